This is an optimization exercise on Yosys and OpenROAD, whose aim is small area, a short achievable clock period and few clock cycles per item, not a production implementation. RTL that was checked went through simulation tests only; none was proved equivalent to the original. Order is by start time. A run may have started before the one above it ended, and the first run may already hold edits. The series may have gaps, and a smaller design here may also do less where the tests do not look. Function not checked in runs 5 to 7, 15 to 17 and 19: the RTL went through the layout flow alone.

==> flow/design.v <==
module minha_fpu
(
    input logic clock_100KHz,
    input logic reset,
    input logic start,
    input logic [31:0] op_A_in,
    input logic [31:0] op_B_in,
    output logic [3:0] status_out,
    output logic [31:0] data_out,
    output logic done
);
    logic        sA, sB;
    logic [9:0]  eA, eB;
    logic [20:0] fA, fB;
    assign sA = op_A_in[31];
    assign sB = op_B_in[31];
    assign eA = op_A_in[30:21];
    assign eB = op_B_in[30:21];
    assign fA = op_A_in[20:0];
    assign fB = op_B_in[20:0];
    logic zA, zB, mA, mB, nan_res;
    assign zA = (op_A_in == 32'h0);
    assign zB = (op_B_in == 32'h0);
    assign mA = &eA;
    assign mB = &eB;
    assign nan_res = (mA && fA != 21'h0) || (mB && fB != 21'h0) || (mA && mB && (sA != sB));
    logic        swap;
    logic        sX;
    logic [9:0]  eX, eY, d;
    logic [20:0] fX, fY;
    assign swap = (op_A_in[30:0] < op_B_in[30:0]);
    assign sX = swap ? sB : sA;
    assign eX = swap ? eB : eA;
    assign eY = swap ? eA : eB;
    assign fX = swap ? fB : fA;
    assign fY = swap ? fA : fB;
    assign d  = eX - eY;
    logic        big;
    logic [21:0] mY;
    logic [22:0] m;
    assign big = (d > 10'd22);
    assign mY  = {1'b1, fY} >> d[4:0];
    assign m   = (sA != sB) ? ({2'b01, fX} - {1'b0, mY}) : ({2'b01, fX} + {1'b0, mY});
    logic [4:0]  lz;
    logic [21:0] mL;
    logic [19:0] mn;      
    logic [9:0]  en;
    always_comb begin
        lz = 5'd0;
        for (int i = 0; i <= 21; i++)
            if (m[i]) lz = 5'(21 - i);
    end
    assign mL = m[21:0] << lz;
    assign mn = m[22] ? m[21:2] : mL[20:1];
    assign en = m[22] ? (eX + 10'd1) : (eX - {5'd0, lz});
    logic [31:0] res;
    logic [1:0]  st;      
    always_comb begin
        if (zA) begin
            res = op_B_in; st = 2'd0;
        end else if (zB) begin
            res = op_A_in; st = 2'd0;
        end else if (mA || mB) begin
            if (nan_res) begin
                res = {1'b0, 10'h3FF, 21'h1}; st = 2'd3;
            end else begin
                res = {(mA ? sA : sB), 10'h3FF, 21'h0}; st = 2'd1;
            end
        end else if (big) begin
            res = {sX, eX, fX}; st = 2'd2;
        end else if (m == 23'h0 || en == 10'h0) begin
            res = 32'h0; st = 2'd2;
        end else begin
            res = {sX, en, 2'b01, mn[19:1]}; st = mn[0] ? 2'd3 : 2'd0;
        end
    end
    logic [1:0] st_q;
    always_ff @(posedge clock_100KHz) begin
        if (start) begin
            data_out <= res;
            st_q     <= st;
        end
    end
    always_ff @(posedge clock_100KHz or negedge reset) begin
        if (!reset) done <= 1'b0;
        else if (start) done <= 1'b1;
    end
    assign status_out = {st_q == 2'd3, st_q == 2'd2, st_q == 2'd1, st_q == 2'd0};
endmodule
==> flow/run.sh <==
#!/bin/bash
# synth_recipe.tcl (not shown) runs the flow's synth.tcl, then flattens the netlist and writes it again
# the make line also repeats each setting of config.mk as NAME=value (left out here)
make -C /OpenROAD-flow-scripts/flow DESIGN_CONFIG=/design/flow/config.mk WORK_HOME=/design/flow/orfs CLKGATE_MAP_FILE= SYNTH_SCRIPT=/design/flow/synth_recipe.tcl finish
==> flow/config.mk <==
export PLATFORM = sky130hd
export DESIGN_NAME = minha_fpu
export DESIGN_NICKNAME = minha_fpu
export VERILOG_FILES = /design/flow/design.v
export SDC_FILE = /design/flow/constraint.sdc
export NUM_CORES = 4
export LEC_CHECK = 0
export CAP_MARGIN = 20
export CORE_MARGIN = 2
export CORE_UTILIZATION = 40
export SLEW_MARGIN = 20
==> flow/constraint.sdc <==
create_clock -name core_clock -period 11.0 [get_ports {clock_100KHz}]
set_input_delay 2.2000 -clock core_clock [delete_from_list [all_inputs] [get_ports {clock_100KHz}]]
set_output_delay 2.2000 -clock core_clock [all_outputs]
set_load 0.01 [all_outputs]
==> qor.txt, run 1 <==
Synth Flop Type: edfxtp_1
Area Overhead vs Synth: 71.7%
Design area: 0.0160 mm²
Ys async rst share: 2.86%
Setup tns final: -42060 ps
Largest net degree at the start of global routing: 40
Vias in the first global route: 12900
Tcrit/Tclk final: 114%
DRT antenna net count: 0
DR vias/cell: 6.23
Die width: 157 µm
Die Area: 0.0245 mm²
Final HPWL DP: 40000 µm
Utilization after layout: 70.2%
Status: complete, but fails checks
Post-Syn Area: 0.00931 mm²
Post-CTS Hold Buffers: 0
Drt drc: 0
Violated checks: setup timing
Final Hold Fails: 0
H-tree levels: 2
Startpoint Class: input pin
Endpoints failing setup: 32
Seq/Total Area, Yosys: 11.2%
TritonCTS clock tree: done
Initial DRC Count: 1712
Core area: 0.0228 mm²
Worst-path clk slew: 60 ps
Worst-Margin Slew: 1280 ps
Hold Crit Class: flip-flop to flip-flop
Routed wire per std cell: 23.1 µm
Global Route Usage Sum: 39.9%
Cells after Synth: 1287
Synthesis Warnings: 1
GR Overflow Total: 0
Die H: 157 µm
Row count: 55
Slew Limit Fails: 0
Critical Path RT: 11030 ps
Effective utilization at floorplan: 40.9%
Worst Clk Skew: 0 ps
Post-Place Cell Area: 0.0143 mm²
Max Freq: 79.4 MHz
Root buf cell: clkbuf_16
Critical path type: input pin to flip-flop
Synthesis-stage register bit count: 35
EDFF count, synth: 34
Global-route wire length before repair: 74700 µm
Router iterations before antenna repair: 6
Max FO, Critical Path: 5
Crit path arrival time: 12620 ps
Clk sinks: 35
RSZ-0062 raised after global routing: true
Crit-path max cell delay: 510 ps
Antenna diode instance count: 0
Final WS setup: -1590 ps
Cell mode on critical path: ha_4
Buffers from clock root to sink, at most: 2
Relative slew margins: 13.8%
Syn avg cell area: 7.24 µm²
Worst setup EP type: flip-flop
WL final: 50700 µm
Placer Congestion: 1.05
Initial antenna violation count: 0
Fraction of layout cells with a size suffix above 1: 45.7%
Worst path slowest cell: or4_4
Port buffer count: 103
Netlist cell types: 98
Min Tclk post-route: 12590 ps
Via count: 13700
# IOs: 104
Mapped Nets: 1421
Inserted Clock Buffers: 5
Clock Latency Late Sink: 290 ps
NumNets Final: 2012
Max Cap Viol: 0
Setup WS pre-CTS: -2480 ps
## logic make-up after synthesis
kind of cell               after synthesis  share of synthesized area, %
buffers and inverters                  136                          6.10
AOI/OAI and AO/OA                      492                          36.0
DFF                                     35                          11.2
and+or+nand+nor                        451                          23.7
muxes                                   58                          9.34
adders and majority gates               67                          9.16
xor gates and xnor gates                48                          4.51
## cells in the final DEF, fill, tap and decap left out, drive strengths merged, types with 12 or more instances in the layout
cell,n
inv,67
mux4,23
or2,13
o22ai,19
nand4,23
mux2i,34
ha,65
nand3,41
a21o,15
o221ai,13
buf,582
xnor2,31
nand2,119
nor2,124
a22oi,22
dlygate4sd2,18
o21a,18
edfxtp,34
xor2,17
nor4,19
and3,12
and2,16
o31ai,15
a21oi,106
o211ai,24
clkdlybuf4s50,42
nor3,45
a211oi,13
o21ai,114
a31oi,16
## registers in the layout, indices dropped and copies added (netlist names)
name      count
data_out     32
st_q          2
done          1
## timing repair
item                       CTS  global route
buffers inserted            48            32
pin swaps                  116            98
gates resized for setup    352            94
setup endpoints to repair   33            33
cloned                       1             0
## path summary, 6_finish.rpt
kind	from	endpoint	slack [ps]	cells after the start
max	op_B_in[16]	data_out[31]$_DFFE_PP_	-1590	55
min	done$_DFFE_PN0P_	done$_DFFE_PN0P_	470	1
max reg2reg	done$_DFFE_PN0P_	done$_DFFE_PN0P_	10230	1
min reg2reg	done$_DFFE_PN0P_	done$_DFFE_PN0P_	470	1
max in group asynchronous	reset	done$_DFFE_PN0P_	8850	1
min in group asynchronous	reset	done$_DFFE_PN0P_	2050	1
## layer usage
metal	GRT usage, %	wire (µm)	part of all wire (%)	up-vias
li1	-	-	-	6173
met1	53.5	20500	40	6426
met2	63.6	22300	44	881
met3	6.62	5150	10	186
met4	16.2	2700	5.3	0
met5	0	0	0	-
## synthesized netlist by cell type, types with 5 or more instances
master / count / area [µm²]
xor2_1: 17 / 149
a2bb2oi_1: 6 / 52.6
a221oi_1: 9 / 78.8
edfxtp_1: 34 / 1020
o21ai_1: 7 / 35.0
a221o_1: 6 / 60.1
and2_1: 16 / 100
nor4_1: 16 / 100
mux2i_1: 34 / 340
nand3_1: 39 / 195
o221ai_1: 12 / 105
a21o_1: 15 / 113
a22oi_1: 22 / 165
o21bai_1: 10 / 75.1
or2_2: 10 / 62.6
nor3_1: 43 / 215
inv_1: 66 / 248
buf_4: 5 / 37.5
clkbuf_1: 44 / 165
o22ai_1: 19 / 119
nand4_1: 22 / 138
a211oi_1: 13 / 97.6
nor2b_1: 10 / 62.6
o21ai_0: 107 / 536
or4_1: 5 / 37.5
or3_1: 10 / 62.6
buf_2: 13 / 65.1
a31oi_1: 16 / 100
ha_1: 65 / 813
nand2_1: 118 / 443
a21boi_0: 5 / 37.5
a21oi_1: 105 / 526
o211ai_1: 23 / 173
nor2_1: 122 / 458
o31ai_1: 12 / 90.1
o21a_1: 18 / 135
mux4_2: 23 / 518
and3_1: 12 / 75.1
xnor2_1: 31 / 272
a211o_1: 8 / 70.1
o32ai_1: 9 / 78.8
## through the flow
step | cells | hold WS [ps]
after floorplan | 1287 | 512
after global placement | 2109 | 451
after detailed placement | 2109 | 464
after CTS | 2163 | 475
after global routing | 2192 | 501
final | 2192 | 473
## layout make-up
type	count	area, µm²
multi-input cells	1116	8920
clock inverters	2	12.5
repair buffers	652	5220
inverters	68	275
clock buffers	6	129
flip-flops and latches	35	1050
well taps	313	392
fillers	1855	6790
## critical path: cells and delay by family
family          cells  cell delay, ps
compound gates     24            5110
simple gates       10            2090
buf+inv            12            1410
fa+ha+maj           6            1310
xor+xnor            3             470
Testbench counts, summed over its fixed seeds: cycles 24,000, items 24,000.
Power of run 1 is not shown: the default activity estimate is doubtful for this run.
==> run 2: changes to the inputs <==
==> flow/design.v (replaced) <==
module minha_fpu
(
    input logic clock_100KHz,
    input logic reset,
    input logic start,
    input logic [31:0] op_A_in,
    input logic [31:0] op_B_in,
    output logic [3:0] status_out,
    output logic [31:0] data_out,
    output logic done
);
    logic        sA, sB;
    logic [9:0]  eA, eB;
    logic [20:0] fA, fB;
    assign sA = op_A_in[31];
    assign sB = op_B_in[31];
    assign eA = op_A_in[30:21];
    assign eB = op_B_in[30:21];
    assign fA = op_A_in[20:0];
    assign fB = op_B_in[20:0];
    logic zA, zB, mA, mB, nan_res;
    assign zA = (op_A_in == 32'h0);
    assign zB = (op_B_in == 32'h0);
    assign mA = &eA;
    assign mB = &eB;
    assign nan_res = (mA && fA != 21'h0) || (mB && fB != 21'h0) || (mA && mB && (sA != sB));
    logic        swap;
    logic        sX;
    logic [9:0]  eX, eY, d;
    logic [20:0] fX, fY;
    assign swap = (op_A_in[30:0] < op_B_in[30:0]);
    assign sX = swap ? sB : sA;
    assign eX = swap ? eB : eA;
    assign eY = swap ? eA : eB;
    assign fX = swap ? fB : fA;
    assign fY = swap ? fA : fB;
    assign d  = eX - eY;
    logic        big;
    logic [21:0] mY;
    logic [22:0] m;
    assign big = (d > 10'd22);
    assign mY  = {1'b1, fY} >> d[4:0];
    assign m   = (sA != sB) ? ({2'b01, fX} - {1'b0, mY}) : ({2'b01, fX} + {1'b0, mY});
    logic        s_d, pass_d;
    logic [9:0]  e_d;
    logic [22:0] m_d;
    logic [1:0]  ps_d;
    always_comb begin
        pass_d = 1'b1;
        s_d = sX; e_d = eX; m_d = {2'b00, fX}; ps_d = 2'd2;
        if (zA) begin
            s_d = sB; e_d = eB; m_d = {2'b00, fB}; ps_d = 2'd0;
        end else if (zB) begin
            s_d = sA; e_d = eA; m_d = {2'b00, fA}; ps_d = 2'd0;
        end else if (mA || mB) begin
            e_d = 10'h3FF;
            if (nan_res) begin
                s_d = 1'b0; m_d = 23'h1; ps_d = 2'd3;
            end else begin
                s_d = mA ? sA : sB; m_d = 23'h0; ps_d = 2'd1;
            end
        end else if (!big) begin
            pass_d = 1'b0; m_d = m;
        end
    end
    logic        s_q, pass_q;
    logic [9:0]  e_q;
    logic [22:0] m_q;
    logic [1:0]  ps_q;
    always_ff @(posedge clock_100KHz) begin
        if (start) begin
            s_q    <= s_d;
            pass_q <= pass_d;
            e_q    <= e_d;
            m_q    <= m_d;
            ps_q   <= ps_d;
        end
    end
    always_ff @(posedge clock_100KHz or negedge reset) begin
        if (!reset) done <= 1'b0;
        else if (start) done <= 1'b1;
    end
    logic [4:0]  lz;
    logic [21:0] mL;
    logic [19:0] mn;      
    logic [9:0]  en;
    always_comb begin
        lz = 5'd0;
        for (int i = 0; i <= 21; i++)
            if (m_q[i]) lz = 5'(21 - i);
    end
    assign mL = m_q[21:0] << lz;
    assign mn = m_q[22] ? m_q[21:2] : mL[20:1];
    assign en = m_q[22] ? (e_q + 10'd1) : (e_q - {5'd0, lz});
    logic [1:0] st;
    always_comb begin
        if (pass_q) begin
            data_out = {s_q, e_q, m_q[20:0]}; st = ps_q;
        end else if (m_q == 23'h0 || en == 10'h0) begin
            data_out = 32'h0; st = 2'd2;
        end else begin
            data_out = {s_q, en, 2'b01, mn[19:1]}; st = mn[0] ? 2'd3 : 2'd0;
        end
    end
    assign status_out = {st == 2'd3, st == 2'd2, st == 2'd1, st == 2'd0};
endmodule
==> run 2 against run 1 <==
Against the previous run: the run now finishes clean; worst setup slack better by 2300 ps; critical path depth is 20 lower; via count is 26% lower; critical path type unchanged.
==> qor.txt, run 2 <==
Worst-path clk slew: 50 ps (about the same)
Die H: 155 µm (-0.74%)
Routed wire per std cell: 21.4 µm (-7.5%)
Fraction of layout cells with a size suffix above 1: 10.6% (-35 points)
Commonest non-fill, non-tap cells in the layout: 152 x nand2_1, 102 x clkdlybuf4s50_1, 99 x a21oi_1, 93 x nor2_1, 77 x o21ai_0
Final Hold Fails: 0 (unchanged)
Synth top cells by count: 152 x nand2_1, 101 x a21oi_1, 94 x nor2_1, 77 x o21ai_0, 68 x inv_1
Largest registers: m_q (23), e_q (10), ps_q (2)
Drt drc: 0 (unchanged)
Clk sinks: 38 (+8.6%)
Global-route wire length before repair: 53200 µm (-29%)
Initial DRC Count: 820 (-52%)
Netlist cell types: 91 (-7.1%)
Row count: 55 (unchanged)
Endpoints failing setup: 0 (-100%)
Die width: 155 µm (-0.74%)
Largest Register: m_q
Max reg flops: 23 (-28%)
Syn avg cell area: 7.37 µm² (+1.8%)
R2R setup slack: 10230 ps (about the same)
Max Cap Viol: 0 (unchanged)
Vias in the first global route: 9383 (-27%)
Initial antenna violation count: 2 (+2)
Synthesis Warnings: 1 (unchanged)
RSZ-0062 raised after global routing: false
Status: complete, no violations
Filler cell count: 2282 (+23%)
Relative slew margins: 27.5% (+14 points)
Post-Syn Area: 0.00917 mm² (-1.5%)
Critical path type: input pin to flip-flop
Synth top area share: 12.1% (+1.1 points)
Worst setup EP type: flip-flop
Max FO, Critical Path: 16 (+11)
Worst path slowest cell: clkdlybuf4s50_1
GR Overflow Total: 0 (unchanged)
DR vias/cell: 6.29 (+0.90%)
Worst Clk Skew: 0 ps (unchanged)
Die Area: 0.0242 mm² (-1.5%)
EDFF count, synth: 37 (+8.8%)
Critical Path RT: 11020 ps (about the same)
TritonCTS clock tree: done
Hold Crit Class: flip-flop to flip-flop
Area Overhead vs Synth: 18.5%
Multi-input logic area: 0.00749 mm² (-16%)
Router iterations before antenna repair: 6 (unchanged)
Placer Congestion: 1.02 (-3.1%)
NumNets Final: 1463 (-27%)
Root buf cell: clkbuf_16
Worst-Margin Slew: 1080 ps (-195 ps)
H-tree levels: 2 (unchanged)
Tcrit/Tclk final: 93.2% (-21 points)
Startpoint Class: input pin
Cells after Synth: 1245 (-3.3%)
Register area: 0.00114 mm² (+8.6%)
Inserted Clock Buffers: 5 (unchanged)
Buffers from clock root to sink, at most: 2 (unchanged)
Largest net degree at the start of global routing: 64 (+60%)
Crit path arrival time: 10270 ps (-2350 ps)
Via count: 10200 (-26%)
Global Route Usage Sum: 28.0% (-12 points)
Commonest non-fill, non-tap cell in the layout: nand2_1
Top-count cell post-synth: nand2_1
Mapped Nets: 1378 (-3.0%)
Final HPWL DP: 27900 µm (-30%)
Synthesis-stage register bit count: 38 (+8.6%)
Crit-path max cell delay: 580 ps (+70 ps)
Clock Latency Late Sink: 280 ps (about the same)
Port buffer count: 103 (unchanged)
Synth Flop Type: edfxtp_1
Seq/Total Area, Yosys: 12.4% (+1.2 points)
DRT antenna net count: 0 (unchanged)
Slew Limit Fails: 0 (unchanged)
Min Tclk post-route: 10250 ps (-2340 ps)
Core area: 0.0226 mm² (-0.91%)
Synth area leader: edfxtp_1
Effective utilization at floorplan: 40.6% (-0.25 points)
Synth area leaders: edfxtp_1 12%, ha_1 8.7%, nand2_1 6.2%
Setup tns final: 0 ps (+42060 ps)
WL final: 34500 µm (-32%)
Max Freq: 97.6 MHz (+23%)
Ys async rst share: 2.63% (-0.23 points)
# IOs: 104 (unchanged)
## run 2: changes by cell type in the layout (fill, tap and decap cells not counted), sizes merged, moves of 14 or more
cell           change
nand2             +34
o21ai             -24
mux2i             +14
nor2              -28
o21a              -14
buf              -530
mux2              +22
nand3             -20
clkdlybuf4s50     +60
dlygate4sd2       -18
## run 2: layout make-up
type	instances	share of cell area [%]
clock inverter	3	0.633
sequential	38	10.5
multi-input combinational	1060	68.9
inverter	71	2.49
clock buffer	5	1.15
antenna	1	0.0230
timing repair buffer	154	13.1
tap	285	3.28
## run 2: per-stage QoR
| stage | worst slack (ps) | util, % | cell area [µm²] | hold WS [ps] | cells |
|---|---|---|---|---|---|
| floorplan | 1780 | - | 9170 | 512 | 1245 |
| finish | 750 | 48.1 | 10900 | 474 | 1617 |
| CTS | 719 | 47.9 | 10800 | 480 | 1611 |
| global placement | 475 | 47.0 | 10600 | 455 | 1603 |
| global route | 28.0 | 48.1 | 10900 | 497 | 1617 |
| detailed placement | 474 | 47.0 | 10600 | 468 | 1603 |
## run 2: repair_timing
action                     CTS  global route
setup buffers                0             5
hold endpoints to repair     0             0
setup endpoints to repair    0             2
resized for setup            0             3
hold buffers                 0             0
## run 2: worst paths after layout
path,from,to,depth (start not counted)
hold / removal,done$_DFFE_PN0P_,done$_DFFE_PN0P_,1
setup reg to reg,done$_DFFE_PN0P_,done$_DFFE_PN0P_,1
min in group asynchronous,reset,done$_DFFE_PN0P_,1
hold reg to reg,done$_DFFE_PN0P_,done$_DFFE_PN0P_,1
max in group asynchronous,reset,done$_DFFE_PN0P_,1
setup / recovery,op_B_in[23],m_q[22]$_SDFFCE_PP0P_,35
## run 2: cell families after synthesis
logic type,synth area share [%]
simple gates,22.7
mux,12.3
buf+inv,6.48
fa+ha+maj,9.17
xor+xnor,4.49
compound gates,32.5
flops,12.4
## run 2: critical path: cells and delay by family
family	cells	cell delay (ps)
compound gates	12	2870
simple gates	14	2430
fa+ha+maj	3	1010
buf+inv	4	1130
xor+xnor	2	630
## run 2: metal layers
metal  up-vias  part of all wire (%)  global-route usage (%)
met3        87                   6.0                    2.03
met5         -                 0.032                       0
met4         2                   5.3                    14.0
li1       4904                     -                       -
met1      4733                    42                    35.9
met2       446                    47                    47.3
Testbench counts for the RTL of run 2, summed over its fixed seeds: cycles 24,000, items 24,000.
Power of run 2 is not shown: the default activity estimate is doubtful for this run.
==> run 3: changes to the inputs <==
--- a/flow/config.mk
+++ b/flow/config.mk
@@ -10,2 +10,3 @@
 export CORE_UTILIZATION = 40
+export SETUP_SLACK_MARGIN = 2
 export SLEW_MARGIN = 20
==> run 3 against run 2 <==
Against the previous run: count of clock-buffer cells in the layout stayed put; sequential share of layout area is 0.83 points lower; area after synthesis unchanged; highest routed layer unchanged.
==> qor.txt, run 3 <==
Status: complete, no violations
Root buf cell: clkbuf_16
GR Overflow Total: 0 (unchanged)
Routed wire per std cell: 22.1 µm (+3.7%)
Largest Register: m_q
Fraction of layout cells with a size suffix above 1: 26.5% (+16 points)
Seq/Total Area, Yosys: 12.4% (unchanged)
NumNets Final: 1511 (+3.3%)
Tcrit/Tclk final: 80.0% (-13 points)
Slew Limit Fails: 0 (unchanged)
Effective utilization at floorplan: 40.6% (unchanged)
Crit path arrival time: 8820 ps (-1450 ps)
Final Instance Count excl. Fillers: 1665 (+3.0%)
Worst-Margin Slew: 1090 ps (+10.1 ps)
Global Route Usage Sum: 29.3% (+1.3 points)
Max Freq: 114 MHz (+16%)
RSZ-0062 raised after global routing: true
Router iterations before antenna repair: 7 (+1)
Synth top area share: 12.1% (unchanged)
Ys async rst share: 2.63% (unchanged)
Worst R2R Path Depth: 1 (unchanged)
# IOs: 104 (unchanged)
Min Tclk post-route: 8800 ps (-1450 ps)
Hold path startpoint: done$_DFFE_PN0P_
Post-CTS Hold Buffers: 0 (unchanged)
Worst hold endpoint: done$_DFFE_PN0P_
Critical Path RT: 11020 ps (about the same)
Synth area leader: edfxtp_1
Synthesis-stage register bit count: 38 (unchanged)
Initial DRC Count: 865 (+5.5%)
Commonest non-fill, non-tap cell in the layout: nand2_1
Worst setup EP type: flip-flop
Cells after DPL: 1593 (-0.62%)
Drt drc: 0 (unchanged)
Global-route wire length before repair: 55400 µm (+4.1%)
Max reg flops: 23 (unchanged)
Buffers from clock root to sink, at most: 2 (unchanged)
Via count: 10500 (+2.8%)
Worst path slowest cell: or4_4
Placer Congestion: 0.972 (-4.3%)
Cells after Synth: 1245 (unchanged)
Max Cap Viol: 0 (unchanged)
DR vias/cell: 6.28 (-0.13%)
H-tree levels: 2 (unchanged)
R2R setup slack: 10220 ps (about the same)
Row count: 55 (unchanged)
Synth Flop Type: edfxtp_1
WL final: 36900 µm (+6.7%)
Worst Clk Skew: 0 ps (unchanged)
Die Area: 0.0242 mm² (unchanged)
Endpoints failing setup: 0 (unchanged)
Worst-path clk slew: 50 ps (about the same)
Startpoint Class: input pin
Core area: 0.0226 mm² (unchanged)
Capturing point of the worst reg2reg path: done$_DFFE_PN0P_
Commonest non-fill, non-tap cells in the layout: 144 x nand2_1, 96 x buf_4, 88 x nor2_1, 81 x a21oi_1, 66 x o21ai_0
Top-count cell post-synth: nand2_1
DRT antenna net count: 0 (unchanged)
Die H: 155 µm (unchanged)
Clock Latency Late Sink: 280 ps (about the same)
EDFF count, synth: 37 (unchanged)
Min-Delay Path Depth: 1 (unchanged)
Worst reg2reg startpoint: done$_DFFE_PN0P_
Clk sinks: 38 (unchanged)
Cell mode on critical path: buf_4
Relative slew margins: 27.0% (-0.49 points)
Area Overhead vs Synth: 28.7%
Inserted Clock Buffers: 5 (unchanged)
Synth top cells by count: 152 x nand2_1, 101 x a21oi_1, 94 x nor2_1, 77 x o21ai_0, 68 x inv_1
Max FO, Critical Path: 6 (-10)
Syn avg cell area: 7.37 µm² (unchanged)
Initial antenna violation count: 2 (unchanged)
Synth area leaders: edfxtp_1 12%, ha_1 8.7%, nand2_1 6.2%
Final HPWL DP: 28400 µm (+1.9%)
Largest net degree at the start of global routing: 64 (unchanged)
Netlist cell types: 91 (unchanged)
Post-Syn Area: 0.00917 mm² (unchanged)
Crit-path max cell delay: 610 ps (+30 ps)
Mapped Nets: 1378 (unchanged)
Port buffer count: 103 (unchanged)
Final Hold Fails: 0 (unchanged)
Final WS setup: 2200 ps (+1450 ps)
TritonCTS clock tree: done
Setup WS pre-CTS: 374 ps (-100 ps)
Hold Crit Class: flip-flop to flip-flop
Vias in the first global route: 9763 (+4.0%)
Synthesis Warnings: 1 (unchanged)
Die width: 155 µm (unchanged)
Largest registers: m_q (23), e_q (10), ps_q (2)
Setup tns final: 0 ps (unchanged)
Critical path type: input pin to flip-flop
[run 3: per-layer routing]
metal | wire length, µm | vias to the layer above | global-route usage (%)
met3 | 2560 | 116 | 3.12
met1 | 14500 | 4852 | 35.9
met4 | 2180 | 2 | 16.5
met2 | 17700 | 486 | 50.0
met5 | 13 | - | 0
li1 | - | 5004 | -
[run 3: cell type report]
type / instances / area, µm²
Sequential cell: 38 / 1140
Clock buffer: 5 / 125
Multi-Input combinational cell: 1062 / 8300
Clock inverter: 3 / 68.8
Inverter: 71 / 284
Fill cell: 2204 / 10800
Timing Repair Buffer: 200 / 1530
Antenna cell: 1 / 2.50
Tap cell: 285 / 357
[run 3: cells by family after synthesis]
family,synth area share [%]
flops,12.4
simple gates,22.7
buf+inv,6.48
fa+ha+maj,9.17
mux,12.3
compound gates,32.5
xor+xnor,4.49
[run 3: what timing repair did]
action                     CTS  global route
setup buffers               36            25
cloned                       2             0
setup endpoints to repair   22            46
pin swaps                   37            63
resized for setup          174           228
[run 3: metrics by stage]
stage	utilization, %	hold slack (ps)	cell area [µm²]
after floorplan	-	512	9180
after global placement	46.7	460	10500
after detailed placement	46.7	470	10500
after CTS	50.2	482	11300
after global routing	52.3	503	11800
final	52.3	481	11800
[run 3: worst max-delay path by stage]
stage / cells after the start / startpoint / slack [ps] / to
final: 36 / op_B_in[29] / 2200 / m_q[19]$_DFFE_PP_
after detailed placement: 35 / op_B_in[29] / 370 / m_q[22]$_SDFFCE_PP0P_
after global routing: 37 / op_B_in[24] / 1900 / m_q[19]$_DFFE_PP_
after floorplan: 38 / op_B_in[29] / 1990 / m_q[19]$_DFFE_PP_
after global placement: 35 / op_B_in[27] / 600 / m_q[22]$_SDFFCE_PP0P_
after CTS: 33 / op_A_in[20] / 2000 / m_q[19]$_DFFE_PP_
[run 3: worst max-delay path: cells and delay by family]
family	cells	cell delay, ps
AOI/OAI and AO/OA	14	2130
and+or+nand+nor	8	1750
muxes	3	960
buffers and inverters	7	880
adders and majority gates	3	790
xor gates and xnor gates	1	130
Power of run 3 is not shown: the default activity estimate is doubtful for this run.
==> run 4: changes to the inputs <==
--- a/flow/config.mk
+++ b/flow/config.mk
@@ -10,3 +10,3 @@
 export CORE_UTILIZATION = 40
-export SETUP_SLACK_MARGIN = 2
+export SETUP_SLACK_MARGIN = 4
 export SLEW_MARGIN = 20
==> run 4 against run 3 <==
Against the previous run: still clean; worst setup slack worse by 16 ps; global-route usage is 2.4 points higher; sequential share of layout area shrank 1.4 points; clock skew unchanged; synthesized cell count unchanged.
==> qor.txt, run 4 <==
Effective utilization at floorplan: 40.6% (unchanged)
Startpoint Class: input pin
Worst-Margin Slew: 879 ps (-215 ps)
Endpoints failing setup: 0 (unchanged)
Clk sinks: 38 (unchanged)
Root buf cell: clkbuf_16
Post-synthesis mux area share: 12.3% (unchanged)
Synth area leader: edfxtp_1
# IOs: 104 (unchanged)
Post-Synth Adder-Cell Area: 9.17% (unchanged)
Synthesis Warnings: 1 (unchanged)
Clock Latency Late Sink: 280 ps (about the same)
Ys async rst share: 2.63% (unchanged)
Max FO, Critical Path: 5 (-1)
Final Hold Fails: 0 (unchanged)
Synth area leaders: edfxtp_1 12%, ha_1 8.7%, nand2_1 6.2%
Commonest non-fill, non-tap cells in the layout: 172 x buf_4, 142 x nand2_1, 87 x nor2_1, 66 x buf_6, 65 x a21oi_1
Max Freq: 113 MHz (-0.19%)
Largest registers: m_q (23), e_q (10), ps_q (2)
Inserted Clock Buffers: 5 (unchanged)
Synth Flop Type: edfxtp_1
Netlist cell types: 91 (unchanged)
TritonCTS clock tree: done
Area Overhead vs Synth: 50.8%
Syn avg cell area: 7.37 µm² (unchanged)
H-tree levels: 2 (unchanged)
Largest Register: m_q
Slew Limit Fails: 0 (unchanged)
Largest family of logic cells by synthesized area: compound AO/OA/AOI/OAI gates
Synth top area share: 12.1% (unchanged)
GR Overflow Total: 0 (unchanged)
Compound-Gate Fraction of Synth Area: 32.5% (unchanged)
Initial DRC Count: 1340 (+55%)
Worst Clk Skew: 0 ps (unchanged)
Core area: 0.0226 mm² (unchanged)
Largest net degree at the start of global routing: 64 (unchanged)
Buffers from clock root to sink, at most: 2 (unchanged)
Simple-Gate Fraction of Synth Area: 22.7% (unchanged)
Tcrit/Tclk final: 80.1% (+0.15 points)
Router iterations before antenna repair: 6 (-1)
Synth top cells by count: 152 x nand2_1, 101 x a21oi_1, 94 x nor2_1, 77 x o21ai_0, 68 x inv_1
Filler cell count: 1912 (-13%)
Mapped Nets: 1378 (unchanged)
Row count: 55 (unchanged)
Global Route Usage Sum: 31.7% (+2.4 points)
EDFF count, synth: 37 (unchanged)
Status: complete, no violations
Initial antenna violation count: 0 (-2)
Commonest non-fill, non-tap cell in the layout: buf_4
Relative slew margins: 40.8% (+14 points)
Hold Crit Class: flip-flop to flip-flop
Max reg flops: 23 (unchanged)
Die H: 155 µm (unchanged)
Worst path slowest cell: or4_4
Synthesis-stage register bit count: 38 (unchanged)
NumNets Final: 1636 (+8.3%)
Cells after Synth: 1245 (unchanged)
Fraction of layout cells with a size suffix above 1: 42.1% (+16 points)
Die Area: 0.0242 mm² (unchanged)
RSZ-0062 raised after global routing: true
DR vias/cell: 6.55 (+4.3%)
Min Tclk post-route: 8820 ps (+16.5 ps)
Critical Path RT: 11030 ps (about the same)
Global-route wire length before repair: 61000 µm (+10%)
Worst setup EP type: flip-flop
Worst-path clk slew: 60 ps (about the same)
Seq/Total Area, Yosys: 12.4% (unchanged)
Via count: 11700 (+12%)
Max Cap Viol: 0 (unchanged)
Drt drc: 0 (unchanged)
Critical path type: input pin to flip-flop
Crit-path max cell delay: 600 ps (about the same)
Top-count cell post-synth: nand2_1
Die width: 155 µm (unchanged)
Post-Syn Area: 0.00917 mm² (unchanged)
R2R setup slack: 10220 ps (about the same)
Post-Synth XOR/XNOR Area: 4.49% (unchanged)
Placer Congestion: 0.974 (+0.24%)
Setup tns final: 0 ps (unchanged)
Final HPWL DP: 27800 µm (-2.2%)
Crit path arrival time: 8840 ps (+20 ps)
Port buffer count: 103 (unchanged)
WL final: 41000 µm (+11%)
Vias in the first global route: 10800 (+11%)
Antenna diode instance count: 0 (-1)
DRT antenna net count: 0 (unchanged)
Routed wire per std cell: 22.9 µm (+3.5%)
-- run 4: cell counts after synthesis --
No cell type changed its count.
-- run 4: metal layers --
layer | global-route usage (%) | part of all wire, %
met5 | 0 | 0
met4 | 10.4 | 3.4
met3 | 2.92 | 8.2
met2 | 52.9 | 48
met1 | 43.1 | 41
-- run 4: logic make-up after synthesis --
group                      after synthesis
AOI/OAI and AO/OA                      435
and+or+nand+nor                        424
buffers and inverters                  147
muxes                                   88
adders and majority gates               66
xor gates and xnor gates                47
DFF                                     38
-- run 4: path summary, 6_finish.rpt --
kind / start / endpoint / cells after the start
worst max-delay path: op_A_in[0] / m_q[22]$_SDFFCE_PP0P_ / 35
worst min-delay path: done$_DFFE_PN0P_ / done$_DFFE_PN0P_ / 1
worst max register to register: done$_DFFE_PN0P_ / done$_DFFE_PN0P_ / 1
worst min register to register: done$_DFFE_PN0P_ / done$_DFFE_PN0P_ / 1
max in group asynchronous: reset / done$_DFFE_PN0P_ / 1
min in group asynchronous: reset / done$_DFFE_PN0P_ / 1
-- run 4: metrics by stage --
stage	worst slack, ps	std cells	hold WS (ps)	util (%)	cell area, µm²
6_report	2180	1789	482	61.3	13800
5_1_grt	2020	1789	498	61.3	13800
4_1_cts	2280	1742	479	56.4	12700
3_5_place_dp	616	1582	466	47.6	10700
3_3_place_gp	585	1582	454	47.6	10700
2_1_floorplan	2450	1245	512	-	9510
-- run 4: repair_timing --
action                                  4_1_cts  5_1_grt
endpoints found under the setup margin       58       57
hold buffers                                  0        0
gates resized for setup                     667      176
buffers inserted                            147       47
gates cloned                                  5        0
pin swaps                                   134      112
-- run 4: critical path: cells and delay by family --
family | cells | cell delay, ps
AOI/OAI and AO/OA | 17 | 2340
and+or+nand+nor | 7 | 1680
buffers and inverters | 7 | 1280
muxes | 2 | 750
adders and majority gates | 2 | 580
-- run 4: area by class of cell --
type	count	area, µm²	area share [%]
multi-input combinational	1063	9060	65.5
timing repair buffer	324	2800	20.2
sequential	38	1140	8.21
tap	285	357	2.58
inverter	71	337	2.43
clock buffer	5	125	0.904
clock inverter	3	21.3	0.154
Power of run 4 is not shown: the default activity estimate is doubtful for this run.
==> run 5: changes to the inputs <==
==> flow/design.v (replaced) <==
module minha_fpu_add #(parameter int W = 8)
(
    input  logic [W-1:0] a,
    input  logic [W-1:0] b,
    input  logic         cin,
    output logic [W-1:0] s,
    output logic         cout
);
    logic [W-1:0] p, g, gg, pp;
    always_comb begin
        p  = a ^ b;
        g  = a & b;
        gg = g;
        pp = p;
        gg[0] = g[0] | (p[0] & cin);
        for (int d = 1; d < W; d = d * 2)
            for (int i = 2 * d - 1; i < W; i += 2 * d) begin
                gg[i] = gg[i] | (pp[i] & gg[i-d]);
                pp[i] = pp[i] & pp[i-d];
            end
        for (int d = (1 << ($clog2(W) - 1)); d >= 1; d = d / 2)
            for (int i = 3 * d - 1; i < W; i += 2 * d) begin
                gg[i] = gg[i] | (pp[i] & gg[i-d]);
                pp[i] = pp[i] & pp[i-d];
            end
        s    = p ^ {gg[W-2:0], cin};
        cout = gg[W-1];
    end
endmodule
module minha_fpu
(
    input logic clock_100KHz,
    input logic reset,
    input logic start,
    input logic [31:0] op_A_in,
    input logic [31:0] op_B_in,
    output logic [3:0] status_out,
    output logic [31:0] data_out,
    output logic done
);
    logic        sA, sB;
    logic [9:0]  eA, eB;
    logic [20:0] fA, fB;
    assign sA = op_A_in[31];
    assign sB = op_B_in[31];
    assign eA = op_A_in[30:21];
    assign eB = op_B_in[30:21];
    assign fA = op_A_in[20:0];
    assign fB = op_B_in[20:0];
    logic zA, zB, mA, mB, nan_res;
    assign zA = (op_A_in == 32'h0);
    assign zB = (op_B_in == 32'h0);
    assign mA = &eA;
    assign mB = &eB;
    assign nan_res = (mA && fA != 21'h0) || (mB && fB != 21'h0) || (mA && mB && (sA != sB));
    logic [9:0] dAB, dBA, d;
    logic       geE, leE, geM, unused0;
    minha_fpu_add #(10) u_dab (.a(eA), .b(~eB), .cin(1'b1), .s(dAB), .cout(geE));
    minha_fpu_add #(10) u_dba (.a(eB), .b(~eA), .cin(1'b1), .s(dBA), .cout(leE));
    logic [30:0] cmp_s;
    minha_fpu_add #(31) u_cmp (.a(op_A_in[30:0]), .b(~op_B_in[30:0]), .cin(1'b1), .s(cmp_s), .cout(geM));
    logic        swap, sX;
    logic [9:0]  eX;
    logic [20:0] fX, fY;
    assign swap = !geM;
    assign sX = swap ? sB : sA;
    assign fX = swap ? fB : fA;
    assign fY = swap ? fA : fB;
    assign eX = geE ? eA : eB;
    assign d  = geE ? dAB : dBA;
    logic        big, sub;
    logic [21:0] mY;
    logic [22:0] m;
    logic [9:0]  eX1;
    assign big = (d[9:5] != 5'd0) || (d[4:0] > 5'd22);
    assign mY  = {1'b1, fY} >> d[4:0];
    assign sub = sA ^ sB;
    minha_fpu_add #(23) u_add (.a({2'b01, fX}), .b({1'b0, mY} ^ {23{sub}}), .cin(sub), .s(m), .cout(unused0));
    assign eX1 = eX + 10'd1;
    logic        s_d, pass_d;
    logic [9:0]  e_d;
    logic [20:0] f_d;
    logic [1:0]  ps_d;
    always_comb begin
        pass_d = 1'b1;
        s_d = sX; e_d = eX; f_d = fX; ps_d = 2'd2;
        if (zA) begin
            s_d = sB; e_d = eB; f_d = fB; ps_d = 2'd0;
        end else if (zB) begin
            s_d = sA; e_d = eA; f_d = fA; ps_d = 2'd0;
        end else if (mA || mB) begin
            e_d = 10'h3FF;
            if (nan_res) begin
                s_d = 1'b0; f_d = 21'h1; ps_d = 2'd3;
            end else begin
                s_d = mA ? sA : sB; f_d = 21'h0; ps_d = 2'd1;
            end
        end else if (!big) begin
            pass_d = 1'b0; e_d = eX1;
        end
    end
    logic        s_q, pass_q;
    logic [9:0]  e_q;
    logic [22:0] m_q;
    logic [1:0]  ps_q;
    always_ff @(posedge clock_100KHz) begin
        if (start) begin
            s_q    <= s_d;
            pass_q <= pass_d;
            e_q    <= e_d;
            m_q    <= pass_d ? {1'b0, f_d[18:0], 1'b0, f_d[20:19]} : m;
            ps_q   <= ps_d;
        end
    end
    always_ff @(posedge clock_100KHz or negedge reset) begin
        if (!reset) done <= 1'b0;
        else if (start) done <= 1'b1;
    end
    logic [22:0] n0, n1, n2, n3, n4, n5;
    logic [4:0]  z;
    always_comb begin
        n0   = m_q;
        z[4] = !pass_q && (n0[22:7] == 16'h0);
        n1   = z[4] ? {n0[6:0], 16'h0} : n0;
        z[3] = !pass_q && (n1[22:15] == 8'h0);
        n2   = z[3] ? {n1[14:0], 8'h0} : n1;
        z[2] = !pass_q && (n2[22:19] == 4'h0);
        n3   = z[2] ? {n2[18:0], 4'h0} : n2;
        z[1] = !pass_q && (n3[22:21] == 2'h0);
        n4   = z[1] ? {n3[20:0], 2'h0} : n3;
        z[0] = !pass_q && !n4[22];
        n5   = z[0] ? {n4[21:0], 1'b0} : n4;
    end
    logic [9:0] en;
    logic       uf, unused1;
    minha_fpu_add #(10) u_en (.a(e_q), .b(~{5'd0, z}), .cin(1'b1), .s(en), .cout(unused1));
    assign uf = !pass_q && (m_q == 23'h0 || (e_q[9:5] == 5'd0 && e_q[4:0] == z));
    assign data_out = uf ? 32'h0 : {s_q, en, (pass_q ? m_q[1:0] : 2'b01), n5[21:3]};
    always_comb begin
        if (pass_q)  status_out = 4'b0001 << ps_q;
        else if (uf) status_out = 4'b0100;
        else         status_out = n5[2] ? 4'b1000 : 4'b0001;
    end
endmodule
--- a/flow/config.mk
+++ b/flow/config.mk
@@ -10,3 +10,3 @@
 export CORE_UTILIZATION = 40
-export SETUP_SLACK_MARGIN = 4
+export SETUP_SLACK_MARGIN = 2
 export SLEW_MARGIN = 20
==> run 5 against run 4 <==
Against the previous run: die area fell by 9.0%; register-to-register slack barely moved; clock skew did not move; utilization fell by 12 points; area after synthesis fell by 9.2%; via count fell by 28%; maximum frequency rose by 1.3%; global-route usage fell by 6.4 points; highest routed layer unchanged.
==> qor.txt, run 5 <==
Row count: 52 (-5.5%)
Crit path arrival time: 8710 ps (-130 ps)
Initial DRC Count: 806 (-40%)
Cells after Synth: 1030 (-17%)
Post-Syn Area: 0.00832 mm² (-9.2%)
Area Overhead vs Synth: 20.5%
Synth Flop Type: edfxtp_1
GR Overflow Total: 0 (unchanged)
Synth area leaders: edfxtp_1 13%, ha_1 10%, mux2i_1 6.4%
Worst setup EP type: flip-flop
DRT antenna net count: 0 (unchanged)
Max Cap Viol: 0 (unchanged)
Synthesis-stage register bit count: 38 (unchanged)
Endpoints failing setup: 0 (unchanged)
DR vias/cell: 6.12 (-6.6%)
Setup tns final: 0 ps (unchanged)
RSZ-0062 raised after global routing: true
WL final: 28200 µm (-31%)
Placer Congestion: 0.986 (+1.2%)
Critical Path RT: 11010 ps (-20 ps)
Syn avg cell area: 8.08 µm² (+9.7%)
NumNets Final: 1265 (-23%)
Routed wire per std cell: 20.5 µm (-11%)
Critical path type: input pin to flip-flop
Synth top area share: 13.3% (+1.2 points)
Max FO, Critical Path: 21 (+16)
Root buf cell: clkbuf_16
Fraction of layout cells with a size suffix above 1: 11.8% (-30 points)
Largest registers: m_q (23), e_q (10), ps_q (2)
TritonCTS clock tree: done
Router iterations before antenna repair: 6 (unchanged)
Top-count cell post-synth: nand2_1
Status: complete, no violations
Synthesis Warnings: 4 (+3)
Startpoint Class: input pin
Commonest non-fill, non-tap cell in the layout: nand2_1
Worst Clk Skew: 0 ps (unchanged)
Ys async rst share: 2.63% (unchanged)
Inserted Clock Buffers: 5 (unchanged)
Max reg flops: 23 (unchanged)
Utilization after layout: 49.4% (-12 points)
Worst-Margin Slew: 939 ps (+59.7 ps)
# IOs: 104 (unchanged)
Via count: 8429 (-28%)
Worst-path clk slew: 50 ps (about the same)
Clock Latency Late Sink: 280 ps (about the same)
Buffers from clock root to sink, at most: 2 (unchanged)
Largest Register: m_q
Final HPWL DP: 22500 µm (-19%)
Clk sinks: 38 (unchanged)
Netlist cell types: 85 (-6.6%)
Synth area leader: edfxtp_1
Core area: 0.0203 mm² (-10%)
Drt drc: 0 (unchanged)
Effective utilization at floorplan: 41.0% (+0.37 points)
Hold Crit Class: flip-flop to flip-flop
Global-route wire length before repair: 44200 µm (-27%)
Fin Hold WS: 470 ps (-11.7 ps)
Largest net degree at the start of global routing: 44 (-31%)
Seq/Total Area, Yosys: 13.6% (+1.3 points)
Port buffer count: 103 (unchanged)
Max Freq: 115 MHz (+1.3%)
Post-CTS Hold Buffers: 0 (unchanged)
Vias in the first global route: 7982 (-26%)
Mapped Nets: 1188 (-14%)
EDFF count, synth: 37 (unchanged)
H-tree levels: 2 (unchanged)
Tcrit/Tclk final: 79.1% (-1.0 points)
Antenna diode instance count: 0 (unchanged)
Initial antenna violation count: 0 (unchanged)
Final Hold Fails: 0 (unchanged)
Relative slew margins: 37.4% (-3.4 points)
Die Area: 0.0220 mm² (-9.0%)
Commonest non-fill, non-tap cells in the layout: 101 x nand2_1, 89 x nor2_1, 88 x clkdlybuf4s50_1, 77 x a21oi_1, 66 x ha_1
Global Route Usage Sum: 25.3% (-6.4 points)
Die width: 148 µm (-4.6%)
Slew Limit Fails: 0 (unchanged)
Min Tclk post-route: 8710 ps (-110 ps)
Synth top cells by count: 101 x nand2_1, 91 x nor2_1, 81 x a21oi_1, 67 x ha_1, 65 x inv_1
Die H: 148 µm (-4.6%)
==> run 5: through the flow <==
step | worst slack, ps | std cells | area [µm²]
2_1_floorplan | 2830 | 1030 | 8320
3_3_place_gp | 1090 | 1361 | 9570
3_5_place_dp | 1030 | 1361 | 9570
4_1_cts | 2050 | 1377 | 9900
5_1_grt | 1990 | 1378 | 10000
6_report | 2290 | 1378 | 10000
==> run 5: path summary, 6_finish.rpt <==
kind,start,end,slack [ps],cells past startpoint
worst max-delay path,op_A_in[28],m_q[21]$_DFFE_PP_,2290,27
worst min-delay path,done$_DFFE_PN0P_,done$_DFFE_PN0P_,470,1
worst max register to register,done$_DFFE_PN0P_,done$_DFFE_PN0P_,10230,1
worst min register to register,done$_DFFE_PN0P_,done$_DFFE_PN0P_,470,1
max in group asynchronous,reset,done$_DFFE_PN0P_,8840,1
min in group asynchronous,reset,done$_DFFE_PN0P_,2060,1
==> run 5: cell type report <==
class,instances,area [µm²]
inverters,70,272
well taps,270,338
flip-flops and latches,38,1140
clock inverters,3,68.8
fillers,2030,10300
multi-input cells,864,6830
clock buffers,5,125
repair buffers,128,1260
==> run 5: metal layers <==
metal	routed length (µm)	GRT usage (%)	up-vias
met5	0	0	-
li1	-	-	4014
met1	12700	35.9	3988
met4	937	8.86	0
met2	12600	40.0	369
met3	1890	2.82	58
==> run 5: worst max-delay path, cell delays in order <==
cell,delay [ps]
clkdlybuf4s50_1,670
inv_1,110
ha_1,400
o21a_1,250
o21a_1,200
o32ai_4,150
buf_12,160
mux2_4,420
mux2i_1,150
mux4_2,510
a21oi_2,220
o221ai_1,220
mux2i_1,180
fa_1,410
a21o_1,190
nand4_1,110
a21oi_1,110
a211oi_2,190
o31ai_1,150
nor4_2,300
o41ai_2,160
a21o_1,210
a21o_1,190
fa_1,430
xnor2_1,190
xnor2_1,140
a21oi_1,90
==> run 5: kinds of logic (layout without fill, tap and decap cells) <==
kind of cell | Yosys count | after routing | synth area share [%]
compound gates | 282 | 282 | 23.8
simple gates | 336 | 337 | 18.9
buf+inv | 129 | 206 | 6.72
mux | 101 | 101 | 15.5
fa+ha+maj | 91 | 91 | 15.8
xor+xnor | 53 | 53 | 5.58
flops | 38 | 38 | 13.6
==> run 5: what timing repair did <==
action                                  CTS  global route
endpoints found under the setup margin    6             5
cloned                                    1             0
setup buffers                             7             1
pin swaps                                 3             2
resized for setup                        17            30
Power of run 5 is not shown: the default activity estimate is doubtful for this run.
==> run 6: changes to the inputs <==
--- a/flow/config.mk
+++ b/flow/config.mk
@@ -10,3 +10,3 @@
 export CORE_UTILIZATION = 40
-export SETUP_SLACK_MARGIN = 2
+export SETUP_SLACK_MARGIN = 1
 export SLEW_MARGIN = 20
==> run 6 against run 5 <==
Against the previous run: register-to-register slack barely moved; via count fell by 0.25%; clock skew did not move; routed wire length fell by 0.56%; worst setup slack got worse by 760 ps; hold slack barely moved; first-iteration DRC count rose by 7.7%; largest cell class unchanged; critical path type unchanged; maximum frequency fell by 8.0%; area after synthesis did not move; sequential share of layout area rose by 0.23 points; die area did not move.
==> qor.txt, run 6 <==
Status: complete, no violations
Post-Place Cell Area: 0.00957 mm² (unchanged)
Synth Flop Type: edfxtp_1
Routed wire per std cell: 20.4 µm (-0.42%)
Fin Hold WS: 470 ps (+0.0850 ps)
Cell mode on critical path: a21oi_1
Buffers from clock root to sink, at most: 2 (unchanged)
Drt drc: 0 (unchanged)
Cells after Synth: 1030 (unchanged)
Commonest non-fill, non-tap cells in the layout: 102 x clkdlybuf4s50_1, 101 x nand2_1, 91 x nor2_1, 80 x a21oi_1, 67 x ha_1
Hold path startpoint: done$_DFFE_PN0P_
TritonCTS clock tree: done
Largest Register: m_q
Synth top area share: 13.3% (unchanged)
Top-count cell post-synth: nand2_1
Largest net degree at the start of global routing: 44 (unchanged)
Effective utilization at floorplan: 41.0% (unchanged)
Die Area: 0.0220 mm² (unchanged)
Worst path slowest cell: clkdlybuf4s50_1
Min Tclk post-route: 9460 ps (+756 ps)
Final Instance Count excl. Fillers: 1376 (-0.15%)
Worst-Margin Slew: 936 ps (-3.34 ps)
Syn avg cell area: 8.08 µm² (unchanged)
DRT antenna net count: 0 (unchanged)
Tcrit/Tclk final: 86.0% (+6.9 points)
Core area: 0.0203 mm² (unchanged)
Vias in the first global route: 7927 (-0.69%)
Placer Congestion: 0.986 (unchanged)
Port buffer count: 103 (unchanged)
Row count: 52 (unchanged)
Seq/Total Area, Yosys: 13.6% (unchanged)
Crit path arrival time: 9470 ps (+760 ps)
Critical path type: input pin to flip-flop
Relative slew margins: 37.6% (+0.22 points)
Critical Path RT: 11010 ps (about the same)
Ys async rst share: 2.63% (unchanged)
Startpoint Class: input pin
EDFF count, synth: 37 (unchanged)
Synth top cells by count: 101 x nand2_1, 91 x nor2_1, 81 x a21oi_1, 67 x ha_1, 65 x inv_1
Netlist cell types: 85 (unchanged)
Crit-path max cell delay: 690 ps (+20 ps)
Setup crit start: op_A_in[27]
Max Freq: 106 MHz (-8.0%)
Worst-path clk slew: 50 ps (about the same)
Worst Clk Skew: 0 ps (unchanged)
Router iterations before antenna repair: 5 (-1)
Hold Crit Class: flip-flop to flip-flop
Synth area leader: edfxtp_1
GR Overflow Total: 0 (unchanged)
Synth area leaders: edfxtp_1 13%, ha_1 10%, mux2i_1 6.4%
Die H: 148 µm (unchanged)
Clk sinks: 38 (unchanged)
Final Hold Fails: 0 (unchanged)
Fraction of layout cells with a size suffix above 1: 10.2% (-1.6 points)
Inserted Clock Buffers: 5 (unchanged)
Area Overhead vs Synth: 18.2%
Worst reg2reg startpoint: done$_DFFE_PN0P_
WL final: 28000 µm (-0.56%)
Clock Latency Late Sink: 280 ps (about the same)
NumNets Final: 1263 (-0.16%)
Via count: 8408 (-0.25%)
Worst setup EP type: flip-flop
Post-Syn Area: 0.00832 mm² (unchanged)
Initial DRC Count: 868 (+7.7%)
Cells after DPL: 1361 (unchanged)
Largest registers: m_q (23), e_q (10), ps_q (2)
Global Route Usage Sum: 25.2% (-0.13 points)
Initial antenna violation count: 0 (unchanged)
Endpoints failing setup: 0 (unchanged)
Antenna diode instance count: 0 (unchanged)
Synthesis-stage register bit count: 38 (unchanged)
H-tree levels: 2 (unchanged)
Setup tns final: 0 ps (unchanged)
Design area: 0.00984 mm² (-2.0%)
Synthesis Warnings: 4 (unchanged)
DR vias/cell: 6.11 (-0.10%)
Mapped Nets: 1188 (unchanged)
RSZ-0062 raised after global routing: false
Root buf cell: clkbuf_16
Max Cap Viol: 0 (unchanged)
Die width: 148 µm (unchanged)
Slew Limit Fails: 0 (unchanged)
Max FO, Critical Path: 21 (unchanged)
Final HPWL DP: 22500 µm (unchanged)
Max reg flops: 23 (unchanged)
Commonest non-fill, non-tap cell in the layout: clkdlybuf4s50_1
# IOs: 104 (unchanged)
Global-route wire length before repair: 44000 µm (-0.66%)
-- run 6: cell families after synthesis --
logic type / share of synthesized area (%)
fa+ha+maj: 15.8
flops: 13.6
buf+inv: 6.72
compound gates: 23.8
mux: 15.5
simple gates: 18.9
xor+xnor: 5.58
-- run 6: final timing paths --
kind	slack, ps	endpoint	depth (start not counted)
setup / recovery	1540	m_q[21]$_DFFE_PP_	25
hold / removal	470	done$_DFFE_PN0P_	1
setup reg to reg	10230	done$_DFFE_PN0P_	1
hold reg to reg	470	done$_DFFE_PN0P_	1
max in group asynchronous	8840	done$_DFFE_PN0P_	1
min in group asynchronous	2060	done$_DFFE_PN0P_	1
-- run 6: critical path, delay by kind of cell --
kind / cells / cell delay, ps
compound gates: 10 / 2640
buf+inv: 2 / 890
simple gates: 4 / 930
xor+xnor: 3 / 470
mux: 3 / 1290
fa+ha+maj: 3 / 1020
-- run 6: cell type report --
class | count | area [µm²]
clock buffers | 5 | 125
clock inverters | 3 | 68.8
fillers | 2043 | 10500
inverters | 70 | 270
multi-input cells | 864 | 6690
flip-flops and latches | 38 | 1140
well taps | 270 | 338
repair buffers | 126 | 1210
-- run 6: repair_timing --
| item | 4_1_cts | 5_1_grt |
|---|---|---|
| resized for setup | 0 | 2 |
| buffers inserted | 0 | 6 |
| endpoints found under the setup margin | 0 | 4 |
| hold buffers | 0 | 0 |
-- run 6: metal layers --
layer	wire [µm]	global-route usage (%)
met1	12600	35.9
met3	1990	2.79
met4	910	8.90
met2	12500	39.6
met5	0	0
-- run 6: stage by stage --
stage	setup WS (ps)	utilization [%]
detailed placement	1030	47.1
CTS	1300	48.1
floorplan	2830	-
global placement	1090	47.1
global route	1030	48.5
finish	1540	48.5
Power of run 6 is not shown: the default activity estimate is doubtful for this run.
==> run 7: changes to the inputs <==
--- a/flow/config.mk
+++ b/flow/config.mk
@@ -10,3 +10,3 @@
 export CORE_UTILIZATION = 40
-export SETUP_SLACK_MARGIN = 1
+export SETUP_SLACK_MARGIN = 3
 export SLEW_MARGIN = 20
==> run 7 against run 6 <==
Against the previous run: count of clock-buffer cells in the layout unchanged; maximum frequency is 20% higher; cell count increased by 2.5%; global-route usage is 1.1 points higher; die area stayed put; routed wire length is 5.2% higher; non-clock buffer count is 33 higher; worst setup slack improved by 1500 ps; final area grew 7.5%; synthesized cell count did not move; utilization rose by 3.6 points; first-iteration DRC count shrank 15%; critical path type unchanged.
==> qor.txt, run 7 <==
Status: complete, no violations
Netlist cell types: 85 (unchanged)
Largest Register: m_q
Crit path arrival time: 7930 ps (-1540 ps)
Final Hold Fails: 0 (unchanged)
Max reg flops: 23 (unchanged)
Synthesis-stage register bit count: 38 (unchanged)
Commonest non-fill, non-tap cell in the layout: nand2_1
Buffers from clock root to sink, at most: 2 (unchanged)
Final WS setup: 3090 ps (+1550 ps)
Largest net degree at the start of global routing: 44 (unchanged)
Worst R2R Path Depth: 1 (unchanged)
Antenna diode instance count: 0 (unchanged)
Core area: 0.0203 mm² (unchanged)
CP endpoint: m_q[21]$_DFFE_PP_
Fraction of layout cells with a size suffix above 1: 25.0% (+15 points)
Seq/Total Area, Yosys: 13.6% (unchanged)
DRT antenna net count: 0 (unchanged)
Tcrit/Tclk final: 71.9% (-14 points)
Mapped Nets: 1188 (unchanged)
Die Area: 0.0220 mm² (unchanged)
Synth top area share: 13.3% (unchanged)
Capturing point of the worst reg2reg path: done$_DFFE_PN0P_
Synth Flop Type: edfxtp_1
Commonest non-fill, non-tap cells in the layout: 97 x nand2_1, 87 x nor2_1, 66 x a21oi_1, 54 x inv_1, 50 x buf_4
Router iterations before antenna repair: 5 (unchanged)
Critical Path RT: 11010 ps (about the same)
Global Route Usage Sum: 26.3% (+1.1 points)
GR Overflow Total: 0 (unchanged)
Root buf cell: clkbuf_16
Cell mode on critical path: a21o_1
Buf+Inv Stages, Crit Path: 3 (+1)
H-tree levels: 2 (unchanged)
Worst-Margin Slew: 963 ps (+27.5 ps)
Initial antenna violation count: 0 (unchanged)
Port buffer count: 103 (unchanged)
Worst reg2reg startpoint: done$_DFFE_PN0P_
Slew Limit Fails: 0 (unchanged)
Relative slew margins: 35.8% (-1.8 points)
R2R setup slack: 10220 ps (about the same)
Vias in the first global route: 8216 (+3.6%)
Worst Clk Skew: 0 ps (unchanged)
Routed wire per std cell: 20.9 µm (+2.6%)
WL final: 29500 µm (+5.2%)
Largest registers: m_q (23), e_q (10), ps_q (2)
Initial DRC Count: 738 (-15%)
Global-route wire length before repair: 46100 µm (+4.9%)
Max Cap Viol: 0 (unchanged)
Setup crit start: op_B_in[21]
Crit-path max cell delay: 500 ps (-190 ps)
Clock Latency Late Sink: 280 ps (about the same)
CP delay by family, top: compound AO/OA/AOI/OAI gates
Synthesis Warnings: 4 (unchanged)
Min Tclk post-route: 7910 ps (-1550 ps)
Synth area leader: edfxtp_1
Top-count cell post-synth: nand2_1
# IOs: 104 (unchanged)
Max Freq: 126 MHz (+20%)
Die width: 148 µm (unchanged)
Synth area leaders: edfxtp_1 13%, ha_1 10%, mux2i_1 6.4%
Drt drc: 0 (unchanged)
Worst-path clk slew: 60 ps (about the same)
TritonCTS clock tree: done
NumNets Final: 1298 (+2.8%)
Synth top cells by count: 101 x nand2_1, 91 x nor2_1, 81 x a21oi_1, 67 x ha_1, 65 x inv_1
EDFF count, synth: 37 (unchanged)
Final Instance Count excl. Fillers: 1411 (+2.5%)
Critical path type: input pin to flip-flop
Setup WS pre-CTS: 1240 ps (+214 ps)
Area Overhead vs Synth: 27.1%
Final HPWL DP: 22600 µm (+0.32%)
Utilization after layout: 52.1% (+3.6 points)
Post-CTS Hold Buffers: 0 (unchanged)
Crit. path cell count: 29 (+16%)
Worst setup EP type: flip-flop
Worst path slowest cell: mux4_2
Post-Syn Area: 0.00832 mm² (unchanged)
Row count: 52 (unchanged)
RSZ-0062 raised after global routing: true
Via count: 8603 (+2.3%)
Cells after DPL: 1362 (+0.073%)
Hold Crit Class: flip-flop to flip-flop
Syn avg cell area: 8.08 µm² (unchanged)
DR vias/cell: 6.10 (-0.22%)
Effective utilization at floorplan: 41.0% (unchanged)
Endpoints failing setup: 0 (unchanged)
Die H: 148 µm (unchanged)
Max FO, Critical Path: 6 (-71%)
Startpoint Class: input pin
Ys async rst share: 2.63% (unchanged)
Setup tns final: 0 ps (unchanged)
Clk sinks: 38 (unchanged)
Inserted Clock Buffers: 5 (unchanged)
Placer Congestion: 1.01 (+2.1%)
Cells after Synth: 1030 (unchanged)
run 7: cell types whose count changed in the layout (fill, tap and decap cells not counted), sizes merged:
cell | before | now
dlygate4sd2 | 0 | 7
buf | 24 | 74
nor2 | 93 | 92
clkdlybuf4s18 | 0 | 2
clkdlybuf4s50 | 102 | 40
clkbuf | 5 | 26
inv | 70 | 69
clkdlybuf4s15 | 0 | 15
mux2 | 27 | 30
clkinvlp | 0 | 1
run 7: layer usage:
layer  part of all wire, %  vias to the layer above  GRT usage (%)
met1                    44                     4062           36.0
met4                   3.3                        0           8.43
li1                      -                     4093              -
met2                    46                      368           43.1
met3                   6.6                       80           3.53
met5                     0                        -              0
run 7: worst min-delay path by stage:
stage	slack, ps	cells after the start	end	from
4_1_cts	480	1	done$_DFFE_PN0P_	done$_DFFE_PN0P_
2_1_floorplan	510	1	done$_DFFE_PN0P_	done$_DFFE_PN0P_
3_5_place_dp	460	1	done$_DFFE_PN0P_	done$_DFFE_PN0P_
3_3_place_gp	470	1	done$_DFFE_PN0P_	done$_DFFE_PN0P_
5_1_grt	500	1	done$_DFFE_PN0P_	done$_DFFE_PN0P_
6_report	480	1	done$_DFFE_PN0P_	done$_DFFE_PN0P_
run 7: cell families (layout without fill, tap and decap cells):
logic type	after synthesis	count (layout)	share of synthesized area (%)
adder cells (fa/ha/maj)	91	91	15.8
flip-flops	38	38	13.6
XOR/XNOR	53	53	5.58
AO/OA/AOI/OAI	282	282	23.8
buffers and inverters	129	237	6.72
multiplexers	101	104	15.5
AND/OR/NAND/NOR	336	336	18.9
run 7: layout make-up:
type,count,area (µm²)
multi-input combinational,866,7280
clock inverter,3,68.8
inverter,70,282
sequential,38,1140
timing repair buffer,159,1350
tap,270,338
fill,1942,9720
clock buffer,5,125
run 7: timing repair:
item                       CTS  global route
resized for setup          209           125
pin swaps                   15            36
setup endpoints to repair   42            30
cloned                       3             0
buffers inserted            20            18
run 7: through the flow:
stage / cell area (µm²) / hold slack, ps
floorplan: 8360 / 512
global placement: 9600 / 472
detailed placement: 9600 / 463
CTS: 10300 / 476
global route: 10600 / 496
finish: 10600 / 477
Power of run 7 is not shown: the default activity estimate is doubtful for this run.
==> run 8: changes to the inputs <==
--- a/flow/design.v
+++ b/flow/design.v
@@ -8,2 +8,3 @@
 );
+    localparam int TOP = (W > 16) ? 16 : (W > 8) ? 8 : (W > 4) ? 4 : (W > 2) ? 2 : 1;
     logic [W-1:0] p, g, gg, pp;
@@ -20,3 +21,3 @@
             end
-        for (int d = (1 << ($clog2(W) - 1)); d >= 1; d = d / 2)
+        for (int d = TOP; d >= 1; d = d / 2)
             for (int i = 3 * d - 1; i < W; i += 2 * d) begin
--- a/flow/config.mk
+++ b/flow/config.mk
@@ -10,3 +10,3 @@
 export CORE_UTILIZATION = 40
-export SETUP_SLACK_MARGIN = 3
+export SETUP_SLACK_MARGIN = 2
 export SLEW_MARGIN = 20
==> run 8 against run 7 <==
Against the previous run: clock skew did not move; maximum frequency shrank 9.1%; synthesized cell count did not move; register-to-register slack about the same; critical path depth down 2; non-clock buffer count is 31 lower; utilization down 2.7 points; hold slack worse by 7.3 ps; sequential cell count is the same; final area shrank 5.1%; via count decreased by 2.0%; global-route usage down 0.98 points; critical path type unchanged; largest cell class unchanged; highest routed layer unchanged.
==> qor.txt, run 8 <==
Ys async rst share: 2.63% (unchanged)
Worst-Margin Slew: 939 ps (-24.2 ps)
Die H: 148 µm (unchanged)
Worst-path clk slew: 50 ps (about the same)
Global-route wire length before repair: 44200 µm (-4.1%)
Met3 usage in global routing: 2.82% (-0.71 points)
NumNets Final: 1265 (-2.5%)
Top-count cell post-synth: nand2_1
Core area: 0.0203 mm² (unchanged)
Clock Latency Late Sink: 280 ps (about the same)
Relative slew margins: 37.4% (+1.6 points)
CP delay by family, top: compound AO/OA/AOI/OAI gates
Worst reg2reg startpoint: done$_DFFE_PN0P_
Synth area leader: edfxtp_1
RSZ-0062 raised after global routing: true
EDFF count, synth: 37 (unchanged)
TritonCTS clock tree: done
Setup crit start: op_A_in[28]
Hold Crit Class: flip-flop to flip-flop
Min Tclk post-route: 8710 ps (+793 ps)
Met2 Use GR: 40.0% (-3.1 points)
Buf+Inv Stages, Crit Path: 3 (unchanged)
Design area: 0.0100 mm² (-5.1%)
Antenna diode instance count: 0 (unchanged)
Initial DRC Count: 806 (+9.2%)
Synthesis Warnings: 4 (unchanged)
Grt met1 use: 35.9% (-0.077 points)
Root buf cell: clkbuf_16
Tcrit/Tclk final: 79.1% (+7.2 points)
Effective utilization at floorplan: 41.0% (unchanged)
Synth top cells by count: 101 x nand2_1, 91 x nor2_1, 81 x a21oi_1, 67 x ha_1, 65 x inv_1
Syn avg cell area: 8.08 µm² (unchanged)
Placer Congestion: 0.986 (-2.0%)
Max FO, Critical Path: 21 (+15)
Router iterations before antenna repair: 6 (+1)
Register area: 0.00114 mm² (unchanged)
Status: complete, no violations
Largest registers: m_q (23), e_q (10), ps_q (2)
DR vias/cell: 6.12 (+0.32%)
Worst setup EP type: flip-flop
Via count: 8429 (-2.0%)
Inserted Clock Buffers: 5 (unchanged)
Mapped Nets: 1188 (unchanged)
Vias in the first global route: 7982 (-2.8%)
Slew Limit Fails: 0 (unchanged)
Initial antenna violation count: 0 (unchanged)
Crit path arrival time: 8710 ps (+780 ps)
Fin Hold WS: 470 ps (-7.31 ps)
Seq/Total Area, Yosys: 13.6% (unchanged)
Synth area leaders: edfxtp_1 13%, ha_1 10%, mux2i_1 6.4%
Endpoints failing setup: 0 (unchanged)
Setup WS pre-CTS: 1030 ps (-214 ps)
Multi-input logic area: 0.00683 mm² (-6.2%)
Largest Register: m_q
Critical path type: input pin to flip-flop
Setup tns final: 0 ps (unchanged)
Worst Clk Skew: 0 ps (unchanged)
Commonest non-fill, non-tap cells in the layout: 101 x nand2_1, 89 x nor2_1, 88 x clkdlybuf4s50_1, 77 x a21oi_1, 66 x ha_1
Crit-path max cell delay: 670 ps (+170 ps)
Clk sinks: 38 (unchanged)
Drt drc: 0 (unchanged)
Fraction of layout cells with a size suffix above 1: 11.8% (-13 points)
Final WS setup: 2290 ps (-793 ps)
Critical Path RT: 11010 ps (about the same)
WL final: 28200 µm (-4.4%)
Die Area: 0.0220 mm² (unchanged)
Die width: 148 µm (unchanged)
Max reg flops: 23 (unchanged)
Synth top area share: 13.3% (unchanged)
Worst path slowest cell: clkdlybuf4s50_1
Most Used Layer, Global Route: met2
Worst R2R Path Depth: 1 (unchanged)
R2R setup slack: 10230 ps (about the same)
CP endpoint: m_q[21]$_DFFE_PP_
Max Freq: 115 MHz (-9.1%)
GR Overflow Total: 0 (unchanged)
Post-Place Cell Area: 0.00957 mm² (-0.36%)
Buffers from clock root to sink, at most: 2 (unchanged)
Crit. path cell count: 27 (-6.9%)
Commonest non-fill, non-tap cell in the layout: nand2_1
Largest net degree at the start of global routing: 44 (unchanged)
Netlist cell types: 85 (unchanged)
Capturing point of the worst reg2reg path: done$_DFFE_PN0P_
Synth Flop Type: edfxtp_1
Filler cell count: 2030 (+4.5%)
Startpoint Class: input pin
Synthesis-stage register bit count: 38 (unchanged)
Post-Syn Area: 0.00832 mm² (unchanged)
Cells after Synth: 1030 (unchanged)
Area Overhead vs Synth: 20.5%
Global Route Usage Sum: 25.3% (-0.98 points)
DRT antenna net count: 0 (unchanged)
Post-CTS Hold Buffers: 0 (unchanged)
Port buffer count: 103 (unchanged)
Cell mode on critical path: a21o_1
Routed wire per std cell: 20.5 µm (-2.1%)
# IOs: 104 (unchanged)
Row count: 52 (unchanged)
Final HPWL DP: 22500 µm (-0.32%)
H-tree levels: 2 (unchanged)
Final Hold Fails: 0 (unchanged)
Max Cap Viol: 0 (unchanged)
[run 8: changes by cell type in the layout (fill, tap and decap cells not counted), moves of 14 or more]
| cell | delta |
|---|---|
| buf_2 | -14 |
| ha_1 | +18 |
| buf_4 | -28 |
| clkdlybuf4s50_1 | +48 |
| ha_4 | -16 |
| clkbuf_2 | -17 |
[run 8: layout make-up]
| class | instances | area share [%] |
|---|---|---|
| Clock inverter | 3 | 0.686 |
| Tap cell | 270 | 3.37 |
| Timing Repair Buffer | 128 | 12.6 |
| Clock buffer | 5 | 1.25 |
| Inverter | 70 | 2.71 |
| Multi-Input combinational cell | 864 | 68.1 |
| Sequential cell | 38 | 11.3 |
[run 8: per-stage QoR]
step,std cells,utilization [%]
floorplan,1030,-
global placement,1361,47.1
detailed placement,1361,47.1
CTS,1377,48.8
global route,1378,49.4
finish,1378,49.4
[run 8: worst min-delay path by stage]
stage                     startpoint               end  slack (ps)  cells after the start
floorplan           done$_DFFE_PN0P_  done$_DFFE_PN0P_         510                      1
global placement    done$_DFFE_PN0P_  done$_DFFE_PN0P_         450                      1
detailed placement  done$_DFFE_PN0P_  done$_DFFE_PN0P_         460                      1
CTS                 done$_DFFE_PN0P_  done$_DFFE_PN0P_         470                      1
global route        done$_DFFE_PN0P_  done$_DFFE_PN0P_         490                      1
finish              done$_DFFE_PN0P_  done$_DFFE_PN0P_         470                      1
[run 8: metal layers]
layer  wire length (µm)  share of wire, %
met1              12700                45
met2              12600                45
met3               1890               6.7
met4                937               3.3
met5                  0                 0
[run 8: kinds of logic after synthesis]
group | share of synthesized area, %
and+or+nand+nor | 18.9
AOI/OAI and AO/OA | 23.8
buffers and inverters | 6.72
xor gates and xnor gates | 5.58
muxes | 15.5
DFF | 13.6
adders and majority gates | 15.8
[run 8: repair_timing]
action,in CTS,in global routing
resized for setup,17,30
endpoints found under the setup margin,6,5
hold endpoints to repair,0,0
buffers inserted,7,1
gates cloned,1,0
pin swaps,3,2
Testbench counts for the RTL of run 8, summed over its fixed seeds: cycles 24,000, items 24,000.
Power of run 8 is not shown: the default activity estimate is doubtful for this run.
==> run 9: changes to the inputs <==
==> flow/flow/run.sh (new file) <==
#!/bin/bash
# Standard ORFS layout (standard.sh), except that the port buffers use
# sky130_fd_sc_hd__buf_1 instead of the cell buffer_ports picks by default.
set -euo pipefail
export BUFFER_PORTS_ARGS="-buffer_cell sky130_fd_sc_hd__buf_1"
bash standard.sh > standard.log 2>&1
==> flow/standard.sh (new file) <==
#!/bin/bash
# synth_recipe.tcl (not shown) runs the flow's synth.tcl, then flattens the netlist and writes it again
# the make line also repeats each setting of config.mk as NAME=value (left out here)
make -C /OpenROAD-flow-scripts/flow DESIGN_CONFIG=/design/flow/config.mk WORK_HOME=/design/flow/orfs CLKGATE_MAP_FILE= SYNTH_SCRIPT=/design/flow/synth_recipe.tcl "${@:-finish}"
removed: flow/run.sh
==> run 9 against run 8 <==
Against the previous run: still clean; via count up 0.82%; routed wire length up 0.18%; sequential cell count stayed put; cell count is 0.15% lower; first-iteration DRC count grew 3.2%; die area unchanged.
==> qor.txt, run 9 <==
Post-Syn Area: 0.00832 mm² (unchanged)
Final Hold Fails: 0 (unchanged)
Max FO, Critical Path: 18 (-14%)
Die Area: 0.0220 mm² (unchanged)
Fraction of layout cells with a size suffix above 1: 11.8% (-0.069 points)
Port buffer count: 103 (unchanged)
Min Tclk post-route: 8690 ps (-16.1 ps)
DRT antenna net count: 0 (unchanged)
NumNets Final: 1263 (-0.16%)
Max Cap Viol: 0 (unchanged)
Tcrit/Tclk final: 79.0% (-0.15 points)
Setup tns final: 0 ps (unchanged)
Slew Limit Fails: 0 (unchanged)
RSZ-0062 raised after global routing: false
Cells after Synth: 1030 (unchanged)
Met3 usage in global routing: 2.61% (-0.21 points)
H-tree levels: 2 (unchanged)
Most Used Layer, Global Route: met2
Commonest non-fill, non-tap cells in the layout: 101 x nand2_1, 97 x buf_1, 90 x nor2_1, 79 x a21oi_1, 66 x ha_1
Synth top cells by count: 101 x nand2_1, 91 x nor2_1, 81 x a21oi_1, 67 x ha_1, 65 x inv_1
Die H: 148 µm (unchanged)
Synthesis Warnings: 4 (unchanged)
Antenna diode instance count: 0 (unchanged)
Synth area leader: edfxtp_1
Worst-Margin Slew: 967 ps (+28.3 ps)
Inserted Clock Buffers: 5 (unchanged)
TritonCTS clock tree: done
Root buf cell: clkbuf_16
Syn avg cell area: 8.08 µm² (unchanged)
Worst Clk Skew: 0 ps (unchanged)
Commonest non-fill, non-tap cell in the layout: nand2_1
Clock Latency Late Sink: 280 ps (about the same)
Seq/Total Area, Yosys: 13.6% (unchanged)
Critical Path RT: 10990 ps (-20 ps)
Core area: 0.0203 mm² (unchanged)
Clk sinks: 38 (unchanged)
Synthesis-stage register bit count: 38 (unchanged)
Synth top area share: 13.3% (unchanged)
Post-CTS Hold Buffers: 0 (unchanged)
Via count: 8498 (+0.82%)
Buffers from clock root to sink, at most: 2 (unchanged)
Status: complete, no violations
Router iterations before antenna repair: 7 (+1)
Filler cell count: 2109 (+3.9%)
Global Route Usage Sum: 25.3% (-0.039 points)
Synth Flop Type: edfxtp_1
Mapped Nets: 1188 (unchanged)
Endpoints failing setup: 0 (unchanged)
Synth area leaders: edfxtp_1 13%, ha_1 10%, mux2i_1 6.4%
Drt drc: 0 (unchanged)
Effective utilization at floorplan: 41.0% (unchanged)
Global-route wire length before repair: 44700 µm (+1.1%)
Max reg flops: 23 (unchanged)
Largest net degree at the start of global routing: 44 (unchanged)
Initial antenna violation count: 0 (unchanged)
Worst setup EP type: flip-flop
Grt met1 use: 36.5% (+0.65 points)
EDFF count, synth: 37 (unchanged)
Top-count cell post-synth: nand2_1
Max Freq: 115 MHz (+0.19%)
GR Overflow Total: 0 (unchanged)
Initial DRC Count: 832 (+3.2%)
DR vias/cell: 6.18 (+0.97%)
Die width: 148 µm (unchanged)
Vias in the first global route: 8003 (+0.26%)
Hold Crit Class: flip-flop to flip-flop
Row count: 52 (unchanged)
Worst-path clk slew: 50 ps (about the same)
Largest registers: m_q (23), e_q (10), ps_q (2)
Netlist cell types: 85 (unchanged)
Final HPWL DP: 22300 µm (-0.92%)
Ys async rst share: 2.63% (unchanged)
# IOs: 104 (unchanged)
WL final: 28200 µm (+0.18%)
Met2 Use GR: 39.8% (-0.25 points)
Placer Congestion: 1.00 (+1.4%)
Largest Register: m_q
Routed wire per std cell: 20.5 µm (+0.33%)
Startpoint Class: input pin
Relative slew margins: 35.5% (-1.9 points)
Critical path type: input pin to flip-flop
Crit path arrival time: 8680 ps (-30 ps)
Area Overhead vs Synth: 12.1%
## run 9: cell counts after synthesis
No cell type changed its count.
## run 9: kinds of logic (layout without fill, tap and decap cells)
family          Yosys count  after routing  synth area share, %
flops                    38             38                 13.6
simple gates            336            337                 18.9
buf+inv                 129            204                 6.72
mux                     101            101                 15.5
compound gates          282            282                 23.8
fa+ha+maj                91             91                 15.8
xor+xnor                 53             53                 5.58
## run 9: final cells by class
cell class,count,area [µm²],share of cell area (%)
multi-input cells,864,6790,72.8
flip-flops and latches,38,1140,12.2
repair buffers,126,604,6.48
well taps,270,338,3.62
inverters,70,270,2.90
clock buffers,5,125,1.34
clock inverters,3,68.8,0.738
## run 9: worst max-delay path, cell delays in order
cell and delay, ps:
buf_1 320, inv_1 120, ha_1 450, a21oi_1 260
a21oi_2 140, o32ai_4 250, buf_12 170, mux2i_2 190
buf_4 280, mux2i_1 100, mux4_2 510, a21oi_1 340
nand2_1 120, a21oi_1 350, xnor2_1 120, ha_1 200
or3_1 370, a211oi_1 300, o31ai_1 170, nor4_2 250
o41ai_2 160, a21o_1 210, a21o_1 190, fa_1 430
xnor2_1 200, xnor2_1 130, a21oi_1 110
## run 9: layer usage
metal	share of wire, %	vias up	wire [µm]
met5	0	-	0
met4	2.6	0	722
met3	6.8	54	1920
met2	45	409	12800
met1	45	4029	12800
li1	-	4006	-
## run 9: metrics by stage
step	util (%)	cells	hold WS [ps]	instance area, µm²	setup slack [ps]
final	46.0	1376	467	9330	2310
after floorplan	-	1030	512	8320	2830
after global placement	43.9	1358	452	8910	1540
after global routing	46.0	1376	504	9330	1940
after CTS	45.5	1374	478	9230	2060
after detailed placement	43.9	1358	464	8910	1350
## run 9: worst paths after layout
kind | slack, ps | from | to | depth (start not counted)
worst max-delay path | 2310 | op_A_in[24] | m_q[21]$_DFFE_PP_ | 27
worst min-delay path | 470 | done$_DFFE_PN0P_ | done$_DFFE_PN0P_ | 1
worst max register to register | 10230 | done$_DFFE_PN0P_ | done$_DFFE_PN0P_ | 1
worst min register to register | 470 | done$_DFFE_PN0P_ | done$_DFFE_PN0P_ | 1
max in group asynchronous | 9230 | reset | done$_DFFE_PN0P_ | 1
min in group asynchronous | 1670 | reset | done$_DFFE_PN0P_ | 1
## run 9: repair_timing
action,4_1_cts,5_1_grt
pin swaps,2,1
resized for setup,4,23
cloned,1,0
setup endpoints to repair,2,4
setup buffers,7,2
Power of run 9 is not shown: the default activity estimate is doubtful for this run.
==> run 10: changes to the inputs <==
==> flow/run.sh (new file) <==
#!/bin/bash
# synth_recipe.tcl (not shown) runs the flow's synth.tcl, then flattens the netlist and writes it again
# the make line also repeats each setting of config.mk as NAME=value (left out here)
make -C /OpenROAD-flow-scripts/flow DESIGN_CONFIG=/design/flow/config.mk WORK_HOME=/design/flow/orfs CLKGATE_MAP_FILE= SYNTH_SCRIPT=/design/flow/synth_recipe.tcl finish
--- a/flow/config.mk
+++ b/flow/config.mk
@@ -7,2 +7,3 @@
 export LEC_CHECK = 0
+export ABC_AREA = 1
 export CAP_MARGIN = 20
@@ -10,3 +11,3 @@
 export CORE_UTILIZATION = 40
-export SETUP_SLACK_MARGIN = 2
+export SETUP_SLACK_MARGIN = 3
 export SLEW_MARGIN = 20
removed: flow/flow/run.sh
removed: flow/standard.sh
==> run 10 against run 9 <==
Against the previous run: hold slack better by 7.1 ps; routed wire length up 5.6%; still clean; die area up 1.2%.
==> qor.txt, run 10 <==
Drt drc: 0 (unchanged)
Fin Hold WS: 474 ps (+7.09 ps)
Synth top area share: 20.5% (+7.1 points)
Max reg flops: 23 (unchanged)
Inserted Clock Buffers: 5 (unchanged)
Die H: 149 µm (+0.59%)
Seq/Total Area, Yosys: 13.5% (-0.16 points)
RSZ-0062 raised after global routing: true
Die Area: 0.0222 mm² (+1.2%)
Top-count cell post-synth: nand2_1
Root buf cell: clkbuf_16
Slew Limit Fails: 0 (unchanged)
Final HPWL DP: 23300 µm (+4.6%)
Endpoints failing setup: 0 (unchanged)
Worst path slowest cell: clkdlybuf4s50_1
TritonCTS clock tree: done
Vias in the first global route: 8843 (+10%)
Ys async rst share: 2.63% (unchanged)
Post-CTS Hold Buffers: 0 (unchanged)
Antenna diode instance count: 0 (unchanged)
Commonest non-fill, non-tap cell in the layout: nand2_1
Worst-Margin Slew: 863 ps (-104 ps)
Routed wire per std cell: 16.8 µm (-18%)
Port buffer count: 103 (unchanged)
Worst Clk Skew: 0 ps (unchanged)
Final Hold Fails: 0 (unchanged)
Min Tclk post-route: 7780 ps (-912 ps)
Router iterations before antenna repair: 5 (-2)
Hold Crit Class: flip-flop to flip-flop
# IOs: 104 (unchanged)
Final Instance Count excl. Fillers: 1772 (+29%)
Cells after DPL: 1728 (+27%)
Die width: 149 µm (+0.59%)
Clk sinks: 38 (unchanged)
Max FO, Critical Path: 13 (-5)
Crit path arrival time: 7780 ps (-900 ps)
Setup tns final: 0 ps (unchanged)
Synthesis Warnings: 4 (unchanged)
Area Overhead vs Synth: 24.8%
Cells after Synth: 1403 (+36%)
Buffers from clock root to sink, at most: 2 (unchanged)
GR Overflow Total: 0 (unchanged)
Critical path type: input pin to flip-flop
Via count: 9659 (+14%)
H-tree levels: 2 (unchanged)
Filler cell count: 2239 (+6.2%)
Max Freq: 129 MHz (+12%)
WL final: 29800 µm (+5.6%)
Synth Flop Type: edfxtp_1
Netlist cell types: 52 (-39%)
Synth area leader: nand2_1
Fraction of layout cells with a size suffix above 1: 10.9% (-0.87 points)
Critical Path RT: 11000 ps (about the same)
Effective utilization at floorplan: 40.5% (-0.54 points)
Global Route Usage Sum: 26.2% (+0.90 points)
Cell mode on critical path: nand3_1
Worst setup EP type: flip-flop
EDFF count, synth: 37 (unchanged)
Status: complete, no violations
Row count: 53 (+1.9%)
Largest net degree at the start of global routing: 59 (+34%)
Worst-path clk slew: 60 ps (about the same)
Initial DRC Count: 812 (-2.4%)
Largest Register: m_q
Startpoint Class: input pin
DR vias/cell: 5.45 (-12%)
DRT antenna net count: 0 (unchanged)
Placer Congestion: 0.958 (-4.2%)
Initial antenna violation count: 0 (unchanged)
Synth area leaders: nand2_1 20%, edfxtp_1 13%, ha_1 9.9%
Max Cap Viol: 0 (unchanged)
Largest registers: m_q (23), e_q (10), ps_q (2)
Synth top cells by count: 460 x nand2_1, 159 x nand3_1, 143 x inv_1, 102 x nor2_1, 89 x o21ai_0
Syn avg cell area: 6.01 µm² (-26%)
Mapped Nets: 1561 (+31%)
Commonest non-fill, non-tap cells in the layout: 447 x nand2_1, 151 x nand3_1, 125 x inv_1, 98 x nor2_1, 79 x o21ai_0
Relative slew margins: 42.3% (+6.8 points)
Synthesis-stage register bit count: 38 (unchanged)
Clock Latency Late Sink: 280 ps (about the same)
Core area: 0.0208 mm² (+2.6%)
Global-route wire length before repair: 46300 µm (+3.5%)
Post-Syn Area: 0.00843 mm² (+1.2%)
Crit-path max cell delay: 670 ps (+160 ps)
Tcrit/Tclk final: 70.7% (-8.3 points)
NumNets Final: 1654 (+31%)
[run 10: changes by cell type in the layout (fill, tap and decap cells not counted), moves of 34 or more]
cell / previous run / this run
a21oi_1: 79 / 26
buf_1: 97 / 0
clkdlybuf4s50_1: 0 / 60
dlymetal6s2s_1: 0 / 34
inv_1: 65 / 125
mux2i_1: 51 / 0
nand2_1: 101 / 447
nand3_1: 35 / 151
o21ai_0: 43 / 79
[run 10: routing by layer]
| layer | share of wire, % | global-route usage (%) | vias to the layer above |
|---|---|---|---|
| li1 | - | - | 4840 |
| met1 | 46 | 37.2 | 4465 |
| met4 | 2.5 | 7.29 | 0 |
| met2 | 46 | 42.9 | 314 |
| met3 | 6.0 | 1.68 | 40 |
| met5 | 0 | 0 | - |
[run 10: layout make-up]
type / count / area, µm² / share of cell area [%]
Multi-Input combinational cell: 1147 / 6760 / 64.2
Timing Repair Buffer: 142 / 1450 / 13.8
Sequential cell: 38 / 1140 / 10.8
Inverter: 158 / 611 / 5.80
Tap cell: 275 / 344 / 3.27
Clock buffer: 5 / 125 / 1.19
Clock inverter: 3 / 68.8 / 0.654
Timing Repair inverter: 4 / 27.5 / 0.262
[run 10: cell families (layout without fill, tap and decap cells)]
family / count (synthesis) / in the layout / synth area share [%]
xor+xnor: 37 / 37 / 3.94
fa+ha+maj: 91 / 91 / 15.7
flops: 38 / 38 / 13.5
simple gates: 805 / 808 / 41.0
buf+inv: 221 / 312 / 11.1
compound gates: 211 / 211 / 14.8
[run 10: path summary, 6_finish.rpt]
path,from,endpoint,slack (ps),cells past startpoint
min in group asynchronous,reset,done$_DFFE_PN0P_,2060,1
setup reg to reg,done$_DFFE_PN0P_,done$_DFFE_PN0P_,10220,1
max in group asynchronous,reset,done$_DFFE_PN0P_,8840,1
hold / removal,done$_DFFE_PN0P_,done$_DFFE_PN0P_,470,1
setup / recovery,op_B_in[29],m_q[21]$_DFFE_PP_,3220,31
hold reg to reg,done$_DFFE_PN0P_,done$_DFFE_PN0P_,470,1
[run 10: worst max-delay path: cells and delay by family]
family	cells	cell delay (ps)
and+or+nand+nor	14	1360
xor gates and xnor gates	2	340
buffers and inverters	6	1580
AOI/OAI and AO/OA	6	1240
adders and majority gates	3	1000
[run 10: what timing repair did]
| action | CTS | global route |
|---|---|---|
| buffers inserted | 13 | 13 |
| cloned | 6 | 4 |
| pin swaps | 7 | 26 |
| hold endpoints to repair | 0 | 0 |
| setup endpoints to repair | 45 | 39 |
| resized for setup | 44 | 123 |
[run 10: stage by stage]
step                util, %  setup WS (ps)  area, µm²
global placement       45.8           1610       9540
global route           50.5           2910      10500
CTS                    48.0           2960       9980
floorplan                 -           3510       8430
detailed placement     45.8           1470       9540
finish                 50.5           3220      10500
Power of run 10 is not shown: the default activity estimate is doubtful for this run.
==> run 11: changes to the inputs <==
==> flow/flow/run.sh (new file) <==
#!/bin/bash
# Standard ORFS layout (standard.sh), except that the port buffers use
# sky130_fd_sc_hd__buf_1 instead of the cell buffer_ports picks by default.
set -euo pipefail
export BUFFER_PORTS_ARGS="-buffer_cell sky130_fd_sc_hd__buf_1"
bash standard.sh > standard.log 2>&1
==> flow/standard.sh (new file) <==
#!/bin/bash
# synth_recipe.tcl (not shown) runs the flow's synth.tcl, then flattens the netlist and writes it again
# the make line also repeats each setting of config.mk as NAME=value (left out here)
make -C /OpenROAD-flow-scripts/flow DESIGN_CONFIG=/design/flow/config.mk WORK_HOME=/design/flow/orfs CLKGATE_MAP_FILE= SYNTH_SCRIPT=/design/flow/synth_recipe.tcl "${@:-finish}"
--- a/flow/config.mk
+++ b/flow/config.mk
@@ -7,3 +7,2 @@
 export LEC_CHECK = 0
-export ABC_AREA = 1
 export CAP_MARGIN = 20
removed: flow/run.sh
==> run 11 against run 10 <==
Against the previous run: critical path depth up 9; still clean on timing, DRC and antenna; global-route usage about the same; hold slack better by 13 ps; maximum frequency down 1.8%; via count down 7.8%; first-iteration DRC count up 31%; sequential share of layout area up 0.22 points; cell count down 19%.
==> qor.txt, run 11 <==
Status: complete, no violations
Multi-input logic area: 0.00726 mm² (+7.4%)
Die Area: 0.0220 mm² (-1.2%)
Fraction of layout cells with a size suffix above 1: 23.7% (+13 points)
Initial DRC Count: 1067 (+31%)
Worst reg2reg startpoint: done$_DFFE_PN0P_
Worst-Margin Slew: 1010 ps (+144 ps)
Max FO, Critical Path: 6 (-7)
Worst path slowest cell: mux4_2
Worst-path clk slew: 60 ps (about the same)
Final WS setup: 3080 ps (-143 ps)
Synth top cells by count: 101 x nand2_1, 91 x nor2_1, 81 x a21oi_1, 67 x ha_1, 65 x inv_1
Via count: 8904 (-7.8%)
Die H: 148 µm (-0.59%)
Global Route Usage Sum: 26.2% (about the same)
Synth top area share: 13.3% (-7.1 points)
Largest net degree at the start of global routing: 44 (-25%)
Worst setup EP type: flip-flop
Antenna diode instance count: 0 (unchanged)
Global-route wire length before repair: 46000 µm (-0.61%)
Clock Latency Late Sink: 280 ps (about the same)
Commonest non-fill, non-tap cell in the layout: nand2_1
Router iterations before antenna repair: 6 (+1)
H-tree levels: 2 (unchanged)
Netlist cell types: 85 (+63%)
EDFF count, synth: 37 (unchanged)
Setup crit start: op_A_in[21]
Setup WS pre-CTS: 1340 ps (-122 ps)
Utilization after layout: 50.8% (+0.25 points)
Synth Flop Type: edfxtp_1
Max Freq: 126 MHz (-1.8%)
Ys async rst share: 2.63% (unchanged)
Vias in the first global route: 8214 (-7.1%)
Area Overhead vs Synth: 23.8%
Filler cell count: 1987 (-11%)
Slew Limit Fails: 0 (unchanged)
Clk sinks: 38 (unchanged)
Final Hold Fails: 0 (unchanged)
Seq/Total Area, Yosys: 13.6% (+0.16 points)
Buf+Inv Stages, Crit Path: 23 (+17)
Row count: 52 (-1.9%)
Synth area leader: edfxtp_1
Hold Crit Class: flip-flop to flip-flop
Initial antenna violation count: 0 (unchanged)
Synthesis-stage register bit count: 38 (unchanged)
CP delay by family, top: buffers and inverters
DR vias/cell: 6.23 (+14%)
Startpoint Class: input pin
Synthesis Warnings: 4 (unchanged)
Min Tclk post-route: 7920 ps (+143 ps)
Register area: 0.00114 mm² (unchanged)
NumNets Final: 1316 (-20%)
Final Instance Count excl. Fillers: 1429 (-19%)
Root buf cell: clkbuf_16
Drt drc: 0 (unchanged)
Post-Syn Area: 0.00832 mm² (-1.2%)
Cells after Synth: 1030 (-27%)
Effective utilization at floorplan: 41.0% (+0.54 points)
Port buffer count: 103 (unchanged)
# IOs: 104 (unchanged)
WL final: 29900 µm (+0.21%)
Max reg flops: 23 (unchanged)
RSZ-0062 raised after global routing: true
Placer Congestion: 0.999 (+4.3%)
Relative slew margins: 32.2% (-10 points)
Synth area leaders: edfxtp_1 13%, ha_1 10%, mux2i_1 6.4%
Max Cap Viol: 0 (unchanged)
Crit-path max cell delay: 540 ps (-130 ps)
Cells after DPL: 1360 (-21%)
Mapped Nets: 1188 (-24%)
Core area: 0.0203 mm² (-2.5%)
Final HPWL DP: 22200 µm (-5.1%)
Buffers from clock root to sink, at most: 2 (unchanged)
TritonCTS clock tree: done
Inserted Clock Buffers: 5 (unchanged)
Tcrit/Tclk final: 72.0% (+1.3 points)
Die width: 148 µm (-0.59%)
Routed wire per std cell: 20.9 µm (+24%)
Top-count cell post-synth: nand2_1
Critical path type: input pin to flip-flop
Critical Path RT: 11020 ps (+20 ps)
Cell mode on critical path: buf_4
Endpoints failing setup: 0 (unchanged)
DRT antenna net count: 0 (unchanged)
Hold path startpoint: done$_DFFE_PN0P_
Crit path arrival time: 7940 ps (+160 ps)
Commonest non-fill, non-tap cells in the layout: 95 x nand2_1, 87 x nor2_1, 70 x a21oi_1, 69 x buf_1, 65 x buf_4
GR Overflow Total: 0 (unchanged)
Setup tns final: 0 ps (unchanged)
Largest Register: m_q
Largest registers: m_q (23), e_q (10), ps_q (2)
Syn avg cell area: 8.08 µm² (+35%)
Post-CTS Hold Buffers: 0 (unchanged)
Worst Clk Skew: 0 ps (unchanged)
[run 11: path summary, 6_finish.rpt]
| check | endpoint | slack, ps | cells past startpoint |
|---|---|---|---|
| worst max register to register | done$_DFFE_PN0P_ | 10210 | 1 |
| max in group asynchronous | done$_DFFE_PN0P_ | 9230 | 1 |
| worst min register to register | done$_DFFE_PN0P_ | 490 | 1 |
| worst max-delay path | m_q[3]$_DFFE_PP_ | 3080 | 40 |
| min in group asynchronous | done$_DFFE_PN0P_ | 1670 | 1 |
| worst min-delay path | done$_DFFE_PN0P_ | 490 | 1 |
[run 11: layer usage]
metal | part of all wire (%) | track usage (%) | routed length (µm) | vias to the layer above
met5 | 0 | 0 | 0 | -
met1 | 42 | 36.6 | 12500 | 4188
met2 | 45 | 40.7 | 13400 | 502
li1 | - | - | - | 4124
met4 | 4.0 | 10.1 | 1190 | 0
met3 | 9.4 | 3.96 | 2820 | 90
[run 11: per-stage QoR]
stage | hold WS (ps) | instance area [µm²]
after floorplan | 512 | 8360
after global placement | 486 | 8940
after detailed placement | 481 | 8950
after CTS | 494 | 9730
after global routing | 508 | 10300
final | 488 | 10300
[run 11: area by class of cell]
type,count,area share (%)
clock buffers,5,1.21
clock inverters,3,0.668
inverters,70,2.72
multi-input cells,867,70.4
flip-flops and latches,38,11.0
well taps,270,3.28
repair buffers,176,10.7
[run 11: what timing repair did]
action                                  CTS  global route
buffers inserted                         35            21
endpoints found under the setup margin   21            11
gates cloned                              4             1
pin swaps                                14            30
endpoints found under the hold margin     0             0
gates resized for setup                  78            97
[run 11: kinds of logic (layout without fill, tap and decap cells)]
group / count (synthesis) / after routing / synth area share (%)
AOI/OAI and AO/OA: 282 / 282 / 23.8
xor gates and xnor gates: 53 / 53 / 5.58
adders and majority gates: 91 / 91 / 15.8
buffers and inverters: 129 / 254 / 6.72
DFF: 38 / 38 / 13.6
muxes: 101 / 104 / 15.5
and+or+nand+nor: 336 / 337 / 18.9
Power of run 11 is not shown: the default activity estimate is doubtful for this run.
==> run 12: changes to the inputs <==
--- a/flow/design.v
+++ b/flow/design.v
@@ -119,16 +119,23 @@
     end
-    logic [22:0] n0, n1, n2, n3, n4, n5;
     logic [4:0]  z;
+    logic [22:0] n5;
     always_comb begin
-        n0   = m_q;
-        z[4] = !pass_q && (n0[22:7] == 16'h0);
-        n1   = z[4] ? {n0[6:0], 16'h0} : n0;
-        z[3] = !pass_q && (n1[22:15] == 8'h0);
-        n2   = z[3] ? {n1[14:0], 8'h0} : n1;
-        z[2] = !pass_q && (n2[22:19] == 4'h0);
-        n3   = z[2] ? {n2[18:0], 4'h0} : n2;
-        z[1] = !pass_q && (n3[22:21] == 2'h0);
-        n4   = z[1] ? {n3[20:0], 2'h0} : n3;
-        z[0] = !pass_q && !n4[22];
-        n5   = z[0] ? {n4[21:0], 1'b0} : n4;
+        logic [31:0] v;
+        logic [4:0]  zz [32];
+        logic [31:0] nv;
+        logic [4:0]  nz [32];
+        v = {m_q, 9'h1FF};
+        for (int i = 0; i < 32; i++) zz[i] = 5'd0;
+        for (int w = 1; w < 32; w = w * 2) begin
+            nv = '0;
+            for (int i = 0; i < 32; i++) nz[i] = 5'd0;
+            for (int j = 0; j < 32 / (2 * w); j++) begin
+                nv[j] = v[2*j+1] | v[2*j];
+                nz[j] = v[2*j+1] ? zz[2*j+1] : (zz[2*j] | 5'(w));
+            end
+            v = nv;
+            for (int i = 0; i < 32; i++) zz[i] = nz[i];
+        end
+        z = pass_q ? 5'd0 : zz[0];
+        n5 = m_q << z;
     end
==> flow/flow/run.sh (replaced) <==
#!/bin/bash
# Standard ORFS layout (standard.sh) with two changes:
# - the port buffers use sky130_fd_sc_hd__buf_1 instead of the cell buffer_ports
#   picks by default;
# - synthesis does not extract full/half adder cells (ADDER_MAP_FILE empty), so
#   ABC maps the prefix adders of the RTL itself.
set -euo pipefail
export BUFFER_PORTS_ARGS="-buffer_cell sky130_fd_sc_hd__buf_1"
export ADDER_MAP_FILE=
bash standard.sh > standard.log 2>&1
--- a/flow/config.mk
+++ b/flow/config.mk
@@ -7,2 +7,3 @@
 export LEC_CHECK = 0
+export ABC_AREA = 1
 export CAP_MARGIN = 20
==> run 12 against run 11 <==
Against the previous run: non-clock buffer count fell by 66; register-to-register slack gained 20 ps; synthesized cell count grew 44%; first-iteration DRC count down 37%; die area is 3.8% lower.
==> qor.txt, run 12 <==
Critical Path RT: 8800 ps (-2220 ps)
Hold Crit Class: flip-flop to flip-flop
Global-route wire length before repair: 43000 µm (-6.6%)
Commonest non-fill, non-tap cell in the layout: nand2_1
Vias in the first global route: 8494 (+3.4%)
Post-CTS Hold Buffers: 0 (unchanged)
Clk sinks: 38 (unchanged)
Cells after DPL: 1799 (+32%)
Slew Limit Fails: 0 (unchanged)
Max FO, Critical Path: 26 (+20)
Compound-Gate Fraction of Synth Area: 20.6% (-3.2 points)
Top-count cell post-synth: nand2_1
Antenna diode instance count: 0 (unchanged)
RSZ-0062 raised after global routing: false
DR vias/cell: 5.35 (-14%)
Final Instance Count excl. Fillers: 1807 (+26%)
WL final: 26600 µm (-11%)
Largest net degree at the start of global routing: 67 (+52%)
Core area: 0.0195 mm² (-3.8%)
Largest Register: m_q
Relative slew margins: 39.8% (+7.6 points)
Post-Synth Adder-Cell Area: 0% (-16 points)
Syn avg cell area: 5.40 µm² (-33%)
Utilization after layout: 44.2% (-6.5 points)
Synthesis-stage register bit count: 38 (unchanged)
Row count: 51 (-1.9%)
Die Area: 0.0211 mm² (-3.8%)
Crit path arrival time: 4760 ps (-3180 ps)
Endpoints failing setup: 0 (unchanged)
Worst-path clk slew: 50 ps (about the same)
TritonCTS clock tree: done
Multi-input logic area: 0.00587 mm² (-19%)
Worst-Margin Slew: 903 ps (-105 ps)
Worst path slowest cell: a31oi_2
Max reg flops: 23 (unchanged)
Post-Synth XOR/XNOR Area: 2.74% (-2.8 points)
Netlist cell types: 54 (-36%)
Tcrit/Tclk final: 63.3% (-8.7 points)
Synth Flop Type: edfxtp_1
CP delay by family, top: simple AND/OR/NAND/NOR gates
Post-CTS setup buffers: 0 (-100%)
Max Freq: 144 MHz (+14%)
R2R setup slack: 10230 ps (+20 ps)
Buffers from clock root to sink, at most: 2 (unchanged)
Die width: 145 µm (-1.9%)
Worst setup EP type: output pin
EDFF count, synth: 37 (unchanged)
Final Hold Fails: 0 (unchanged)
Worst R2R Path Depth: 1 (unchanged)
Root buf cell: clkbuf_16
Largest family of logic cells by synthesized area: simple AND/OR/NAND/NOR gates
Buf+Inv Stages, Crit Path: 6 (-74%)
Worst Clk Skew: 0 ps (unchanged)
Setup tns final: 0 ps (unchanged)
Initial antenna violation count: 0 (unchanged)
Setup WS pre-CTS: 3770 ps (+2430 ps)
Seq/Total Area, Yosys: 14.2% (+0.56 points)
Critical path type: flip-flop to output pin
Die H: 145 µm (-1.9%)
Synth area leader: nand2_1
Synth top cells by count: 474 x nand2_1, 173 x nand3_1, 168 x inv_1, 132 x o21ai_0, 115 x nor2_1
Crit. path cell count: 25 (-38%)
Register area: 0.00114 mm² (unchanged)
Synth top area share: 22.2% (+8.9 points)
Worst reg2reg startpoint: done$_DFFE_PN0P_
Global Route Usage Sum: 24.3% (-1.8 points)
Cells after Synth: 1482 (+44%)
CP endpoint: data_out[30]
Min Tclk post-route: 6960 ps (-957 ps)
DRT antenna net count: 0 (unchanged)
Commonest non-fill, non-tap cells in the layout: 474 x nand2_1, 173 x nand3_1, 168 x inv_1, 132 x o21ai_0, 115 x nor2_1
Routed wire per std cell: 14.7 µm (-30%)
Effective utilization at floorplan: 41.0% (-0.049 points)
Area Overhead vs Synth: 7.98%
Final WS setup: 4040 ps (+957 ps)
Inserted Clock Buffers: 5 (unchanged)
Synth area leaders: nand2_1 22%, edfxtp_1 14%, nand3_1 11%
Final HPWL DP: 22000 µm (-0.70%)
Clock Latency Late Sink: 280 ps (about the same)
# IOs: 104 (unchanged)
H-tree levels: 2 (unchanged)
GR Overflow Total: 0 (unchanged)
Drt drc: 0 (unchanged)
Synthesis Warnings: 6 (+2)
Fraction of layout cells with a size suffix above 1: 6.61% (-17 points)
Status: complete, no violations
Port buffer count: 103 (unchanged)
Simple-Gate Fraction of Synth Area: 49.3% (+30 points)
Router iterations before antenna repair: 5 (-1)
Post-synthesis mux area share: 0.501% (-15 points)
Placer Congestion: 0.983 (-1.6%)
Filler cell count: 2228 (+12%)
Mapped Nets: 1549 (+30%)
Setup crit start: m_q[21]$_DFFE_PP_
Ys async rst share: 2.63% (unchanged)
Largest registers: m_q (23), e_q (10), ps_q (2)
Via count: 9668 (+8.6%)
Initial DRC Count: 673 (-37%)
NumNets Final: 1608 (+22%)
Post-Syn Area: 0.00800 mm² (-3.9%)
Crit-path max cell delay: 660 ps (+120 ps)
Capturing point of the worst reg2reg path: done$_DFFE_PN0P_
Startpoint Class: flip-flop
Post-CTS Resized: 0 (-100%)
Max Cap Viol: 0 (unchanged)
-- run 12: worst min path at each step --
stage,startpoint,end,cells past startpoint
after global placement,done$_DFFE_PN0P_,done$_DFFE_PN0P_,1
after floorplan,done$_DFFE_PN0P_,done$_DFFE_PN0P_,1
after global routing,done$_DFFE_PN0P_,done$_DFFE_PN0P_,1
final,done$_DFFE_PN0P_,done$_DFFE_PN0P_,1
after CTS,done$_DFFE_PN0P_,done$_DFFE_PN0P_,1
after detailed placement,done$_DFFE_PN0P_,done$_DFFE_PN0P_,1
-- run 12: layout make-up --
| class | count | area share (%) |
|---|---|---|
| clock buffer | 7 | 1.54 |
| timing repair buffer | 110 | 5.10 |
| sequential | 38 | 13.2 |
| multi-input combinational | 1200 | 67.9 |
| inverter | 186 | 8.10 |
| tap | 265 | 3.84 |
| clock inverter | 1 | 0.348 |
-- run 12: logic make-up after synthesis --
kind of cell           after synthesis
AND/OR/NAND/NOR                    887
flip-flops                          38
multiplexers                         4
XOR/XNOR                            25
AO/OA/AOI/OAI                      284
buffers and inverters              244
-- run 12: metal layers --
metal,GRT usage [%],wire [µm],vias up
met4,6.32,552,0
met5,0,0,-
met1,35.7,13000,4304
met3,1.50,1400,33
li1,-,-,5029
met2,38.8,11700,302
-- run 12: metrics by stage --
step / hold slack [ps] / instance area [µm²]
after detailed placement: 461 / 8470
final: 466 / 8640
after global routing: 504 / 8640
after CTS: 473 / 8630
after global placement: 454 / 8470
after floorplan: 512 / 8000
Testbench counts for the RTL of run 12, summed over its fixed seeds: cycles 24,000, items 24,000.
Power of run 12 is not shown: the default activity estimate is doubtful for this run.
==> run 13: changes to the inputs <==
--- a/flow/config.mk
+++ b/flow/config.mk
@@ -11,3 +11,3 @@
 export CORE_UTILIZATION = 40
-export SETUP_SLACK_MARGIN = 3
+export SETUP_SLACK_MARGIN = 2
 export SLEW_MARGIN = 20
==> run 13 against run 12 <==
Against the previous run: cell count unchanged; utilization is the same; synthesized cell count unchanged; global-route usage did not move.
==> qor.txt, run 13 <==
Largest Register: m_q
Most Used Layer, Global Route: met2
Die Area: 0.0211 mm² (unchanged)
Synthesis Warnings: 6 (unchanged)
Crit-path max cell delay: 660 ps (about the same)
Placer Congestion: 0.983 (unchanged)
Crit path arrival time: 4760 ps (about the same)
Row count: 51 (unchanged)
Grt met1 use: 35.7% (unchanged)
Filler cell count: 2228 (unchanged)
Synth Flop Type: edfxtp_1
Worst-Margin Slew: 903 ps (unchanged)
Endpoints failing setup: 0 (unchanged)
Die width: 145 µm (unchanged)
Via count: 9668 (unchanged)
Synth area leaders: nand2_1 22%, edfxtp_1 14%, nand3_1 11%
H-tree levels: 2 (unchanged)
Met3 usage in global routing: 1.50% (unchanged)
Post-CTS Hold Buffers: 0 (unchanged)
Effective utilization at floorplan: 41.0% (unchanged)
Netlist cell types: 54 (unchanged)
Max Cap Viol: 0 (unchanged)
WL final: 26600 µm (unchanged)
DRT antenna net count: 0 (unchanged)
Max FO, Critical Path: 26 (unchanged)
Core area: 0.0195 mm² (unchanged)
Fraction of layout cells with a size suffix above 1: 6.61% (unchanged)
Critical path type: flip-flop to output pin
Commonest non-fill, non-tap cell in the layout: nand2_1
Cells after Synth: 1482 (unchanged)
GR Overflow Total: 0 (unchanged)
TritonCTS clock tree: done
NumNets Final: 1608 (unchanged)
# IOs: 104 (unchanged)
Met2 Use GR: 38.8% (unchanged)
Synth top area share: 22.2% (unchanged)
Commonest non-fill, non-tap cells in the layout: 474 x nand2_1, 173 x nand3_1, 168 x inv_1, 132 x o21ai_0, 115 x nor2_1
Ys async rst share: 2.63% (unchanged)
Clock Latency Late Sink: 280 ps (about the same)
Hold Crit Class: flip-flop to flip-flop
Mapped Nets: 1549 (unchanged)
Initial DRC Count: 673 (unchanged)
Worst path slowest cell: a31oi_2
Buffers from clock root to sink, at most: 2 (unchanged)
Relative slew margins: 39.8% (unchanged)
RSZ-0062 raised after global routing: false
Initial antenna violation count: 0 (unchanged)
Min Tclk post-route: 6960 ps (unchanged)
Seq/Total Area, Yosys: 14.2% (unchanged)
Syn avg cell area: 5.40 µm² (unchanged)
EDFF count, synth: 37 (unchanged)
Synthesis-stage register bit count: 38 (unchanged)
Max reg flops: 23 (unchanged)
Inserted Clock Buffers: 5 (unchanged)
Global-route wire length before repair: 43000 µm (unchanged)
Worst setup EP type: output pin
Antenna diode instance count: 0 (unchanged)
Largest net degree at the start of global routing: 67 (unchanged)
Fin Hold WS: 466 ps (unchanged)
Global Route Usage Sum: 24.3% (unchanged)
Worst-path clk slew: 50 ps (about the same)
Vias in the first global route: 8494 (unchanged)
Post-CTS Resized: 0 (unchanged)
Status: complete, no violations
Port buffer count: 103 (unchanged)
Tcrit/Tclk final: 63.3% (unchanged)
Synth top cells by count: 474 x nand2_1, 173 x nand3_1, 168 x inv_1, 132 x o21ai_0, 115 x nor2_1
Max Freq: 144 MHz (unchanged)
DR vias/cell: 5.35 (unchanged)
Router iterations before antenna repair: 5 (unchanged)
Startpoint Class: flip-flop
Post-CTS setup buffers: 0 (unchanged)
Setup WS pre-CTS: 3770 ps (unchanged)
Final Hold Fails: 0 (unchanged)
Die H: 145 µm (unchanged)
Routed wire per std cell: 14.7 µm (unchanged)
Worst Clk Skew: 0 ps (unchanged)
Synth area leader: nand2_1
Slew Limit Fails: 0 (unchanged)
Root buf cell: clkbuf_16
Area Overhead vs Synth: 7.98% (unchanged)
Final WS setup: 4040 ps (unchanged)
Setup tns final: 0 ps (unchanged)
Post-Syn Area: 0.00800 mm² (unchanged)
Drt drc: 0 (unchanged)
Critical Path RT: 8800 ps (about the same)
Top-count cell post-synth: nand2_1
Clk sinks: 38 (unchanged)
Final HPWL DP: 22000 µm (unchanged)
Largest registers: m_q (23), e_q (10), ps_q (2)
[run 13: worst paths after layout]
check                                  start          endpoint  slack (ps)  cells past startpoint
setup / recovery           m_q[21]$_DFFE_PP_      data_out[30]        4040                     25
hold / removal              done$_DFFE_PN0P_  done$_DFFE_PN0P_         470                      1
setup reg to reg            done$_DFFE_PN0P_  done$_DFFE_PN0P_       10230                      1
hold reg to reg             done$_DFFE_PN0P_  done$_DFFE_PN0P_         470                      1
max in group asynchronous              reset  done$_DFFE_PN0P_        9220                      1
min in group asynchronous              reset  done$_DFFE_PN0P_        1680                      1
[run 13: worst max-delay path: cells and delay by family, from the launching register on]
family          cells  cell delay (ps)
compound gates      6             1280
buf+inv             6              770
flops               1              380
simple gates       13             2050
[run 13: kinds of logic after synthesis]
| logic type | share of synthesized area [%] |
|---|---|
| AO/OA/AOI/OAI | 20.6 |
| XOR/XNOR | 2.74 |
| buffers and inverters | 12.7 |
| AND/OR/NAND/NOR | 49.3 |
| flip-flops | 14.2 |
| multiplexers | 0.501 |
[run 13: layer usage]
| metal | vias to the layer above | part of all wire (%) | wire length [µm] |
|---|---|---|---|
| met2 | 302 | 44 | 11700 |
| met3 | 33 | 5.3 | 1400 |
| li1 | 5029 | - | - |
| met1 | 4304 | 49 | 13000 |
| met5 | - | 0 | 0 |
| met4 | 0 | 2.1 | 552 |
[run 13: stage by stage]
| stage | util, % | instances | area (µm²) |
|---|---|---|---|
| 2_1_floorplan | - | 1482 | 8000 |
| 3_3_place_gp | 43.4 | 1799 | 8470 |
| 3_5_place_dp | 43.4 | 1799 | 8470 |
| 4_1_cts | 44.2 | 1807 | 8630 |
| 5_1_grt | 44.2 | 1807 | 8640 |
| 6_report | 44.2 | 1807 | 8640 |
[run 13: final cells by class]
cell class	instances	area [µm²]	area share, %
multi-input combinational	1200	5870	67.9
sequential	38	1140	13.2
inverter	186	699	8.10
timing repair buffer	110	440	5.10
tap	265	332	3.84
clock buffer	7	133	1.54
clock inverter	1	30.0	0.348
Power of run 13 is not shown: the default activity estimate is doubtful for this run.
==> run 14: changes to the inputs <==
--- a/flow/config.mk
+++ b/flow/config.mk
@@ -11,3 +11,3 @@
 export CORE_UTILIZATION = 40
-export SETUP_SLACK_MARGIN = 2
+export SETUP_SLACK_MARGIN = 4.5
 export SLEW_MARGIN = 20
==> run 14 against run 13 <==
Against the previous run: non-clock buffer count is 14 higher; maximum frequency is 12% higher; utilization is 1.6 points higher.
==> qor.txt, run 14 <==
Final HPWL DP: 22000 µm (unchanged)
TritonCTS clock tree: done
Root buf cell: clkbuf_16
Initial antenna violation count: 0 (unchanged)
Die H: 145 µm (unchanged)
Synth top area share: 22.2% (unchanged)
Endpoints failing setup: 0 (unchanged)
Commonest non-fill, non-tap cell in the layout: nand2_1
Syn avg cell area: 5.40 µm² (unchanged)
Worst path slowest cell: o21ai_2
Met2 Use GR: 39.5% (+0.71 points)
Effective utilization at floorplan: 41.0% (unchanged)
Startpoint Class: input pin
Commonest non-fill, non-tap cells in the layout: 470 x nand2_1, 172 x nand3_1, 167 x inv_1, 132 x o21ai_0, 113 x nor2_1
Router iterations before antenna repair: 5 (unchanged)
Synth Flop Type: edfxtp_1
Largest net degree at the start of global routing: 67 (unchanged)
EDFF count, synth: 37 (unchanged)
Crit. path cell count: 34 (+36%)
Global-route wire length before repair: 43300 µm (+0.64%)
Largest Register: m_q
Max Freq: 161 MHz (+12%)
Routed wire per std cell: 15.3 µm (+3.6%)
Worst reg2reg startpoint: done$_DFFE_PN0P_
Critical Path RT: 11030 ps (+2230 ps)
Clk sinks: 38 (unchanged)
DRT antenna net count: 0 (unchanged)
Via count: 9855 (+1.9%)
CP delay by family, top: simple AND/OR/NAND/NOR gates
Final Hold Fails: 0 (unchanged)
Grt met1 use: 35.6% (-0.12 points)
Fin Hold WS: 466 ps (-0.00400 ps)
Fraction of layout cells with a size suffix above 1: 8.77% (+2.2 points)
Crit path arrival time: 6230 ps (+1470 ps)
R2R setup slack: 10230 ps (about the same)
Global Route Usage Sum: 24.5% (+0.19 points)
Die width: 145 µm (unchanged)
Max FO, Critical Path: 8 (-69%)
Cells after DPL: 1799 (unchanged)
Setup tns final: 0 ps (unchanged)
Register area: 0.00114 mm² (unchanged)
Netlist cell types: 54 (unchanged)
Worst-path clk slew: 50 ps (about the same)
Tcrit/Tclk final: 56.4% (-6.9 points)
Top-count cell post-synth: nand2_1
Vias in the first global route: 8520 (+0.31%)
Cell mode on critical path: nand2_1
Seq/Total Area, Yosys: 14.2% (unchanged)
Multi-input logic area: 0.00603 mm² (+2.8%)
Core area: 0.0195 mm² (unchanged)
Worst Clk Skew: 0 ps (unchanged)
Drt drc: 0 (unchanged)
Synth area leader: nand2_1
Ys async rst share: 2.63% (unchanged)
Initial DRC Count: 796 (+18%)
Buf+Inv Stages, Crit Path: 6 (unchanged)
Max Cap Viol: 0 (unchanged)
Setup crit start: op_A_in[28]
Final Instance Count excl. Fillers: 1828 (+1.2%)
Relative slew margins: 41.0% (+1.2 points)
H-tree levels: 2 (unchanged)
Met3 usage in global routing: 1.69% (+0.19 points)
Clock Latency Late Sink: 280 ps (about the same)
Synthesis-stage register bit count: 38 (unchanged)
Worst-Margin Slew: 884 ps (-18.5 ps)
Utilization after layout: 45.8% (+1.6 points)
Die Area: 0.0211 mm² (unchanged)
Placer Congestion: 0.983 (unchanged)
Area Overhead vs Synth: 11.9%
Max reg flops: 23 (unchanged)
NumNets Final: 1629 (+1.3%)
Inserted Clock Buffers: 5 (unchanged)
WL final: 27900 µm (+4.8%)
Crit-path max cell delay: 330 ps (-330 ps)
CP endpoint: m_q[15]$_DFFE_PP_
Synthesis Warnings: 6 (unchanged)
Most Used Layer, Global Route: met2
Slew Limit Fails: 0 (unchanged)
Cells after Synth: 1482 (unchanged)
Port buffer count: 103 (unchanged)
Post-Syn Area: 0.00800 mm² (unchanged)
Row count: 51 (unchanged)
Filler cell count: 2195 (-1.5%)
Worst R2R Path Depth: 1 (unchanged)
RSZ-0062 raised after global routing: false
Buffers from clock root to sink, at most: 2 (unchanged)
Min Tclk post-route: 6200 ps (-764 ps)
Synth top cells by count: 474 x nand2_1, 173 x nand3_1, 168 x inv_1, 132 x o21ai_0, 115 x nor2_1
Antenna diode instance count: 0 (unchanged)
Worst setup EP type: flip-flop
Synth area leaders: nand2_1 22%, edfxtp_1 14%, nand3_1 11%
Status: complete, no violations
Critical path type: input pin to flip-flop
Largest registers: m_q (23), e_q (10), ps_q (2)
# IOs: 104 (unchanged)
GR Overflow Total: 0 (unchanged)
Capturing point of the worst reg2reg path: done$_DFFE_PN0P_
Hold Crit Class: flip-flop to flip-flop
DR vias/cell: 5.39 (+0.76%)
Mapped Nets: 1549 (unchanged)
run 14: cell counts after synthesis:
No cell type changed its count.
run 14: metal layers:
metal	wire length, µm	vias to the layer above	share of wire, %
li1	-	5077	-
met2	12300	323	44
met3	1860	40	6.7
met5	0	-	0
met1	12900	4415	46
met4	803	0	2.9
run 14: area by class of cell:
type	instances	area share, %
well taps	265	3.71
repair buffers	124	6.36
repair inverters	1	0.0559
flip-flops and latches	38	12.7
multi-input cells	1206	67.4
clock inverters	1	0.336
inverters	186	8.00
clock buffers	7	1.48
run 14: through the flow:
| stage | cell area, µm² | setup WS (ps) |
|---|---|---|
| 2_1_floorplan | 8000 | 5480 |
| 3_3_place_gp | 8470 | 3860 |
| 3_5_place_dp | 8470 | 3770 |
| 4_1_cts | 8670 | 4560 |
| 5_1_grt | 8950 | 4500 |
| 6_report | 8950 | 4800 |
run 14: kinds of logic (layout without fill, tap and decap cells):
| group | Yosys count | count (layout) | share of synthesized area (%) |
|---|---|---|---|
| AO/OA/AOI/OAI | 284 | 285 | 20.6 |
| XOR/XNOR | 25 | 25 | 2.74 |
| buffers and inverters | 244 | 319 | 12.7 |
| flip-flops | 38 | 38 | 14.2 |
| multiplexers | 4 | 4 | 0.501 |
| AND/OR/NAND/NOR | 887 | 892 | 49.3 |
run 14: repair_timing:
| action | 4_1_cts | 5_1_grt |
|---|---|---|
| cloned | 1 | 6 |
| pin swaps | 2 | 5 |
| hold buffers | 0 | 0 |
| buffers inserted | 1 | 13 |
| setup endpoints to repair | 40 | 45 |
| gates resized for setup | 4 | 29 |
run 14: how the worst min path moves through the flow:
stage	start	to	slack (ps)	depth (start not counted)
after floorplan	done$_DFFE_PN0P_	done$_DFFE_PN0P_	510	1
final	done$_DFFE_PN0P_	done$_DFFE_PN0P_	470	1
after detailed placement	done$_DFFE_PN0P_	done$_DFFE_PN0P_	460	1
after CTS	done$_DFFE_PN0P_	done$_DFFE_PN0P_	470	1
after global routing	done$_DFFE_PN0P_	done$_DFFE_PN0P_	500	1
after global placement	done$_DFFE_PN0P_	done$_DFFE_PN0P_	450	1
Power of run 14 is not shown: the default activity estimate is doubtful for this run.
==> run 15: changes to the inputs <==
--- a/flow/design.v
+++ b/flow/design.v
@@ -64,6 +64,5 @@
     logic [9:0]  eX;
-    logic [20:0] fX, fY;
+    logic [20:0] fY;
     assign swap = !geM;
     assign sX = swap ? sB : sA;
-    assign fX = swap ? fB : fA;
     assign fY = swap ? fA : fB;
@@ -71,33 +70,26 @@
     assign d  = geE ? dAB : dBA;
-    logic        big, sub;
-    logic [21:0] mY;
+    logic        spec, big, pass_d, kill, selB, sub;
+    logic [20:0] fXp;
+    logic [21:0] mY, mYp;
     logic [22:0] m;
-    logic [9:0]  eX1;
-    assign big = (d[9:5] != 5'd0) || (d[4:0] > 5'd22);
-    assign mY  = {1'b1, fY} >> d[4:0];
-    assign sub = sA ^ sB;
-    minha_fpu_add #(23) u_add (.a({2'b01, fX}), .b({1'b0, mY} ^ {23{sub}}), .cin(sub), .s(m), .cout(unused0));
-    assign eX1 = eX + 10'd1;
-    logic        s_d, pass_d;
-    logic [9:0]  e_d;
-    logic [20:0] f_d;
-    logic [1:0]  ps_d;
+    assign spec   = !zA && !zB && (mA || mB);
+    assign big    = (d[9:5] != 5'd0) || (d[4:0] > 5'd22);
+    assign pass_d = zA || zB || mA || mB || big;
+    assign kill   = zA || zB || mA || mB || (d[9:5] != 5'd0);
+    assign selB   = zA || (!zB && swap);
+    assign fXp    = spec ? {20'h0, nan_res} : (selB ? fB : fA);
+    assign mY     = {1'b1, fY} >> d[4:0];
+    assign mYp    = kill ? 22'h0 : mY;
+    assign sub    = sA ^ sB;
+    minha_fpu_add #(23) u_add (.a({2'b01, fXp}), .b({1'b0, mYp} ^ {23{sub}}), .cin(sub), .s(m), .cout(unused0));
+    logic [9:0] e_raw, e_d;
+    logic       s_d;
+    logic [1:0] ps_d;
     always_comb begin
-        pass_d = 1'b1;
-        s_d = sX; e_d = eX; f_d = fX; ps_d = 2'd2;
-        if (zA) begin
-            s_d = sB; e_d = eB; f_d = fB; ps_d = 2'd0;
-        end else if (zB) begin
-            s_d = sA; e_d = eA; f_d = fA; ps_d = 2'd0;
-        end else if (mA || mB) begin
-            e_d = 10'h3FF;
-            if (nan_res) begin
-                s_d = 1'b0; f_d = 21'h1; ps_d = 2'd3;
-            end else begin
-                s_d = mA ? sA : sB; f_d = 21'h0; ps_d = 2'd1;
-            end
-        end else if (!big) begin
-            pass_d = 1'b0; e_d = eX1;
-        end
+        if (zA)        begin e_raw = eB;     s_d = sB;  ps_d = 2'd0; end
+        else if (zB)   begin e_raw = eA;     s_d = sA;  ps_d = 2'd0; end
+        else if (spec) begin e_raw = 10'h3FF; s_d = nan_res ? 1'b0 : (mA ? sA : sB); ps_d = nan_res ? 2'd3 : 2'd1; end
+        else           begin e_raw = eX;     s_d = sX;  ps_d = 2'd2; end
     end
+    assign e_d = e_raw + {8'd0, pass_d, 1'b1};
     logic        s_q, pass_q;
@@ -111,3 +103,3 @@
             e_q    <= e_d;
-            m_q    <= pass_d ? {1'b0, f_d[18:0], 1'b0, f_d[20:19]} : m;
+            m_q    <= m;
             ps_q   <= ps_d;
@@ -138,3 +130,3 @@
         end
-        z = pass_q ? 5'd0 : zz[0];
+        z = pass_q ? 5'd3 : zz[0];
         n5 = m_q << z;
@@ -145,3 +137,3 @@
     assign uf = !pass_q && (m_q == 23'h0 || (e_q[9:5] == 5'd0 && e_q[4:0] == z));
-    assign data_out = uf ? 32'h0 : {s_q, en, (pass_q ? m_q[1:0] : 2'b01), n5[21:3]};
+    assign data_out = uf ? 32'h0 : {s_q, en, (pass_q ? m_q[20:19] : 2'b01), n5[21:3]};
     always_comb begin
--- a/flow/config.mk
+++ b/flow/config.mk
@@ -11,3 +11,3 @@
 export CORE_UTILIZATION = 40
-export SETUP_SLACK_MARGIN = 4.5
+export SETUP_SLACK_MARGIN = 2
 export SLEW_MARGIN = 20
==> run 15 against run 14 <==
Against the previous run: hold slack improved by 11 ps; count of clock-buffer cells in the layout decreased by 2; global-route usage up 0.49 points; register-to-register slack about the same; area after synthesis is 7.2% lower; cell count decreased by 8.5%; sequential share of layout area grew 1.3 points; worst setup slack got worse by 1800 ps; final area shrank 9.4%; via count fell by 9.1%.
==> qor.txt, run 15 <==
WL final: 24700 µm (-12%)
Max reg flops: 23 (unchanged)
DRT antenna net count: 0 (unchanged)
Synth top cells by count: 449 x nand2_1, 191 x nand3_1, 165 x inv_1, 115 x nor2_1, 88 x o21ai_0
Largest net degree at the start of global routing: 41 (-39%)
Worst setup EP type: flip-flop
Max Cap Viol: 0 (unchanged)
Clock Latency Late Sink: 280 ps (about the same)
Setup tns final: 0 ps (unchanged)
Startpoint Class: input pin
EDFF count, synth: 37 (unchanged)
Clk sinks: 38 (unchanged)
Largest registers: m_q (23), e_q (10), ps_q (2)
Worst-Margin Slew: 984 ps (+99.7 ps)
Buf+Inv Stages, Crit Path: 5 (-1)
Critical Path RT: 11040 ps (about the same)
Die H: 140 µm (-3.6%)
Netlist cell types: 61 (+13%)
Cells after Synth: 1377 (-7.1%)
Synth top area share: 22.7% (+0.46 points)
Area Overhead vs Synth: 9.22%
# IOs: 104 (unchanged)
Crit path arrival time: 8040 ps (+1810 ps)
TritonCTS clock tree: done
Placer Congestion: 0.931 (-5.3%)
Initial DRC Count: 642 (-19%)
Synthesis-stage register bit count: 38 (unchanged)
Effective utilization at floorplan: 41.0% (+0.079 points)
R2R setup slack: 10220 ps (about the same)
GR Overflow Total: 0 (unchanged)
Largest Register: m_q
Synth area leaders: nand2_1 23%, edfxtp_1 15%, nand3_1 13%
Post-CTS Hold Buffers: 0 (unchanged)
Tcrit/Tclk final: 72.7% (+16 points)
Synth area leader: nand2_1
Worst path slowest cell: clkinv_1
Critical path type: input pin to flip-flop
Core area: 0.0181 mm² (-7.4%)
Die Area: 0.0197 mm² (-7.0%)
Synth Flop Type: edfxtp_1
Endpoints failing setup: 0 (unchanged)
Fraction of layout cells with a size suffix above 1: 5.34% (-3.4 points)
Worst-path clk slew: 60 ps (about the same)
Inserted Clock Buffers: 5 (unchanged)
Max Freq: 125 MHz (-22%)
Top-count cell post-synth: nand2_1
Status: complete, no violations
Cell mode on critical path: nand2_1
Port buffer count: 103 (unchanged)
Syn avg cell area: 5.39 µm² (-0.12%)
Final Hold Fails: 0 (unchanged)
Post-CTS setup buffers: 0 (-1)
Commonest non-fill, non-tap cell in the layout: nand2_1
Vias in the first global route: 8260 (-3.1%)
Buffers from clock root to sink, at most: 2 (unchanged)
Ys async rst share: 2.63% (unchanged)
Seq/Total Area, Yosys: 15.3% (+1.1 points)
Row count: 49 (-3.9%)
Global Route Usage Sum: 25.0% (+0.49 points)
H-tree levels: 2 (unchanged)
Routed wire per std cell: 14.8 µm (-3.4%)
Crit-path max cell delay: 780 ps (+450 ps)
Hold Crit Class: flip-flop to flip-flop
Global-route wire length before repair: 40400 µm (-6.6%)
Post-Syn Area: 0.00742 mm² (-7.2%)
DR vias/cell: 5.36 (-0.64%)
Worst Clk Skew: 0 ps (unchanged)
Min Tclk post-route: 8000 ps (+1800 ps)
Max FO, Critical Path: 40 (+32)
CP delay by family, top: simple AND/OR/NAND/NOR gates
Final HPWL DP: 20200 µm (-8.0%)
Relative slew margins: 34.2% (-6.9 points)
Die width: 140 µm (-3.6%)
Commonest non-fill, non-tap cells in the layout: 449 x nand2_1, 191 x nand3_1, 164 x inv_1, 115 x nor2_1, 102 x buf_1
Router iterations before antenna repair: 6 (+1)
Post-CTS Resized: 0 (-4)
Slew Limit Fails: 0 (unchanged)
Synthesis Warnings: 6 (unchanged)
Mapped Nets: 1444 (-6.8%)
Antenna diode instance count: 0 (unchanged)
NumNets Final: 1509 (-7.4%)
RSZ-0062 raised after global routing: false
Via count: 8956 (-9.1%)
Drt drc: 0 (unchanged)
Initial antenna violation count: 0 (unchanged)
Root buf cell: clkbuf_16
## run 15: area by class of cell
| class | count | area, µm² |
|---|---|---|
| clock buffers | 5 | 125 |
| clock inverters | 3 | 68.8 |
| fillers | 1997 | 9980 |
| inverters | 182 | 688 |
| multi-input cells | 1110 | 5400 |
| flip-flops and latches | 38 | 1140 |
| well taps | 229 | 287 |
| repair buffers | 105 | 403 |
## run 15: kinds of logic after synthesis
| kind of cell | synth area share, % |
|---|---|
| simple gates | 50.0 |
| buf+inv | 12.1 |
| compound gates | 15.7 |
| xor+xnor | 6.09 |
| flops | 15.3 |
| mux | 0.843 |
## run 15: final timing paths
path,startpoint,end,cells past startpoint
worst max-delay path,op_B_in[21],m_q[22]$_DFFE_PP_,33
worst min-delay path,done$_DFFE_PN0P_,done$_DFFE_PN0P_,1
worst max register to register,done$_DFFE_PN0P_,done$_DFFE_PN0P_,1
worst min register to register,done$_DFFE_PN0P_,done$_DFFE_PN0P_,1
max in group asynchronous,reset,done$_DFFE_PN0P_,1
min in group asynchronous,reset,done$_DFFE_PN0P_,1
## run 15: through the flow
step	cell area (µm²)	utilization, %	hold slack, ps	std cells	setup slack [ps]
finish	8110	44.8	478	1672	3000
global route	8110	44.8	495	1672	2270
CTS	8110	44.8	479	1672	3620
detailed placement	7910	43.7	464	1664	3320
global placement	7910	43.7	450	1664	3490
floorplan	7420	-	512	1377	5270
## run 15: layer usage
metal	routed length, µm	track usage, %
met5	0	0
met1	10900	31.7
met4	1090	11.4
met3	1250	2.15
met2	11400	43.2
Power of run 15 is not shown: the default activity estimate is doubtful for this run.
==> run 16: changes to the inputs <==
--- a/flow/config.mk
+++ b/flow/config.mk
@@ -11,3 +11,3 @@
 export CORE_UTILIZATION = 40
-export SETUP_SLACK_MARGIN = 2
+export SETUP_SLACK_MARGIN = 4.5
 export SLEW_MARGIN = 20
==> run 16 against run 15 <==
Against the previous run: still clean; synthesized cell count stayed put; global-route usage is 0.91 points higher; register-to-register slack is essentially flat; cell count increased by 2.9%; maximum frequency grew 27%; count of clock-buffer cells in the layout unchanged; hold slack about the same.
==> qor.txt, run 16 <==
Post-Place Cell Area: 0.00791 mm² (unchanged)
Utilization after layout: 48.5% (+3.6 points)
Largest registers: m_q (23), e_q (10), ps_q (2)
Endpoints failing setup: 0 (unchanged)
Min Tclk post-route: 6280 ps (-1710 ps)
Worst Clk Skew: 0 ps (unchanged)
TritonCTS clock tree: done
Synth area leader: nand2_1
Startpoint Class: input pin
Largest Register: m_q
Post-CTS Hold Buffers: 0 (unchanged)
Max Cap Viol: 0 (unchanged)
Commonest non-fill, non-tap cell in the layout: nand2_1
EDFF count, synth: 37 (unchanged)
Router iterations before antenna repair: 6 (unchanged)
Initial antenna violation count: 0 (unchanged)
Buffers from clock root to sink, at most: 2 (unchanged)
Final HPWL DP: 20200 µm (unchanged)
Mapped Nets: 1444 (unchanged)
Synth top area share: 22.7% (unchanged)
# IOs: 104 (unchanged)
Crit-path max cell delay: 320 ps (-460 ps)
Vias in the first global route: 8467 (+2.5%)
Global-route wire length before repair: 41700 µm (+3.3%)
Critical Path RT: 11040 ps (about the same)
Max FO, Critical Path: 14 (-65%)
Placer Congestion: 0.931 (unchanged)
Worst-path clk slew: 60 ps (about the same)
Die width: 140 µm (unchanged)
Row count: 49 (unchanged)
Worst setup EP type: flip-flop
Synth top cells by count: 449 x nand2_1, 191 x nand3_1, 165 x inv_1, 115 x nor2_1, 88 x o21ai_0
Final Hold Fails: 0 (unchanged)
Commonest non-fill, non-tap cells in the layout: 442 x nand2_1, 189 x nand3_1, 158 x inv_1, 102 x nor2_1, 89 x buf_1
Seq/Total Area, Yosys: 15.3% (unchanged)
Area Overhead vs Synth: 18.1%
Worst path slowest cell: or2_2
Clk sinks: 38 (unchanged)
Worst-Margin Slew: 918 ps (-66.4 ps)
Setup tns final: 0 ps (unchanged)
Syn avg cell area: 5.39 µm² (unchanged)
RSZ-0062 raised after global routing: true
Critical path type: input pin to flip-flop
Effective utilization at floorplan: 41.0% (unchanged)
DR vias/cell: 5.50 (+2.7%)
Drt drc: 0 (unchanged)
Die Area: 0.0197 mm² (unchanged)
Fraction of layout cells with a size suffix above 1: 11.8% (+6.5 points)
Global Route Usage Sum: 25.9% (+0.91 points)
Fin Hold WS: 478 ps (+0.485 ps)
Relative slew margins: 38.8% (+4.7 points)
Design area: 0.00876 mm² (+8.1%)
Synth Flop Type: edfxtp_1
Antenna diode instance count: 0 (unchanged)
WL final: 26900 µm (+9.1%)
Status: complete, no violations
Max Freq: 159 MHz (+27%)
Ys async rst share: 2.63% (unchanged)
Post-Syn Area: 0.00742 mm² (unchanged)
Root buf cell: clkbuf_16
Largest net degree at the start of global routing: 39 (-4.9%)
Max reg flops: 23 (unchanged)
Slew Limit Fails: 0 (unchanged)
Die H: 140 µm (unchanged)
NumNets Final: 1557 (+3.2%)
Cell mode on critical path: nand2_1
Routed wire per std cell: 15.7 µm (+6.1%)
Crit path arrival time: 6320 ps (-1720 ps)
Synthesis Warnings: 6 (unchanged)
DRT antenna net count: 0 (unchanged)
GR Overflow Total: 0 (unchanged)
Synthesis-stage register bit count: 38 (unchanged)
Initial DRC Count: 796 (+24%)
Core area: 0.0181 mm² (unchanged)
Netlist cell types: 61 (unchanged)
Clock Latency Late Sink: 280 ps (about the same)
Top-count cell post-synth: nand2_1
Tcrit/Tclk final: 57.1% (-16 points)
Cells after Synth: 1377 (unchanged)
Port buffer count: 103 (unchanged)
Synth area leaders: nand2_1 23%, edfxtp_1 15%, nand3_1 13%
Hold Crit Class: flip-flop to flip-flop
Via count: 9464 (+5.7%)
H-tree levels: 2 (unchanged)
Inserted Clock Buffers: 5 (unchanged)
run 16: cells by family after synthesis:
group / after synthesis / share of synthesized area, %
AND/OR/NAND/NOR: 853 / 50.0
buffers and inverters: 229 / 12.1
AO/OA/AOI/OAI: 201 / 15.7
XOR/XNOR: 50 / 6.09
flip-flops: 38 / 15.3
multiplexers: 6 / 0.843
run 16: final timing paths:
path	start	slack, ps	to	cells after the start
min reg2reg	done$_DFFE_PN0P_	480	done$_DFFE_PN0P_	1
max in group asynchronous	reset	9230	done$_DFFE_PN0P_	1
min	done$_DFFE_PN0P_	480	done$_DFFE_PN0P_	1
min in group asynchronous	reset	1670	done$_DFFE_PN0P_	1
max reg2reg	done$_DFFE_PN0P_	10220	done$_DFFE_PN0P_	1
max	op_A_in[26]	4720	m_q[22]$_DFFE_PP_	31
run 16: area by class of cell:
class / instances / area [µm²]
Timing Repair Buffer: 138 / 667
Fill cell: 1965 / 9320
Clock buffer: 5 / 125
Inverter: 182 / 731
Tap cell: 229 / 287
Multi-Input combinational cell: 1117 / 5700
Sequential cell: 38 / 1140
Timing Repair inverter: 8 / 50.0
Clock inverter: 3 / 68.8
run 16: metal layers:
layer | vias to the layer above | share of wire (%) | global-route usage [%]
met5 | - | 0 | 0
met4 | 0 | 4.6 | 12.7
met3 | 74 | 6.0 | 2.36
met2 | 381 | 47 | 44.4
met1 | 4265 | 43 | 32.7
li1 | 4744 | - | -
run 16: timing repair:
action | CTS | global route
endpoints found under the setup margin | 54 | 42
resized for setup | 20 | 66
pin swaps | 4 | 13
setup buffers | 3 | 30
cloned | 6 | 9
run 16: worst max-delay path, delay by kind of cell:
kind                   cells  cell delay [ps]
AO/OA/AOI/OAI              5              720
XOR/XNOR                   1              200
buffers and inverters      5              580
AND/OR/NAND/NOR           20             2630
run 16: per-stage QoR:
stage | std cells | worst slack, ps
after floorplan | 1377 | 5270
after global placement | 1664 | 3490
after detailed placement | 1664 | 3320
after CTS | 1681 | 4500
after global routing | 1720 | 4420
final | 1720 | 4720
Power of run 16 is not shown: the default activity estimate is doubtful for this run.
==> run 17: changes to the inputs <==
--- a/flow/config.mk
+++ b/flow/config.mk
@@ -11,3 +11,3 @@
 export CORE_UTILIZATION = 40
-export SETUP_SLACK_MARGIN = 4.5
+export SETUP_SLACK_MARGIN = 5
 export SLEW_MARGIN = 20
==> run 17 against run 16 <==
Against the previous run: sequential share of layout area fell by 2.0 points; utilization rose by 8.8 points; area after synthesis stayed put; global-route usage grew 1.3 points; critical path type is now flip-flop to output pin; clock skew did not move; still clean on timing, DRC and antenna; via count grew 6.6%.
==> qor.txt, run 17 <==
Antenna diode instance count: 0 (unchanged)
Die Area: 0.0197 mm² (unchanged)
Worst path slowest cell: edfxtp_1
Tcrit/Tclk final: 55.8% (-1.3 points)
Cells after Synth: 1377 (unchanged)
Worst Clk Skew: 0 ps (unchanged)
Area Overhead vs Synth: 39.4%
Buffers from clock root to sink, at most: 2 (unchanged)
Setup WS pre-CTS: 3320 ps (unchanged)
DR vias/cell: 5.62 (+2.1%)
Max Freq: 163 MHz (+2.3%)
Post-Syn Area: 0.00742 mm² (unchanged)
Crit. path cell count: 28 (-9.7%)
Commonest non-fill, non-tap cell in the layout: nand2_1
Seq/Total Area, Yosys: 15.3% (unchanged)
Multi-input logic area: 0.00649 mm² (+14%)
Drt drc: 0 (unchanged)
Max reg flops: 23 (unchanged)
Vias in the first global route: 8834 (+4.3%)
Relative slew margins: 34.3% (-4.5 points)
Global-route wire length before repair: 43700 µm (+4.7%)
Worst setup EP type: output pin
Mapped Nets: 1444 (unchanged)
Clock Latency Late Sink: 280 ps (about the same)
GR Overflow Total: 0 (unchanged)
Setup crit start: m_q[14]$_DFFE_PP_
Status: complete, no violations
NumNets Final: 1633 (+4.9%)
Root buf cell: clkbuf_16
WL final: 29800 µm (+11%)
Clk sinks: 38 (unchanged)
Max Cap Viol: 0 (unchanged)
Effective utilization at floorplan: 41.0% (unchanged)
Setup tns final: 0 ps (unchanged)
DRT antenna net count: 0 (unchanged)
Largest registers: m_q (23), e_q (10), ps_q (2)
Global Route Usage Sum: 27.2% (+1.3 points)
Top-count cell post-synth: nand2_1
Synth area leaders: nand2_1 23%, edfxtp_1 15%, nand3_1 13%
Synth Flop Type: edfxtp_1
Core area: 0.0181 mm² (unchanged)
Register area: 0.00114 mm² (unchanged)
Synth top area share: 22.7% (unchanged)
Fraction of layout cells with a size suffix above 1: 29.0% (+17 points)
Die H: 140 µm (unchanged)
EDFF count, synth: 37 (unchanged)
Startpoint Class: flip-flop
Routed wire per std cell: 16.6 µm (+6.1%)
Worst reg2reg startpoint: done$_DFFE_PN0P_
Largest net degree at the start of global routing: 39 (unchanged)
Largest Register: m_q
Buf+Inv Stages, Crit Path: 6 (+1)
Hold Crit Class: flip-flop to flip-flop
Final WS setup: 4860 ps (+142 ps)
Worst R2R Path Depth: 1 (unchanged)
Critical path type: flip-flop to output pin
# IOs: 104 (unchanged)
Via count: 10100 (+6.6%)
Inserted Clock Buffers: 5 (unchanged)
Crit-path max cell delay: 400 ps (+80 ps)
Filler cell count: 1758 (-11%)
Die width: 140 µm (unchanged)
Min Tclk post-route: 6140 ps (-142 ps)
Synthesis Warnings: 6 (unchanged)
Synth top cells by count: 449 x nand2_1, 191 x nand3_1, 165 x inv_1, 115 x nor2_1, 88 x o21ai_0
CP endpoint: data_out[30]
Placer Congestion: 0.931 (unchanged)
RSZ-0062 raised after global routing: true
TritonCTS clock tree: done
Row count: 49 (unchanged)
Netlist cell types: 61 (unchanged)
Synthesis-stage register bit count: 38 (unchanged)
Worst-Margin Slew: 972 ps (+54.7 ps)
Initial DRC Count: 1097 (+38%)
R2R setup slack: 10220 ps (about the same)
CP delay by family, top: simple AND/OR/NAND/NOR gates
Worst-path clk slew: 60 ps (about the same)
Slew Limit Fails: 0 (unchanged)
Commonest non-fill, non-tap cells in the layout: 385 x nand2_1, 154 x nand3_1, 136 x inv_1, 98 x buf_4, 80 x nor2_1
Critical Path RT: 8800 ps (-2240 ps)
Cell mode on critical path: nand2_2
Syn avg cell area: 5.39 µm² (unchanged)
Synth area leader: nand2_1
Ys async rst share: 2.63% (unchanged)
Final HPWL DP: 20200 µm (unchanged)
Final Hold Fails: 0 (unchanged)
Initial antenna violation count: 0 (unchanged)
Post-CTS Hold Buffers: 0 (unchanged)
H-tree levels: 2 (unchanged)
Endpoints failing setup: 0 (unchanged)
Router iterations before antenna repair: 8 (+2)
Max FO, Critical Path: 3 (-11)
Port buffer count: 103 (unchanged)
Crit path arrival time: 3940 ps (-2380 ps)
Capturing point of the worst reg2reg path: done$_DFFE_PN0P_
-- run 17: layer usage --
layer | vias up | GRT usage [%] | share of wire [%]
met4 | 0 | 14.1 | 6.6
met5 | - | 0 | 0
met2 | 535 | 46.8 | 47
li1 | 4898 | - | -
met1 | 4527 | 33.9 | 39
met3 | 132 | 2.67 | 7.4
-- run 17: worst min path at each step --
stage	startpoint	to	slack [ps]	depth (start not counted)
2_1_floorplan	done$_DFFE_PN0P_	done$_DFFE_PN0P_	510	1
3_3_place_gp	done$_DFFE_PN0P_	done$_DFFE_PN0P_	450	1
3_5_place_dp	done$_DFFE_PN0P_	done$_DFFE_PN0P_	460	1
4_1_cts	done$_DFFE_PN0P_	done$_DFFE_PN0P_	480	1
5_1_grt	done$_DFFE_PN0P_	done$_DFFE_PN0P_	500	1
6_report	done$_DFFE_PN0P_	done$_DFFE_PN0P_	480	1
-- run 17: cell type report --
| class | count | share of cell area, % |
|---|---|---|
| timing repair buffer | 209 | 13.6 |
| inverter | 182 | 7.31 |
| sequential | 38 | 11.0 |
| clock inverter | 3 | 0.665 |
| tap | 229 | 2.77 |
| clock buffer | 5 | 1.21 |
| timing repair inverter | 12 | 0.786 |
| multi-input combinational | 1118 | 62.7 |
-- run 17: cells by family (layout without fill, tap and decap cells) --
kind of cell	Yosys count	in the layout	share of synthesized area [%]
DFF	38	38	15.3
AOI/OAI and AO/OA	201	201	15.7
buffers and inverters	229	411	12.1
xor gates and xnor gates	50	50	6.09
muxes	6	6	0.843
and+or+nand+nor	853	861	50.0
-- run 17: timing repair --
item	CTS	global route
cloned	14	7
endpoints found under the setup margin	64	56
buffers inserted	37	66
resized for setup	76	331
pin swaps	17	106
-- run 17: through the flow --
stage | hold slack [ps] | cells | util, % | cell area [µm²]
2_1_floorplan | 512 | 1377 | - | 7420
3_3_place_gp | 450 | 1664 | 43.7 | 7910
3_5_place_dp | 464 | 1664 | 43.7 | 7910
4_1_cts | 479 | 1723 | 48.5 | 8770
5_1_grt | 495 | 1796 | 57.2 | 10300
6_report | 478 | 1796 | 57.2 | 10300
Power of run 17 is not shown: the default activity estimate is doubtful for this run.
==> run 18: changes to the inputs <==
==> flow/design.v: back to that of run 12 <==
==> run 18 against run 17 <==
Against the previous run: via count is 4.0% higher; final area is 2.1% lower; synthesized cell count is 7.6% higher; critical path depth is 2 higher; sequential cell count stayed put; count of clock-buffer cells in the layout is 2 higher; worst setup slack better by 190 ps; sequential share of layout area is 0.24 points higher; area after synthesis is 7.8% higher; critical endpoint is now m_q[22]$_SDFFCE_PN0P_.
==> qor.txt, run 18 <==
Status: complete, no violations
Cells after DPL: 1799 (+8.1%)
Synthesis-stage register bit count: 38 (unchanged)
Initial DRC Count: 893 (-19%)
Tcrit/Tclk final: 54.1% (-1.7 points)
Synth Flop Type: edfxtp_1
Crit path arrival time: 5990 ps (+2050 ps)
Clock Latency Late Sink: 280 ps (about the same)
Worst path slowest cell: a211oi_2
Worst-path clk slew: 50 ps (about the same)
Commonest non-fill, non-tap cells in the layout: 428 x nand2_1, 149 x inv_1, 139 x nand3_1, 128 x o21ai_0, 93 x nor2_1
Die width: 145 µm (+3.7%)
WL final: 30200 µm (+1.1%)
Buffers from clock root to sink, at most: 2 (unchanged)
Global Route Usage Sum: 25.4% (-1.9 points)
Final Hold Fails: 0 (unchanged)
Relative slew margins: 41.4% (+7.0 points)
Synth top area share: 22.2% (-0.46 points)
Routed wire per std cell: 16.0 µm (-3.7%)
RSZ-0062 raised after global routing: true
Final HPWL DP: 22000 µm (+8.8%)
Row count: 51 (+4.1%)
CP delay by family, top: simple AND/OR/NAND/NOR gates
Max Cap Viol: 0 (unchanged)
Post-Syn Area: 0.00800 mm² (+7.8%)
Worst-Margin Slew: 880 ps (-92.9 ps)
Slew Limit Fails: 0 (unchanged)
Syn avg cell area: 5.40 µm² (+0.12%)
Inserted Clock Buffers: 5 (unchanged)
Max Freq: 168 MHz (+3.2%)
Die Area: 0.0211 mm² (+7.5%)
Top-count cell post-synth: nand2_1
NumNets Final: 1688 (+3.4%)
Hold Crit Class: flip-flop to flip-flop
Buf+Inv Stages, Crit Path: 3 (-3)
Clk sinks: 38 (unchanged)
Max FO, Critical Path: 8 (+5)
Commonest non-fill, non-tap cell in the layout: nand2_1
Root buf cell: clkbuf_16
# IOs: 104 (unchanged)
Initial antenna violation count: 0 (unchanged)
Setup tns final: 0 ps (unchanged)
Global-route wire length before repair: 44600 µm (+2.1%)
Area Overhead vs Synth: 26.7%
Synthesis Warnings: 6 (unchanged)
Cells after Synth: 1482 (+7.6%)
Vias in the first global route: 8730 (-1.2%)
Synth area leader: nand2_1
DR vias/cell: 5.56 (-0.99%)
Cell mode on critical path: nand2_2
Worst Clk Skew: 0 ps (unchanged)
Synth top cells by count: 474 x nand2_1, 173 x nand3_1, 168 x inv_1, 132 x o21ai_0, 115 x nor2_1
Largest Register: m_q
Filler cell count: 2062 (+17%)
Max reg flops: 23 (unchanged)
Core area: 0.0195 mm² (+8.0%)
Largest net degree at the start of global routing: 41 (+5.1%)
Port buffer count: 103 (unchanged)
H-tree levels: 2 (unchanged)
Largest registers: m_q (23), e_q (10), ps_q (2)
Placer Congestion: 0.983 (+5.6%)
Critical path type: input pin to flip-flop
Crit-path max cell delay: 680 ps (+280 ps)
Mapped Nets: 1549 (+7.3%)
Min Tclk post-route: 5950 ps (-190 ps)
Drt drc: 0 (unchanged)
TritonCTS clock tree: done
Effective utilization at floorplan: 41.0% (-0.079 points)
Final Instance Count excl. Fillers: 1887 (+5.1%)
Endpoints failing setup: 0 (unchanged)
Fraction of layout cells with a size suffix above 1: 22.1% (-7.0 points)
Startpoint Class: input pin
Seq/Total Area, Yosys: 14.2% (-1.1 points)
Post-CTS Hold Buffers: 0 (unchanged)
Synth area leaders: nand2_1 22%, edfxtp_1 14%, nand3_1 11%
Ys async rst share: 2.63% (unchanged)
Netlist cell types: 54 (-11%)
Critical Path RT: 11040 ps (+2240 ps)
DRT antenna net count: 0 (unchanged)
GR Overflow Total: 0 (unchanged)
Worst setup EP type: flip-flop
Antenna diode instance count: 0 (unchanged)
EDFF count, synth: 37 (unchanged)
Router iterations before antenna repair: 5 (-3)
Die H: 145 µm (+3.7%)
Via count: 10500 (+4.0%)
## run 18: area by class of cell
type | instances | area, µm² | share of cell area, %
repair buffers | 176 | 1100 | 10.9
clock buffers | 7 | 133 | 1.31
clock inverters | 1 | 30.0 | 0.296
inverters | 186 | 754 | 7.45
multi-input cells | 1209 | 6610 | 65.3
flip-flops and latches | 38 | 1140 | 11.2
repair inverters | 5 | 31.3 | 0.309
well taps | 265 | 332 | 3.27
## run 18: timing repair
| action | in CTS | in global routing |
|---|---|---|
| pin swaps | 8 | 65 |
| buffers inserted | 13 | 52 |
| cloned | 5 | 10 |
| endpoints found under the setup margin | 66 | 50 |
| gates resized for setup | 25 | 244 |
## run 18: logic make-up after synthesis
group / after synthesis / share of synthesized area (%)
xor+xnor: 25 / 2.74
mux: 4 / 0.501
flops: 38 / 14.2
compound gates: 284 / 20.6
buf+inv: 244 / 12.7
simple gates: 887 / 49.3
## run 18: routing by layer
| metal | wire, µm | part of all wire, % | vias up | track usage (%) |
|---|---|---|---|---|
| li1 | - | - | 5219 | - |
| met1 | 13100 | 44 | 4719 | 35.9 |
| met2 | 13500 | 45 | 468 | 40.8 |
| met3 | 2250 | 7.5 | 92 | 2.57 |
| met4 | 1300 | 4.3 | 0 | 7.84 |
| met5 | 0 | 0 | - | 0 |
## run 18: through the flow
| stage | cell area (µm²) | utilization (%) | worst slack [ps] | hold slack [ps] |
|---|---|---|---|---|
| 6_report | 10100 | 51.9 | 5050 | 467 |
| 5_1_grt | 10100 | 51.9 | 4790 | 504 |
| 4_1_cts | 8920 | 45.7 | 5000 | 473 |
| 3_5_place_dp | 8470 | 43.4 | 3770 | 461 |
| 3_3_place_gp | 8470 | 43.4 | 3860 | 454 |
| 2_1_floorplan | 8000 | - | 5480 | 512 |
## run 18: worst paths after layout
check / endpoint / slack, ps / cells past startpoint / from
setup / recovery: m_q[22]$_SDFFCE_PN0P_ / 5050 / 30 / op_B_in[29]
hold / removal: done$_DFFE_PN0P_ / 470 / 1 / done$_DFFE_PN0P_
setup reg to reg: done$_DFFE_PN0P_ / 10230 / 1 / done$_DFFE_PN0P_
hold reg to reg: done$_DFFE_PN0P_ / 470 / 1 / done$_DFFE_PN0P_
max in group asynchronous: done$_DFFE_PN0P_ / 9220 / 1 / reset
min in group asynchronous: done$_DFFE_PN0P_ / 1680 / 1 / reset
Testbench counts for the RTL of run 18, summed over its fixed seeds: cycles 24,000, items 24,000.
Power of run 18 is not shown: the default activity estimate is doubtful for this run.
==> run 19: changes to the inputs <==
==> flow/design.v: back to that of run 15 <==
--- a/flow/config.mk
+++ b/flow/config.mk
@@ -11,3 +11,3 @@
 export CORE_UTILIZATION = 40
-export SETUP_SLACK_MARGIN = 5
+export SETUP_SLACK_MARGIN = 4
 export SLEW_MARGIN = 20
==> run 19 against run 18 <==
Against the previous run: still clean; die area shrank 7.0%; area after synthesis shrank 7.2%; utilization shrank 5.7 points; hold slack gained 12 ps.
==> qor.txt, run 19 <==
Clock Latency Late Sink: 280 ps (about the same)
Initial antenna violation count: 0 (unchanged)
TritonCTS clock tree: done
Largest Register: m_q
Max FO, Critical Path: 17 (+9)
Relative slew margins: 39.1% (-2.3 points)
Worst-Margin Slew: 914 ps (+34.5 ps)
Largest registers: m_q (23), e_q (10), ps_q (2)
Commonest non-fill, non-tap cell in the layout: nand2_1
Cells after Synth: 1377 (-7.1%)
Die H: 140 µm (-3.6%)
Routed wire per std cell: 15.2 µm (-5.0%)
Synth top area share: 22.7% (+0.46 points)
Placer Congestion: 0.931 (-5.3%)
Startpoint Class: input pin
Critical path type: input pin to flip-flop
Crit path arrival time: 6720 ps (+730 ps)
Min Tclk post-route: 6670 ps (+721 ps)
Port buffer count: 103 (unchanged)
Synth top cells by count: 449 x nand2_1, 191 x nand3_1, 165 x inv_1, 115 x nor2_1, 88 x o21ai_0
Post-CTS Hold Buffers: 0 (unchanged)
Worst Clk Skew: 0 ps (unchanged)
Post-Syn Area: 0.00742 mm² (-7.2%)
Top-count cell post-synth: nand2_1
Vias in the first global route: 8364 (-4.2%)
Worst path slowest cell: clkinv_1
Hold Crit Class: flip-flop to flip-flop
Worst-path clk slew: 60 ps (about the same)
H-tree levels: 2 (unchanged)
Slew Limit Fails: 0 (unchanged)
Largest net degree at the start of global routing: 39 (-4.9%)
Inserted Clock Buffers: 5 (unchanged)
Clk sinks: 38 (unchanged)
Router iterations before antenna repair: 6 (+1)
Synth area leaders: nand2_1 23%, edfxtp_1 15%, nand3_1 13%
Cell mode on critical path: nand2_1
Netlist cell types: 61 (+13%)
Endpoints failing setup: 0 (unchanged)
Synthesis-stage register bit count: 38 (unchanged)
Seq/Total Area, Yosys: 15.3% (+1.1 points)
Fraction of layout cells with a size suffix above 1: 7.77% (-14 points)
DRT antenna net count: 0 (unchanged)
RSZ-0062 raised after global routing: false
Area Overhead vs Synth: 12.6%
# IOs: 104 (unchanged)
Mapped Nets: 1444 (-6.8%)
Effective utilization at floorplan: 41.0% (+0.079 points)
Tcrit/Tclk final: 60.6% (+6.6 points)
Global-route wire length before repair: 41200 µm (-7.6%)
Ys async rst share: 2.63% (unchanged)
Synth area leader: nand2_1
Max reg flops: 23 (unchanged)
Final HPWL DP: 20200 µm (-8.0%)
NumNets Final: 1534 (-9.1%)
Max Freq: 150 MHz (-11%)
Status: complete, no violations
WL final: 25800 µm (-15%)
Global Route Usage Sum: 25.6% (+0.19 points)
DR vias/cell: 5.42 (-2.6%)
Setup tns final: 0 ps (unchanged)
Max Cap Viol: 0 (unchanged)
Via count: 9197 (-12%)
Syn avg cell area: 5.39 µm² (-0.12%)
Final WS setup: 4330 ps (-721 ps)
EDFF count, synth: 37 (unchanged)
Die Area: 0.0197 mm² (-7.0%)
Core area: 0.0181 mm² (-7.4%)
Commonest non-fill, non-tap cells in the layout: 448 x nand2_1, 191 x nand3_1, 160 x inv_1, 112 x nor2_1, 102 x buf_1
Final Hold Fails: 0 (unchanged)
Initial DRC Count: 781 (-13%)
Root buf cell: clkbuf_16
Drt drc: 0 (unchanged)
Antenna diode instance count: 0 (unchanged)
Die width: 140 µm (-3.6%)
Synthesis Warnings: 6 (unchanged)
GR Overflow Total: 0 (unchanged)
Buffers from clock root to sink, at most: 2 (unchanged)
Crit-path max cell delay: 640 ps (-40 ps)
Critical Path RT: 11050 ps (about the same)
Setup WS pre-CTS: 3320 ps (-450 ps)
Synth Flop Type: edfxtp_1
Row count: 49 (-3.9%)
Worst setup EP type: flip-flop
## run 19: cell types whose count changed after synthesis, moves of 7 or more
cell / before / now
a211oi_1: 15 / 7
nand2_1: 474 / 449
nand3_1: 173 / 191
nand3_2: 10 / 1
nand4_1: 24 / 16
o211ai_1: 22 / 7
o21ai_0: 132 / 88
o22ai_1: 18 / 1
xnor2_1: 6 / 13
xor2_1: 19 / 36
## run 19: worst paths after layout
path,slack (ps),to,depth (start not counted),startpoint
max,4330,m_q[22]$_DFFE_PP_,25,op_A_in[19]
min,480,done$_DFFE_PN0P_,1,done$_DFFE_PN0P_
max reg2reg,10220,done$_DFFE_PN0P_,1,done$_DFFE_PN0P_
min reg2reg,480,done$_DFFE_PN0P_,1,done$_DFFE_PN0P_
max in group asynchronous,9230,done$_DFFE_PN0P_,1,reset
min in group asynchronous,1670,done$_DFFE_PN0P_,1,reset
## run 19: per-layer routing
metal  part of all wire [%]  GRT usage (%)  wire length (µm)
met1                     43           32.5             11000
met2                     46           43.9             11900
met3                    6.0           2.26              1550
met4                    5.2           12.1              1350
met5                      0              0                 0
## run 19: cell families after synthesis
group	share of synthesized area [%]
AND/OR/NAND/NOR	50.0
buffers and inverters	12.1
XOR/XNOR	6.09
AO/OA/AOI/OAI	15.7
multiplexers	0.843
flip-flops	15.3
## run 19: cell type report
class / count / area [µm²]
flip-flops and latches: 38 / 1140
repair inverters: 6 / 37.5
repair buffers: 121 / 523
inverters: 182 / 709
multi-input cells: 1113 / 5470
well taps: 229 / 287
clock inverters: 3 / 68.8
fillers: 1970 / 9730
clock buffers: 5 / 125
## run 19: timing repair
item                                    in CTS  in global routing
endpoints found under the setup margin      19                 45
gates resized for setup                      8                 18
gates cloned                                 3                  6
buffers inserted                             0                 16
pin swaps                                    2                  5
## run 19: critical path, delay by kind of cell
family          cells  cell delay, ps
buf+inv             4             960
compound gates      2             680
simple gates       19            2870
## run 19: metrics by stage
step | cells | util [%] | area (µm²) | hold WS, ps
4_1_cts | 1675 | 45.0 | 8140 | 479
3_3_place_gp | 1664 | 43.7 | 7910 | 450
3_5_place_dp | 1664 | 43.7 | 7910 | 464
5_1_grt | 1697 | 46.2 | 8360 | 495
6_report | 1697 | 46.2 | 8360 | 478
2_1_floorplan | 1377 | - | 7420 | 512
Power of run 19 is not shown: the default activity estimate is doubtful for this run.
==> run 20: changes to the inputs <==
--- a/flow/design.v
+++ b/flow/design.v
@@ -8,4 +8,3 @@
 );
-    localparam int TOP = (W > 16) ? 16 : (W > 8) ? 8 : (W > 4) ? 4 : (W > 2) ? 2 : 1;
-    logic [W-1:0] p, g, gg, pp;
+    logic [W-1:0] p, g, gg, pp, ng, np;
     always_comb begin
@@ -16,12 +15,13 @@
         gg[0] = g[0] | (p[0] & cin);
-        for (int d = 1; d < W; d = d * 2)
-            for (int i = 2 * d - 1; i < W; i += 2 * d) begin
-                gg[i] = gg[i] | (pp[i] & gg[i-d]);
-                pp[i] = pp[i] & pp[i-d];
-            end
-        for (int d = TOP; d >= 1; d = d / 2)
-            for (int i = 3 * d - 1; i < W; i += 2 * d) begin
-                gg[i] = gg[i] | (pp[i] & gg[i-d]);
-                pp[i] = pp[i] & pp[i-d];
-            end
+        for (int k = 1; k < W; k = k * 2) begin
+            ng = gg;
+            np = pp;
+            for (int i = 0; i < W; i++)
+                if ((i / k) % 2 == 1) begin
+                    ng[i] = gg[i] | (pp[i] & gg[(i / k) * k - 1]);
+                    np[i] = pp[i] & pp[(i / k) * k - 1];
+                end
+            gg = ng;
+            pp = np;
+        end
         s    = p ^ {gg[W-2:0], cin};
@@ -134,4 +134,7 @@
     logic [9:0] en;
-    logic       uf, unused1;
-    minha_fpu_add #(10) u_en (.a(e_q), .b(~{5'd0, z}), .cin(1'b1), .s(en), .cout(unused1));
+    logic [4:0] eh1;
+    logic       uf, nb, unused1;
+    minha_fpu_add #(5) u_enl (.a(e_q[4:0]), .b(~z), .cin(1'b1), .s(en[4:0]), .cout(nb));
+    minha_fpu_add #(5) u_enh (.a(e_q[9:5]), .b(5'h1F), .cin(1'b0), .s(eh1), .cout(unused1));
+    assign en[9:5] = nb ? e_q[9:5] : eh1;
     assign uf = !pass_q && (m_q == 23'h0 || (e_q[9:5] == 5'd0 && e_q[4:0] == z));
--- a/flow/config.mk
+++ b/flow/config.mk
@@ -11,3 +11,3 @@
 export CORE_UTILIZATION = 40
-export SETUP_SLACK_MARGIN = 4
+export SETUP_SLACK_MARGIN = 4.5
 export SLEW_MARGIN = 20
==> run 20 against run 19 <==
Against the previous run: still clean on timing, DRC and antenna; cell count is 3.5% higher; critical path depth is 1 higher; via count is 0.52% lower; worst setup slack better by 570 ps; hold slack worse by 10 ps; first-iteration DRC count is 11% lower; utilization is 0.47 points lower; critical endpoint is now data_out[30]; largest cell class unchanged.
==> qor.txt, run 20 <==
Status: complete, no violations
Worst reg2reg startpoint: done$_DFFE_PN0P_
Fraction of layout cells with a size suffix above 1: 9.08% (+1.3 points)
Cell mode on critical path: nand2_1
Cells after Synth: 1416 (+2.8%)
Relative slew margins: 43.0% (+4.0 points)
Largest family of logic cells by synthesized area: simple AND/OR/NAND/NOR gates
Min-Delay Path Depth: 1 (unchanged)
Max Cap Viol: 0 (unchanged)
Synthesis-stage register bit count: 38 (unchanged)
Crit. path cell count: 26 (+4.0%)
Setup crit start: m_q[21]$_DFFE_PP_
Endpoints failing setup: 0 (unchanged)
EDFF count, synth: 37 (unchanged)
Worst R2R Path Depth: 1 (unchanged)
Capturing point of the worst reg2reg path: done$_DFFE_PN0P_
Critical Path RT: 8800 ps (-2250 ps)
R2R setup slack: 10230 ps (about the same)
H-tree levels: 2 (unchanged)
Clock Latency Late Sink: 280 ps (about the same)
Final HPWL DP: 18800 µm (-7.2%)
Global-route wire length before repair: 37900 µm (-8.1%)
Max Freq: 164 MHz (+9.3%)
Drt drc: 0 (unchanged)
Slew Limit Fails: 0 (unchanged)
Design area: 0.00861 mm² (+3.1%)
CP endpoint: data_out[30]
Compound-Gate Fraction of Synth Area: 15.5% (-0.25 points)
Final Hold Fails: 0 (unchanged)
Mapped Nets: 1483 (+2.7%)
Post-Synth XOR/XNOR Area: 6.00% (-0.083 points)
Startpoint Class: flip-flop
Critical path type: flip-flop to output pin
Routed wire per std cell: 13.4 µm (-12%)
Inserted Clock Buffers: 5 (unchanged)
Row count: 50 (+2.0%)
Worst-path clk slew: 50 ps (about the same)
Worst-Margin Slew: 854 ps (-59.7 ps)
Worst setup EP type: output pin
# IOs: 104 (unchanged)
Synth top area share: 20.3% (-2.4 points)
Worst Clk Skew: 0 ps (unchanged)
NumNets Final: 1563 (+1.9%)
Setup WS pre-CTS: 3920 ps (+594 ps)
Top-count cell post-synth: nand2_1
RSZ-0062 raised after global routing: true
Port buffer count: 103 (unchanged)
DR vias/cell: 5.21 (-3.9%)
Router iterations before antenna repair: 5 (-1)
GR Overflow Total: 0 (unchanged)
Post-Synth Adder-Cell Area: 0% (unchanged)
Vias in the first global route: 8056 (-3.7%)
Simple-Gate Fraction of Synth Area: 51.2% (+1.2 points)
Root buf cell: clkbuf_16
Largest Register: m_q
Post-Syn Area: 0.00771 mm² (+3.9%)
Syn avg cell area: 5.45 µm² (+1.0%)
Seq/Total Area, Yosys: 14.7% (-0.58 points)
Synth top cells by count: 417 x nand2_1, 194 x nand3_1, 164 x inv_1, 135 x nor2_1, 94 x o21ai_0
Largest net degree at the start of global routing: 39 (unchanged)
Min Tclk post-route: 6110 ps (-565 ps)
Worst path slowest cell: edfxtp_1
Setup tns final: 0 ps (unchanged)
Largest registers: m_q (23), e_q (10), ps_q (2)
Buf+Inv Stages, Crit Path: 4 (unchanged)
Effective utilization at floorplan: 41.0% (-0.081 points)
Cells after DPL: 1735 (+4.3%)
Die width: 143 µm (+1.9%)
Post-synthesis mux area share: 0.130% (-0.71 points)
Post-CTS Hold Buffers: 0 (unchanged)
Synth area leaders: nand2_1 20%, edfxtp_1 14%, nand3_1 13%
Max FO, Critical Path: 9 (-8)
Initial DRC Count: 695 (-11%)
Via count: 9149 (-0.52%)
Crit-path max cell delay: 400 ps (-240 ps)
CP delay by family, top: simple AND/OR/NAND/NOR gates
Post-Place Cell Area: 0.00823 mm² (+4.0%)
Netlist cell types: 57 (-6.6%)
WL final: 23600 µm (-8.5%)
Crit path arrival time: 3910 ps (-2810 ps)
Max reg flops: 23 (unchanged)
Die Area: 0.0204 mm² (+3.8%)
Core area: 0.0188 mm² (+4.1%)
Commonest non-fill, non-tap cell in the layout: nand2_1
Placer Congestion: 0.959 (+3.1%)
Final WS setup: 4890 ps (+565 ps)
Ys async rst share: 2.63% (unchanged)
Global Route Usage Sum: 22.3% (-3.2 points)
Final Instance Count excl. Fillers: 1757 (+3.5%)
Synthesis Warnings: 7 (+1)
Antenna diode instance count: 0 (unchanged)
TritonCTS clock tree: done
Clk sinks: 38 (unchanged)
Area Overhead vs Synth: 11.7%
Tcrit/Tclk final: 55.5% (-5.1 points)
Synth Flop Type: edfxtp_1
DRT antenna net count: 0 (unchanged)
Buffers from clock root to sink, at most: 2 (unchanged)
Commonest non-fill, non-tap cells in the layout: 413 x nand2_1, 193 x nand3_1, 164 x inv_1, 133 x nor2_1, 100 x buf_1
Die H: 143 µm (+1.9%)
Synth area leader: nand2_1
Hold Crit Class: flip-flop to flip-flop
Initial antenna violation count: 0 (unchanged)
## run 20: cell count changes after synthesis, moves of 5 or more
cell     before  now
nor3_1       15   28
o21ai_0      88   94
nand2_1     449  417
buf_4         1    6
nor2_1      115  135
nand4_1      16   25
inv_2        12   23
## run 20: final cells by class
class	instances	area, µm²
fillers	2108	10200
multi-input cells	1143	5780
flip-flops and latches	38	1140
inverters	191	729
repair buffers	117	507
well taps	260	325
clock buffers	6	129
clock inverters	2	8.76
## run 20: per-stage QoR
step	hold slack (ps)	utilization [%]
6_report	468	45.7
5_1_grt	484	45.7
4_1_cts	471	44.6
3_5_place_dp	459	43.7
3_3_place_gp	456	43.7
2_1_floorplan	512	-
## run 20: layer usage
layer | global-route usage [%] | part of all wire [%] | wire [µm]
met5 | 0 | 0 | 0
met4 | 7.30 | 3.0 | 705
met3 | 0.738 | 4.6 | 1080
met2 | 36.9 | 45 | 10600
met1 | 31.5 | 47 | 11200
## run 20: how the worst min path moves through the flow
stage / endpoint / start
2_1_floorplan: done$_DFFE_PN0P_ / done$_DFFE_PN0P_
3_3_place_gp: done$_DFFE_PN0P_ / done$_DFFE_PN0P_
3_5_place_dp: done$_DFFE_PN0P_ / done$_DFFE_PN0P_
4_1_cts: done$_DFFE_PN0P_ / done$_DFFE_PN0P_
5_1_grt: done$_DFFE_PN0P_ / done$_DFFE_PN0P_
6_report: done$_DFFE_PN0P_ / done$_DFFE_PN0P_
## run 20: cells by family (layout without fill, tap and decap cells)
group	count (synthesis)	count (layout)
AOI/OAI and AO/OA	205	206
xor gates and xnor gates	49	49
buffers and inverters	240	316
DFF	38	38
muxes	1	1
and+or+nand+nor	883	887
## run 20: repair_timing
| item | 4_1_cts | 5_1_grt |
|---|---|---|
| endpoints found under the setup margin | 47 | 37 |
| pin swaps | 0 | 7 |
| buffers inserted | 0 | 9 |
| cloned | 0 | 5 |
| resized for setup | 8 | 30 |
Testbench counts for the RTL of run 20, summed over its fixed seeds: cycles 24,000, items 24,000.
Power of run 20 is not shown: the default activity estimate is doubtful for this run.
==> run 21: changes to the inputs <==
--- a/flow/config.mk
+++ b/flow/config.mk
@@ -11,2 +11,4 @@
 export CORE_UTILIZATION = 40
+export CTS_BUF_LIST = sky130_fd_sc_hd__clkbuf_4
+export CTS_CLUSTER_SIZE = 20
 export SETUP_SLACK_MARGIN = 4.5
==> run 21 against run 20 <==
Against the previous run: still clean; non-clock buffer count shrank 4; maximum frequency shrank 2.3%; worst setup slack lost 140 ps; final area shrank 1.4%; routed wire length shrank 0.46%; synthesized cell count is the same; largest cell class unchanged; highest routed layer unchanged.
==> qor.txt, run 21 <==
Critical Path RT: 11100 ps (+2300 ps)
Post-CTS Hold Buffers: 0 (unchanged)
# IOs: 104 (unchanged)
Commonest non-fill, non-tap cells in the layout: 413 x nand2_1, 193 x nand3_1, 164 x inv_1, 133 x nor2_1, 100 x buf_1
GR Overflow Total: 0 (unchanged)
Die Area: 0.0204 mm² (unchanged)
Synthesis-stage register bit count: 38 (unchanged)
Startpoint Class: input pin
Synth area leaders: nand2_1 20%, edfxtp_1 14%, nand3_1 13%
Simple-Gate Fraction of Synth Area: 51.2% (unchanged)
Row count: 50 (unchanged)
Root buf cell: clkbuf_4
Port buffer count: 103 (unchanged)
Global Route Usage Sum: 22.4% (about the same)
Relative slew margins: 43.3% (+0.24 points)
Area Overhead vs Synth: 10.1%
Post-synthesis mux area share: 0.130% (unchanged)
Filler cell count: 2123 (+0.71%)
WL final: 23500 µm (-0.46%)
Max FO, Critical Path: 19 (+10)
Router iterations before antenna repair: 5 (unchanged)
Placer Congestion: 0.959 (unchanged)
Cells after Synth: 1416 (unchanged)
DR vias/cell: 5.19 (-0.26%)
Die width: 143 µm (unchanged)
Inserted Clock Buffers: 5 (unchanged)
Initial antenna violation count: 1 (+1)
Seq/Total Area, Yosys: 14.7% (unchanged)
Synth area leader: nand2_1
Post-Synth Adder-Cell Area: 0% (unchanged)
Worst-Margin Slew: 851 ps (-3.65 ps)
NumNets Final: 1559 (-0.26%)
Setup tns final: 0 ps (unchanged)
Clock Latency Late Sink: 330 ps (+50 ps)
Via count: 9110 (-0.43%)
Synth top cells by count: 417 x nand2_1, 194 x nand3_1, 164 x inv_1, 135 x nor2_1, 94 x o21ai_0
Synthesis Warnings: 7 (unchanged)
Synth top area share: 20.3% (unchanged)
Routed wire per std cell: 13.4 µm (-0.29%)
RSZ-0062 raised after global routing: false
Status: complete, no violations
TritonCTS clock tree: done
Post-Syn Area: 0.00771 mm² (unchanged)
Max Freq: 160 MHz (-2.3%)
Final HPWL DP: 18800 µm (unchanged)
Crit path arrival time: 6350 ps (+2440 ps)
H-tree levels: 2 (unchanged)
Multi-input logic area: 0.00577 mm² (-0.13%)
DRT antenna net count: 0 (unchanged)
Tcrit/Tclk final: 56.8% (+1.3 points)
Max Cap Viol: 0 (unchanged)
Largest registers: m_q (23), e_q (10), ps_q (2)
Worst setup EP type: flip-flop
Hold Crit Class: flip-flop to flip-flop
Ys async rst share: 2.63% (unchanged)
Register area: 0.00114 mm² (unchanged)
Final Hold Fails: 0 (unchanged)
Worst-path clk slew: 110 ps (+60 ps)
Commonest non-fill, non-tap cell in the layout: nand2_1
Synth Flop Type: edfxtp_1
Worst Clk Skew: 0 ps (unchanged)
Die H: 143 µm (unchanged)
Mapped Nets: 1483 (unchanged)
Core area: 0.0188 mm² (unchanged)
Vias in the first global route: 8084 (+0.35%)
Largest net degree at the start of global routing: 39 (unchanged)
Slew Limit Fails: 0 (unchanged)
Buffers from clock root to sink, at most: 2 (unchanged)
Endpoints failing setup: 0 (unchanged)
Fraction of layout cells with a size suffix above 1: 8.84% (-0.24 points)
Critical path type: input pin to flip-flop
Netlist cell types: 57 (unchanged)
EDFF count, synth: 37 (unchanged)
Drt drc: 0 (unchanged)
Top-count cell post-synth: nand2_1
Post-Synth XOR/XNOR Area: 6.00% (unchanged)
Largest family of logic cells by synthesized area: simple AND/OR/NAND/NOR gates
Initial DRC Count: 654 (-5.9%)
Syn avg cell area: 5.45 µm² (unchanged)
Min Tclk post-route: 6250 ps (+143 ps)
Compound-Gate Fraction of Synth Area: 15.5% (unchanged)
Effective utilization at floorplan: 41.0% (unchanged)
Largest Register: m_q
Clk sinks: 38 (unchanged)
Max reg flops: 23 (unchanged)
Global-route wire length before repair: 38000 µm (+0.33%)
run 21: area by class of cell:
cell class / count / share of cell area, %
Inverter: 191 / 8.59
Tap cell: 260 / 3.83
Clock inverter: 2 / 0.103
Clock buffer: 6 / 0.531
Timing Repair Buffer: 113 / 5.57
Antenna cell: 1 / 0.0295
Sequential cell: 38 / 13.4
Multi-Input combinational cell: 1143 / 68.0
run 21: worst paths after layout:
kind | start | to | slack [ps] | depth (start not counted)
max reg2reg | done$_DFFE_PN0P_ | done$_DFFE_PN0P_ | 10220 | 1
min reg2reg | done$_DFFE_PN0P_ | done$_DFFE_PN0P_ | 480 | 1
min in group asynchronous | reset | done$_DFFE_PN0P_ | 1600 | 1
max in group asynchronous | reset | done$_DFFE_PN0P_ | 9300 | 1
min | done$_DFFE_PN0P_ | done$_DFFE_PN0P_ | 480 | 1
max | op_A_in[14] | m_q[22]$_DFFE_PP_ | 4750 | 23
run 21: kinds of logic (layout without fill, tap and decap cells):
group                     after synthesis  count (layout)
xor gates and xnor gates               49              49
AOI/OAI and AO/OA                     205             206
muxes                                   1               1
buffers and inverters                 240             312
and+or+nand+nor                       883             887
other                                   0               1
DFF                                    38              38
run 21: through the flow:
stage	utilization [%]	std cells	instance area [µm²]	hold slack, ps	setup slack, ps
detailed placement	43.7	1735	8230	459	3920
finish	45.1	1754	8490	481	4750
global route	45.1	1754	8490	500	4480
CTS	44.2	1744	8320	484	4550
global placement	43.7	1735	8230	456	4010
floorplan	-	1416	7710	512	5690
run 21: per-layer routing:
metal / wire [µm] / up-vias / GRT usage [%]
met4: 655 / 0 / 6.83
met2: 10500 / 302 / 37.0
met1: 11100 / 3977 / 31.7
li1: - / 4790 / -
met5: 0 / - / 0
met3: 1210 / 41 / 0.838
run 21: what timing repair did:
item,CTS,global route
gates cloned,1,4
resized for setup,7,29
setup endpoints to repair,42,37
buffers inserted,0,5
pin swaps,1,7
run 21: worst max-delay path, cell delays in order:
cell and delay [ps]:
buf_1 120, nor4_1 650, nand4_1 310, nor2_1 340, nor2_1 120, nand2_1 300, clkinvlp_4 480, nor3_1 530
inv_1 80, nand3_1 130, nand3_1 80, nand2_1 120, nand2_1 80, nand2_2 90, nand2_1 70, nand2_2 150
nand2_2 90, nand2_4 110, nand2_2 80, nand2_2 70, nand2_1 50, nand2_1 60, inv_1 30
Power of run 21 is not shown: the default activity estimate is doubtful for this run.
==> run 22: changes to the inputs <==
--- a/flow/config.mk
+++ b/flow/config.mk
@@ -10,5 +10,3 @@
 export CORE_MARGIN = 2
-export CORE_UTILIZATION = 40
-export CTS_BUF_LIST = sky130_fd_sc_hd__clkbuf_4
-export CTS_CLUSTER_SIZE = 20
+export CORE_UTILIZATION = 60
 export SETUP_SLACK_MARGIN = 4.5
==> run 22 against run 21 <==
Against the previous run: worst setup slack improved by 110 ps; area after synthesis did not move; largest cell class unchanged; die area fell by 32%; maximum frequency rose by 1.8%; cell count fell by 5.0%; utilization rose by 23 points; sequential share of layout area fell by 0.076 points; synthesized cell count did not move; first-iteration DRC count rose by 76%; still clean.
==> qor.txt, run 22 <==
Clock Latency Late Sink: 280 ps (-50 ps)
Metal3 WL: 1990 µm (+64%)
Effective utilization at floorplan: 61.4% (+20 points)
Global-route wire length before repair: 37600 µm (-1.0%)
Area Overhead vs Synth: 10.7%
Largest net degree at the start of global routing: 39 (unchanged)
Die width: 117 µm (-18%)
Post-CTS Hold Buffers: 0 (unchanged)
Placer Congestion: 0.997 (+3.9%)
DR vias/cell: 5.74 (+10%)
Netlist cell types: 57 (unchanged)
Worst R2R Path Depth: 1 (unchanged)
Met1 WL: 10200 µm (-8.0%)
Final Hold Fails: 0 (unchanged)
Worst Clk Skew: 0 ps (unchanged)
Router iterations before antenna repair: 6 (+1)
Min-Delay Path Depth: 1 (unchanged)
CP delay by family, top: simple AND/OR/NAND/NOR gates
Post-Synth Adder-Cell Area: 0% (unchanged)
Largest Register: m_q
Worst path slowest cell: nor3_2
Hold path startpoint: done$_DFFE_PN0P_
Largest family of logic cells by synthesized area: simple AND/OR/NAND/NOR gates
Synth area leader: nand2_1
Drt drc: 0 (unchanged)
RSZ-0062 raised after global routing: true
Worst setup EP type: flip-flop
Worst reg2reg startpoint: done$_DFFE_PN0P_
Max Freq: 163 MHz (+1.8%)
GR Overflow Total: 0 (unchanged)
Tcrit/Tclk final: 55.8% (-1.0 points)
Setup crit start: op_B_in[26]
WL final: 23600 µm (+0.52%)
Status: complete, no violations
Final HPWL DP: 18500 µm (-1.4%)
Endpoints failing setup: 0 (unchanged)
Synthesis-stage register bit count: 38 (unchanged)
Inserted Clock Buffers: 5 (unchanged)
Metal2 WL: 10800 µm (+3.3%)
DR top layer: met4
Startpoint Class: input pin
# IOs: 104 (unchanged)
Crit path arrival time: 6170 ps (-180 ps)
Top-count cell post-synth: nand2_1
Seq/Total Area, Yosys: 14.7% (unchanged)
Commonest non-fill, non-tap cell in the layout: nand2_1
Synth Flop Type: edfxtp_1
Crit-path max cell delay: 250 ps (-400 ps)
Vias in the first global route: 7979 (-1.3%)
Clk sinks: 38 (unchanged)
Min Tclk post-route: 6140 ps (-110 ps)
Simple-Gate Fraction of Synth Area: 51.2% (unchanged)
Buf+Inv Stages, Crit Path: 7 (+3)
Port buffer count: 103 (unchanged)
Max FO, Critical Path: 22 (+3)
Buffers from clock root to sink, at most: 2 (unchanged)
Hold Crit Class: flip-flop to flip-flop
Slew Limit Fails: 0 (unchanged)
Root buf cell: clkbuf_16
Die H: 117 µm (-18%)
Critical path type: input pin to flip-flop
Routed wire per std cell: 14.2 µm (+5.8%)
Commonest non-fill, non-tap cells in the layout: 413 x nand2_1, 193 x nand3_1, 164 x inv_1, 130 x nor2_1, 101 x buf_1
Filler cell count: 1250 (-41%)
Relative slew margins: 38.1% (-5.2 points)
DRT antenna net count: 0 (unchanged)
Row count: 41 (-18%)
Global Route Usage Sum: 32.2% (+9.8 points)
Fraction of layout cells with a size suffix above 1: 9.36% (+0.52 points)
Max Cap Viol: 0 (unchanged)
Die Area: 0.0138 mm² (-32%)
Post-Syn Area: 0.00771 mm² (unchanged)
Crit. path cell count: 32 (+39%)
NumNets Final: 1561 (+0.13%)
Synth top cells by count: 417 x nand2_1, 194 x nand3_1, 164 x inv_1, 135 x nor2_1, 94 x o21ai_0
Post-Synth XOR/XNOR Area: 6.00% (unchanged)
Cells after Synth: 1416 (unchanged)
Synthesis Warnings: 7 (unchanged)
Largest registers: m_q (23), e_q (10), ps_q (2)
Antenna diode instance count: 0 (-1)
EDFF count, synth: 37 (unchanged)
Max reg flops: 23 (unchanged)
Initial antenna violation count: 0 (-1)
Core area: 0.0126 mm² (-33%)
Mapped Nets: 1483 (unchanged)
Setup tns final: 0 ps (unchanged)
Via count: 9564 (+5.0%)
Synth area leaders: nand2_1 20%, edfxtp_1 14%, nand3_1 13%
TritonCTS clock tree: done
Compound-Gate Fraction of Synth Area: 15.5% (unchanged)
Initial DRC Count: 1148 (+76%)
Post-synthesis mux area share: 0.130% (unchanged)
Worst-Margin Slew: 929 ps (+78.2 ps)
Critical Path RT: 11030 ps (-70 ps)
Worst-path clk slew: 60 ps (-50 ps)
Syn avg cell area: 5.45 µm² (unchanged)
Synth top area share: 20.3% (unchanged)
Ys async rst share: 2.63% (unchanged)
H-tree levels: 2 (unchanged)
## run 22: changes by cell type in the layout (fill, tap and decap cells not counted), sizes merged
cell,before,now
a21oi,57,56
bufinv,0,2
diode,1,0
clkbuf,9,7
buf,110,114
clkinv,4,3
## run 22: worst paths after layout
| kind | end | slack [ps] |
|---|---|---|
| worst max-delay path | m_q[22]$_DFFE_PP_ | 4860 |
| min in group asynchronous | done$_DFFE_PN0P_ | 1670 |
| max in group asynchronous | done$_DFFE_PN0P_ | 9230 |
| worst min-delay path | done$_DFFE_PN0P_ | 470 |
| worst min register to register | done$_DFFE_PN0P_ | 470 |
| worst max register to register | done$_DFFE_PN0P_ | 10220 |
## run 22: layer usage
layer	vias up	GRT usage [%]
met4	0	7.08
met2	465	52.9
li1	4797	-
met1	4242	45.2
met5	-	0
met3	60	4.09
## run 22: per-stage QoR
stage	std cells	setup WS (ps)	instance area [µm²]	hold WS (ps)	utilization (%)
after floorplan	1416	5690	7710	512	-
after global placement	1646	3990	8120	450	64.6
after detailed placement	1646	3920	8120	461	64.6
after CTS	1654	4560	8330	475	66.2
after global routing	1667	4420	8540	497	67.9
final	1667	4860	8540	472	67.9
## run 22: repair_timing
| action | in CTS | in global routing |
|---|---|---|
| setup endpoints to repair | 43 | 39 |
| cloned | 0 | 4 |
| setup buffers | 0 | 9 |
| pin swaps | 0 | 8 |
| resized for setup | 7 | 34 |
## run 22: final cells by class
cell class	instances	area [µm²]	share of cell area (%)
Clock buffer	5	125	1.47
Clock inverter	3	63.8	0.747
Inverter	191	729	8.54
Multi-Input combinational cell	1142	5780	67.6
Sequential cell	38	1140	13.3
Tap cell	172	215	2.52
Timing Repair Buffer	116	494	5.79
## run 22: cell families (layout without fill, tap and decap cells)
logic type      Yosys count  in the layout
flops                    38             38
compound gates          205            205
buf+inv                 240            315
simple gates            883            887
mux                       1              1
xor+xnor                 49             49
Power of run 22 is not shown: the default activity estimate is doubtful for this run.
==> run 23: changes to the inputs <==
--- a/flow/design.v
+++ b/flow/design.v
@@ -60,4 +60,6 @@
     minha_fpu_add #(10) u_dba (.a(eB), .b(~eA), .cin(1'b1), .s(dBA), .cout(leE));
-    logic [30:0] cmp_s;
-    minha_fpu_add #(31) u_cmp (.a(op_A_in[30:0]), .b(~op_B_in[30:0]), .cin(1'b1), .s(cmp_s), .cout(geM));
+    logic        geF;
+    logic [20:0] cmp_s;
+    minha_fpu_add #(21) u_cmp (.a(fA), .b(~fB), .cin(1'b1), .s(cmp_s), .cout(geF));
+    assign geM = !leE || (geE && geF);       
     logic        swap, sX;
--- a/flow/config.mk
+++ b/flow/config.mk
@@ -8,6 +8,6 @@
 export ABC_AREA = 1
-export CAP_MARGIN = 20
+export CAP_MARGIN = 0
 export CORE_MARGIN = 2
-export CORE_UTILIZATION = 60
+export CORE_UTILIZATION = 40
 export SETUP_SLACK_MARGIN = 4.5
-export SLEW_MARGIN = 20
+export SLEW_MARGIN = 0
==> run 23 against run 22 <==
Against the previous run: sequential cell count unchanged; first-iteration DRC count shrank 38%; die area grew 46%; area after synthesis shrank 1.6%; utilization fell by 22 points; critical endpoint is now data_out[30]; final area decreased by 0.75%; cell count rose by 3.1%; critical path type is now flip-flop to output pin; worst setup slack lost 8.8 ps; via count decreased by 7.2%; maximum frequency fell by 0.14%; highest routed layer unchanged; synthesized cell count decreased by 0.99%.
==> qor.txt, run 23 <==
Post-Syn Area: 0.00759 mm² (-1.6%)
Max FO, Critical Path: 25 (+14%)
DRT antenna net count: 0 (unchanged)
Die Area: 0.0201 mm² (+46%)
Max Cap Viol: 0 (unchanged)
Synth area leaders: nand2_1 21%, edfxtp_1 15%, nand3_1 12%
Netlist cell types: 54 (-5.3%)
Routed wire per std cell: 13.1 µm (-7.8%)
H-tree levels: 2 (unchanged)
DR vias/cell: 5.17 (-10%)
Row count: 50 (+22%)
Initial antenna violation count: 0 (unchanged)
Buffers from clock root to sink, at most: 2 (unchanged)
GR Overflow Total: 0 (unchanged)
Min Tclk post-route: 6150 ps (+8.85 ps)
Worst reg2reg startpoint: done$_DFFE_PN0P_
Commonest non-fill, non-tap cells in the layout: 424 x nand2_1, 179 x nand3_1, 164 x inv_1, 152 x nor2_1, 102 x buf_1
Synth Flop Type: edfxtp_1
Worst Clk Skew: 0 ps (unchanged)
Fraction of layout cells with a size suffix above 1: 7.41% (-2.0 points)
Die H: 142 µm (+21%)
Status: complete, no violations
Max Freq: 163 MHz (-0.14%)
Final Hold Fails: 0 (unchanged)
Root buf cell: clkbuf_16
Synth top cells by count: 426 x nand2_1, 181 x nand3_1, 169 x inv_1, 155 x nor2_1, 89 x o21ai_0
Cells after Synth: 1402 (-0.99%)
Register area: 0.00114 mm² (unchanged)
NumNets Final: 1551 (-0.64%)
Worst-Margin Slew: 835 ps (-93.6 ps)
Commonest non-fill, non-tap cell in the layout: nand2_1
Largest net degree at the start of global routing: 39 (unchanged)
Max reg flops: 23 (unchanged)
Hold Crit Class: flip-flop to flip-flop
Area Overhead vs Synth: 11.7%
Synth top area share: 21.1% (+0.78 points)
Placer Congestion: 0.924 (-7.3%)
Post-CTS Hold Buffers: 0 (unchanged)
Inserted Clock Buffers: 5 (unchanged)
Synth area leader: nand2_1
Die width: 142 µm (+21%)
Startpoint Class: flip-flop
Final WS setup: 4850 ps (-8.85 ps)
Via count: 8880 (-7.2%)
Worst setup EP type: output pin
Endpoints failing setup: 0 (unchanged)
Relative slew margins: 44.3% (+6.2 points)
Design area: 0.00848 mm² (-0.75%)
Seq/Total Area, Yosys: 15.0% (+0.25 points)
Critical Path RT: 8800 ps (-2230 ps)
Core area: 0.0186 mm² (+48%)
Clk sinks: 38 (unchanged)
RSZ-0062 raised after global routing: true
Multi-input logic area: 0.00568 mm² (-1.7%)
EDFF count, synth: 37 (unchanged)
Setup tns final: 0 ps (unchanged)
# IOs: 104 (unchanged)
TritonCTS clock tree: done
Slew Limit Fails: 0 (unchanged)
Synthesis-stage register bit count: 38 (unchanged)
Final HPWL DP: 18500 µm (-0.23%)
Post-Place Cell Area: 0.00806 mm² (-0.65%)
Global Route Usage Sum: 21.6% (-11 points)
Ys async rst share: 2.63% (unchanged)
Top-count cell post-synth: nand2_1
Fin Hold WS: 467 ps (-4.36 ps)
Largest Register: m_q
Critical path type: flip-flop to output pin
Setup WS pre-CTS: 3040 ps (-882 ps)
Largest registers: m_q (23), e_q (10), ps_q (2)
Vias in the first global route: 7595 (-4.8%)
Clock Latency Late Sink: 270 ps (about the same)
Hold path startpoint: done$_DFFE_PN0P_
Effective utilization at floorplan: 40.7% (-21 points)
WL final: 22400 µm (-5.0%)
Router iterations before antenna repair: 5 (-1)
Port buffer count: 103 (unchanged)
Global-route wire length before repair: 36300 µm (-3.5%)
Syn avg cell area: 5.41 µm² (-0.66%)
Synthesis Warnings: 7 (unchanged)
Tcrit/Tclk final: 55.9% (+0.080 points)
Crit path arrival time: 3950 ps (-2220 ps)
Drt drc: 0 (unchanged)
Filler cell count: 2072 (+66%)
Worst-path clk slew: 50 ps (about the same)
Initial DRC Count: 710 (-38%)
Mapped Nets: 1469 (-0.94%)
Antenna diode instance count: 0 (unchanged)
Setup crit start: m_q[20]$_DFFE_PP_
## run 23: per-stage QoR
step / std cells / util (%)
floorplan: 1402 / -
global placement: 1696 / 43.2
detailed placement: 1696 / 43.2
CTS: 1706 / 44.3
global route: 1719 / 45.5
finish: 1719 / 45.5
## run 23: cells by family (layout without fill, tap and decap cells)
| kind of cell | after synthesis | count (layout) | synth area share, % |
|---|---|---|---|
| xor+xnor | 53 | 53 | 6.50 |
| buf+inv | 227 | 309 | 12.2 |
| flops | 38 | 38 | 15.0 |
| mux | 4 | 4 | 0.528 |
| simple gates | 895 | 896 | 51.8 |
| compound gates | 185 | 185 | 14.0 |
## run 23: routing by layer
metal  vias up  global-route usage (%)  wire, µm
li1       4750                       -         -
met1      3812                    30.9     10800
met2       290                    34.9      9950
met3        28                    1.48      1180
met4         0                    6.95       470
met5         -                       0         0
## run 23: worst paths after layout
path | end | cells after the start | slack (ps)
max in group asynchronous | done$_DFFE_PN0P_ | 1 | 9220
worst max register to register | done$_DFFE_PN0P_ | 1 | 10230
min in group asynchronous | done$_DFFE_PN0P_ | 1 | 1680
worst min register to register | done$_DFFE_PN0P_ | 1 | 470
worst max-delay path | data_out[30] | 20 | 4850
worst min-delay path | done$_DFFE_PN0P_ | 1 | 470
## run 23: final cells by class
class	instances	share of cell area (%)
Clock buffer	5	1.48
Clock inverter	3	0.192
Inverter	180	8.30
Multi-Input combinational cell	1138	67.0
Sequential cell	38	13.4
Tap cell	234	3.45
Timing Repair Buffer	120	6.08
Timing Repair inverter	1	0.0886
## run 23: repair_timing
item	4_1_cts	5_1_grt
resized for setup	9	26
endpoints found under the setup margin	44	45
buffers inserted	2	11
cloned	0	2
pin swaps	0	4
## run 23: worst max-delay path: stages (launching register included)
cell and delay, ps:
edfxtp_1 410, inv_1 130, nand2_1 90, nor3_1 250
nand4_1 290, nor2_2 290, nand3_1 140, a31oi_2 180
buf_4 280, inv_1 260, nand2_1 140, nand2_1 70
a21boi_0 270, nor2_1 70, nor2_1 120, nand2_1 100
nor2_1 140, nand2_1 100, o21ai_0 150, a21oi_1 50
buf_1 120
Testbench counts for the RTL of run 23, summed over its fixed seeds: cycles 24,000, items 24,000.
Power of run 23 is not shown: the default activity estimate is doubtful for this run.
==> run 24: changes to the inputs <==
--- a/flow/config.mk
+++ b/flow/config.mk
@@ -8,6 +8,6 @@
 export ABC_AREA = 1
-export CAP_MARGIN = 0
+export CAP_MARGIN = 20
 export CORE_MARGIN = 2
 export CORE_UTILIZATION = 40
-export SETUP_SLACK_MARGIN = 4.5
-export SLEW_MARGIN = 0
+export SETUP_SLACK_MARGIN = 4.2
+export SLEW_MARGIN = 20
==> run 24 against run 23 <==
Against the previous run: first-iteration DRC count grew 3.5%; final area shrank 2.1%; sequential cell count is the same; largest cell class unchanged; maximum frequency shrank 3.4%; count of clock-buffer cells in the layout is the same; critical path type unchanged; synthesized cell count is the same.
==> qor.txt, run 24 <==
Status: complete, no violations
Antenna diode instance count: 0 (unchanged)
Inserted Clock Buffers: 5 (unchanged)
EDFF count, synth: 37 (unchanged)
Root buf cell: clkbuf_16
Startpoint Class: flip-flop
Placer Congestion: 0.924 (unchanged)
Clk sinks: 38 (unchanged)
Endpoints failing setup: 0 (unchanged)
Routed wire per std cell: 13.0 µm (-0.36%)
Effective utilization at floorplan: 40.7% (unchanged)
Initial DRC Count: 735 (+3.5%)
Ys async rst share: 2.63% (unchanged)
Global Route Usage Sum: 21.6% (unchanged)
Final Hold Fails: 0 (unchanged)
Hold Crit Class: flip-flop to flip-flop
Synthesis-stage register bit count: 38 (unchanged)
Area Overhead vs Synth: 9.37%
Slew Limit Fails: 0 (unchanged)
Cells after Synth: 1402 (unchanged)
Min Tclk post-route: 6370 ps (+219 ps)
Setup tns final: 0 ps (unchanged)
Synth area leader: nand2_1
Cell mode on critical path: nand2_1
Synth area leaders: nand2_1 21%, edfxtp_1 15%, nand3_1 12%
Mapped Nets: 1469 (unchanged)
Worst path slowest cell: nor2_2
Largest net degree at the start of global routing: 39 (unchanged)
Tcrit/Tclk final: 57.9% (+2.0 points)
Worst-path clk slew: 50 ps (about the same)
Syn avg cell area: 5.41 µm² (unchanged)
DR vias/cell: 5.16 (-0.12%)
Fin Hold WS: 467 ps (-0.0150 ps)
Min-Delay Path Depth: 1 (unchanged)
Max Cap Viol: 0 (unchanged)
Crit-path cells: inv_1, nand2_1, nor3_1, nand4_1, inv_1, nand2_1, nor2_2, clkinv_1, nand2_1, nand2_1, nor3_1, nand3_1, o21ai_0, nand2_1, inv_1, o32ai_1, buf_1
Critical path type: flip-flop to output pin
Synthesis Warnings: 7 (unchanged)
Netlist cell types: 54 (unchanged)
H-tree levels: 2 (unchanged)
Setup WS pre-CTS: 3040 ps (unchanged)
GR Overflow Total: 0 (unchanged)
Top-count cell post-synth: nand2_1
Global-route wire length before repair: 36300 µm (about the same)
Final WS setup: 4630 ps (-219 ps)
Worst setup EP type: output pin
Worst-Margin Slew: 834 ps (-1.35 ps)
Router iterations before antenna repair: 6 (+1)
NumNets Final: 1538 (-0.84%)
Synth top area share: 21.1% (unchanged)
Critical Path RT: 8800 ps (about the same)
Commonest non-fill, non-tap cells in the layout: 424 x nand2_1, 179 x nand3_1, 167 x inv_1, 154 x nor2_1, 102 x buf_1
Worst Clk Skew: 0 ps (unchanged)
Largest Register: m_q
# IOs: 104 (unchanged)
Max FO, Critical Path: 14 (-44%)
Synth top cells by count: 426 x nand2_1, 181 x nand3_1, 169 x inv_1, 155 x nor2_1, 89 x o21ai_0
Die Area: 0.0201 mm² (unchanged)
Final HPWL DP: 18500 µm (unchanged)
Seq/Total Area, Yosys: 15.0% (unchanged)
TritonCTS clock tree: done
Post-Syn Area: 0.00759 mm² (unchanged)
Row count: 50 (unchanged)
Crit-path max cell delay: 440 ps (+30 ps)
Largest registers: m_q (23), e_q (10), ps_q (2)
WL final: 22200 µm (-1.1%)
Synth Flop Type: edfxtp_1
Filler cell count: 2078 (+0.29%)
Die H: 142 µm (unchanged)
Post-CTS Hold Buffers: 0 (unchanged)
Drt drc: 0 (unchanged)
Register area: 0.00114 mm² (unchanged)
Core area: 0.0186 mm² (unchanged)
Multi-input logic area: 0.00559 mm² (-1.5%)
Buffers from clock root to sink, at most: 2 (unchanged)
Initial antenna violation count: 0 (unchanged)
Fraction of layout cells with a size suffix above 1: 6.05% (-1.4 points)
Via count: 8802 (-0.88%)
Die width: 142 µm (unchanged)
Port buffer count: 103 (unchanged)
Worst R2R Path Depth: 1 (unchanged)
Max Freq: 157 MHz (-3.4%)
Relative slew margins: 44.4% (+0.090 points)
RSZ-0062 raised after global routing: true
Max reg flops: 23 (unchanged)
Clock Latency Late Sink: 270 ps (about the same)
Crit path arrival time: 4170 ps (+220 ps)
Vias in the first global route: 7590 (-0.066%)
DRT antenna net count: 0 (unchanged)
Commonest non-fill, non-tap cell in the layout: nand2_1
-- run 24: worst paths after layout --
path                                   startpoint               end  slack [ps]
worst min register to register   done$_DFFE_PN0P_  done$_DFFE_PN0P_         470
worst max-delay path            m_q[20]$_DFFE_PP_     status_out[0]        4630
worst max register to register   done$_DFFE_PN0P_  done$_DFFE_PN0P_       10230
worst min-delay path             done$_DFFE_PN0P_  done$_DFFE_PN0P_         470
max in group asynchronous                   reset  done$_DFFE_PN0P_        9220
min in group asynchronous                   reset  done$_DFFE_PN0P_        1680
-- run 24: stage by stage --
stage | util (%) | instances | instance area (µm²)
global placement | 43.2 | 1696 | 8060
floorplan | - | 1402 | 7590
CTS | 44.1 | 1704 | 8220
detailed placement | 43.2 | 1696 | 8060
finish | 44.5 | 1706 | 8300
global route | 44.5 | 1706 | 8300
-- run 24: what timing repair did --
item	CTS	global route
cloned	0	1
setup buffers	0	1
hold endpoints to repair	0	0
pin swaps	0	0
setup endpoints to repair	26	51
resized for setup	5	11
-- run 24: per-layer routing --
metal | part of all wire (%) | vias up | track usage, %
li1 | - | 4727 | -
met1 | 48 | 3756 | 31.1
met2 | 44 | 289 | 34.9
met3 | 5.7 | 30 | 1.05
met4 | 2.0 | 0 | 6.95
met5 | 0 | - | 0
-- run 24: cell type report --
cell class                 instances  share of cell area [%]
multi-input combinational       1137                    67.4
clock inverter                     3                   0.196
sequential                        38                    13.7
clock buffer                       5                    1.51
timing repair inverter             1                  0.0603
tap                              234                    3.53
inverter                         180                    8.31
timing repair buffer             108                    5.28
-- run 24: critical path: cells and delay by family, from the launching register on --
family                 cells  cell delay, ps
and+or+nand+nor           10            1940
DFF                        1             410
AOI/OAI and AO/OA          2             310
buffers and inverters      5            1230
-- run 24: cell families after synthesis --
kind of cell | after synthesis | synth area share, %
AO/OA/AOI/OAI | 185 | 14.0
XOR/XNOR | 53 | 6.50
buffers and inverters | 227 | 12.2
flip-flops | 38 | 15.0
multiplexers | 4 | 0.528
AND/OR/NAND/NOR | 895 | 51.8
Power of run 24 is not shown: the default activity estimate is doubtful for this run.
==> run 25: changes to the inputs <==
--- a/flow/config.mk
+++ b/flow/config.mk
@@ -11,3 +11,3 @@
 export CORE_UTILIZATION = 40
-export SETUP_SLACK_MARGIN = 4.2
+export SETUP_SLACK_MARGIN = 4.5
 export SLEW_MARGIN = 20
==> run 25 against run 24 <==
Against the previous run: still clean; register-to-register slack is essentially flat; clock skew is the same; area after synthesis is the same; die area is the same; global-route usage is the same; synthesized cell count is the same; critical path type unchanged; largest cell class unchanged.
==> qor.txt, run 25 <==
Status: complete, no violations
TritonCTS clock tree: done
Synth top area share: 21.1% (unchanged)
Inserted Clock Buffers: 5 (unchanged)
Largest net degree at the start of global routing: 39 (unchanged)
Routed wire per std cell: 13.1 µm (+0.36%)
Synthesis-stage register bit count: 38 (unchanged)
Initial antenna violation count: 0 (unchanged)
Largest Register: m_q
Worst-Margin Slew: 835 ps (+1.35 ps)
Startpoint Class: flip-flop
Largest registers: m_q (23), e_q (10), ps_q (2)
Die H: 142 µm (unchanged)
R2R setup slack: 10230 ps (about the same)
Crit path arrival time: 3950 ps (-220 ps)
Worst-path clk slew: 50 ps (about the same)
Die width: 142 µm (unchanged)
Min Tclk post-route: 6150 ps (-219 ps)
Synth area leader: nand2_1
CP delay by family, top: simple AND/OR/NAND/NOR gates
Vias in the first global route: 7595 (+0.066%)
Worst setup EP type: output pin
NumNets Final: 1551 (+0.85%)
Global-route wire length before repair: 36300 µm (about the same)
Setup tns final: 0 ps (unchanged)
Post-Syn Area: 0.00759 mm² (unchanged)
Filler cell count: 2072 (-0.29%)
Top-count cell post-synth: nand2_1
Via count: 8880 (+0.89%)
Final WS setup: 4850 ps (+219 ps)
Global Route Usage Sum: 21.6% (unchanged)
Worst path slowest cell: edfxtp_1
WL final: 22400 µm (+1.1%)
Placer Congestion: 0.924 (unchanged)
Max Cap Viol: 0 (unchanged)
Syn avg cell area: 5.41 µm² (unchanged)
Synth Flop Type: edfxtp_1
Seq/Total Area, Yosys: 15.0% (unchanged)
Hold Crit Class: flip-flop to flip-flop
Crit-path max cell delay: 410 ps (-30 ps)
Max FO, Critical Path: 25 (+11)
Buffers from clock root to sink, at most: 2 (unchanged)
Capturing point of the worst reg2reg path: done$_DFFE_PN0P_
Effective utilization at floorplan: 40.7% (unchanged)
Row count: 50 (unchanged)
Synth area leaders: nand2_1 21%, edfxtp_1 15%, nand3_1 12%
Antenna diode instance count: 0 (unchanged)
Ys async rst share: 2.63% (unchanged)
Commonest non-fill, non-tap cells in the layout: 424 x nand2_1, 179 x nand3_1, 164 x inv_1, 152 x nor2_1, 102 x buf_1
Cells after Synth: 1402 (unchanged)
Relative slew margins: 44.3% (-0.090 points)
Fraction of layout cells with a size suffix above 1: 7.41% (+1.4 points)
Drt drc: 0 (unchanged)
Synthesis Warnings: 7 (unchanged)
Root buf cell: clkbuf_16
# IOs: 104 (unchanged)
Worst reg2reg startpoint: done$_DFFE_PN0P_
GR Overflow Total: 0 (unchanged)
Tcrit/Tclk final: 55.9% (-2.0 points)
Netlist cell types: 54 (unchanged)
Buf+Inv Stages, Crit Path: 4 (-1)
Mapped Nets: 1469 (unchanged)
Crit-path cells: inv_1, nand2_1, nor3_1, nand4_1, nor2_2, nand3_1, a31oi_2, buf_4, inv_1, nand2_1, nand2_1, a21boi_0, nor2_1, nor2_1, nand2_1, nor2_1, nand2_1, o21ai_0, a21oi_1, buf_1
Commonest non-fill, non-tap cell in the layout: nand2_1
Max Freq: 163 MHz (+3.6%)
Critical Path RT: 8800 ps (about the same)
Port buffer count: 103 (unchanged)
Endpoints failing setup: 0 (unchanged)
Core area: 0.0186 mm² (unchanged)
Clock Latency Late Sink: 270 ps (about the same)
Cell mode on critical path: nand2_1
RSZ-0062 raised after global routing: true
Slew Limit Fails: 0 (unchanged)
Synth top cells by count: 426 x nand2_1, 181 x nand3_1, 169 x inv_1, 155 x nor2_1, 89 x o21ai_0
DRT antenna net count: 0 (unchanged)
Min-Delay Path Depth: 1 (unchanged)
EDFF count, synth: 37 (unchanged)
Clk sinks: 38 (unchanged)
Setup WS pre-CTS: 3040 ps (unchanged)
Router iterations before antenna repair: 5 (-1)
Die Area: 0.0201 mm² (unchanged)
H-tree levels: 2 (unchanged)
Final HPWL DP: 18500 µm (unchanged)
Critical path type: flip-flop to output pin
DR vias/cell: 5.17 (+0.12%)
Initial DRC Count: 710 (-3.4%)
Area Overhead vs Synth: 11.7%
Final Hold Fails: 0 (unchanged)
Max reg flops: 23 (unchanged)
Worst Clk Skew: 0 ps (unchanged)
Worst hold endpoint: done$_DFFE_PN0P_
Hold path startpoint: done$_DFFE_PN0P_
Worst R2R Path Depth: 1 (unchanged)
run 25: cell counts after synthesis:
Identical to the previous run, type by type.
run 25: cell type report:
type	count	area (µm²)	area share, %
clock buffer	5	125	1.48
clock inverter	3	16.3	0.192
inverter	180	703	8.30
multi-input combinational	1138	5680	67.0
sequential	38	1140	13.4
tap	234	293	3.45
timing repair buffer	120	515	6.08
timing repair inverter	1	7.51	0.0886
run 25: repair_timing:
| action | 4_1_cts | 5_1_grt |
|---|---|---|
| setup buffers | 2 | 11 |
| gates resized for setup | 9 | 26 |
| hold buffers | 0 | 0 |
| pin swaps | 0 | 4 |
| gates cloned | 0 | 2 |
| endpoints found under the setup margin | 44 | 45 |
run 25: worst max-delay path by stage:
stage | endpoint | slack, ps | startpoint | cells past startpoint
2_1_floorplan | m_q[22]$_DFFE_PP_ | 5640 | op_B_in[27] | 31
3_3_place_gp | m_q[22]$_DFFE_PP_ | 3200 | op_B_in[25] | 29
3_5_place_dp | m_q[22]$_DFFE_PP_ | 3040 | op_A_in[22] | 30
4_1_cts | data_out[30] | 4570 | m_q[20]$_DFFE_PP_ | 21
5_1_grt | m_q[22]$_DFFE_PP_ | 4440 | op_A_in[27] | 32
6_report | data_out[30] | 4850 | m_q[20]$_DFFE_PP_ | 20
run 25: layer usage:
| layer | GRT usage, % | wire length [µm] |
|---|---|---|
| met1 | 30.9 | 10800 |
| met2 | 34.9 | 9950 |
| met3 | 1.48 | 1180 |
| met4 | 6.95 | 470 |
| met5 | 0 | 0 |
run 25: through the flow:
step                cells  hold slack, ps  util [%]  area [µm²]
detailed placement   1696             459      43.2        8060
CTS                  1706             471      44.3        8250
finish               1719             467      45.5        8480
global route         1719             479      45.5        8480
floorplan            1402             512         -        7590
global placement     1696             456      43.2        8060
run 25: kinds of logic after synthesis:
logic type,count (synthesis),synth area share (%)
buf+inv,227,12.2
flops,38,15.0
mux,4,0.528
xor+xnor,53,6.50
simple gates,895,51.8
compound gates,185,14.0
Power of run 25 is not shown: the default activity estimate is doubtful for this run.
==> run 26: changes to the inputs <==
--- a/flow/config.mk
+++ b/flow/config.mk
@@ -11,3 +11,3 @@
 export CORE_UTILIZATION = 40
-export SETUP_SLACK_MARGIN = 4.5
+export SETUP_SLACK_MARGIN = 4.75
 export SLEW_MARGIN = 20
==> run 26 against run 25 <==
Against the previous run: still clean; first-iteration DRC count grew 0.99%; final area grew 2.3%; count of clock-buffer cells in the layout is the same; non-clock buffer count grew 8; register-to-register slack is essentially flat; sequential share of layout area shrank 0.30 points; highest routed layer unchanged.
==> qor.txt, run 26 <==
Status: complete, no violations
Largest net degree at the start of global routing: 39 (unchanged)
Initial DRC Count: 717 (+0.99%)
Worst path slowest cell: o21ai_1
Ys async rst share: 2.63% (unchanged)
Synth top area share: 21.1% (unchanged)
Max Cap Viol: 0 (unchanged)
Endpoints failing setup: 0 (unchanged)
Row count: 50 (unchanged)
R2R setup slack: 10230 ps (about the same)
Crit-path max cell delay: 570 ps (+160 ps)
Post-Synth XOR/XNOR Area: 6.50% (unchanged)
Largest Register: m_q
Die Area: 0.0201 mm² (unchanged)
Slew Limit Fails: 0 (unchanged)
Worst reg2reg startpoint: done$_DFFE_PN0P_
Global Route Usage Sum: 21.9% (+0.29 points)
Capturing point of the worst reg2reg path: done$_DFFE_PN0P_
Compound-Gate Fraction of Synth Area: 14.0% (unchanged)
RSZ-0062 raised after global routing: true
H-tree levels: 2 (unchanged)
Max reg flops: 23 (unchanged)
Cells after Synth: 1402 (unchanged)
Worst setup EP type: flip-flop
Worst-Margin Slew: 1010 ps (+172 ps)
Commonest non-fill, non-tap cells in the layout: 419 x nand2_1, 179 x nand3_1, 163 x inv_1, 147 x nor2_1, 101 x buf_1
Post-synthesis mux area share: 0.528% (unchanged)
DR vias/cell: 5.22 (+1.1%)
TritonCTS clock tree: done
Simple-Gate Fraction of Synth Area: 51.8% (unchanged)
Root buf cell: clkbuf_16
Setup tns final: 0 ps (unchanged)
Min-Delay Path Depth: 1 (unchanged)
Synthesis Warnings: 7 (unchanged)
Clock Latency Late Sink: 270 ps (about the same)
GR Overflow Total: 0 (unchanged)
NumNets Final: 1564 (+0.84%)
Hold Crit Class: flip-flop to flip-flop
Area Overhead vs Synth: 14.3%
Worst hold endpoint: done$_DFFE_PN0P_
# IOs: 104 (unchanged)
Inserted Clock Buffers: 5 (unchanged)
Die width: 142 µm (unchanged)
DRT antenna net count: 0 (unchanged)
Syn avg cell area: 5.41 µm² (unchanged)
Synth area leader: nand2_1
Post-Synth Adder-Cell Area: 0% (unchanged)
Router iterations before antenna repair: 6 (+1)
Netlist cell types: 54 (unchanged)
Commonest non-fill, non-tap cell in the layout: nand2_1
Die H: 142 µm (unchanged)
Hold path startpoint: done$_DFFE_PN0P_
Critical path type: input pin to flip-flop
Worst Clk Skew: 0 ps (unchanged)
Crit path arrival time: 6080 ps (+2130 ps)
Initial antenna violation count: 0 (unchanged)
Synth Flop Type: edfxtp_1
Max FO, Critical Path: 13 (-48%)
Global-route wire length before repair: 36800 µm (+1.3%)
Largest registers: m_q (23), e_q (10), ps_q (2)
Mapped Nets: 1469 (unchanged)
Worst R2R Path Depth: 1 (unchanged)
Worst-path clk slew: 50 ps (about the same)
Synth area leaders: nand2_1 21%, edfxtp_1 15%, nand3_1 12%
Buffers from clock root to sink, at most: 2 (unchanged)
Max Freq: 165 MHz (+1.7%)
Routed wire per std cell: 13.5 µm (+3.5%)
Final HPWL DP: 18500 µm (unchanged)
Via count: 9045 (+1.9%)
Final Hold Fails: 0 (unchanged)
Effective utilization at floorplan: 40.7% (unchanged)
Tcrit/Tclk final: 54.9% (-0.95 points)
Post-Syn Area: 0.00759 mm² (unchanged)
Antenna diode instance count: 0 (unchanged)
Synth top cells by count: 426 x nand2_1, 181 x nand3_1, 169 x inv_1, 155 x nor2_1, 89 x o21ai_0
Synthesis-stage register bit count: 38 (unchanged)
Largest family of logic cells by synthesized area: simple AND/OR/NAND/NOR gates
Placer Congestion: 0.924 (unchanged)
Min Tclk post-route: 6040 ps (-104 ps)
WL final: 23400 µm (+4.2%)
Port buffer count: 103 (unchanged)
Fraction of layout cells with a size suffix above 1: 9.35% (+1.9 points)
Critical Path RT: 11030 ps (+2230 ps)
Top-count cell post-synth: nand2_1
EDFF count, synth: 37 (unchanged)
Seq/Total Area, Yosys: 15.0% (unchanged)
Startpoint Class: input pin
Relative slew margins: 32.2% (-12 points)
Core area: 0.0186 mm² (unchanged)
Drt drc: 0 (unchanged)
Vias in the first global route: 7687 (+1.2%)
Clk sinks: 38 (unchanged)
## run 26: cell counts after synthesis
No cell type changed its count.
## run 26: layer usage
| metal | global-route usage [%] | wire, µm | vias to the layer above | part of all wire (%) |
|---|---|---|---|---|
| met2 | 35.4 | 10400 | 328 | 44 |
| met4 | 7.26 | 640 | 0 | 2.7 |
| met5 | 0 | 0 | - | 0 |
| met1 | 31.0 | 10900 | 3886 | 47 |
| li1 | - | - | 4789 | - |
| met3 | 1.75 | 1420 | 42 | 6.1 |
## run 26: logic make-up after synthesis
family / Yosys count
compound gates: 185
xor+xnor: 53
buf+inv: 227
flops: 38
mux: 4
simple gates: 895
## run 26: worst max path at each step
stage               slack (ps)  depth (start not counted)         from           endpoint
floorplan                 5640                         31  op_B_in[27]  m_q[22]$_DFFE_PP_
global placement          3200                         29  op_B_in[25]  m_q[22]$_DFFE_PP_
detailed placement        3040                         30  op_A_in[22]  m_q[22]$_DFFE_PP_
CTS                       4720                         36  op_A_in[22]  m_q[22]$_DFFE_PP_
global route              4650                         36  op_B_in[22]  m_q[22]$_DFFE_PP_
finish                    4960                         27  op_B_in[30]  m_q[22]$_DFFE_PP_
## run 26: through the flow
stage / hold slack, ps / worst slack [ps] / utilization [%] / area, µm² / std cells
finish: 467 / 4960 / 46.5 / 8670 / 1732
detailed placement: 459 / 3040 / 43.2 / 8060 / 1696
global route: 479 / 4650 / 46.5 / 8670 / 1732
floorplan: 512 / 5640 / - / 7590 / 1402
global placement: 456 / 3200 / 43.2 / 8060 / 1696
CTS: 471 / 4720 / 44.7 / 8330 / 1711
## run 26: timing repair
item | in CTS | in global routing
setup endpoints to repair | 59 | 55
pin swaps | 1 | 5
gates cloned | 2 | 5
hold buffers | 0 | 0
setup buffers | 5 | 16
gates resized for setup | 17 | 41
## run 26: critical path: cells and delay by family
family | cells | cell delay, ps
and+or+nand+nor | 18 | 2040
buffers and inverters | 6 | 790
AOI/OAI and AO/OA | 2 | 790
xor gates and xnor gates | 1 | 230
## run 26: area by class of cell
class	count	area, µm²
multi-input combinational	1143	5790
sequential	38	1140
timing repair buffer	128	589
timing repair inverter	1	7.51
inverter	180	712
clock inverter	3	16.3
tap	234	293
fill	2079	9970
clock buffer	5	125
Power of run 26 is not shown: the default activity estimate is doubtful for this run.
==> run 27: changes to the inputs <==
--- a/flow/flow/run.sh
+++ b/flow/flow/run.sh
@@ -9,2 +9,3 @@
 export ADDER_MAP_FILE=
+export CTS_ARGS="-sink_clustering_enable -repair_clock_nets -sink_clustering_size 20 -buf_list sky130_fd_sc_hd__clkbuf_4 -dont_use_dummy_load"
 bash standard.sh > standard.log 2>&1
--- a/flow/config.mk
+++ b/flow/config.mk
@@ -11,3 +11,5 @@
 export CORE_UTILIZATION = 40
-export SETUP_SLACK_MARGIN = 4.75
+export CTS_BUF_LIST = sky130_fd_sc_hd__clkbuf_4
+export CTS_CLUSTER_SIZE = 20
+export SETUP_SLACK_MARGIN = 4.5
 export SLEW_MARGIN = 20
==> run 27 against run 26 <==
Against the previous run: sequential share of layout area is 0.47 points higher; worst setup slack got worse by 120 ps; area after synthesis stayed put; final area shrank 3.4%; cell count down 0.64%; utilization down 1.6 points; routed wire length fell by 4.5%; clock skew stayed put; register-to-register slack about the same; sequential cell count is the same; largest cell class unchanged.
==> qor.txt, run 27 <==
Clock Latency Late Sink: 320 ps (+50 ps)
NumNets Final: 1555 (-0.58%)
Worst setup EP type: flip-flop
Die width: 142 µm (unchanged)
Inserted Clock Buffers: 5 (unchanged)
Router iterations before antenna repair: 5 (-1)
Critical Path RT: 11090 ps (+60 ps)
Worst-Margin Slew: 838 ps (-169 ps)
Synthesis-stage register bit count: 38 (unchanged)
Synth area leader: nand2_1
Slew Limit Fails: 0 (unchanged)
Filler cell count: 2089 (+0.48%)
Tcrit/Tclk final: 56.0% (+1.1 points)
Syn avg cell area: 5.41 µm² (unchanged)
Initial DRC Count: 682 (-4.9%)
Hold Crit Class: flip-flop to flip-flop
H-tree levels: 2 (unchanged)
Hold path startpoint: done$_DFFE_PN0P_
Global-route wire length before repair: 36200 µm (-1.4%)
Top-count cell post-synth: nand2_1
Crit path arrival time: 6250 ps (+170 ps)
Largest net degree at the start of global routing: 39 (unchanged)
Ys async rst share: 2.63% (unchanged)
Area Overhead vs Synth: 10.4%
Seq/Total Area, Yosys: 15.0% (unchanged)
Cells after Synth: 1402 (unchanged)
Worst reg2reg startpoint: done$_DFFE_PN0P_
Die Area: 0.0201 mm² (unchanged)
Crit-path max cell delay: 370 ps (-200 ps)
CP delay by family, top: simple AND/OR/NAND/NOR gates
# IOs: 104 (unchanged)
Largest Register: m_q
Synth area leaders: nand2_1 21%, edfxtp_1 15%, nand3_1 12%
Final Hold Fails: 0 (unchanged)
Startpoint Class: input pin
Max Cap Viol: 0 (unchanged)
Commonest non-fill, non-tap cell in the layout: nand2_1
Synthesis Warnings: 7 (unchanged)
Via count: 8911 (-1.5%)
Post-Syn Area: 0.00759 mm² (unchanged)
Core area: 0.0186 mm² (unchanged)
Buffers from clock root to sink, at most: 2 (unchanged)
Final WS setup: 4840 ps (-120 ps)
Post-CTS Hold Buffers: 0 (unchanged)
Effective utilization at floorplan: 40.7% (unchanged)
Row count: 50 (unchanged)
Placer Congestion: 0.924 (unchanged)
Setup tns final: 0 ps (unchanged)
Max FO, Critical Path: 29 (+16)
Fin Hold WS: 476 ps (+8.52 ps)
Worst Clk Skew: 0 ps (unchanged)
GR Overflow Total: 0 (unchanged)
Multi-input logic area: 0.00565 mm² (-2.5%)
Drt drc: 0 (unchanged)
Worst-path clk slew: 90 ps (+40 ps)
Critical path type: input pin to flip-flop
Root buf cell: clkbuf_4
Synth top area share: 21.1% (unchanged)
Final HPWL DP: 18500 µm (unchanged)
Register area: 0.00114 mm² (unchanged)
Endpoints failing setup: 0 (unchanged)
Global Route Usage Sum: 21.6% (-0.34 points)
Setup WS pre-CTS: 3040 ps (unchanged)
Status: complete, no violations
RSZ-0062 raised after global routing: true
Clk sinks: 38 (unchanged)
Mapped Nets: 1469 (unchanged)
Relative slew margins: 44.1% (+12 points)
Synth Flop Type: edfxtp_1
Fraction of layout cells with a size suffix above 1: 7.60% (-1.7 points)
Commonest non-fill, non-tap cells in the layout: 423 x nand2_1, 179 x nand3_1, 164 x inv_1, 152 x nor2_1, 102 x buf_1
Netlist cell types: 54 (unchanged)
Synth top cells by count: 426 x nand2_1, 181 x nand3_1, 169 x inv_1, 155 x nor2_1, 89 x o21ai_0
Die H: 142 µm (unchanged)
DR vias/cell: 5.18 (-0.85%)
Worst path slowest cell: nor3_1
Max reg flops: 23 (unchanged)
EDFF count, synth: 37 (unchanged)
Initial antenna violation count: 1 (+1)
Max Freq: 162 MHz (-1.9%)
WL final: 22300 µm (-4.5%)
Routed wire per std cell: 13.0 µm (-3.9%)
Largest registers: m_q (23), e_q (10), ps_q (2)
Min Tclk post-route: 6160 ps (+120 ps)
DRT antenna net count: 0 (unchanged)
TritonCTS clock tree: done
Vias in the first global route: 7586 (-1.3%)
Setup crit start: op_A_in[27]
Port buffer count: 103 (unchanged)
Buf+Inv Stages, Crit Path: 6 (unchanged)
## run 27: cell counts after synthesis
No cell type changed its count.
## run 27: cell type report
cell class	count	area share (%)
Inverter	180	8.41
Multi-Input combinational cell	1138	67.4
Antenna cell	1	0.0299
Clock buffer	5	0.448
Sequential cell	38	13.6
Tap cell	234	3.50
Timing Repair Buffer	124	6.52
Timing Repair inverter	1	0.0897
## run 27: worst paths after layout
path | to | slack [ps] | cells after the start
setup reg to reg | done$_DFFE_PN0P_ | 10220 | 1
hold / removal | done$_DFFE_PN0P_ | 480 | 1
max in group asynchronous | done$_DFFE_PN0P_ | 9280 | 1
setup / recovery | m_q[22]$_DFFE_PP_ | 4840 | 32
hold reg to reg | done$_DFFE_PN0P_ | 480 | 1
min in group asynchronous | done$_DFFE_PN0P_ | 1620 | 1
## run 27: routing by layer
metal	vias up	track usage, %	part of all wire, %
li1	4759	-	-
met1	3824	30.9	47
met2	295	34.7	44
met3	33	1.48	6.1
met4	0	6.79	2.3
met5	-	0	0
## run 27: repair_timing
item                       in CTS  in global routing
setup endpoints to repair      49                 50
resized for setup               9                 23
setup buffers                   2                 15
gates cloned                    0                  2
pin swaps                       0                  3
## run 27: logic make-up (layout without fill, tap and decap cells)
logic type,count (synthesis),in the layout,share of synthesized area (%)
buf+inv,227,310,12.2
xor+xnor,53,53,6.50
simple gates,895,896,51.8
mux,4,4,0.528
flops,38,38,15.0
other cells,0,1,0
compound gates,185,185,14.0
## run 27: stage by stage
step                cells  util [%]  instance area, µm²
floorplan            1402         -                7590
global placement     1696      43.2                8060
detailed placement   1696      43.2                8060
CTS                  1703      43.7                8150
global route         1721      44.9                8370
finish               1721      44.9                8370
Power of run 27 is not shown: the default activity estimate is doubtful for this run.
==> run 28: changes to the inputs <==
--- a/flow/flow/run.sh
+++ b/flow/flow/run.sh
@@ -9,3 +9,2 @@
 export ADDER_MAP_FILE=
-export CTS_ARGS="-sink_clustering_enable -repair_clock_nets -sink_clustering_size 20 -buf_list sky130_fd_sc_hd__clkbuf_4 -dont_use_dummy_load"
 bash standard.sh > standard.log 2>&1
--- a/flow/config.mk
+++ b/flow/config.mk
@@ -11,4 +11,3 @@
 export CORE_UTILIZATION = 40
-export CTS_BUF_LIST = sky130_fd_sc_hd__clkbuf_4
-export CTS_CLUSTER_SIZE = 20
+export PLACE_DENSITY = 0.8
 export SETUP_SLACK_MARGIN = 4.5
==> run 28 against run 27 <==
Against the previous run: still clean on timing, DRC and antenna; critical endpoint unchanged; die area did not move; largest cell class unchanged; worst setup slack lost 3.4 ps; highest routed layer unchanged; critical path depth is 1 lower.
==> qor.txt, run 28 <==
Status: complete, no violations
Synth area leader: nand2_1
Design area: 0.00859 mm² (+2.6%)
Syn avg cell area: 5.41 µm² (unchanged)
Synth Flop Type: edfxtp_1
Largest family of logic cells by synthesized area: simple AND/OR/NAND/NOR gates
R2R setup slack: 10230 ps (about the same)
Crit-path max cell delay: 280 ps (-90 ps)
Global Route Usage Sum: 22.1% (+0.49 points)
Area Overhead vs Synth: 13.3%
Initial antenna violation count: 0 (-1)
Ys async rst share: 2.63% (unchanged)
Startpoint Class: input pin
Via count: 9414 (+5.6%)
Root buf cell: clkbuf_16
Post-Place Cell Area: 0.00806 mm² (about the same)
Synth area leaders: nand2_1 21%, edfxtp_1 15%, nand3_1 12%
Tcrit/Tclk final: 56.1% (about the same)
Commonest non-fill, non-tap cell in the layout: nand2_1
Worst Clk Skew: 0 ps (unchanged)
Initial DRC Count: 1167 (+71%)
Max FO, Critical Path: 29 (unchanged)
Post-synthesis mux area share: 0.528% (unchanged)
Critical path type: input pin to flip-flop
Max Cap Viol: 0 (unchanged)
Final HPWL DP: 18200 µm (-1.4%)
Synthesis Warnings: 7 (unchanged)
Utilization after layout: 46.1% (+1.2 points)
Seq/Total Area, Yosys: 15.0% (unchanged)
Synth top area share: 21.1% (unchanged)
Antenna diode instance count: 0 (-1)
Netlist cell types: 54 (unchanged)
Largest net degree at the start of global routing: 39 (unchanged)
Global-route wire length before repair: 37600 µm (+3.8%)
Routed wire per std cell: 13.4 µm (+3.4%)
Endpoints failing setup: 0 (unchanged)
Final Instance Count excl. Fillers: 1729 (+0.46%)
Post-Syn Area: 0.00759 mm² (unchanged)
Hold Crit Class: flip-flop to flip-flop
Post-CTS Hold Buffers: 0 (unchanged)
Cells after Synth: 1402 (unchanged)
Max reg flops: 23 (unchanged)
DR vias/cell: 5.44 (+5.2%)
Vias in the first global route: 8090 (+6.6%)
Router iterations before antenna repair: 6 (+1)
Worst-Margin Slew: 863 ps (+25.2 ps)
Inserted Clock Buffers: 5 (unchanged)
Relative slew margins: 42.4% (-1.7 points)
Max Freq: 162 MHz (about the same)
Multi-input logic area: 0.00570 mm² (+1.0%)
Port buffer count: 103 (unchanged)
Filler cell count: 1994 (-4.5%)
Grt met1 use: 31.5% (+0.63 points)
Worst setup EP type: flip-flop
Setup tns final: 0 ps (unchanged)
Synthesis-stage register bit count: 38 (unchanged)
# IOs: 104 (unchanged)
Buffers from clock root to sink, at most: 2 (unchanged)
Commonest non-fill, non-tap cells in the layout: 423 x nand2_1, 179 x nand3_1, 164 x inv_1, 152 x nor2_1, 102 x buf_1
Slew Limit Fails: 0 (unchanged)
Met2 Use GR: 35.9% (+1.2 points)
WL final: 23200 µm (+3.8%)
Clk sinks: 38 (unchanged)
Final Hold Fails: 0 (unchanged)
GR Overflow Total: 0 (unchanged)
Worst path slowest cell: a21oi_1
Row count: 50 (unchanged)
Cells after DPL: 1695 (-0.059%)
Die H: 142 µm (unchanged)
Drt drc: 0 (unchanged)
Met3 usage in global routing: 2.09% (+0.61 points)
Crit path arrival time: 6210 ps (-40 ps)
Core area: 0.0186 mm² (unchanged)
Simple-Gate Fraction of Synth Area: 51.8% (unchanged)
Die width: 142 µm (unchanged)
Compound-Gate Fraction of Synth Area: 14.0% (unchanged)
TritonCTS clock tree: done
Top-count cell post-synth: nand2_1
Largest Register: m_q
Post-Synth Adder-Cell Area: 0% (unchanged)
Fraction of layout cells with a size suffix above 1: 8.16% (+0.56 points)
Largest registers: m_q (23), e_q (10), ps_q (2)
EDFF count, synth: 37 (unchanged)
NumNets Final: 1561 (+0.39%)
Placer Congestion: 1.06 (+15%)
RSZ-0062 raised after global routing: false
Most Used Layer, Global Route: met2
Die Area: 0.0201 mm² (unchanged)
Mapped Nets: 1469 (unchanged)
Clock Latency Late Sink: 280 ps (-40 ps)
Synth top cells by count: 426 x nand2_1, 181 x nand3_1, 169 x inv_1, 155 x nor2_1, 89 x o21ai_0
DRT antenna net count: 0 (unchanged)
Post-Synth XOR/XNOR Area: 6.50% (unchanged)
H-tree levels: 2 (unchanged)
Worst-path clk slew: 50 ps (-40 ps)
Effective utilization at floorplan: 40.7% (unchanged)
Min Tclk post-route: 6170 ps (+3.41 ps)
Critical Path RT: 11040 ps (-50 ps)
Register area: 0.00114 mm² (unchanged)
-- run 28: changes by cell type in the layout (fill, tap and decap cells not counted), moves of 2 or more --
| cell | before | now |
|---|---|---|
| buf_4 | 21 | 26 |
| clkbuf_16 | 0 | 5 |
| clkbuf_4 | 5 | 0 |
| clkbuf_8 | 0 | 3 |
| nand2_4 | 7 | 5 |
| nand2_8 | 1 | 4 |
-- run 28: final cells by class --
cell class | instances | share of cell area, %
Clock buffer | 8 | 1.94
Inverter | 180 | 8.18
Multi-Input combinational cell | 1139 | 66.4
Sequential cell | 38 | 13.2
Tap cell | 234 | 3.41
Timing Repair Buffer | 129 | 6.79
Timing Repair inverter | 1 | 0.0874
-- run 28: stage by stage --
stage	hold WS, ps	setup slack [ps]
after floorplan	512	5640
after global placement	453	3370
after detailed placement	451	3240
after CTS	464	4530
after global routing	503	4450
final	459	4830
-- run 28: cell families (layout without fill, tap and decap cells) --
logic type / Yosys count / in the layout
compound gates: 185 / 186
xor+xnor: 53 / 53
buf+inv: 227 / 318
flops: 38 / 38
mux: 4 / 4
simple gates: 895 / 896
-- run 28: what timing repair did --
item / in CTS / in global routing
gates cloned: 1 / 2
pin swaps: 1 / 4
resized for setup: 9 / 29
hold endpoints to repair: 0 / 0
buffers inserted: 0 / 23
setup endpoints to repair: 44 / 56
-- run 28: path summary, 6_finish.rpt --
| kind | from | to | cells past startpoint |
|---|---|---|---|
| setup / recovery | op_A_in[27] | m_q[22]$_DFFE_PP_ | 31 |
| hold / removal | done$_DFFE_PN0P_ | done$_DFFE_PN0P_ | 1 |
| setup reg to reg | done$_DFFE_PN0P_ | done$_DFFE_PN0P_ | 1 |
| hold reg to reg | done$_DFFE_PN0P_ | done$_DFFE_PN0P_ | 1 |
| max in group asynchronous | reset | done$_DFFE_PN0P_ | 1 |
| min in group asynchronous | reset | done$_DFFE_PN0P_ | 1 |
-- run 28: per-layer routing --
layer / up-vias / part of all wire, % / wire (µm)
li1: 4782 / - / -
met1: 4110 / 45 / 10500
met2: 467 / 44 / 10300
met3: 55 / 8.1 / 1880
met4: 0 / 2.2 / 516
met5: - / 0 / 0
-- run 28: worst max-delay path: cells and delay by family --
kind                      cells  cell delay (ps)
and+or+nand+nor              22             2540
buffers and inverters         6              800
AOI/OAI and AO/OA             2              430
xor gates and xnor gates      1              220
Power of run 28 is not shown: the default activity estimate is doubtful for this run.
==> run 29: changes to the inputs <==
--- a/flow/config.mk
+++ b/flow/config.mk
@@ -11,3 +11,3 @@
 export CORE_UTILIZATION = 40
-export PLACE_DENSITY = 0.8
+export GPL_ROUTABILITY_DRIVEN = 0
 export SETUP_SLACK_MARGIN = 4.5
==> run 29 against run 28 <==
Against the previous run: final area is 1.5% lower; global-route usage is 0.15 points lower; highest routed layer unchanged; sequential cell count stayed put; still clean.
==> qor.txt, run 29 <==
Worst path slowest cell: nor3_1
Startpoint Class: input pin
Worst-Margin Slew: 866 ps (+2.58 ps)
Router iterations before antenna repair: 8 (+2)
WL final: 22500 µm (-3.1%)
Max Freq: 163 MHz (+0.49%)
R2R setup slack: 10230 ps (about the same)
RSZ-0062 raised after global routing: true
Tcrit/Tclk final: 55.8% (-0.28 points)
Mapped Nets: 1469 (unchanged)
Effective utilization at floorplan: 40.7% (unchanged)
# IOs: 104 (unchanged)
Critical path type: input pin to flip-flop
Vias in the first global route: 7648 (-5.5%)
Drt drc: 0 (unchanged)
Row count: 50 (unchanged)
Min Tclk post-route: 6140 ps (-30.3 ps)
Root buf cell: clkbuf_16
Worst-path clk slew: 50 ps (about the same)
Global Route Usage Sum: 21.9% (-0.15 points)
NumNets Final: 1553 (-0.51%)
CP endpoint: m_q[22]$_DFFE_PP_
Worst setup EP type: flip-flop
Crit path arrival time: 6170 ps (-40 ps)
Die width: 142 µm (unchanged)
Largest net degree at the start of global routing: 41 (+5.1%)
Final Hold Fails: 0 (unchanged)
Utilization after layout: 45.4% (-0.67 points)
Final HPWL DP: 18500 µm (+1.4%)
Setup WS pre-CTS: 3530 ps (+292 ps)
Hold Crit Class: flip-flop to flip-flop
CP delay by family, top: simple AND/OR/NAND/NOR gates
Buf+Inv Stages, Crit Path: 6 (unchanged)
Global-route wire length before repair: 36800 µm (-2.2%)
Capturing point of the worst reg2reg path: done$_DFFE_PN0P_
Seq/Total Area, Yosys: 15.0% (unchanged)
Initial DRC Count: 688 (-41%)
Endpoints failing setup: 0 (unchanged)
Commonest non-fill, non-tap cell in the layout: nand2_1
Critical Path RT: 11040 ps (about the same)
GR Overflow Total: 0 (unchanged)
Antenna diode instance count: 0 (unchanged)
DR vias/cell: 5.21 (-4.3%)
H-tree levels: 2 (unchanged)
Slew Limit Fails: 0 (unchanged)
Clk sinks: 38 (unchanged)
Status: complete, no violations
Crit. path cell count: 32 (+3.2%)
Synth top cells by count: 426 x nand2_1, 181 x nand3_1, 169 x inv_1, 155 x nor2_1, 89 x o21ai_0
Synth area leader: nand2_1
Netlist cell types: 54 (unchanged)
Buffers from clock root to sink, at most: 2 (unchanged)
Largest registers: m_q (23), e_q (10), ps_q (2)
Met1 WL: 10800 µm (+3.0%)
Die H: 142 µm (unchanged)
Ys async rst share: 2.63% (unchanged)
DR top layer: met4
Die Area: 0.0201 mm² (unchanged)
Filler cell count: 2071 (+3.9%)
Fraction of layout cells with a size suffix above 1: 7.46% (-0.70 points)
Top-count cell post-synth: nand2_1
Syn avg cell area: 5.41 µm² (unchanged)
Initial antenna violation count: 0 (unchanged)
Area Overhead vs Synth: 11.6%
Register area: 0.00114 mm² (unchanged)
Setup crit start: op_A_in[27]
Inserted Clock Buffers: 5 (unchanged)
Commonest non-fill, non-tap cells in the layout: 424 x nand2_1, 180 x nand3_1, 165 x inv_1, 153 x nor2_1, 102 x buf_1
Final WS setup: 4860 ps (+30.3 ps)
Setup tns final: 0 ps (unchanged)
Crit-path max cell delay: 360 ps (+80 ps)
Worst Clk Skew: 0 ps (unchanged)
Multi-input logic area: 0.00565 mm² (-0.99%)
Synthesis-stage register bit count: 38 (unchanged)
Max reg flops: 23 (unchanged)
EDFF count, synth: 37 (unchanged)
Largest Register: m_q
Max Cap Viol: 0 (unchanged)
Synth area leaders: nand2_1 21%, edfxtp_1 15%, nand3_1 12%
Clock Latency Late Sink: 270 ps (about the same)
Worst reg2reg startpoint: done$_DFFE_PN0P_
TritonCTS clock tree: done
Metal3 WL: 1210 µm (-35%)
DRT antenna net count: 0 (unchanged)
Relative slew margins: 42.2% (-0.24 points)
Routed wire per std cell: 13.1 µm (-2.7%)
Post-Syn Area: 0.00759 mm² (unchanged)
Synthesis Warnings: 7 (unchanged)
Min-Delay Path Depth: 1 (unchanged)
Via count: 8970 (-4.7%)
Metal2 WL: 9780 µm (-4.7%)
Worst R2R Path Depth: 1 (unchanged)
Cells after Synth: 1402 (unchanged)
Port buffer count: 103 (unchanged)
Max FO, Critical Path: 29 (unchanged)
Core area: 0.0186 mm² (unchanged)
Synth Flop Type: edfxtp_1
Synth top area share: 21.1% (unchanged)
run 29: cell counts after synthesis:
Identical to the previous run, type by type.
run 29: per-layer routing:
metal / global-route usage [%] / vias up
met1: 31.8 / 3860
met3: 0.574 / 44
met2: 35.4 / 312
li1: - / 4754
met5: 0 / -
met4: 6.95 / 0
run 29: timing repair:
action / in CTS / in global routing
hold buffers: 0 / 0
hold endpoints to repair: 0 / 0
gates resized for setup: 7 / 23
buffers inserted: 0 / 14
endpoints found under the setup margin: 33 / 54
gates cloned: 0 / 2
pin swaps: 0 / 2
run 29: worst min-delay path by stage:
stage | endpoint | slack (ps) | from
2_1_floorplan | done$_DFFE_PN0P_ | 510 | done$_DFFE_PN0P_
3_3_place_gp | done$_DFFE_PN0P_ | 450 | done$_DFFE_PN0P_
3_5_place_dp | done$_DFFE_PN0P_ | 460 | done$_DFFE_PN0P_
4_1_cts | done$_DFFE_PN0P_ | 470 | done$_DFFE_PN0P_
5_1_grt | done$_DFFE_PN0P_ | 500 | done$_DFFE_PN0P_
6_report | done$_DFFE_PN0P_ | 460 | done$_DFFE_PN0P_
run 29: cells by family after synthesis:
| kind of cell | count (synthesis) | synth area share, % |
|---|---|---|
| and+or+nand+nor | 895 | 51.8 |
| AOI/OAI and AO/OA | 185 | 14.0 |
| buffers and inverters | 227 | 12.2 |
| muxes | 4 | 0.528 |
| xor gates and xnor gates | 53 | 6.50 |
| DFF | 38 | 15.0 |
run 29: final cells by class:
| cell class | count | share of cell area, % |
|---|---|---|
| Multi-Input combinational cell | 1138 | 66.7 |
| Inverter | 180 | 8.26 |
| Clock inverter | 3 | 0.192 |
| Tap cell | 234 | 3.46 |
| Sequential cell | 38 | 13.4 |
| Timing Repair inverter | 1 | 0.0887 |
| Clock buffer | 5 | 1.48 |
| Timing Repair Buffer | 122 | 6.41 |
run 29: through the flow:
stage / cell area [µm²] / std cells / hold slack [ps]
2_1_floorplan: 7590 / 1402 / 512
3_3_place_gp: 8070 / 1697 / 453
3_5_place_dp: 8070 / 1697 / 457
4_1_cts: 8240 / 1705 / 470
5_1_grt: 8470 / 1721 / 500
6_report: 8470 / 1721 / 460
Power of run 29 is not shown: the default activity estimate is doubtful for this run.
==> run 30: changes to the inputs <==
--- a/flow/config.mk
+++ b/flow/config.mk
@@ -11,3 +11,3 @@
 export CORE_UTILIZATION = 40
-export GPL_ROUTABILITY_DRIVEN = 0
+export CTS_BUF_LIST = sky130_fd_sc_hd__clkbuf_4
 export SETUP_SLACK_MARGIN = 4.5
==> run 30 against run 29 <==
Against the previous run: non-clock buffer count up 2; first-iteration DRC count up 9.3%; critical endpoint unchanged; register-to-register slack about the same; maximum frequency hardly changed; largest cell class unchanged; worst setup slack worse by 0.52 ps; count of clock-buffer cells in the layout unchanged; via count fell by 0.86%; clock skew is the same; die area stayed put; cell count rose by 0.17%.
==> qor.txt, run 30 <==
Status: complete, no violations
Inserted Clock Buffers: 5 (unchanged)
Synth Flop Type: edfxtp_1
Row count: 50 (unchanged)
Drt drc: 0 (unchanged)
WL final: 22300 µm (-0.51%)
Buffers from clock root to sink, at most: 2 (unchanged)
EDFF count, synth: 37 (unchanged)
Global Route Usage Sum: 21.6% (-0.36 points)
Mapped Nets: 1469 (unchanged)
Worst reg2reg startpoint: done$_DFFE_PN0P_
Post-Syn Area: 0.00759 mm² (unchanged)
Via count: 8893 (-0.86%)
Clk sinks: 38 (unchanged)
Area Overhead vs Synth: 10.6%
Slew Limit Fails: 0 (unchanged)
Router iterations before antenna repair: 5 (-3)
Max Freq: 163 MHz (about the same)
Root buf cell: clkbuf_4
Synth top cells by count: 426 x nand2_1, 181 x nand3_1, 169 x inv_1, 155 x nor2_1, 89 x o21ai_0
Worst-path clk slew: 100 ps (+50 ps)
Largest net degree at the start of global routing: 39 (-4.9%)
Commonest non-fill, non-tap cell in the layout: nand2_1
Port buffer count: 103 (unchanged)
Relative slew margins: 43.5% (+1.3 points)
Setup tns final: 0 ps (unchanged)
Clock Latency Late Sink: 320 ps (+50 ps)
Cells after Synth: 1402 (unchanged)
Global-route wire length before repair: 36200 µm (-1.4%)
CP delay by family, top: simple AND/OR/NAND/NOR gates
Max Cap Viol: 0 (unchanged)
DRT antenna net count: 0 (unchanged)
Synth area leader: nand2_1
Worst-Margin Slew: 847 ps (-18.7 ps)
Buf+Inv Stages, Crit Path: 6 (unchanged)
Min Tclk post-route: 6140 ps (+0.520 ps)
Initial DRC Count: 752 (+9.3%)
Placer Congestion: 0.924
GR Overflow Total: 0 (unchanged)
Synthesis Warnings: 7 (unchanged)
RSZ-0062 raised after global routing: true
Worst setup EP type: flip-flop
Largest registers: m_q (23), e_q (10), ps_q (2)
Synth top area share: 21.1% (unchanged)
NumNets Final: 1555 (+0.13%)
Die width: 142 µm (unchanged)
Hold path startpoint: done$_DFFE_PN0P_
Top-count cell post-synth: nand2_1
Synth area leaders: nand2_1 21%, edfxtp_1 15%, nand3_1 12%
Synthesis-stage register bit count: 38 (unchanged)
Worst path slowest cell: nor3_1
Post-CTS Hold Buffers: 0 (unchanged)
Seq/Total Area, Yosys: 15.0% (unchanged)
Ys async rst share: 2.63% (unchanged)
Endpoints failing setup: 0 (unchanged)
Die Area: 0.0201 mm² (unchanged)
Worst Clk Skew: 0 ps (unchanged)
Core area: 0.0186 mm² (unchanged)
TritonCTS clock tree: done
Startpoint Class: input pin
# IOs: 104 (unchanged)
Netlist cell types: 54 (unchanged)
H-tree levels: 2 (unchanged)
Vias in the first global route: 7582 (-0.86%)
Crit-path max cell delay: 350 ps (about the same)
Fraction of layout cells with a size suffix above 1: 7.72% (+0.26 points)
Hold Crit Class: flip-flop to flip-flop
Critical Path RT: 11100 ps (+60 ps)
Max reg flops: 23 (unchanged)
DR vias/cell: 5.16 (-1.0%)
Routed wire per std cell: 13.0 µm (-0.68%)
Commonest non-fill, non-tap cells in the layout: 423 x nand2_1, 179 x nand3_1, 164 x inv_1, 152 x nor2_1, 102 x buf_1
Crit path arrival time: 6230 ps (+60 ps)
Effective utilization at floorplan: 40.7% (unchanged)
Setup crit start: op_A_in[27]
Critical path type: input pin to flip-flop
Final Hold Fails: 0 (unchanged)
Final HPWL DP: 18500 µm (about the same)
Initial antenna violation count: 1 (+1)
Largest Register: m_q
Syn avg cell area: 5.41 µm² (unchanged)
Tcrit/Tclk final: 55.8% (about the same)
Die H: 142 µm (unchanged)
Max FO, Critical Path: 29 (unchanged)
==> run 30: cell counts after synthesis <==
No cell type changed its count.
==> run 30: cell type report <==
type / count / area (µm²)
Antenna cell: 1 / 2.50
Clock buffer: 5 / 37.5
Clock inverter: 3 / 16.3
Fill cell: 2091 / 10300
Inverter: 180 / 704
Multi-Input combinational cell: 1138 / 5650
Sequential cell: 38 / 1140
Tap cell: 234 / 293
Timing Repair Buffer: 124 / 546
Timing Repair inverter: 1 / 7.51
==> run 30: metal layers <==
layer,global-route usage [%],share of wire (%)
met5,0,0
met4,6.63,2.3
met3,1.48,5.6
met2,34.7,44
met1,30.9,48
==> run 30: worst paths after layout <==
path	slack [ps]	to	depth (start not counted)
setup / recovery	4860	m_q[22]$_DFFE_PP_	32
hold / removal	480	done$_DFFE_PN0P_	1
setup reg to reg	10220	done$_DFFE_PN0P_	1
hold reg to reg	480	done$_DFFE_PN0P_	1
max in group asynchronous	9290	done$_DFFE_PN0P_	1
min in group asynchronous	1610	done$_DFFE_PN0P_	1
==> run 30: stage by stage <==
step | hold WS (ps) | util [%] | setup WS (ps) | area, µm² | std cells
2_1_floorplan | 512 | - | 5640 | 7590 | 1402
3_3_place_gp | 456 | 43.2 | 3200 | 8060 | 1696
3_5_place_dp | 459 | 43.2 | 3040 | 8060 | 1696
4_1_cts | 483 | 43.8 | 4450 | 8170 | 1706
5_1_grt | 494 | 45.0 | 4410 | 8390 | 1724
6_report | 479 | 45.0 | 4860 | 8390 | 1724
==> run 30: timing repair <==
| item | 4_1_cts | 5_1_grt |
|---|---|---|
| buffers inserted | 2 | 15 |
| pin swaps | 0 | 3 |
| gates resized for setup | 8 | 24 |
| gates cloned | 0 | 2 |
| endpoints found under the setup margin | 49 | 54 |
==> run 30: kinds of logic after synthesis <==
group | after synthesis | synth area share, %
and+or+nand+nor | 895 | 51.8
buffers and inverters | 227 | 12.2
AOI/OAI and AO/OA | 185 | 14.0
xor gates and xnor gates | 53 | 6.50
DFF | 38 | 15.0
muxes | 4 | 0.528
Power of run 30 is not shown: the default activity estimate is doubtful for this run.
==> run 31: changes to the inputs <==
--- a/flow/config.mk
+++ b/flow/config.mk
@@ -11,3 +11,5 @@
 export CORE_UTILIZATION = 40
-export CTS_BUF_LIST = sky130_fd_sc_hd__clkbuf_4
+export CTS_BUF_LIST = sky130_fd_sc_hd__clkbuf_8
+export CTS_CLUSTER_DIAMETER = 200
+export CTS_CLUSTER_SIZE = 40
 export SETUP_SLACK_MARGIN = 4.5
==> run 31 against run 30 <==
Against the previous run: still clean on timing, DRC and antenna; first-iteration DRC count rose by 2.1%; worst setup slack improved by 35 ps; utilization grew 0.34 points; count of clock-buffer cells in the layout stayed put; synthesized cell count is the same; sequential cell count unchanged.
==> qor.txt, run 31 <==
Status: complete, no violations
Clk sinks: 38 (unchanged)
Worst-path clk slew: 70 ps (-30 ps)
Port buffer count: 103 (unchanged)
Post-CTS Hold Buffers: 0 (unchanged)
Worst Clk Skew: 0 ps (unchanged)
Startpoint Class: flip-flop
Synth area leaders: nand2_1 21%, edfxtp_1 15%, nand3_1 12%
Final Hold Fails: 0 (unchanged)
Core area: 0.0186 mm² (unchanged)
Global-route wire length before repair: 36300 µm (+0.27%)
# IOs: 104 (unchanged)
Die Area: 0.0201 mm² (unchanged)
Setup WS pre-CTS: 3040 ps (unchanged)
DRT antenna net count: 0 (unchanged)
Worst-Margin Slew: 843 ps (-4.64 ps)
Initial antenna violation count: 0 (-1)
Crit path arrival time: 3900 ps (-2330 ps)
Cells after Synth: 1402 (unchanged)
Synth Flop Type: edfxtp_1
Endpoints failing setup: 0 (unchanged)
Crit-path max cell delay: 410 ps (+60 ps)
Crit-path cells: inv_1, nand2_1, nor3_1, nand4_1, nor2_2, nand3_1, a31oi_2, buf_4, xor2_1, inv_1, nand2_1, nand2_1, a21boi_0, nor2_1, nor2_1, nand2_1, nor2_1, nand2_1, o21ai_0, a21oi_1, buf_1
Area Overhead vs Synth: 11.4%
DR vias/cell: 5.16 (about the same)
Register area: 0.00114 mm² (unchanged)
Netlist cell types: 54 (unchanged)
Synthesis-stage register bit count: 38 (unchanged)
Commonest non-fill, non-tap cells in the layout: 423 x nand2_1, 179 x nand3_1, 163 x inv_1, 152 x nor2_1, 102 x buf_1
Final WS setup: 4900 ps (+35.1 ps)
Clock Latency Late Sink: 280 ps (-40 ps)
Inserted Clock Buffers: 5 (unchanged)
Worst path slowest cell: edfxtp_1
Root buf cell: clkbuf_8
Max Freq: 164 MHz (+0.58%)
Seq/Total Area, Yosys: 15.0% (unchanged)
Capturing point of the worst reg2reg path: done$_DFFE_PN0P_
Max reg flops: 23 (unchanged)
Syn avg cell area: 5.41 µm² (unchanged)
Antenna diode instance count: 0 (-1)
Max FO, Critical Path: 25 (-14%)
Hold Crit Class: flip-flop to flip-flop
Tcrit/Tclk final: 55.5% (-0.32 points)
Final HPWL DP: 18500 µm (unchanged)
Synthesis Warnings: 7 (unchanged)
EDFF count, synth: 37 (unchanged)
Die H: 142 µm (unchanged)
Relative slew margins: 43.8% (+0.31 points)
Worst hold endpoint: done$_DFFE_PN0P_
Drt drc: 0 (unchanged)
Synth top cells by count: 426 x nand2_1, 181 x nand3_1, 169 x inv_1, 155 x nor2_1, 89 x o21ai_0
Hold path startpoint: done$_DFFE_PN0P_
Setup tns final: 0 ps (unchanged)
Critical path type: flip-flop to output pin
R2R setup slack: 10230 ps (about the same)
Post-Syn Area: 0.00759 mm² (unchanged)
Via count: 8881 (-0.13%)
Cells after DPL: 1696 (unchanged)
Filler cell count: 2079 (-0.57%)
Buffers from clock root to sink, at most: 2 (unchanged)
Slew Limit Fails: 0 (unchanged)
Effective utilization at floorplan: 40.7% (unchanged)
Mapped Nets: 1469 (unchanged)
Max Cap Viol: 0 (unchanged)
Routed wire per std cell: 13.1 µm (+0.78%)
Worst reg2reg startpoint: done$_DFFE_PN0P_
Commonest non-fill, non-tap cell in the layout: nand2_1
Worst setup EP type: output pin
Top-count cell post-synth: nand2_1
Vias in the first global route: 7591 (+0.12%)
Largest net degree at the start of global routing: 39 (unchanged)
Die width: 142 µm (unchanged)
Row count: 50 (unchanged)
Final Instance Count excl. Fillers: 1720 (-0.23%)
Min Tclk post-route: 6100 ps (-35.1 ps)
Worst R2R Path Depth: 1 (unchanged)
Min-Delay Path Depth: 1 (unchanged)
Fraction of layout cells with a size suffix above 1: 7.81% (+0.083 points)
Placer Congestion: 0.924 (unchanged)
Utilization after layout: 45.3% (+0.34 points)
Global Route Usage Sum: 21.6% (+0.086 points)
Largest Register: m_q
Synth area leader: nand2_1
Ys async rst share: 2.63% (unchanged)
Largest registers: m_q (23), e_q (10), ps_q (2)
Cell mode on critical path: nand2_1
Initial DRC Count: 768 (+2.1%)
RSZ-0062 raised after global routing: true
Multi-input logic area: 0.00570 mm² (+0.95%)
GR Overflow Total: 0 (unchanged)
NumNets Final: 1552 (-0.19%)
H-tree levels: 2 (unchanged)
WL final: 22500 µm (+0.54%)
Router iterations before antenna repair: 5 (unchanged)
Synth top area share: 21.1% (unchanged)
TritonCTS clock tree: done
Critical Path RT: 8800 ps (-2300 ps)
-- run 31: cell counts after synthesis --
No cell type changed its count.
-- run 31: logic make-up (layout without fill, tap and decap cells) --
| logic type | count (synthesis) | in the layout | share of synthesized area [%] |
|---|---|---|---|
| flops | 38 | 38 | 15.0 |
| xor+xnor | 53 | 53 | 6.50 |
| buf+inv | 227 | 310 | 12.2 |
| compound gates | 185 | 185 | 14.0 |
| simple gates | 895 | 896 | 51.8 |
| mux | 4 | 4 | 0.528 |
-- run 31: cell type report --
| type | count | share of cell area [%] |
|---|---|---|
| clock buffer | 5 | 0.814 |
| clock inverter | 3 | 0.192 |
| inverter | 180 | 8.36 |
| multi-input combinational | 1138 | 67.4 |
| sequential | 38 | 13.4 |
| tap | 234 | 3.46 |
| timing repair buffer | 121 | 6.19 |
| timing repair inverter | 1 | 0.0888 |
-- run 31: critical path: cells and delay by family (launching register included) --
kind	cells	cell delay, ps
AND/OR/NAND/NOR	12	1740
AO/OA/AOI/OAI	4	650
buffers and inverters	4	640
flip-flops	1	410
XOR/XNOR	1	170
-- run 31: metal layers --
layer / GRT usage (%) / vias up / part of all wire (%) / routed length (µm)
met4: 6.95 / 0 / 2.5 / 551
li1: - / 4749 / - / -
met3: 1.59 / 35 / 5.3 / 1190
met2: 34.9 / 280 / 44 / 9940
met1: 30.8 / 3817 / 48 / 10800
met5: 0 / - / 0 / 0
-- run 31: worst max path at each step --
stage,start,end,slack (ps),cells after the start
finish,m_q[20]$_DFFE_PP_,data_out[30],4900,21
global route,op_A_in[22],m_q[22]$_DFFE_PP_,4470,36
CTS,m_q[20]$_DFFE_PP_,data_out[30],4550,21
detailed placement,op_A_in[22],m_q[22]$_DFFE_PP_,3040,30
global placement,op_B_in[25],m_q[22]$_DFFE_PP_,3200,29
floorplan,op_B_in[27],m_q[22]$_DFFE_PP_,5640,31
-- run 31: what timing repair did --
item                                    CTS  global route
endpoints found under the setup margin   44            48
gates cloned                              0             2
endpoints found under the hold margin     0             0
buffers inserted                          2            12
pin swaps                                 0             4
gates resized for setup                   9            32
-- run 31: through the flow --
| step | cell area (µm²) | hold slack, ps |
|---|---|---|
| after floorplan | 7590 | 512 |
| after global placement | 8060 | 456 |
| after detailed placement | 8060 | 459 |
| after CTS | 8200 | 475 |
| after global routing | 8450 | 484 |
| final | 8450 | 471 |
Power of run 31 is not shown: the default activity estimate is doubtful for this run.
==> run 32: changes to the inputs <==
--- a/flow/config.mk
+++ b/flow/config.mk
@@ -14,2 +14,3 @@
 export CTS_CLUSTER_SIZE = 40
+export GPL_TIMING_DRIVEN = 0
 export SETUP_SLACK_MARGIN = 4.5
==> run 32 against run 31 <==
Against the previous run: sequential share of layout area shrank 0.067 points; register-to-register slack hardly changed; critical endpoint is now m_q[20]$_DFFE_PP_; still clean on timing, DRC and antenna; first-iteration DRC count down 26%; synthesized cell count is the same.
==> qor.txt, run 32 <==
Status: complete, no violations
Synth top cells by count: 426 x nand2_1, 181 x nand3_1, 169 x inv_1, 155 x nor2_1, 89 x o21ai_0
Synthesis-stage register bit count: 38 (unchanged)
Largest registers: m_q (23), e_q (10), ps_q (2)
Met2 Use GR: 40.0% (+5.1 points)
H-tree levels: 2 (unchanged)
Grt met1 use: 30.5% (-0.34 points)
GR Overflow Total: 0 (unchanged)
Tcrit/Tclk final: 56.5% (+1.1 points)
Vias in the first global route: 8086 (+6.5%)
Via count: 9007 (+1.4%)
Seq/Total Area, Yosys: 15.0% (unchanged)
Initial antenna violation count: 0 (unchanged)
Synth Flop Type: edfxtp_1
Critical Path RT: 11040 ps (+2240 ps)
Placer Congestion: 0.971 (+5.1%)
Crit path arrival time: 6260 ps (+2360 ps)
Worst Clk Skew: 0 ps (unchanged)
Largest net degree at the start of global routing: 38 (-2.6%)
Final HPWL DP: 20200 µm (+9.6%)
Startpoint Class: input pin
Hold path startpoint: done$_DFFE_PN0P_
Router iterations before antenna repair: 5 (unchanged)
Setup crit start: op_A_in[3]
Most Used Layer, Global Route: met2
Buffers from clock root to sink, at most: 2 (unchanged)
Effective utilization at floorplan: 40.7% (unchanged)
Inserted Clock Buffers: 5 (unchanged)
Relative slew margins: 57.4% (+14 points)
Synth area leaders: nand2_1 21%, edfxtp_1 15%, nand3_1 12%
Final Hold Fails: 0 (unchanged)
Cells after Synth: 1402 (unchanged)
Worst-path clk slew: 70 ps (about the same)
Initial DRC Count: 566 (-26%)
Commonest non-fill, non-tap cells in the layout: 426 x nand2_1, 181 x nand3_1, 169 x inv_1, 154 x nor2_1, 103 x buf_1
Clk sinks: 38 (unchanged)
Root buf cell: clkbuf_8
Row count: 50 (unchanged)
TritonCTS clock tree: done
Hold Crit Class: flip-flop to flip-flop
Min Tclk post-route: 6220 ps (+117 ps)
Core area: 0.0186 mm² (unchanged)
Commonest non-fill, non-tap cell in the layout: nand2_1
Met3 usage in global routing: 1.08% (-0.51 points)
Synth top area share: 21.1% (unchanged)
DR vias/cell: 5.15 (-0.32%)
Synth area leader: nand2_1
Top-count cell post-synth: nand2_1
Die H: 142 µm (unchanged)
Antenna diode instance count: 0 (unchanged)
Worst-Margin Slew: 634 ps (-209 ps)
Clock Latency Late Sink: 290 ps (about the same)
Fin Hold WS: 477 ps (+6.01 ps)
Fraction of layout cells with a size suffix above 1: 7.52% (-0.29 points)
Slew Limit Fails: 0 (unchanged)
Mapped Nets: 1469 (unchanged)
Global-route wire length before repair: 38400 µm (+5.6%)
Worst R2R Path Depth: 1 (unchanged)
Area Overhead vs Synth: 12.0%
Max FO, Critical Path: 10 (-60%)
RSZ-0062 raised after global routing: true
Critical path type: input pin to flip-flop
Setup tns final: 0 ps (unchanged)
Die width: 142 µm (unchanged)
Cells after DPL: 1740 (+2.6%)
Post-Syn Area: 0.00759 mm² (unchanged)
Die Area: 0.0201 mm² (unchanged)
Worst reg2reg startpoint: done$_DFFE_PN0P_
R2R setup slack: 10220 ps (about the same)
Global Route Usage Sum: 23.2% (+1.5 points)
Port buffer count: 103 (unchanged)
Drt drc: 0 (unchanged)
Final Instance Count excl. Fillers: 1750 (+1.7%)
Netlist cell types: 54 (unchanged)
Ys async rst share: 2.63% (unchanged)
Endpoints failing setup: 0 (unchanged)
Max Cap Viol: 0 (unchanged)
Syn avg cell area: 5.41 µm² (unchanged)
Post-CTS Hold Buffers: 0 (unchanged)
CP endpoint: m_q[20]$_DFFE_PP_
NumNets Final: 1582 (+1.9%)
DRT antenna net count: 0 (unchanged)
Largest Register: m_q
# IOs: 104 (unchanged)
Max reg flops: 23 (unchanged)
Synthesis Warnings: 7 (unchanged)
Capturing point of the worst reg2reg path: done$_DFFE_PN0P_
Worst setup EP type: flip-flop
EDFF count, synth: 37 (unchanged)
Max Freq: 161 MHz (-1.9%)
WL final: 23400 µm (+3.9%)
Routed wire per std cell: 13.3 µm (+2.1%)
[run 32: changes by cell type in the layout (fill, tap and decap cells not counted), moves of 6 or more]
| cell | delta |
|---|---|
| buf_4 | -10 |
| clkbuf_1 | +21 |
| buf_2 | +13 |
| inv_1 | +6 |
| clkinvlp_4 | -8 |
[run 32: per-layer routing]
metal	vias up	routed length [µm]
met5	-	0
met4	0	881
met3	46	839
met2	236	10700
met1	3927	10900
li1	4798	-
[run 32: what timing repair did]
item / 4_1_cts / 5_1_grt
resized for setup: 0 / 16
endpoints found under the setup margin: 0 / 42
setup buffers: 0 / 2
[run 32: cell families (layout without fill, tap and decap cells)]
logic type             count (synthesis)  count (layout)  share of synthesized area (%)
XOR/XNOR                              53              53                           6.50
buffers and inverters                227             341                           12.2
flip-flops                            38              38                           15.0
AND/OR/NAND/NOR                      895             895                           51.8
AO/OA/AOI/OAI                        185             185                           14.0
multiplexers                           4               4                          0.528
[run 32: area by class of cell]
class | instances | area, µm²
Buffer | 47 | 250
Clock buffer | 5 | 68.8
Clock inverter | 3 | 68.8
Fill cell | 2125 | 10100
Inverter | 180 | 679
Multi-Input combinational cell | 1137 | 5580
Sequential cell | 38 | 1140
Tap cell | 234 | 293
Timing Repair Buffer | 106 | 423
[run 32: critical path: stages]
cell,delay (ps)
buf_1,110
nor4_1,420
nand4_1,220
nor3_1,380
nand4_1,250
nand2_1,180
inv_1,50
nand2_1,270
clkinvlp_4,300
clkbuf_2,330
nor3_1,480
nand3_1,190
nand2_1,140
nor2_1,70
nand3_1,80
nand3_1,80
a21oi_2,170
nand2_4,100
nand2_1,80
nand2_1,60
nand2_1,50
nand2_1,60
[run 32: through the flow]
stage / worst slack [ps] / instance area, µm² / util (%)
2_1_floorplan: 5640 / 7590 / -
3_3_place_gp: 4340 / 8270 / 44.3
3_5_place_dp: 4330 / 8290 / 44.4
4_1_cts: 4500 / 8420 / 45.2
5_1_grt: 4380 / 8490 / 45.6
6_report: 4780 / 8490 / 45.6
[run 32: how the worst min path moves through the flow]
stage	to	slack, ps	cells after the start
6_report	done$_DFFE_PN0P_	480	1
2_1_floorplan	done$_DFFE_PN0P_	510	1
3_5_place_dp	done$_DFFE_PN0P_	460	1
3_3_place_gp	done$_DFFE_PN0P_	450	1
5_1_grt	done$_DFFE_PN0P_	510	1
4_1_cts	done$_DFFE_PN0P_	480	1
Power of run 32 is not shown: the default activity estimate is doubtful for this run.

==> separate check: timing with driven ports <==
The flow's constraints put no driver on any port. The routed layouts listed below were extracted and timed again, unchanged, in two steps.
Step 1, drivers: a clkbuf_16 drives clock_100KHz and a buf_2 each remaining input, both assumed.
Step 2 also shifts input and output timing later by t, the mid clock arrival at the registers, as if the neighbouring blocks saw the same clock.
Slacks: ideal / step 1 / step 2; pairs: ideal / step 1.
| run | shift t [ns] | slack for setup (ns) | clock arrival spread, ns |
|---|---|---|---|
| run 1 | 0.318 | -1.588 / -1.596 / -1.914 | 0.006 / 0.006 |
| run 2 | 0.314 | 0.750 / 0.747 / 0.433 | 0.005 / 0.006 |
| run 3 | 0.322 | 2.200 / 2.176 / 1.855 | 0.003 / 0.003 |
| run 4 | 0.317 | 2.184 / 2.174 / 1.858 | 0.008 / 0.007 |
| run 5 | 0.317 | 2.294 / 2.308 / 1.991 | 0.006 / 0.006 |
| run 6 | 0.317 | 1.538 / 1.554 / 1.237 | 0.006 / 0.006 |
| run 7 | 0.315 | 3.087 / 3.096 / 2.781 | 0.004 / 0.004 |
| run 8 | 0.317 | 2.294 / 2.308 / 1.991 | 0.006 / 0.006 |
| run 9 | 0.315 | 2.310 / 2.319 / 2.004 | 0.006 / 0.007 |
| run 10 | 0.313 | 3.222 / 3.235 / 2.922 | 0.005 / 0.006 |
| run 11 | 0.316 | 3.079 / 3.086 / 2.770 | 0.007 / 0.007 |
| run 12 | 0.315 | 4.035 / 3.999 / 3.887 | 0.002 / 0.002 |
| run 13 | 0.315 | 4.035 / 3.999 / 3.887 | 0.002 / 0.002 |
| run 14 | 0.315 | 4.800 / 4.806 / 4.491 | 0.003 / 0.003 |
| run 15 | 0.311 | 3.005 / 3.009 / 2.698 | 0.009 / 0.009 |
| run 16 | 0.308 | 4.718 / 4.728 / 4.419 | 0.009 / 0.009 |
| run 17 | 0.314 | 4.861 / 4.826 / 4.675 | 0.009 / 0.009 |
| run 18 | 0.315 | 5.050 / 5.041 / 4.748 | 0.003 / 0.002 |
| run 19 | 0.311 | 4.329 / 4.341 / 4.030 | 0.009 / 0.010 |
| run 20 | 0.311 | 4.895 / 4.860 / 4.597 | 0.003 / 0.002 |
| run 21 | 0.355 | 4.752 / 4.760 / 4.405 | 0.009 / 0.009 |
| run 22 | 0.309 | 4.862 / 4.851 / 4.566 | 0.007 / 0.008 |
| run 23 | 0.307 | 4.853 / 4.817 / 4.589 | 0.004 / 0.005 |
| run 24 | 0.308 | 4.634 / 4.598 / 4.390 | 0.004 / 0.004 |
| run 25 | 0.307 | 4.853 / 4.817 / 4.589 | 0.004 / 0.005 |
| run 26 | 0.307 | 4.957 / 4.971 / 4.663 | 0.004 / 0.005 |
| run 27 | 0.353 | 4.837 / 4.842 / 4.489 | 0.034 / 0.034 |
| run 28 | 0.309 | 4.834 / 4.844 / 4.535 | 0.001 / 0.002 |
| run 29 | 0.308 | 4.864 / 4.873 / 4.565 | 0.003 / 0.004 |
| run 30 | 0.355 | 4.863 / 4.870 / 4.515 | 0.012 / 0.011 |
| run 31 | 0.312 | 4.899 / 4.867 / 4.628 | 0.008 / 0.008 |
| run 32 | 0.315 | 4.781 / 4.786 / 4.471 | 0.005 / 0.006 |
